Background: an optimization exercise with open tools, aiming at small area. Do not read the settings as production practice. Only simulation tests tie the RTL to the original design; equivalence was not proved. Runs are listed by start time; runs that overlapped did not see each other's results, and the first one shown may already differ from the original design. Not every run is shown, and edits may drop behaviour that the tests do not exercise. Power and IR drop assume default switching activity.

==> design.v <==
module font_fixed (
   input  wire [6:0] ch,
   input  wire [3:0] row,
   input  wire [2:0] col,
   output wire       dot
);
   reg [7:0] b;
   always @* begin
      case ({ch, row})
         11'h3a4: b = 8'h18;
         11'h3a5: b = 8'h18;
         11'h3a9: b = 8'h18;
         11'h3aa: b = 8'h18;
         11'h422: b = 8'hfc;
         11'h423: b = 8'h66;
         11'h424: b = 8'h66;
         11'h425: b = 8'h66;
         11'h426: b = 8'h7c;
         11'h427: b = 8'h66;
         11'h428: b = 8'h66;
         11'h429: b = 8'h66;
         11'h42a: b = 8'h66;
         11'h42b: b = 8'hfc;
         11'h472: b = 8'h3c;
         11'h473: b = 8'h66;
         11'h474: b = 8'hc2;
         11'h475: b = 8'hc0;
         11'h476: b = 8'hc0;
         11'h477: b = 8'hde;
         11'h478: b = 8'hc6;
         11'h479: b = 8'hc6;
         11'h47a: b = 8'h66;
         11'h47b: b = 8'h3a;
         11'h4e2: b = 8'hc6;
         11'h4e3: b = 8'he6;
         11'h4e4: b = 8'hf6;
         11'h4e5: b = 8'hfe;
         11'h4e6: b = 8'hde;
         11'h4e7: b = 8'hce;
         11'h4e8: b = 8'hc6;
         11'h4e9: b = 8'hc6;
         11'h4ea: b = 8'hc6;
         11'h4eb: b = 8'hc6;
         11'h4f2: b = 8'h7c;
         11'h4f3: b = 8'hc6;
         11'h4f4: b = 8'hc6;
         11'h4f5: b = 8'hc6;
         11'h4f6: b = 8'hc6;
         11'h4f7: b = 8'hc6;
         11'h4f8: b = 8'hc6;
         11'h4f9: b = 8'hc6;
         11'h4fa: b = 8'hc6;
         11'h4fb: b = 8'h7c;
         11'h502: b = 8'hfc;
         11'h503: b = 8'h66;
         11'h504: b = 8'h66;
         11'h505: b = 8'h66;
         11'h506: b = 8'h7c;
         11'h507: b = 8'h60;
         11'h508: b = 8'h60;
         11'h509: b = 8'h60;
         11'h50a: b = 8'h60;
         11'h50b: b = 8'hf0;
         11'h532: b = 8'h7c;
         11'h533: b = 8'hc6;
         11'h534: b = 8'hc6;
         11'h535: b = 8'h60;
         11'h536: b = 8'h38;
         11'h537: b = 8'h0c;
         11'h538: b = 8'h06;
         11'h539: b = 8'hc6;
         11'h53a: b = 8'hc6;
         11'h53b: b = 8'h7c;
         11'h615: b = 8'h78;
         11'h616: b = 8'h0c;
         11'h617: b = 8'h7c;
         11'h618: b = 8'hcc;
         11'h619: b = 8'hcc;
         11'h61a: b = 8'hcc;
         11'h61b: b = 8'h76;
         11'h635: b = 8'h7c;
         11'h636: b = 8'hc6;
         11'h637: b = 8'hc0;
         11'h638: b = 8'hc0;
         11'h639: b = 8'hc0;
         11'h63a: b = 8'hc6;
         11'h63b: b = 8'h7c;
         11'h655: b = 8'h7c;
         11'h656: b = 8'hc6;
         11'h657: b = 8'hfe;
         11'h658: b = 8'hc0;
         11'h659: b = 8'hc0;
         11'h65a: b = 8'hc6;
         11'h65b: b = 8'h7c;
         11'h6c2: b = 8'h38;
         11'h6c3: b = 8'h18;
         11'h6c4: b = 8'h18;
         11'h6c5: b = 8'h18;
         11'h6c6: b = 8'h18;
         11'h6c7: b = 8'h18;
         11'h6c8: b = 8'h18;
         11'h6c9: b = 8'h18;
         11'h6ca: b = 8'h18;
         11'h6cb: b = 8'h3c;
         11'h6d5: b = 8'hec;
         11'h6d6: b = 8'hfe;
         11'h6d7: b = 8'hd6;
         11'h6d8: b = 8'hd6;
         11'h6d9: b = 8'hd6;
         11'h6da: b = 8'hd6;
         11'h6db: b = 8'hc6;
         11'h6f5: b = 8'h7c;
         11'h6f6: b = 8'hc6;
         11'h6f7: b = 8'hc6;
         11'h6f8: b = 8'hc6;
         11'h6f9: b = 8'hc6;
         11'h6fa: b = 8'hc6;
         11'h6fb: b = 8'h7c;
         11'h725: b = 8'hdc;
         11'h726: b = 8'h76;
         11'h727: b = 8'h66;
         11'h728: b = 8'h60;
         11'h729: b = 8'h60;
         11'h72a: b = 8'h60;
         11'h72b: b = 8'hf0;
         11'h765: b = 8'h66;
         11'h766: b = 8'h66;
         11'h767: b = 8'h66;
         11'h768: b = 8'h66;
         11'h769: b = 8'h66;
         11'h76a: b = 8'h3c;
         11'h76b: b = 8'h18;
         default: b = 8'h00;
      endcase
   end
   assign dot = b[~col];
endmodule
module font_digit (
   input  wire [3:0] d,
   input  wire [3:0] row,
   input  wire [2:0] col,
   output wire       dot
);
   reg [7:0] b;
   always @* begin
      case ({d, row})
         8'h02: b = 8'h38;
         8'h03: b = 8'h6c;
         8'h04: b = 8'hc6;
         8'h05: b = 8'hc6;
         8'h06: b = 8'hd6;
         8'h07: b = 8'hd6;
         8'h08: b = 8'hc6;
         8'h09: b = 8'hc6;
         8'h0a: b = 8'h6c;
         8'h0b: b = 8'h38;
         8'h12: b = 8'h18;
         8'h13: b = 8'h38;
         8'h14: b = 8'h78;
         8'h15: b = 8'h18;
         8'h16: b = 8'h18;
         8'h17: b = 8'h18;
         8'h18: b = 8'h18;
         8'h19: b = 8'h18;
         8'h1a: b = 8'h18;
         8'h1b: b = 8'h7e;
         8'h22: b = 8'h7c;
         8'h23: b = 8'hc6;
         8'h24: b = 8'h06;
         8'h25: b = 8'h0c;
         8'h26: b = 8'h18;
         8'h27: b = 8'h30;
         8'h28: b = 8'h60;
         8'h29: b = 8'hc0;
         8'h2a: b = 8'hc6;
         8'h2b: b = 8'hfe;
         8'h32: b = 8'h7c;
         8'h33: b = 8'hc6;
         8'h34: b = 8'h06;
         8'h35: b = 8'h06;
         8'h36: b = 8'h3c;
         8'h37: b = 8'h06;
         8'h38: b = 8'h06;
         8'h39: b = 8'h06;
         8'h3a: b = 8'hc6;
         8'h3b: b = 8'h7c;
         8'h42: b = 8'h0c;
         8'h43: b = 8'h1c;
         8'h44: b = 8'h3c;
         8'h45: b = 8'h6c;
         8'h46: b = 8'hcc;
         8'h47: b = 8'hfe;
         8'h48: b = 8'h0c;
         8'h49: b = 8'h0c;
         8'h4a: b = 8'h0c;
         8'h4b: b = 8'h1e;
         8'h52: b = 8'hfe;
         8'h53: b = 8'hc0;
         8'h54: b = 8'hc0;
         8'h55: b = 8'hc0;
         8'h56: b = 8'hfc;
         8'h57: b = 8'h06;
         8'h58: b = 8'h06;
         8'h59: b = 8'h06;
         8'h5a: b = 8'hc6;
         8'h5b: b = 8'h7c;
         8'h62: b = 8'h38;
         8'h63: b = 8'h60;
         8'h64: b = 8'hc0;
         8'h65: b = 8'hc0;
         8'h66: b = 8'hfc;
         8'h67: b = 8'hc6;
         8'h68: b = 8'hc6;
         8'h69: b = 8'hc6;
         8'h6a: b = 8'hc6;
         8'h6b: b = 8'h7c;
         8'h72: b = 8'hfe;
         8'h73: b = 8'hc6;
         8'h74: b = 8'h06;
         8'h75: b = 8'h06;
         8'h76: b = 8'h0c;
         8'h77: b = 8'h18;
         8'h78: b = 8'h30;
         8'h79: b = 8'h30;
         8'h7a: b = 8'h30;
         8'h7b: b = 8'h30;
         8'h82: b = 8'h7c;
         8'h83: b = 8'hc6;
         8'h84: b = 8'hc6;
         8'h85: b = 8'hc6;
         8'h86: b = 8'h7c;
         8'h87: b = 8'hc6;
         8'h88: b = 8'hc6;
         8'h89: b = 8'hc6;
         8'h8a: b = 8'hc6;
         8'h8b: b = 8'h7c;
         8'h92: b = 8'h7c;
         8'h93: b = 8'hc6;
         8'h94: b = 8'hc6;
         8'h95: b = 8'hc6;
         8'h96: b = 8'h7e;
         8'h97: b = 8'h06;
         8'h98: b = 8'h06;
         8'h99: b = 8'h06;
         8'h9a: b = 8'h0c;
         8'h9b: b = 8'h78;
         8'ha4: b = 8'h18;
         8'ha5: b = 8'h18;
         8'ha9: b = 8'h18;
         8'haa: b = 8'h18;
         8'hb4: b = 8'h18;
         8'hb5: b = 8'h18;
         8'hb9: b = 8'h18;
         8'hba: b = 8'h18;
         8'hbb: b = 8'h30;
         8'hc3: b = 8'h06;
         8'hc4: b = 8'h0c;
         8'hc5: b = 8'h18;
         8'hc6: b = 8'h30;
         8'hc7: b = 8'h60;
         8'hc8: b = 8'h30;
         8'hc9: b = 8'h18;
         8'hca: b = 8'h0c;
         8'hcb: b = 8'h06;
         8'hd5: b = 8'h7e;
         8'hd8: b = 8'h7e;
         8'he3: b = 8'h60;
         8'he4: b = 8'h30;
         8'he5: b = 8'h18;
         8'he6: b = 8'h0c;
         8'he7: b = 8'h06;
         8'he8: b = 8'h0c;
         8'he9: b = 8'h18;
         8'hea: b = 8'h30;
         8'heb: b = 8'h60;
         8'hf2: b = 8'h7c;
         8'hf3: b = 8'hc6;
         8'hf4: b = 8'hc6;
         8'hf5: b = 8'h0c;
         8'hf6: b = 8'h18;
         8'hf7: b = 8'h18;
         8'hf8: b = 8'h18;
         8'hfa: b = 8'h18;
         8'hfb: b = 8'h18;
         default: b = 8'h00;
      endcase
   end
   assign dot = b[~col];
endmodule
module text (
   input  wire        clk,
   input  wire        rst,
   input  wire [9:0]  pixel_x,
   input  wire [9:0]  pixel_y,
   input  wire [3:0]  dig0,
   input  wire [3:0]  dig1,
   input  wire [1:0]  ball_num,
   output wire [2:0]  text_strings_on,
   output reg         text_bit_on,
   output wire [2:0]  text_color
);
   localparam [1:0] A_NONE = 2'd0, A_LOGO = 2'd1, A_SCORE = 2'd2, A_OVER = 2'd3;
   wire score_on = (pixel_y[9:5] == 5'd0) && (pixel_x[9:8] == 2'd0);
   wire logo_on  = (pixel_y[9:7] == 3'd2) && (pixel_x[9:6] >= 4'd3) && (pixel_x[9:6] <= 4'd6);
   wire over_on  = (pixel_y[9:6] == 4'd3) && (pixel_x[9:5] >= 5'd5) && (pixel_x[9:5] <= 5'd13);
   reg  [6:0] ch;
   reg  [3:0] row;
   reg  [2:0] col;
   reg  [1:0] area;
   reg  [1:0] sel;       
   always @* begin
      ch   = 7'h20;
      row  = 4'd0;
      col  = 3'd0;
      area = A_NONE;
      sel  = 2'd0;
      if (score_on) begin
         area = A_SCORE;
         row  = pixel_y[4:1];
         col  = pixel_x[3:1];
         case (pixel_x[7:4])
           4'h0 : ch = 7'h53;  
           4'h1 : ch = 7'h63;  
           4'h2 : ch = 7'h6f;  
           4'h3 : ch = 7'h72;  
           4'h4 : ch = 7'h65;  
           4'h5 : ch = 7'h3a;  
           4'h6 : sel = 2'd1;
           4'h7 : sel = 2'd2;
           4'h8 : ch = 7'h20;
           4'h9 : ch = 7'h20;
           4'ha : ch = 7'h42;  
           4'hb : ch = 7'h61;  
           4'hc : ch = 7'h6c;  
           4'hd : ch = 7'h6c;  
           4'he : ch = 7'h3a;  
           default : sel = 2'd3;
         endcase
      end else if (logo_on) begin
         area = A_LOGO;
         row  = pixel_y[6:3];
         col  = pixel_x[5:3];
         case (pixel_x[8:6])
           3'o3 : ch = 7'h50;  
           3'o4 : ch = 7'h4f;  
           3'o5 : ch = 7'h4e;  
           default : ch = 7'h47;  
         endcase
      end else if (over_on) begin
         area = A_OVER;
         row  = pixel_y[5:2];
         col  = pixel_x[4:2];
         case (pixel_x[8:5])
           4'h5 : ch = 7'h47;  
           4'h6 : ch = 7'h61;  
           4'h7 : ch = 7'h6d;  
           4'h8 : ch = 7'h65;  
           4'h9 : ch = 7'h20; 
           4'ha : ch = 7'h4f;  
           4'hb : ch = 7'h76;  
           4'hc : ch = 7'h65;  
           default : ch = 7'h72;  
         endcase
      end
   end
   wire fixed_dot;
   font_fixed u_fixed (.ch(ch), .row(row), .col(col), .dot(fixed_dot));
   reg [1:0] a_sel;
   reg [6:0] a_info;
   always @(posedge clk) begin
      a_sel  <= sel;
      a_info <= (sel != 2'd0) ? {row, col} : {area, fixed_dot, 4'b0000};
   end
   reg [3:0] digit;
   always @* begin
      case (a_sel)
        2'd1 :   digit = dig1;
        2'd2 :   digit = dig0;
        default: digit = {2'b00, ball_num};
      endcase
   end
   wire digit_dot;
   font_digit u_digit (.d(digit), .row(a_info[6:3]), .col(a_info[2:0]), .dot(digit_dot));
   reg [1:0] b_area, c_area, d_area, e_area;
   reg       b_dot, c_dot, d_dot;
   always @(posedge clk) begin
      if (a_sel != 2'd0) begin
         b_area <= A_SCORE;
         b_dot  <= digit_dot;
      end else begin
         b_area <= a_info[6:5];
         b_dot  <= a_info[4];
      end
      c_area <= b_area;
      c_dot  <= b_dot;
      d_area <= c_area;
      d_dot  <= c_dot;
      e_area <= d_area;
   end
   always @(posedge clk) begin
      if (rst)
         text_bit_on <= 1'b0;
      else
         text_bit_on <= d_dot;
   end
   assign text_strings_on = {e_area == A_OVER, e_area == A_SCORE, e_area == A_LOGO};
   assign text_color      = 3'b011;
endmodule
==> run.sh <==
#!/bin/bash
# synth_recipe.tcl (not shown) runs the flow's synth.tcl, then flattens the netlist and writes it again
# the make line also repeats each setting of config.mk as NAME=value (left out here)
make -C /OpenROAD-flow-scripts/flow DESIGN_CONFIG=/design/flow/config.mk WORK_HOME=/design/flow/orfs CLKGATE_MAP_FILE= SYNTH_SCRIPT=/design/flow/synth_recipe.tcl finish
==> config.mk <==
export PLATFORM = sky130hd
export DESIGN_NAME = text
export DESIGN_NICKNAME = text
export VERILOG_FILES = /design/flow/design.v
export SDC_FILE = /design/flow/constraint.sdc
export NUM_CORES = 4
export LEC_CHECK = 0
export CAP_MARGIN = 20
export CORE_MARGIN = 2
export CORE_UTILIZATION = 25
export SLEW_MARGIN = 20
export SYNTH_MEMORY_MAX_BITS = 16384
==> constraint.sdc <==
create_clock -name core_clock -period 10.0 [get_ports {clk}]
set_input_delay 2.0000 -clock core_clock [delete_from_list [all_inputs] [get_ports {clk}]]
set_output_delay 2.0000 -clock core_clock [all_outputs]
set_load 0.01 [all_outputs]
==> out/qor.csv, run 1 <==
stage;metric;value;unit
status;status;complete, no violations;
power_and_ir_drop;p_leak;1.706;nW
sta;setup-violations-final;0;
routing;wl;15490;um
cells_and_area;areaGrowthSynthToFinish;11.53;%
flow_run;maxCapViolCount;0;
global_route;grt_util_all_layers;0.1528;
global_route;grt_pass1_vias;4755;
synthesis;yosysWarnings;3;
synthesis;synthTopCellsByArea;dfxtp_1 9.2%, ha_1 7.2%, a21oi_1 5.9%, nand2_1 5.9%, nor2_1 5.9%;
synthesis;synth_top_area_frac;0.09243;
sta;hold_ws;0.3242;ns
routing;drt_first_pass_iters;6;
cts;clock_latency;0.25;ns
sta;fin_tns_setup;0;ns
setup_path;critPathMaxFanout;20;
floorplan;die_y;138.9;um
cells_and_area;final_nets;721;
setup_path;r2r-end;b_dot;
setup_path;reg2reg_depth;13;
placement;hpwl;11600;um
synthesis;synth_area_per_cell;6.881;sq um
routing;wl_per_cell;17.38;um
setup_path;path_cells;clkdlybuf4s50_1, inv_1, ha_1, o2111a_1, and2_4, a221oi_4, nand4b_2, o32ai_1, a2111oi_2, nand3_1, nor4_1, a31oi_1, a22oi_1, mux2i_1;
cts;cts_root_buffer;clkbuf_16;
sta;fmax;148.5;MHz
sta;slew_viol_final;0;
placement;portBuffers;33;
routing;drt_iter0_markers;722;
cts;cts_setup_buffers;0;
global_route;overflow;0;
global_route;grt_pass1_wl;24960;um
cts;clockBufferDepth;2;
cts;cts_resized;0;
synthesis;synth_largest_area_cell;dfxtp_1;
global_route;antenna_found_initial;0;
power_and_ir_drop;ir_worst_vdd;0.04494;mV
synthesis;async_flop_share;0;
synthesis;synth.cell_area;4548;sq um
cts;cts_tree;built;
setup_path;r2r-start;a_sel[0];
sta;min_period;6.734;ns
floorplan;dieArea;19290;sq um
placement;dp_slack;3.104;ns
floorplan;dieWidth;138.9;um
setup_path;reg2reg_slack;6.26;ns
sta;slew_headroom;0.3654;
setup_path;critPathSlowestCell;clkdlybuf4s50_1;
sta;skew;0.001673;ns
floorplan;coreArea;17900;sq um
placement;gp_congestion;0.9931;
setup_path;endpoint_kind;register;
routing;drc;0;
min_path;hold_class;reg -> reg;
cells_and_area;num_antenna_cells;0;
cells_and_area;drive_gt1_frac;0.09366;
cts;clk_pin_slew_worst_paths;0.06;ns
synthesis;synthTopCellsByCount;72 x nand2_1, 71 x nor2_1, 54 x a21oi_1;
synthesis;synth_seq_cells;21;
floorplan;core.rowCount;49;
setup_path;critPathMaxStageDelay;0.86;ns
power_and_ir_drop;power_density;54.09;nW/um^2
setup_path;crit_path_end;a_info[4];
setup_path;path_class;in -> reg;
sta;hold_violations;0;
setup_path;cp-startpoint;pixel_x[6];
global_route;grt_start_max_net_pins;44;
synthesis;syn_inst;661;
cts;clkSinkCount;21;
synthesis;synth_most_common_cell;nand2_1;
sta;tightest_slew;0.9518;ns
min_path;hp-start;d_area[1];
synthesis;synth_edf_count;0;
synthesis;yosysSeqAreaShare;0.09243;
routing;postRouteAntennaNets;0;
sta;fin_ws;3.266;ns
synthesis;synthFlopType;dfxtp_1;
sta;rsz0062_at_grt;no;
cts;htree_levels;1;
cts;hold_buffers;0;
routing;dr_total_vias;5305;
setup_path;worst_setup_path_start_kind;input pin;
synthesis;synth.distinct_cells;103;
setup_path;cp.required;10.10;ns
routing;viasPerCell;5.954;
cts;cts_buffers;3;
sta;period_share;0.6734;
floorplan;initial_utilization;0.2541;
setup_path;arrival;6.84;ns
floorplan;ios;39;
[sequential cells by signal, summed over array words and instances, names as in the netlist]
register	flops
text_bit_on	1
a_info	7
e_area	2
d_area	2
c_dot	1
c_area	2
b_area	2
b_dot	1
a_sel	2
d_dot	1
[power by group]
part,leakage [nW],internal [W],switching [W],total [W]
sequential,0.170,0.0000856,0.00000107,0.0000867
clock,0.0409,0.0000537,0.0000300,0.0000837
combinational,1.49,0.0000395,0.0000645,0.000104
[worst max-delay path: cells and delay by family]
family                   cells  cell delay [ns]
AND/OR/NAND/NOR              4             1.33
multiplexers                 1             0.10
buffers and inverters        2             1.20
AO/OA/AOI/OAI                6             1.84
adder cells (fa/ha/maj)      1             0.33
[placed cells by master (no fill, tap or decap), types with 4 or more instances in the layout]
master           synthesis  layout
nand2b_1                13      13
a211oi_1                20      20
nor2b_1                 10      10
nor4_1                   9       9
nand3b_1                 4       4
nor2_1                  71      71
nor3_1                  29      29
nand4_1                  7       7
buf_4                    7       8
and3_1                   7       7
dfxtp_1                 21      21
a21oi_1                 54      53
a22o_1                   7       7
o2111ai_1                5       5
o21ai_0                 45      45
a22oi_1                 12      12
inv_1                   15      15
ha_1                    26      26
o32ai_1                  4       4
o21a_1                   6       6
nand2_1                 72      72
nand3_1                 23      23
mux2i_1                  5       5
o211ai_1                13      13
o22ai_1                  6       6
o31ai_1                  4       4
a21o_1                   4       4
a311oi_1                 5       5
nand2_2                  4       4
or3_1                    5       5
a31oi_1                 11      11
clkdlybuf4s50_1          0      33
[routing by layer]
metal / part of all wire / routed length [um] / up-vias / global-route usage
met5: 0 / 0 / - / 0
met4: 0.032 / 492 / 0 / 0.05369
met3: 0.065 / 1004 / 42 / 0.01312
met2: 0.47 / 7238 / 268 / 0.2520
met1: 0.44 / 6754 / 2469 / 0.2093
li1: - / - / 2526 / -
[cell families (layout without fill, tap and decap cells)]
group           after synthesis  count (layout)  share of synthesized area
buf+inv                      62              62                    0.06685
other cells                   2               3                   0.001651
flops                        21              21                    0.09243
compound gates              250             250                     0.4091
xor+xnor                      3               3                   0.005778
simple gates                290             290                     0.3343
mux                           7               7                    0.01843
fa+ha+maj                    26              26                    0.07153
[final cells by class]
| class | instances | area, sq um |
|---|---|---|
| fillers | 1939 | 12830 |
| multi-input cells | 579 | 3831 |
| flip-flops and latches | 21 | 420.4 |
| repair buffers | 41 | 390.4 |
| well taps | 229 | 286.5 |
| clock buffers | 3 | 75.07 |
| inverters | 17 | 63.81 |
| clock inverters | 1 | 5.005 |
[through the flow]
stage          utilization   power, W  cell area [sq um]  instances
2_1_floorplan            -  0.0001569               4552        662
3_3_place_gp        0.2789  0.0001903               4992        887
3_5_place_dp        0.2789  0.0001898               4992        887
4_1_cts             0.2833  0.0002738               5072        891
5_1_grt             0.2833  0.0002884               5072        891
6_report            0.2833  0.0002744               5072        891
[worst min-delay path by stage]
| stage | endpoint | depth (start not counted) |
|---|---|---|
| 6_report | e_area[1] | 0 |
| 4_1_cts | c_area[0] | 0 |
| 2_1_floorplan | c_area[0] | 0 |
| 3_5_place_dp | e_area[0] | 0 |
| 3_3_place_gp | d_dot | 0 |
| 5_1_grt | e_area[0] | 0 |
==> inputs of run 2 (changes only) <==
--- a/config.mk
+++ b/config.mk
@@ -5,8 +5,9 @@
 export SDC_FILE = /design/flow/constraint.sdc
 export NUM_CORES = 4
 export LEC_CHECK = 0
+export ABC_AREA = 1
 export CAP_MARGIN = 20
 export CORE_MARGIN = 2
-export CORE_UTILIZATION = 25
+export CORE_UTILIZATION = 70
 export SLEW_MARGIN = 20
 export SYNTH_MEMORY_MAX_BITS = 16384
==> run 2 against run 1 <==
Against the previous run:
- still clean
- synthesized cell count rose by 16%
- critical path depth rose by 9
- clock power fell by 33%
- area after synthesis fell by 5.3%
- combinational power fell by 25%
- global-route usage rose by 27 points
- cell area fell by 8.2%
- via count rose by 5.5%
- routed wire length fell by 9.1%
- final cell count fell by 3.3%
- critical path type unchanged
- critical endpoint unchanged
- largest cell class unchanged
- highest routed layer unchanged
==> out/qor.csv, run 2 <==
stage;metric;value;unit;change
status;status;complete, no violations;;
power_and_ir_drop;ir_worst_vdd;0.05014;mV;+12%
synthesis;yosysWarnings;3;;unchanged
synthesis;synth_area_per_cell;5.596;sq um;-19%
sta;fmax;184.2;MHz;+24%
global_route;grt_pass1_vias;5000;;+5.2%
sta;slew_viol_final;0;;unchanged
cts;hold_buffers;0;;unchanged
routing;drc;0;;unchanged
min_path;hp-start;b_area[1];;
placement;portBuffers;33;;unchanged
synthesis;synth.cell_area;4309;sq um;-5.3%
cts;cts_resized;0;;unchanged
routing;wl_per_cell;16.33;um;-6.1%
routing;postRouteAntennaNets;0;;unchanged
cells_and_area;final_cell_mix;208 x nand2_1, 100 x nor2_1, 90 x nand3_1, 82 x inv_1, 45 x o21ai_0;;
synthesis;yosysSeqAreaShare;0.09756;;+0.005126
synthesis;async_flop_share;0;;unchanged
min_path;worstHoldEndpoint;c_area[1];;
synthesis;synth_largest_area_cell;nand2_1;;
sta;fin_tns_setup;0;ns;unchanged
cells_and_area;fin_cells;862;;-3.3%
flow_run;maxCapViolCount;0;;unchanged
setup_path;arrival;5.59;ns;-1.25 ns
setup_path;r2r-start;a_sel[1];;
global_route;grt_pass1_wl;22540;um;-9.7%
placement;dp_cells;858;;-3.3%
setup_path;reg2reg_slack;5.98;ns;-0.28 ns
cells_and_area;final_nets;846;;+17%
sta;min_period;5.429;ns;-1.305 ns
cells_and_area;n_fill_cell;495;;-74%
sta;tightest_slew;1.115;ns;+0.1634 ns
cells_and_area;drive_gt1_frac;0.1004;;+0.006726
global_route;overflow;0;;unchanged
min_path;hold_path_depth;0;;unchanged
synthesis;synth_edf_count;0;;unchanged
setup_path;endpoint_kind;register;;
power_and_ir_drop;p_int;0.0001407;W;-21%
floorplan;initial_utilization;0.7278;;+0.4738
synthesis;synth.distinct_cells;48;;-53%
cts;htree_levels;1;;unchanged
synthesis;synthFlopType;dfxtp_1;;
cells_and_area;regMostFlops;a_info;;
setup_path;r2r-end;b_dot;;
cts;cts_tree;built;;
cts;cts_buffers;3;;unchanged
floorplan;dieWidth;82.46;um;-41%
cells_and_area;fin_util;0.7861;;+0.5028
setup_path;cp.required;10.16;ns;+0.06 ns
cts;clock_latency;0.26;ns;about the same
placement;hpwl;10680;um;-7.9%
routing;wl;14080;um;-9.1%
synthesis;synthTopCellsByCount;208 x nand2_1, 100 x nor2_1, 90 x nand3_1;;
setup_path;path_class;in -> reg;;
cells_and_area;largest_reg_flops;7;;unchanged
placement;gp_congestion;1.085;;+9.2%
cts;clockBufferDepth;2;;unchanged
sta;period_share;0.5429;;-0.1305
synthesis;synth_top_area_frac;0.1812;;+0.08875
power_and_ir_drop;power_density;47.25;nW/um^2;-13%
routing;drt_first_pass_iters;8;;+2
global_route;antenna_found_initial;0;;unchanged
floorplan;core.rowCount;28;;-43%
synthesis;synthTopCellsByArea;nand2_1 18%, nand3_1 10%, dfxtp_1 9.8%, nor2_1 8.7%, ha_1 7.5%;;
power_and_ir_drop;sw_frac_of_total;0.3601;;+0.01190
synthesis;synth_seq_cells;21;;unchanged
routing;viasPerCell;6.493;;+9.1%
cells_and_area;num_antenna_cells;0;;unchanged
floorplan;dieArea;6800;sq um;-65%
setup_path;worst_setup_path_start_kind;input pin;;
power_and_ir_drop;p_clk_frac;0.254;;-0.051
sta;hold_ws;0.3309;ns;+0.006700 ns
floorplan;ios;39;;unchanged
power_and_ir_drop;p_leak;2.333;nW;+37%
power_and_ir_drop;p_sw;0.00007919;W;-17%
sta;slew_headroom;0.2538;;-0.1117
sta;hold_violations;0;;unchanged
cts;cts_root_buffer;clkbuf_8;;
setup_path;critPathMaxFanout;11;;-45%
cells_and_area;areaGrowthSynthToFinish;8.014;%;
power_and_ir_drop;pwr-share-seq;0.389;;+0.073
floorplan;coreArea;5921;sq um;-67%
synthesis;synth_most_common_cell;nand2_1;;
cts;clkSinkCount;21;;unchanged
cts;clk_pin_slew_worst_paths;0.08;ns;+0.02 ns
sta;rsz0062_at_grt;no;;
cells_and_area;final_common_cell;nand2_1;;
routing;drt_iter0_markers;759;;+5.1%
setup_path;reg2reg_depth;16;;+3
min_path;hold_class;reg -> reg;;
floorplan;die_y;82.46;um;-41%
global_route;grt_start_max_net_pins;29;;-34%
sta;skew;0.001438;ns;-0.0002353 ns
sta;setup-violations-final;0;;unchanged
synthesis;syn_inst;770;;+16%
routing;dr_total_vias;5597;;+5.5%
power_and_ir_drop;pwr-share-comb;0.357;;-0.022
cts;cts_setup_buffers;0;;unchanged
global_route;grt_util_all_layers;0.4226;;+0.2698
==> run 2: critical path: stages <==
cell	delay, ns
clkdlybuf4s50_1	0.65
inv_1	0.23
ha_1	0.27
nand2_2	0.09
nand3_2	0.31
nand2_2	0.22
nand2_2	0.09
nand2_1	0.12
nand2_1	0.14
nand2_2	0.15
inv_2	0.07
nand2_2	0.08
nand2_1	0.10
nand2_1	0.07
a21oi_1	0.04
o21ai_0	0.23
nand3_1	0.21
nor3_2	0.21
nand2_1	0.07
nand2_1	0.08
nand2_1	0.05
nand2_1	0.07
nand2_1	0.04
==> run 2: final cells by class <==
cell class	instances	area (sq um)	share of cell area
clock inverter	1	5.005	0.001075
timing repair buffer	35	345.3	0.07419
clock buffer	3	41.29	0.008871
inverter	95	359.1	0.07715
tap	75	93.84	0.02016
multi-input combinational	632	3390	0.7282
sequential	21	420.4	0.09032
==> run 2: metrics by stage <==
step / setup slack [ns] / power [W] / cell area [sq um]
2_1_floorplan: 5.925 / 0.0001384 / 4313
3_3_place_gp: 4.548 / 0.0001596 / 4608
3_5_place_dp: 4.433 / 0.0001623 / 4608
4_1_cts: 4.696 / 0.0002163 / 4654
5_1_grt: 4.293 / 0.0002301 / 4654
6_report: 4.571 / 0.0002199 / 4654
==> run 2: per-layer routing <==
metal	up-vias	wire length, um	global-route usage	part of all wire
met2	454	6505	0.7097	0.46
met3	127	1689	0.1022	0.12
met5	-	0	0	0
met4	0	916	0.2567	0.065
li1	2575	-	-	-
met1	2441	4967	0.4812	0.35
==> run 2: how the worst max path moves through the flow <==
stage               depth (start not counted)  slack [ns]         to       start
floorplan                                  21        5.93  a_info[4]  pixel_x[6]
global placement                           23        4.55  a_info[4]  pixel_x[6]
detailed placement                         21        4.43  a_info[4]  pixel_y[8]
CTS                                        21        4.70  a_info[4]  pixel_y[8]
global route                               21        4.29  a_info[4]  pixel_y[8]
finish                                     23        4.57  a_info[4]  pixel_x[6]
==> run 2: kinds of logic (layout without fill, tap and decap cells) <==
logic type,Yosys count,in the layout,share of synthesized area
and+or+nand+nor,478,478,0.5299
AOI/OAI and AO/OA,125,125,0.1786
buffers and inverters,118,134,0.1167
adders and majority gates,26,26,0.07549
DFF,21,21,0.09756
other,2,3,0.001743
==> run 2: power by group through the flow <==
| stage | Clock (W) | Combinational (W) | Sequential [W] |
|---|---|---|---|
| finish | 0.0000558 | 0.0000785 | 0.0000856 |
| global placement | 0 | 0.0000721 | 0.0000875 |
| detailed placement | 0 | 0.0000747 | 0.0000876 |
| floorplan | 0 | 0.0000514 | 0.0000870 |
| CTS | 0.0000556 | 0.0000751 | 0.0000856 |
| global route | 0.0000592 | 0.0000850 | 0.0000858 |
==> inputs of run 3 (changes only) <==
==> design.v (replaced) <==
module combA (
   input  wire [9:0] pixel_x,
   input  wire [9:0] pixel_y,
   output wire [1:0] sel_o,
   output wire [6:0] info_o
);
  wire new_n30, new_n31, new_n32, new_n33, new_n34, new_n35, new_n36,
    new_n37, new_n38, new_n39, new_n40, new_n41, new_n42, new_n43, new_n48,
    new_n49, new_n50, new_n51, new_n52, new_n53, new_n54, new_n55, new_n56,
    new_n57, new_n58, new_n59, new_n60, new_n61, new_n62, new_n63, new_n64,
    new_n65, new_n66, new_n67, new_n68, new_n70, new_n71, new_n72, new_n73,
    new_n74, new_n75, new_n77, new_n78, new_n79, new_n80, new_n81, new_n82,
    new_n83, new_n84, new_n85, new_n86, new_n87, new_n88, new_n89, new_n90,
    new_n91, new_n92, new_n93, new_n94, new_n95, new_n96, new_n97, new_n98,
    new_n99, new_n100, new_n101, new_n102, new_n103, new_n104, new_n105,
    new_n106, new_n107, new_n108, new_n109, new_n110, new_n111, new_n112,
    new_n113, new_n114, new_n115, new_n116, new_n117, new_n118, new_n119,
    new_n120, new_n121, new_n122, new_n123, new_n124, new_n125, new_n126,
    new_n127, new_n128, new_n129, new_n130, new_n131, new_n132, new_n133,
    new_n134, new_n135, new_n136, new_n137, new_n138, new_n139, new_n140,
    new_n141, new_n142, new_n143, new_n144, new_n145, new_n146, new_n147,
    new_n148, new_n149, new_n150, new_n151, new_n152, new_n153, new_n154,
    new_n155, new_n156, new_n157, new_n158, new_n159, new_n160, new_n161,
    new_n162, new_n163, new_n164, new_n165, new_n166, new_n167, new_n168,
    new_n169, new_n170, new_n171, new_n172, new_n173, new_n174, new_n175,
    new_n176, new_n177, new_n178, new_n179, new_n180, new_n181, new_n182,
    new_n183, new_n184, new_n185, new_n186, new_n187, new_n188, new_n189,
    new_n190, new_n191, new_n192, new_n193, new_n194, new_n195, new_n196,
    new_n197, new_n198, new_n199, new_n200, new_n201, new_n202, new_n203,
    new_n204, new_n205, new_n206, new_n207, new_n208, new_n209, new_n210,
    new_n211, new_n212, new_n213, new_n214, new_n215, new_n216, new_n217,
    new_n218, new_n219, new_n220, new_n221, new_n222, new_n223, new_n224,
    new_n225, new_n226, new_n227, new_n228, new_n229, new_n230, new_n231,
    new_n232, new_n233, new_n234, new_n235, new_n236, new_n237, new_n238,
    new_n239, new_n240, new_n241, new_n242, new_n243, new_n244, new_n245,
    new_n246, new_n247, new_n248, new_n249, new_n250, new_n251, new_n252,
    new_n253, new_n254, new_n255, new_n256, new_n257, new_n258, new_n259,
    new_n260, new_n261, new_n262, new_n263, new_n264, new_n265, new_n266,
    new_n267, new_n268, new_n269, new_n270, new_n271, new_n272, new_n273,
    new_n274, new_n275, new_n276, new_n277, new_n278, new_n279, new_n280,
    new_n281, new_n282, new_n283, new_n284, new_n285, new_n286, new_n287,
    new_n288, new_n289, new_n290, new_n291, new_n292, new_n293, new_n294,
    new_n295, new_n296, new_n297, new_n298, new_n299, new_n300, new_n301,
    new_n302, new_n303, new_n304, new_n305, new_n306, new_n307, new_n308,
    new_n309, new_n310, new_n311, new_n312, new_n313, new_n314, new_n315,
    new_n316, new_n317, new_n318, new_n319, new_n320, new_n321, new_n322,
    new_n323, new_n324, new_n325, new_n326, new_n327, new_n328, new_n329,
    new_n331, new_n333;
  assign new_n30 = pixel_x[4]  & ~pixel_x[7] ;
  assign new_n31 = pixel_x[4]  & pixel_x[5] ;
  assign new_n32 = pixel_x[5]  & pixel_x[7] ;
  assign new_n33 = ~new_n30 & ~new_n32;
  assign new_n34 = ~new_n31 & ~new_n33;
  assign new_n35 = ~pixel_x[9]  & ~pixel_y[9] ;
  assign new_n36 = ~pixel_y[8]  & new_n35;
  assign new_n37 = ~pixel_x[8]  & ~pixel_y[5] ;
  assign new_n38 = ~pixel_y[6]  & ~pixel_y[7] ;
  assign new_n39 = new_n37 & new_n38;
  assign new_n40 = new_n36 & new_n39;
  assign new_n41 = pixel_x[6]  & new_n40;
  assign new_n42 = pixel_x[5]  & new_n41;
  assign new_n43 = ~new_n34 & new_n42;
  assign sel_o[0]  = ~new_n30 & new_n43;
  assign sel_o[1]  = pixel_x[4]  & new_n42;
  assign info_o[0]  = pixel_x[1]  & new_n43;
  assign info_o[1]  = pixel_x[2]  & new_n43;
  assign new_n48 = pixel_y[6]  & pixel_y[7] ;
  assign new_n49 = new_n36 & new_n48;
  assign new_n50 = pixel_x[6]  & pixel_x[7] ;
  assign new_n51 = pixel_x[8]  & ~new_n50;
  assign new_n52 = ~pixel_x[8]  & new_n50;
  assign new_n53 = ~new_n51 & ~new_n52;
  assign new_n54 = ~pixel_y[7]  & pixel_y[8] ;
  assign new_n55 = new_n35 & new_n54;
  assign new_n56 = pixel_x[8]  & new_n55;
  assign new_n57 = ~pixel_x[6]  & new_n32;
  assign new_n58 = new_n49 & new_n57;
  assign new_n59 = ~new_n56 & ~new_n58;
  assign new_n60 = new_n53 & new_n59;
  assign new_n61 = new_n49 & ~new_n60;
  assign new_n62 = ~new_n53 & new_n55;
  assign new_n63 = ~new_n61 & ~new_n62;
  assign new_n64 = pixel_x[3]  & new_n63;
  assign new_n65 = pixel_x[4]  & new_n61;
  assign new_n66 = pixel_x[5]  & new_n62;
  assign new_n67 = ~new_n65 & ~new_n66;
  assign new_n68 = ~new_n64 & new_n67;
  assign info_o[2]  = new_n43 & ~new_n68;
  assign new_n70 = ~new_n40 & ~new_n61;
  assign new_n71 = pixel_y[3]  & new_n70;
  assign new_n72 = pixel_y[2]  & new_n61;
  assign new_n73 = pixel_y[1]  & new_n40;
  assign new_n74 = ~new_n72 & ~new_n73;
  assign new_n75 = ~new_n71 & new_n74;
  assign info_o[3]  = new_n43 & ~new_n75;
  assign new_n77 = pixel_y[4]  & new_n70;
  assign new_n78 = pixel_y[3]  & new_n61;
  assign new_n79 = pixel_y[2]  & new_n40;
  assign new_n80 = ~new_n78 & ~new_n79;
  assign new_n81 = ~new_n77 & new_n80;
  assign new_n82 = new_n43 & ~new_n81;
  assign new_n83 = pixel_x[3]  & new_n70;
  assign new_n84 = pixel_x[2]  & new_n61;
  assign new_n85 = pixel_x[1]  & new_n40;
  assign new_n86 = ~new_n84 & ~new_n85;
  assign new_n87 = ~new_n83 & new_n86;
  assign new_n88 = pixel_x[6]  & new_n49;
  assign new_n89 = ~pixel_x[5]  & new_n88;
  assign new_n90 = ~pixel_x[7]  & new_n55;
  assign new_n91 = new_n50 & ~new_n55;
  assign new_n92 = ~new_n90 & ~new_n91;
  assign new_n93 = ~new_n89 & new_n92;
  assign new_n94 = ~pixel_x[6]  & new_n40;
  assign new_n95 = ~pixel_x[4]  & new_n94;
  assign new_n96 = ~pixel_x[7]  & new_n95;
  assign new_n97 = pixel_x[5]  & pixel_x[8] ;
  assign new_n98 = new_n61 & ~new_n97;
  assign new_n99 = pixel_x[7]  & new_n94;
  assign new_n100 = new_n31 & new_n99;
  assign new_n101 = ~pixel_x[6]  & new_n56;
  assign new_n102 = ~pixel_x[5]  & ~pixel_x[7] ;
  assign new_n103 = new_n40 & new_n102;
  assign new_n104 = ~new_n101 & ~new_n103;
  assign new_n105 = ~new_n100 & new_n104;
  assign new_n106 = ~new_n98 & new_n105;
  assign new_n107 = ~new_n96 & new_n106;
  assign new_n108 = pixel_x[6]  & ~new_n40;
  assign new_n109 = ~new_n94 & ~new_n108;
  assign new_n110 = ~pixel_x[7]  & ~new_n109;
  assign new_n111 = new_n34 & new_n40;
  assign new_n112 = new_n59 & ~new_n111;
  assign new_n113 = ~new_n110 & new_n112;
  assign new_n114 = new_n107 & ~new_n113;
  assign new_n115 = new_n93 & new_n114;
  assign new_n116 = pixel_y[5]  & ~new_n61;
  assign new_n117 = pixel_y[4]  & new_n61;
  assign new_n118 = pixel_y[3]  & new_n40;
  assign new_n119 = ~new_n117 & ~new_n118;
  assign new_n120 = ~new_n116 & new_n119;
  assign new_n121 = pixel_y[4]  & ~pixel_y[6] ;
  assign new_n122 = ~pixel_y[5]  & ~new_n121;
  assign new_n123 = ~new_n62 & new_n122;
  assign new_n124 = ~pixel_y[6]  & new_n62;
  assign new_n125 = ~new_n123 & ~new_n124;
  assign new_n126 = ~new_n120 & ~new_n125;
  assign new_n127 = ~new_n81 & new_n126;
  assign new_n128 = ~new_n75 & ~new_n81;
  assign new_n129 = new_n120 & new_n125;
  assign new_n130 = ~new_n128 & new_n129;
  assign new_n131 = ~new_n127 & ~new_n130;
  assign new_n132 = ~new_n107 & new_n113;
  assign new_n133 = ~pixel_x[5]  & pixel_y[7] ;
  assign new_n134 = pixel_x[6]  & ~new_n133;
  assign new_n135 = ~pixel_x[6]  & new_n133;
  assign new_n136 = ~new_n134 & ~new_n135;
  assign new_n137 = new_n132 & new_n136;
  assign new_n138 = ~new_n128 & ~new_n137;
  assign new_n139 = ~new_n131 & ~new_n138;
  assign new_n140 = new_n81 & new_n129;
  assign new_n141 = new_n75 & new_n81;
  assign new_n142 = ~new_n120 & ~new_n141;
  assign new_n143 = ~new_n125 & new_n142;
  assign new_n144 = ~new_n140 & ~new_n143;
  assign new_n145 = pixel_x[6]  & ~new_n144;
  assign new_n146 = ~new_n139 & ~new_n145;
  assign new_n147 = new_n115 & ~new_n146;
  assign new_n148 = new_n120 & ~new_n128;
  assign new_n149 = ~new_n125 & ~new_n127;
  assign new_n150 = ~new_n148 & new_n149;
  assign new_n151 = ~pixel_x[6]  & new_n130;
  assign new_n152 = ~new_n150 & ~new_n151;
  assign new_n153 = pixel_x[7]  & ~new_n59;
  assign new_n154 = ~new_n106 & new_n153;
  assign new_n155 = ~new_n81 & new_n154;
  assign new_n156 = new_n32 & new_n95;
  assign new_n157 = new_n52 & new_n55;
  assign new_n158 = ~new_n156 & ~new_n157;
  assign new_n159 = ~new_n155 & new_n158;
  assign new_n160 = ~new_n152 & ~new_n159;
  assign new_n161 = new_n75 & new_n127;
  assign new_n162 = ~new_n99 & ~new_n108;
  assign new_n163 = new_n115 & new_n162;
  assign new_n164 = new_n161 & new_n163;
  assign new_n165 = new_n128 & new_n129;
  assign new_n166 = new_n137 & new_n165;
  assign new_n167 = ~new_n164 & ~new_n166;
  assign new_n168 = ~new_n160 & new_n167;
  assign new_n169 = ~new_n147 & new_n168;
  assign new_n170 = ~new_n81 & new_n120;
  assign new_n171 = ~new_n126 & ~new_n129;
  assign new_n172 = ~new_n170 & new_n171;
  assign new_n173 = new_n120 & new_n141;
  assign new_n174 = ~pixel_x[5]  & new_n96;
  assign new_n175 = ~new_n142 & new_n174;
  assign new_n176 = ~new_n173 & new_n175;
  assign new_n177 = ~new_n93 & ~new_n113;
  assign new_n178 = ~new_n107 & new_n177;
  assign new_n179 = ~new_n176 & ~new_n178;
  assign new_n180 = new_n75 & new_n125;
  assign new_n181 = new_n170 & ~new_n180;
  assign new_n182 = ~new_n150 & new_n181;
  assign new_n183 = ~new_n179 & ~new_n182;
  assign new_n184 = pixel_x[5]  & ~pixel_x[8] ;
  assign new_n185 = new_n88 & new_n184;
  assign new_n186 = ~new_n149 & new_n185;
  assign new_n187 = pixel_x[8]  & ~new_n93;
  assign new_n188 = new_n114 & new_n187;
  assign new_n189 = new_n140 & new_n154;
  assign new_n190 = ~new_n188 & ~new_n189;
  assign new_n191 = ~new_n186 & new_n190;
  assign new_n192 = ~new_n183 & new_n191;
  assign new_n193 = ~new_n172 & ~new_n192;
  assign new_n194 = ~pixel_x[4]  & ~pixel_x[5] ;
  assign new_n195 = ~new_n31 & ~new_n194;
  assign new_n196 = new_n94 & ~new_n195;
  assign new_n197 = new_n40 & new_n194;
  assign new_n198 = pixel_x[6]  & ~new_n197;
  assign new_n199 = new_n59 & ~new_n198;
  assign new_n200 = ~new_n196 & new_n199;
  assign new_n201 = ~new_n107 & new_n200;
  assign new_n202 = ~new_n131 & new_n201;
  assign new_n203 = new_n75 & ~new_n81;
  assign new_n204 = ~pixel_x[5]  & ~new_n203;
  assign new_n205 = new_n202 & ~new_n204;
  assign new_n206 = new_n140 & new_n174;
  assign new_n207 = ~new_n205 & ~new_n206;
  assign new_n208 = ~new_n193 & new_n207;
  assign new_n209 = new_n169 & new_n208;
  assign new_n210 = new_n150 & new_n188;
  assign new_n211 = new_n129 & new_n155;
  assign new_n212 = ~new_n210 & ~new_n211;
  assign new_n213 = new_n126 & new_n154;
  assign new_n214 = new_n141 & new_n213;
  assign new_n215 = new_n93 & ~new_n128;
  assign new_n216 = new_n132 & ~new_n136;
  assign new_n217 = ~new_n215 & new_n216;
  assign new_n218 = new_n127 & new_n217;
  assign new_n219 = ~new_n128 & ~new_n188;
  assign new_n220 = new_n128 & ~new_n154;
  assign new_n221 = new_n126 & ~new_n220;
  assign new_n222 = ~new_n219 & new_n221;
  assign new_n223 = ~new_n218 & ~new_n222;
  assign new_n224 = ~new_n214 & new_n223;
  assign new_n225 = new_n212 & new_n224;
  assign new_n226 = new_n209 & new_n225;
  assign new_n227 = new_n87 & ~new_n226;
  assign new_n228 = pixel_x[3]  & ~new_n62;
  assign new_n229 = pixel_x[4]  & new_n62;
  assign new_n230 = ~new_n228 & ~new_n229;
  assign new_n231 = ~new_n40 & ~new_n230;
  assign new_n232 = pixel_x[2]  & new_n40;
  assign new_n233 = ~new_n231 & ~new_n232;
  assign new_n234 = ~new_n227 & ~new_n233;
  assign new_n235 = ~pixel_x[5]  & new_n107;
  assign new_n236 = new_n81 & new_n180;
  assign new_n237 = ~new_n81 & ~new_n180;
  assign new_n238 = ~new_n113 & ~new_n237;
  assign new_n239 = ~new_n236 & new_n238;
  assign new_n240 = ~new_n235 & ~new_n239;
  assign new_n241 = new_n41 & ~new_n240;
  assign new_n242 = new_n165 & ~new_n241;
  assign new_n243 = new_n154 & new_n182;
  assign new_n244 = pixel_x[6]  & ~new_n81;
  assign new_n245 = new_n129 & new_n244;
  assign new_n246 = new_n115 & new_n245;
  assign new_n247 = ~new_n243 & ~new_n246;
  assign new_n248 = ~new_n165 & new_n247;
  assign new_n249 = ~new_n242 & ~new_n248;
  assign new_n250 = ~new_n93 & new_n128;
  assign new_n251 = new_n143 & ~new_n250;
  assign new_n252 = new_n217 & new_n251;
  assign new_n253 = ~new_n87 & ~new_n252;
  assign new_n254 = ~new_n249 & new_n253;
  assign new_n255 = new_n209 & new_n254;
  assign new_n256 = ~new_n172 & new_n241;
  assign new_n257 = ~new_n75 & new_n126;
  assign new_n258 = new_n137 & new_n257;
  assign new_n259 = new_n247 & ~new_n258;
  assign new_n260 = ~new_n256 & new_n259;
  assign new_n261 = new_n182 & new_n241;
  assign new_n262 = new_n161 & new_n174;
  assign new_n263 = new_n87 & ~new_n262;
  assign new_n264 = ~new_n252 & new_n263;
  assign new_n265 = ~new_n261 & new_n264;
  assign new_n266 = new_n188 & new_n257;
  assign new_n267 = new_n233 & ~new_n266;
  assign new_n268 = new_n265 & new_n267;
  assign new_n269 = new_n260 & new_n268;
  assign new_n270 = ~new_n255 & ~new_n269;
  assign new_n271 = ~new_n158 & new_n182;
  assign new_n272 = ~pixel_y[3]  & new_n271;
  assign new_n273 = new_n81 & new_n257;
  assign new_n274 = new_n163 & new_n273;
  assign new_n275 = new_n127 & new_n188;
  assign new_n276 = ~new_n274 & ~new_n275;
  assign new_n277 = ~new_n272 & new_n276;
  assign new_n278 = ~new_n81 & new_n258;
  assign new_n279 = ~new_n179 & new_n182;
  assign new_n280 = ~new_n158 & new_n161;
  assign new_n281 = ~new_n165 & ~new_n273;
  assign new_n282 = new_n201 & ~new_n281;
  assign new_n283 = ~new_n280 & ~new_n282;
  assign new_n284 = ~new_n279 & new_n283;
  assign new_n285 = ~new_n278 & new_n284;
  assign new_n286 = ~new_n174 & new_n220;
  assign new_n287 = new_n139 & ~new_n286;
  assign new_n288 = new_n285 & ~new_n287;
  assign new_n289 = new_n277 & new_n288;
  assign new_n290 = ~new_n270 & new_n289;
  assign new_n291 = ~new_n234 & ~new_n290;
  assign new_n292 = ~new_n68 & ~new_n291;
  assign new_n293 = ~new_n157 & ~new_n163;
  assign new_n294 = new_n129 & ~new_n293;
  assign new_n295 = new_n126 & new_n157;
  assign new_n296 = ~new_n137 & ~new_n174;
  assign new_n297 = new_n273 & ~new_n296;
  assign new_n298 = ~new_n295 & ~new_n297;
  assign new_n299 = ~new_n294 & new_n298;
  assign new_n300 = new_n169 & new_n299;
  assign new_n301 = new_n285 & new_n300;
  assign new_n302 = ~new_n87 & ~new_n301;
  assign new_n303 = ~new_n126 & new_n139;
  assign new_n304 = ~new_n213 & new_n233;
  assign new_n305 = ~new_n202 & new_n304;
  assign new_n306 = ~new_n252 & new_n305;
  assign new_n307 = ~new_n303 & new_n306;
  assign new_n308 = ~new_n193 & new_n307;
  assign new_n309 = new_n277 & new_n308;
  assign new_n310 = ~new_n302 & new_n309;
  assign new_n311 = new_n212 & new_n265;
  assign new_n312 = ~new_n249 & new_n311;
  assign new_n313 = new_n301 & new_n312;
  assign new_n314 = new_n130 & new_n185;
  assign new_n315 = ~new_n87 & ~new_n314;
  assign new_n316 = ~new_n262 & new_n315;
  assign new_n317 = ~new_n274 & new_n316;
  assign new_n318 = new_n167 & new_n223;
  assign new_n319 = new_n317 & new_n318;
  assign new_n320 = new_n284 & new_n319;
  assign new_n321 = new_n260 & new_n320;
  assign new_n322 = ~new_n313 & ~new_n321;
  assign new_n323 = ~new_n233 & ~new_n271;
  assign new_n324 = ~new_n322 & new_n323;
  assign new_n325 = ~new_n310 & ~new_n324;
  assign new_n326 = new_n165 & ~new_n293;
  assign new_n327 = new_n68 & ~new_n326;
  assign new_n328 = ~new_n325 & new_n327;
  assign new_n329 = ~new_n292 & ~new_n328;
  assign info_o[4]  = new_n82 | new_n329;
  assign new_n331 = new_n43 & ~new_n120;
  assign info_o[5]  = ~new_n63 | new_n331;
  assign new_n333 = new_n43 & ~new_n125;
  assign info_o[6]  = ~new_n70 & ~new_n333;
endmodule
module combB (
   input  wire [1:0] a_sel,
   input  wire [6:0] a_info,
   input  wire [3:0] dig0,
   input  wire [3:0] dig1,
   input  wire [1:0] ball_num,
   output wire [1:0] b_area,
   output wire b_dot
);
  wire new_n23, new_n26, new_n27, new_n28, new_n29, new_n30, new_n31,
    new_n32, new_n33, new_n34, new_n35, new_n36, new_n37, new_n38, new_n39,
    new_n40, new_n41, new_n42, new_n43, new_n44, new_n45, new_n46, new_n47,
    new_n48, new_n49, new_n50, new_n51, new_n52, new_n53, new_n54, new_n55,
    new_n56, new_n57, new_n58, new_n59, new_n60, new_n61, new_n62, new_n63,
    new_n64, new_n65, new_n66, new_n67, new_n68, new_n69, new_n70, new_n71,
    new_n72, new_n73, new_n74, new_n75, new_n76, new_n77, new_n78, new_n79,
    new_n80, new_n81, new_n82, new_n83, new_n84, new_n85, new_n86, new_n87,
    new_n88, new_n89, new_n90, new_n91, new_n92, new_n93, new_n94, new_n95,
    new_n96, new_n97, new_n98, new_n99, new_n100, new_n101, new_n102,
    new_n103, new_n104, new_n105, new_n106, new_n107, new_n108, new_n109,
    new_n110, new_n111, new_n112, new_n113, new_n114, new_n115, new_n116,
    new_n117, new_n118, new_n119, new_n120, new_n121, new_n122, new_n123,
    new_n124, new_n125, new_n126, new_n127, new_n128, new_n129, new_n130,
    new_n131, new_n132, new_n133, new_n134, new_n135, new_n136, new_n137,
    new_n138, new_n139, new_n140, new_n141, new_n142, new_n143, new_n144,
    new_n145, new_n146, new_n147, new_n148, new_n149, new_n150, new_n151,
    new_n152, new_n153, new_n154, new_n155, new_n156, new_n157, new_n158,
    new_n159, new_n160, new_n161, new_n162, new_n163, new_n164, new_n165,
    new_n166, new_n167, new_n168, new_n169, new_n170, new_n171, new_n172,
    new_n173, new_n174, new_n175, new_n176, new_n177, new_n178, new_n179,
    new_n180, new_n181, new_n182, new_n183, new_n184, new_n185, new_n186,
    new_n187, new_n188, new_n189, new_n190, new_n191, new_n192, new_n193,
    new_n194, new_n195, new_n196, new_n197, new_n198, new_n199, new_n200,
    new_n201, new_n202, new_n203, new_n204, new_n205, new_n206, new_n207,
    new_n208, new_n209, new_n210, new_n211, new_n212, new_n213, new_n214,
    new_n215, new_n216, new_n217, new_n218, new_n219, new_n220, new_n221,
    new_n222, new_n223, new_n224, new_n225, new_n226, new_n227, new_n228,
    new_n229, new_n230, new_n231, new_n232, new_n233, new_n234, new_n235,
    new_n236, new_n237, new_n238, new_n239, new_n240, new_n241, new_n242,
    new_n243, new_n244, new_n245, new_n246, new_n247, new_n248, new_n249,
    new_n250, new_n251, new_n252, new_n253, new_n254, new_n255, new_n256,
    new_n257, new_n258, new_n259, new_n260, new_n261, new_n262, new_n263,
    new_n264, new_n265, new_n266, new_n267, new_n268, new_n269, new_n270,
    new_n271, new_n272, new_n273, new_n274, new_n275, new_n276, new_n277,
    new_n278, new_n279, new_n280, new_n281, new_n282, new_n283, new_n284,
    new_n285, new_n286, new_n287, new_n288, new_n289, new_n290, new_n291,
    new_n292, new_n293, new_n294, new_n295, new_n296, new_n297;
  assign new_n23 = ~a_sel[0]  & ~a_sel[1] ;
  assign b_area[0]  = a_info[5]  & new_n23;
  assign b_area[1]  = a_info[6]  | ~new_n23;
  assign new_n26 = ~a_sel[0]  & dig0[2] ;
  assign new_n27 = ~a_sel[1]  & dig1[2] ;
  assign new_n28 = ~new_n26 & ~new_n27;
  assign new_n29 = a_sel[0]  & a_sel[1] ;
  assign new_n30 = ~new_n23 & ~new_n29;
  assign new_n31 = ~ball_num[1]  & ~new_n30;
  assign new_n32 = ~a_sel[1]  & ~dig1[1] ;
  assign new_n33 = ~a_sel[0]  & ~dig0[1] ;
  assign new_n34 = ~new_n32 & ~new_n33;
  assign new_n35 = ~new_n31 & new_n34;
  assign new_n36 = ~new_n28 & ~new_n35;
  assign new_n37 = ~ball_num[0]  & ~new_n30;
  assign new_n38 = ~a_sel[0]  & ~dig0[0] ;
  assign new_n39 = ~a_sel[1]  & ~dig1[0] ;
  assign new_n40 = ~new_n38 & ~new_n39;
  assign new_n41 = ~new_n37 & new_n40;
  assign new_n42 = a_info[5]  & ~a_info[6] ;
  assign new_n43 = ~a_info[4]  & new_n42;
  assign new_n44 = a_info[3]  & new_n43;
  assign new_n45 = ~a_info[5]  & a_info[6] ;
  assign new_n46 = ~a_info[3]  & ~a_info[4] ;
  assign new_n47 = new_n45 & new_n46;
  assign new_n48 = ~new_n44 & ~new_n47;
  assign new_n49 = new_n41 & ~new_n48;
  assign new_n50 = a_info[3]  & a_info[4] ;
  assign new_n51 = new_n42 & new_n50;
  assign new_n52 = ~new_n41 & new_n51;
  assign new_n53 = ~new_n49 & ~new_n52;
  assign new_n54 = new_n36 & ~new_n53;
  assign new_n55 = new_n28 & ~new_n35;
  assign new_n56 = a_info[4]  & ~a_info[6] ;
  assign new_n57 = ~a_info[5]  & new_n41;
  assign new_n58 = new_n56 & new_n57;
  assign new_n59 = new_n41 & new_n43;
  assign new_n60 = ~new_n58 & ~new_n59;
  assign new_n61 = ~a_info[3]  & new_n56;
  assign new_n62 = new_n45 & new_n50;
  assign new_n63 = ~new_n61 & ~new_n62;
  assign new_n64 = a_info[4]  & ~a_info[5] ;
  assign new_n65 = ~new_n42 & ~new_n45;
  assign new_n66 = ~new_n64 & new_n65;
  assign new_n67 = ~new_n41 & ~new_n66;
  assign new_n68 = new_n63 & ~new_n67;
  assign new_n69 = new_n60 & new_n68;
  assign new_n70 = new_n55 & ~new_n69;
  assign new_n71 = ~new_n46 & ~new_n50;
  assign new_n72 = ~new_n60 & ~new_n71;
  assign new_n73 = ~new_n28 & new_n35;
  assign new_n74 = ~new_n52 & new_n73;
  assign new_n75 = new_n72 & new_n74;
  assign new_n76 = ~a_sel[0]  & dig0[3] ;
  assign new_n77 = ~a_sel[1]  & dig1[3] ;
  assign new_n78 = ~new_n76 & ~new_n77;
  assign new_n79 = ~new_n75 & ~new_n78;
  assign new_n80 = ~new_n70 & new_n79;
  assign new_n81 = ~new_n54 & new_n80;
  assign new_n82 = a_info[6]  & new_n41;
  assign new_n83 = ~a_info[5]  & new_n82;
  assign new_n84 = new_n50 & new_n83;
  assign new_n85 = ~new_n41 & new_n45;
  assign new_n86 = ~new_n50 & new_n85;
  assign new_n87 = new_n35 & ~new_n64;
  assign new_n88 = a_info[5]  & new_n72;
  assign new_n89 = a_info[3]  & ~new_n41;
  assign new_n90 = new_n56 & new_n89;
  assign new_n91 = ~new_n41 & new_n42;
  assign new_n92 = ~new_n35 & ~new_n91;
  assign new_n93 = ~new_n90 & new_n92;
  assign new_n94 = ~new_n88 & new_n93;
  assign new_n95 = ~new_n87 & ~new_n94;
  assign new_n96 = ~new_n86 & ~new_n95;
  assign new_n97 = ~new_n84 & new_n96;
  assign new_n98 = new_n28 & ~new_n97;
  assign new_n99 = ~a_info[3]  & a_info[4] ;
  assign new_n100 = new_n57 & new_n99;
  assign new_n101 = a_info[4]  & new_n91;
  assign new_n102 = new_n60 & ~new_n101;
  assign new_n103 = new_n41 & new_n61;
  assign new_n104 = new_n102 & ~new_n103;
  assign new_n105 = ~new_n100 & new_n104;
  assign new_n106 = ~new_n44 & ~new_n84;
  assign new_n107 = new_n105 & new_n106;
  assign new_n108 = new_n36 & ~new_n107;
  assign new_n109 = ~new_n58 & ~new_n91;
  assign new_n110 = ~new_n86 & new_n109;
  assign new_n111 = new_n73 & ~new_n110;
  assign new_n112 = new_n78 & ~new_n111;
  assign new_n113 = ~new_n108 & new_n112;
  assign new_n114 = ~new_n98 & new_n113;
  assign new_n115 = ~new_n81 & ~new_n114;
  assign new_n116 = new_n64 & new_n89;
  assign new_n117 = ~new_n58 & ~new_n116;
  assign new_n118 = new_n73 & ~new_n117;
  assign new_n119 = ~new_n115 & ~new_n118;
  assign new_n120 = ~a_info[1]  & ~a_info[2] ;
  assign new_n121 = ~new_n119 & new_n120;
  assign new_n122 = new_n36 & ~new_n68;
  assign new_n123 = new_n78 & ~new_n122;
  assign new_n124 = ~new_n41 & ~new_n96;
  assign new_n125 = new_n50 & new_n82;
  assign new_n126 = new_n55 & ~new_n125;
  assign new_n127 = ~new_n124 & new_n126;
  assign new_n128 = new_n41 & ~new_n65;
  assign new_n129 = a_info[4]  & new_n128;
  assign new_n130 = ~new_n103 & ~new_n129;
  assign new_n131 = ~new_n64 & ~new_n128;
  assign new_n132 = ~new_n65 & new_n131;
  assign new_n133 = new_n91 & ~new_n99;
  assign new_n134 = new_n132 & ~new_n133;
  assign new_n135 = new_n130 & ~new_n134;
  assign new_n136 = new_n45 & ~new_n99;
  assign new_n137 = new_n135 & new_n136;
  assign new_n138 = new_n36 & ~new_n51;
  assign new_n139 = ~new_n100 & new_n138;
  assign new_n140 = ~new_n137 & new_n139;
  assign new_n141 = new_n55 & new_n132;
  assign new_n142 = new_n28 & ~new_n141;
  assign new_n143 = ~new_n43 & new_n131;
  assign new_n144 = new_n142 & new_n143;
  assign new_n145 = new_n73 & ~new_n85;
  assign new_n146 = new_n104 & new_n145;
  assign new_n147 = ~new_n144 & ~new_n146;
  assign new_n148 = ~new_n140 & new_n147;
  assign new_n149 = ~new_n127 & new_n148;
  assign new_n150 = new_n123 & ~new_n149;
  assign new_n151 = new_n46 & new_n85;
  assign new_n152 = new_n35 & ~new_n151;
  assign new_n153 = new_n102 & new_n152;
  assign new_n154 = ~new_n35 & ~new_n49;
  assign new_n155 = new_n45 & new_n71;
  assign new_n156 = ~new_n43 & ~new_n155;
  assign new_n157 = ~new_n41 & ~new_n156;
  assign new_n158 = ~a_info[3]  & new_n157;
  assign new_n159 = ~new_n116 & ~new_n158;
  assign new_n160 = new_n154 & new_n159;
  assign new_n161 = ~new_n28 & ~new_n160;
  assign new_n162 = ~new_n153 & new_n161;
  assign new_n163 = new_n55 & ~new_n66;
  assign new_n164 = ~new_n125 & new_n163;
  assign new_n165 = ~new_n78 & ~new_n164;
  assign new_n166 = ~new_n162 & new_n165;
  assign new_n167 = ~a_info[1]  & a_info[2] ;
  assign new_n168 = ~new_n166 & new_n167;
  assign new_n169 = ~new_n150 & new_n168;
  assign new_n170 = a_info[1]  & ~a_info[2] ;
  assign new_n171 = new_n51 & new_n73;
  assign new_n172 = ~new_n163 & ~new_n171;
  assign new_n173 = new_n41 & ~new_n172;
  assign new_n174 = new_n28 & new_n63;
  assign new_n175 = ~new_n101 & new_n174;
  assign new_n176 = new_n73 & ~new_n83;
  assign new_n177 = ~new_n41 & new_n61;
  assign new_n178 = ~new_n100 & ~new_n177;
  assign new_n179 = new_n176 & new_n178;
  assign new_n180 = new_n46 & new_n91;
  assign new_n181 = new_n36 & ~new_n103;
  assign new_n182 = ~new_n90 & new_n181;
  assign new_n183 = ~new_n180 & new_n182;
  assign new_n184 = ~new_n179 & ~new_n183;
  assign new_n185 = ~new_n62 & ~new_n184;
  assign new_n186 = ~new_n175 & ~new_n185;
  assign new_n187 = ~new_n173 & ~new_n186;
  assign new_n188 = new_n78 & ~new_n187;
  assign new_n189 = new_n35 & ~new_n82;
  assign new_n190 = ~new_n63 & ~new_n189;
  assign new_n191 = new_n28 & ~new_n190;
  assign new_n192 = new_n28 & new_n35;
  assign new_n193 = ~new_n156 & new_n192;
  assign new_n194 = new_n191 & ~new_n193;
  assign new_n195 = ~new_n78 & ~new_n194;
  assign new_n196 = ~a_info[3]  & new_n83;
  assign new_n197 = new_n73 & ~new_n157;
  assign new_n198 = ~new_n196 & new_n197;
  assign new_n199 = new_n130 & new_n198;
  assign new_n200 = new_n36 & new_n48;
  assign new_n201 = ~new_n134 & new_n200;
  assign new_n202 = ~new_n199 & ~new_n201;
  assign new_n203 = new_n195 & new_n202;
  assign new_n204 = ~new_n188 & ~new_n203;
  assign new_n205 = new_n170 & ~new_n204;
  assign new_n206 = a_info[0]  & ~new_n205;
  assign new_n207 = ~new_n169 & new_n206;
  assign new_n208 = ~new_n121 & new_n207;
  assign new_n209 = ~new_n100 & new_n174;
  assign new_n210 = new_n73 & ~new_n135;
  assign new_n211 = ~new_n35 & new_n157;
  assign new_n212 = ~new_n44 & ~new_n49;
  assign new_n213 = ~new_n55 & new_n212;
  assign new_n214 = ~new_n211 & new_n213;
  assign new_n215 = ~new_n210 & new_n214;
  assign new_n216 = ~new_n209 & ~new_n215;
  assign new_n217 = ~new_n78 & ~new_n193;
  assign new_n218 = ~new_n216 & new_n217;
  assign new_n219 = new_n63 & ~new_n129;
  assign new_n220 = new_n176 & ~new_n219;
  assign new_n221 = ~new_n41 & new_n44;
  assign new_n222 = new_n63 & ~new_n221;
  assign new_n223 = new_n192 & ~new_n222;
  assign new_n224 = new_n55 & ~new_n131;
  assign new_n225 = ~new_n223 & ~new_n224;
  assign new_n226 = new_n123 & new_n225;
  assign new_n227 = ~new_n220 & new_n226;
  assign new_n228 = ~a_info[1]  & ~new_n227;
  assign new_n229 = ~new_n218 & new_n228;
  assign new_n230 = new_n74 & ~new_n86;
  assign new_n231 = new_n60 & new_n230;
  assign new_n232 = ~new_n61 & new_n189;
  assign new_n233 = ~new_n131 & new_n232;
  assign new_n234 = ~new_n35 & ~new_n50;
  assign new_n235 = new_n35 & new_n50;
  assign new_n236 = ~new_n234 & ~new_n235;
  assign new_n237 = new_n83 & new_n236;
  assign new_n238 = ~new_n180 & ~new_n237;
  assign new_n239 = ~new_n233 & new_n238;
  assign new_n240 = new_n142 & new_n239;
  assign new_n241 = ~new_n231 & ~new_n240;
  assign new_n242 = ~new_n140 & new_n241;
  assign new_n243 = new_n78 & ~new_n242;
  assign new_n244 = ~new_n72 & new_n74;
  assign new_n245 = ~new_n116 & new_n154;
  assign new_n246 = ~new_n28 & ~new_n245;
  assign new_n247 = ~new_n244 & new_n246;
  assign new_n248 = ~new_n62 & new_n163;
  assign new_n249 = new_n178 & new_n248;
  assign new_n250 = ~new_n78 & ~new_n249;
  assign new_n251 = ~new_n247 & new_n250;
  assign new_n252 = a_info[1]  & ~new_n251;
  assign new_n253 = ~new_n243 & new_n252;
  assign new_n254 = ~new_n229 & ~new_n253;
  assign new_n255 = a_info[2]  & ~new_n254;
  assign new_n256 = new_n36 & ~new_n105;
  assign new_n257 = new_n63 & new_n64;
  assign new_n258 = a_info[3]  & new_n85;
  assign new_n259 = ~new_n257 & ~new_n258;
  assign new_n260 = new_n192 & ~new_n259;
  assign new_n261 = ~new_n141 & ~new_n260;
  assign new_n262 = new_n112 & new_n261;
  assign new_n263 = ~new_n256 & new_n262;
  assign new_n264 = ~new_n179 & ~new_n231;
  assign new_n265 = new_n159 & ~new_n264;
  assign new_n266 = ~new_n28 & ~new_n47;
  assign new_n267 = ~new_n101 & new_n266;
  assign new_n268 = new_n154 & new_n267;
  assign new_n269 = ~new_n78 & ~new_n191;
  assign new_n270 = ~new_n268 & new_n269;
  assign new_n271 = ~new_n265 & new_n270;
  assign new_n272 = ~new_n80 & new_n120;
  assign new_n273 = ~new_n271 & new_n272;
  assign new_n274 = ~new_n263 & new_n273;
  assign new_n275 = new_n64 & ~new_n100;
  assign new_n276 = new_n55 & ~new_n275;
  assign new_n277 = ~new_n88 & new_n276;
  assign new_n278 = new_n41 & ~new_n63;
  assign new_n279 = new_n36 & ~new_n133;
  assign new_n280 = ~new_n63 & new_n64;
  assign new_n281 = ~new_n52 & ~new_n280;
  assign new_n282 = ~new_n73 & new_n281;
  assign new_n283 = new_n152 & new_n282;
  assign new_n284 = ~new_n279 & ~new_n283;
  assign new_n285 = ~new_n278 & ~new_n284;
  assign new_n286 = ~new_n116 & new_n179;
  assign new_n287 = new_n78 & ~new_n286;
  assign new_n288 = ~new_n285 & new_n287;
  assign new_n289 = ~new_n277 & new_n288;
  assign new_n290 = ~new_n271 & ~new_n289;
  assign new_n291 = new_n170 & ~new_n290;
  assign new_n292 = ~a_info[0]  & ~new_n291;
  assign new_n293 = ~new_n274 & new_n292;
  assign new_n294 = ~new_n255 & new_n293;
  assign new_n295 = ~new_n208 & ~new_n294;
  assign new_n296 = ~new_n23 & ~new_n295;
  assign new_n297 = ~a_info[4]  & new_n23;
  assign b_dot = ~new_n296 & ~new_n297;
endmodule
module text (
   input  wire        clk,
   input  wire        rst,
   input  wire [9:0]  pixel_x,
   input  wire [9:0]  pixel_y,
   input  wire [3:0]  dig0,
   input  wire [3:0]  dig1,
   input  wire [1:0]  ball_num,
   output wire [2:0]  text_strings_on,
   output reg         text_bit_on,
   output wire [2:0]  text_color
);
   wire [1:0] sel;
   wire [6:0] info;
   combA u_a (.pixel_x(pixel_x), .pixel_y(pixel_y), .sel_o(sel), .info_o(info));
   reg [1:0] a_sel;
   reg [6:0] a_info;
   always @(posedge clk) begin
      a_sel  <= sel;
      a_info <= info;
   end
   wire [1:0] area_b;
   wire       dot_b;
   combB u_b (.a_sel(a_sel), .a_info(a_info), .dig0(dig0), .dig1(dig1), .ball_num(ball_num),
              .b_area(area_b), .b_dot(dot_b));
   reg [1:0] b_area, c_area, d_area, e_area;
   reg       b_dot, c_dot, d_dot;
   always @(posedge clk) begin
      b_area <= area_b;
      b_dot  <= dot_b;
      c_area <= b_area;
      c_dot  <= b_dot;
      d_area <= c_area;
      d_dot  <= c_dot;
      e_area <= d_area;
   end
   always @(posedge clk) begin
      if (rst)
         text_bit_on <= 1'b0;
      else
         text_bit_on <= d_dot;
   end
   assign text_strings_on = {e_area == 2'd3, e_area == 2'd2, e_area == 2'd1};
   assign text_color      = 3'b011;
endmodule
--- a/config.mk
+++ b/config.mk
@@ -8,6 +8,7 @@
 export ABC_AREA = 1
 export CAP_MARGIN = 20
 export CORE_MARGIN = 2
-export CORE_UTILIZATION = 70
+export CORE_UTILIZATION = 25
+export CTS_BUF_LIST = sky130_fd_sc_hd__clkbuf_2 sky130_fd_sc_hd__clkbuf_4
 export SLEW_MARGIN = 20
 export SYNTH_MEMORY_MAX_BITS = 16384
==> run 3 against run 2 <==
Against the previous run:
- critical path type unchanged
- routed wire length decreased by 30%
- highest routed layer unchanged
- still clean on timing, DRC and antenna
- largest cell class unchanged
- fmax increased by 5.7%
- power is 11% higher
==> out/qor.csv, run 3 <==
stage;metric;value;unit;change
status;status;complete, no violations;;
sta;min_period;5.137;ns;-0.2923 ns
sta;slew_headroom;0.5769;;+0.3231
synthesis;yosysWarnings;1;;-2
global_route;grt_pass1_wl;16200;um;-28%
synthesis;synth.mux.area_fraction;0;;unchanged
sta;rsz0062_at_grt;no;;
placement;dp_slack;4.582;ns;+0.1490 ns
power_and_ir_drop;p_leak;1.828;nW;-22%
routing;drc;0;;unchanged
synthesis;synthTopCellsByArea;nand2_1 16%, dfxtp_1 13%, inv_1 10%, nand3_1 8.3%, nor2_1 7.4%;;
synthesis;synth_fa_ha_area_frac;0.05488;;-0.02061
global_route;antenna_found_initial;0;;unchanged
global_route;overflow;0;;unchanged
routing;postRouteAntennaNets;0;;unchanged
synthesis;yosysSeqAreaShare;0.1317;;+0.03415
cells_and_area;final_cell_area;3735;sq um;-20%
sta;hold_ws;0.3369;ns;+0.005982 ns
placement;gp_congestion;1.013;;-6.7%
floorplan;initial_utilization;0.2550;;-0.4728
sta;fmax;194.7;MHz;+5.7%
placement;hpwl;8130;um;-24%
cells_and_area;drive_gt1_frac;0.1227;;+0.02228
setup_path;arrival;5.34;ns;-0.25 ns
cells_and_area;largest_reg_flops;7;;unchanged
cells_and_area;final_common_cell;nand2_1;;
sta;fin_tns_setup;0;ns;unchanged
sta;hold_violations;0;;unchanged
floorplan;coreArea;12520;sq um;+110%
setup_path;path_buf_inv;5;;+2
sta;period_share;0.5137;;-0.02923
cells_and_area;regMostFlops;a_info;;
synthesis;synth_area_per_cell;5.751;sq um;+2.8%
setup_path;critPathMaxStageDelay;0.70;ns;+0.05 ns
routing;drt_first_pass_iters;7;;-1
synthesis;synthFlopType;dfxtp_1;;
synthesis;synthTopCellsByCount;134 x nand2_1, 87 x inv_1, 63 x nor2_1;;
placement;portBuffers;33;;unchanged
synthesis;synth_largest_area_cell;nand2_1;;
cts;cts_resized;0;;unchanged
floorplan;dieWidth;117.0;um;+42%
cts;cts_buffers;3;;unchanged
cells_and_area;final_nets;634;;-25%
synthesis;synth.distinct_cells;50;;+4.2%
floorplan;ios;39;;unchanged
global_route;grt_util_all_layers;0.1446;;-0.2780
cts;clockBufferDepth;2;;unchanged
cts;clock_latency;0.29;ns;+0.03 ns
cts;clk_pin_slew_worst_paths;0.11;ns;+0.03 ns
routing;dr_total_vias;3661;;-35%
setup_path;critPathMaxFanout;10;;-1
cts;clkSinkCount;21;;unchanged
routing;wl;9815;um;-30%
floorplan;dieArea;13690;sq um;+100%
sta;skew;0.005268;ns;+0.003831 ns
cells_and_area;n_fill_cell;1445;;+190%
floorplan;core.rowCount;41;;+46%
routing;wl_per_cell;12.93;um;-21%
synthesis;synthXorXnorAreaFrac;0.002744;;+0.002744
setup_path;path_cells;clkdlybuf4s50_1, nand2_1, inv_1, ha_1, nor2_2, inv_2, o21ai_4, inv_1, ha_1, nand2_2, nor2_2, nand2_1, nand2_1, inv_1, nand2_1, a21oi_2, nand4_1, nand2_1, nand2_1, nand2_1, nand2_1, nand2_1, nand2_1;;
setup_path;critPathSlowestCell;clkdlybuf4s50_1;;
cts;cts_tree;built;;
synthesis;synth_top_family_by_area;simple AND/OR/NAND/NOR gates;;
synthesis;synth_edf_count;0;;unchanged
synthesis;synth_most_common_cell;nand2_1;;
cells_and_area;areaGrowthSynthToFinish;17.01;%;
sta;slew_viol_final;0;;unchanged
cells_and_area;fin_cells;759;;-12%
sta;setup-violations-final;0;;unchanged
flow_run;maxCapViolCount;0;;unchanged
cts;cts_root_buffer;clkbuf_4;;
power_and_ir_drop;power_density;65.27;nW/um^2;+38%
cells_and_area;final_cell_mix;134 x nand2_1, 87 x inv_1, 63 x nor2_1, 53 x nand3_1, 33 x clkdlybuf4s50_1;;
cells_and_area;num_antenna_cells;0;;unchanged
setup_path;critPathTopFamily;simple AND/OR/NAND/NOR gates;;
setup_path;cp.required;10.20;ns;+0.04 ns
placement;dpl_cell_area;3705;sq um;-20%
synthesis;synth-simple-area-share;0.5104;;-0.01952
setup_path;cpMostUsedCell;nand2_1;;
min_path;hold_class;reg -> reg;;
synthesis;syn_inst;555;;-28%
synthesis;async_flop_share;0;;unchanged
cts;cts_setup_buffers;0;;unchanged
routing;viasPerCell;4.823;;-26%
synthesis;synth.cell_area;3192;sq um;-26%
sta;fin_ws;4.863;ns;+0.2923 ns
global_route;grt_start_max_net_pins;16;;-45%
setup_path;path_class;in -> reg;;
placement;dp_cells;755;;-12%
synthesis;synth_top_area_frac;0.1576;;-0.02360
routing;drt_iter0_markers;346;;-54%
cts;hold_buffers;0;;unchanged
synthesis;synth_seq_cells;21;;unchanged
sta;tightest_slew;0.6280;ns;-0.4872 ns
synthesis;synth_compound_area_frac;0.1682;;-0.01040
global_route;grt_pass1_vias;3396;;-32%
cts;htree_levels;1;;unchanged
power_and_ir_drop;ir_worst_vdd;0.04214;mV;-16%
setup_path;worst_setup_path_start_kind;input pin;;
setup_path;endpoint_kind;register;;
floorplan;die_y;117.0;um;+42%
-- run 3: kinds of logic (layout without fill, tap and decap cells) --
family | after synthesis | after routing
other cells | 2 | 3
simple gates | 325 | 325
compound gates | 86 | 86
fa+ha+maj | 14 | 14
buf+inv | 106 | 137
xor+xnor | 1 | 1
flops | 21 | 21
-- run 3: where the power goes --
part | internal [W] | switching, W
Clock | 0.0000182 | 0.0000227
Sequential | 0.0000875 | 0.00000258
Combinational | 0.0000406 | 0.0000722
Total | 0.000146 | 0.0000975
-- run 3: worst paths after layout --
| check | startpoint | end | slack [ns] | cells after the start |
|---|---|---|---|---|
| setup / recovery | pixel_x[6] | a_info[4] | 4.86 | 23 |
| hold / removal | b_dot | c_dot | 0.34 | 0 |
| setup reg to reg | a_sel[1] | b_dot | 6.76 | 19 |
| hold reg to reg | b_dot | c_dot | 0.34 | 0 |
-- run 3: layer usage --
| layer | wire length (um) | part of all wire | vias up | global-route usage |
|---|---|---|---|---|
| met5 | 0 | 0 | - | 0 |
| met4 | 314 | 0.032 | 0 | 0.04941 |
| met3 | 739 | 0.075 | 35 | 0.01905 |
| met2 | 4173 | 0.43 | 184 | 0.2304 |
| met1 | 4588 | 0.47 | 1578 | 0.2012 |
| li1 | - | - | 1864 | - |
-- run 3: final cells by class --
type / count / area [sq um] / share of cell area
inverters: 100 / 377.9 / 0.1012
clock buffers: 4 / 30.03 / 0.008040
multi-input cells: 429 / 2361 / 0.6322
repair buffers: 33 / 330.3 / 0.08844
well taps: 172 / 215.2 / 0.05762
flip-flops and latches: 21 / 420.4 / 0.1126
-- run 3: stage by stage --
stage           power, W    util
2_1_floorplan  0.0001671       -
3_3_place_gp   0.0002039  0.2960
3_5_place_dp   0.0002021  0.2960
4_1_cts        0.0002433  0.2984
5_1_grt        0.0002621  0.2984
6_report       0.0002438  0.2984
-- run 3: worst register-to-register path, stage by stage, from the launching register on --
cell and delay (ns):
dfxtp_1 0.45, inv_1 0.07, ha_1 0.30, or2_2 0.30, nand2_1 0.41, nor2_1 0.12, nand3_1 0.15, o21ai_0 0.15
nand2_1 0.19, nor2_1 0.06, o31ai_1 0.19, nand3_1 0.15, o21ai_0 0.18, nand2_1 0.07, nand2_1 0.06, nand2_1 0.05
nand2_1 0.05, nand3_1 0.07, nand2_1 0.06, nand2_1 0.05
==> inputs of run 4 (changes only) <==
==> flow/run.sh (new file) <==
#!/bin/bash
# Own layout flow: the standard synthesis, then the combinational logic is
# re-mapped for area (flip-flops untouched, same names and cells), then the standard flow's
# standard layout (floorplan .. finish) with small port buffers.
set -euo pipefail
W=$PWD
F=$W/flow
R=$W/orfs/results/$FLOW_PLATFORM/text/base
YOSYS=${YOSYS_EXE:-$FLOW_HOME/../tools/install/yosys/bin/yosys}
[ -x "$YOSYS" ] || YOSYS=yosys
LIB=$FLOW_HOME/platforms/$FLOW_PLATFORM/lib/sky130_fd_sc_hd__tt_025C_1v80.lib

# 1. standard synthesis
bash standard.sh synth > $W/1_synth.log 2>&1

# 2. area re-mapping of the combinational logic
cp $R/1_2_yosys.v $W/1_2_yosys.std.v
if REMAP_LIB=$LIB REMAP_RESULTS=$R REMAP_ABC=$F/remap.script FLOW_TOP=$FLOW_TOP \
     $YOSYS -c $F/remap.tcl > $W/2_remap.log 2>&1 &&
   bash $F/eqcheck.sh $YOSYS $LIB $W/1_2_yosys.std.v $R/1_2_yosys.remap.v $FLOW_TOP > $W/3_eqcheck.log 2>&1; then
  cp $R/1_2_yosys.remap.v $R/1_2_yosys.v
  rm -f $R/1_synth.odb $R/1_synth.sdc
  echo "remapped netlist in use" >> $W/3_eqcheck.log
else
  echo "remap failed or not equivalent: standard netlist kept" >> $W/3_eqcheck.log
fi

# 3. standard layout
bash standard.sh "BUFFER_PORTS_ARGS=-buffer_cell sky130_fd_sc_hd__buf_1" finish > $W/4_layout.log 2>&1
==> flow/eqcheck.sh (new file) <==
#!/bin/bash
# eqcheck.sh YOSYS LIB gold.v gate.v TOP : equivalence of two netlists, registers matched by name
Y=$1; LIB=$2; T=$5
D=$(mktemp -d)
sed "s/^module $T(/module gold(/; s/^module $T (/module gold (/" $3 > $D/gold.v
sed "s/^module $T(/module gate(/; s/^module $T (/module gate (/" $4 > $D/gate.v
$Y -p "read_liberty -ignore_miss_func $LIB; read_verilog $D/gold.v; read_verilog $D/gate.v; setattr -mod -set keep 1 gold gate; flatten gold gate; proc; opt_clean; async2sync; equiv_make gold gate equiv; hierarchy -top equiv; equiv_simple -seq 2; equiv_induct; equiv_status -assert"
r=$?; rm -rf $D; exit $r
==> flow/remap.script (new file) <==
strash
dch -f
amap
==> flow/remap.tcl (new file) <==
# Re-map the combinational logic of the standard synthesis netlist for area.
# The flip-flops are kept as they are (same instances, names and cells).
yosys -import
set lib $::env(REMAP_LIB)
set res $::env(REMAP_RESULTS)
read_liberty -ignore_miss_func $lib
read_verilog -defer $res/1_2_yosys.v
hierarchy -top $::env(FLOW_TOP)
# keep sequential cells as instances
foreach m [split [exec sh -c {grep -o 'sky130_fd_sc_hd__df[a-z0-9_]*' "$0" | sort -u} $res/1_2_yosys.v] "\n"] {
  if {$m ne ""} { setattr -mod -set keep_hierarchy 1 $m }
}
flatten
opt_clean -purge
stat
abc -script $::env(REMAP_ABC) -liberty $lib -dont_use sky130_fd_sc_hd__probe_p_8 -dont_use sky130_fd_sc_hd__probec_p_8 -dont_use *lpflow*
opt_clean -purge
hilomap -singleton -hicell sky130_fd_sc_hd__conb_1 HI -locell sky130_fd_sc_hd__conb_1 LO
insbuf -buf sky130_fd_sc_hd__buf_1 A X
splitnets
opt_clean -purge
hierarchy -top $::env(FLOW_TOP)
tee -o $res/remap_stat.txt stat -liberty $lib
select -module $::env(FLOW_TOP)
write_verilog -noattr -nohex -nodec -selected $res/1_2_yosys.remap.v
==> standard.sh (new file) <==
#!/bin/bash
# synth_recipe.tcl (not shown) runs the flow's synth.tcl, then flattens the netlist and writes it again
# the make line also repeats each setting of config.mk as NAME=value (left out here)
make -C /OpenROAD-flow-scripts/flow DESIGN_CONFIG=/design/flow/config.mk WORK_HOME=/design/flow/orfs CLKGATE_MAP_FILE= SYNTH_SCRIPT=/design/flow/synth_recipe.tcl "${@:-finish}"
removed: run.sh
==> run 4 against run 3 <==
Against the previous run:
- setup slack got worse by 2.1 ns
- utilization fell by 0.22 points
- largest power group is now sequential cells
- hold slack barely moved
- critical path type unchanged
- sequential power fell by 1%
- largest cell class unchanged
- non-clock buffer count rose by 4
- still clean on timing, DRC and antenna
==> out/qor.csv, run 4 <==
stage;metric;value;unit;change
setup_path;arrival;7.43;ns;+2.09 ns
global_route;grt_util_all_layers;0.1708;;+0.02624
power_and_ir_drop;power_density;76.78;nW/um^2;+18%
setup_path;endpoint_kind;register;;
status;status;complete, no violations;;
setup_path;critPathMaxFanout;8;;-2
placement;gp_congestion;0.9875;;-2.5%
cts;cts_buffers;3;;unchanged
cells_and_area;largest_reg_flops;7;;unchanged
flow_run;maxCapViolCount;0;;unchanged
cts;hold_buffers;0;;unchanged
cts;clockBufferDepth;2;;unchanged
global_route;grt_start_max_net_pins;17;;+1
global_route;antenna_found_initial;0;;unchanged
placement;dp_cells;587;;-22%
sta;fmax;138.0;MHz;-29%
cts;cts_tree;built;;
routing;drt_iter0_markers;366;;+5.8%
floorplan;core.rowCount;35;;-15%
setup_path;critPathTopFamily;compound AO/OA/AOI/OAI gates;;
placement;portBuffers;33;;unchanged
global_route;overflow;0;;unchanged
sta;rsz0062_at_grt;no;;
cells_and_area;final_cell_mix;115 x nor2_1, 67 x clkinv_1, 38 x o21ai_0, 33 x buf_1, 31 x nand2_1;;
sta;period_share;0.7245;;+0.2109
floorplan;coreArea;9284;sq um;-26%
routing;drt_first_pass_iters;5;;-2
synthesis;synth_area_per_cell;5.697;sq um;-0.94%
cells_and_area;num_antenna_cells;0;;unchanged
routing;postRouteAntennaNets;0;;unchanged
floorplan;initial_utilization;0.2596;;+0.004571
cts;clk_pin_slew_worst_paths;0.11;ns;about the same
power_and_ir_drop;p_int;0.0001287;W;-12%
power_and_ir_drop;p_clk_frac;0.187;;+0.019
cells_and_area;fin_util;0.2962;;-0.002155
sta;tightest_slew;0.8552;ns;+0.2272 ns
sta;hold_violations;0;;unchanged
power_and_ir_drop;pwr-share-seq;0.421;;+0.051
setup_path;cpMostUsedCell;o21ai_0;;
cts;clkSinkCount;21;;unchanged
floorplan;die_y;102.2;um;-13%
cells_and_area;fin_cells;591;;-22%
setup_path;cp.required;10.19;ns;about the same
cts;cts_setup_buffers;0;;unchanged
routing;wl;8675;um;-12%
global_route;grt_pass1_vias;3177;;-6.4%
cts;cts_root_buffer;clkbuf_4;;
sta;setup-violations-final;0;;unchanged
global_route;grt_pass1_wl;14560;um;-10%
setup_path;path_cells;buf_1, or2_0, or2_0, or3_1, o41a_1, a21oi_1, clkinv_1, a222oi_1, clkinv_1, a21oi_1, o21ai_0, o211ai_1, o21ai_0, a21o_1, a2111oi_0, nor2_1, nor4_1, a31oi_1, nor2_1, nand2b_1, o21ai_0;;
min_path;hold_class;reg -> reg;;
sta;skew;0.001224;ns;-0.004044 ns
setup_path;critPathMaxStageDelay;0.71;ns;about the same
placement;dpl_cell_area;2718;sq um;-27%
cts;htree_levels;1;;unchanged
placement;dp_slack;2.715;ns;-1.868 ns
power_and_ir_drop;p_leak;0.8819;nW;-52%
cells_and_area;drive_gt1_frac;0.01948;;-0.1032
power_and_ir_drop;p_sw;0.00008243;W;-15%
sta;fin_ws;2.755;ns;-2.109 ns
synthesis;yosysWarnings;1;;unchanged
sta;slew_headroom;0.4246;;-0.1523
routing;dr_total_vias;3390;;-7.4%
floorplan;dieArea;10440;sq um;-24%
cells_and_area;final_cell_area;2750;sq um;-26%
setup_path;worst_setup_path_start_kind;input pin;;
routing;wl_per_cell;14.68;um;+14%
routing;drc;0;;unchanged
sta;min_period;7.245;ns;+2.109 ns
power_and_ir_drop;ir_worst_vdd;0.03552;mV;-16%
cells_and_area;regMostFlops;a_info;;
floorplan;dieWidth;102.2;um;-13%
power_and_ir_drop;sw_frac_of_total;0.3904;;-0.009554
setup_path;path_buf_inv;3;;-2
floorplan;ios;39;;unchanged
cells_and_area;areaGrowthSynthToFinish;14.12;%;
cts;clock_latency;0.30;ns;about the same
cells_and_area;final_common_cell;nor2_1;;
sta;fin_tns_setup;0;ns;unchanged
sta;slew_viol_final;0;;unchanged
placement;hpwl;6913;um;-15%
power_and_ir_drop;pwr-share-comb;0.392;;-0.071
cts;cts_resized;0;;unchanged
routing;viasPerCell;5.736;;+19%
synthesis;synth.cell_area;2410;sq um;-25%
synthesis;syn_inst;423;;-24%
cells_and_area;final_nets;495;;-22%
setup_path;path_class;in -> reg;;
setup_path;critPathSlowestCell;a222oi_1;;
[run 4: per-layer routing]
metal | up-vias | share of wire | track usage
met5 | - | 0 | 0
met4 | 0 | 0.067 | 0.1036
met3 | 70 | 0.12 | 0.03899
met2 | 300 | 0.41 | 0.2682
met1 | 1439 | 0.40 | 0.2127
li1 | 1581 | - | -
[run 4: cell type report]
cell class                      instances  area (sq um)
Sequential cell                        21         420.4
Clock buffer                            3         22.52
Tap cell                              129         161.4
Timing Repair Buffer                   37         153.9
Clock inverter                          1         5.005
Multi-Input combinational cell        333          1735
Inverter                               67         251.5
Fill cell                            1052          6534
[run 4: per-stage QoR]
step                      hold slack [ns]  power (W)
after floorplan                    0.3096  0.0001455
after global placement             0.3122  0.0001720
after detailed placement           0.3121  0.0001696
after CTS                          0.3388  0.0002085
after global routing               0.3450  0.0002243
final                              0.3373  0.0002112
[run 4: path summary, 6_finish.rpt]
kind	startpoint	end	slack, ns	cells after the start
max	pixel_x[9]	a_info[4]	2.75	21
min	b_area[0]	c_area[0]	0.34	0
max reg2reg	a_sel[1]	b_dot	6.14	20
min reg2reg	b_area[0]	c_area[0]	0.34	0
[run 4: power groups by stage]
stage,Sequential (W),Clock [W],Combinational (W)
floorplan,0.0000907,0,0.0000548
global placement,0.0000907,0,0.0000813
detailed placement,0.0000908,0,0.0000788
CTS,0.0000889,0.0000404,0.0000792
global route,0.0000895,0.0000440,0.0000909
finish,0.0000889,0.0000396,0.0000827
==> inputs of run 5 (changes only) <==
==> design.v (replaced) <==
module combA (
   input  wire [9:0] pixel_x,
   input  wire [9:0] pixel_y,
   output wire [1:0] sel_o,
   output wire [6:0] info_o
);
  wire new_n30, new_n31, new_n32, new_n33, new_n34, new_n35, new_n36,
    new_n37, new_n38, new_n39, new_n40, new_n41, new_n42, new_n43, new_n44,
    new_n45, new_n46, new_n47, new_n48, new_n49, new_n50, new_n51, new_n52,
    new_n53, new_n54, new_n55, new_n56, new_n57, new_n58, new_n59, new_n60,
    new_n61, new_n62, new_n63, new_n64, new_n66, new_n68, new_n69, new_n70,
    new_n71, new_n72, new_n73, new_n74, new_n75, new_n76, new_n77, new_n79,
    new_n80, new_n81, new_n82, new_n83, new_n85, new_n86, new_n87, new_n88,
    new_n89, new_n90, new_n92, new_n93, new_n94, new_n95, new_n96, new_n98,
    new_n99, new_n100, new_n101, new_n102, new_n103, new_n104, new_n105,
    new_n106, new_n107, new_n108, new_n109, new_n110, new_n111, new_n112,
    new_n113, new_n114, new_n115, new_n116, new_n117, new_n118, new_n119,
    new_n120, new_n121, new_n122, new_n123, new_n124, new_n125, new_n126,
    new_n127, new_n128, new_n129, new_n130, new_n131, new_n132, new_n133,
    new_n134, new_n135, new_n136, new_n137, new_n138, new_n139, new_n140,
    new_n141, new_n142, new_n143, new_n144, new_n145, new_n146, new_n147,
    new_n148, new_n149, new_n150, new_n151, new_n152, new_n153, new_n154,
    new_n155, new_n156, new_n157, new_n158, new_n159, new_n160, new_n161,
    new_n162, new_n163, new_n164, new_n165, new_n166, new_n167, new_n168,
    new_n169, new_n170, new_n171, new_n172, new_n173, new_n174, new_n175,
    new_n176, new_n177, new_n178, new_n179, new_n180, new_n181, new_n182,
    new_n183, new_n184, new_n185, new_n186, new_n187, new_n188, new_n189,
    new_n190, new_n191, new_n192, new_n193, new_n194, new_n195, new_n196,
    new_n197, new_n198, new_n199, new_n200, new_n201, new_n202, new_n203,
    new_n204, new_n205, new_n206, new_n207, new_n208, new_n209, new_n210,
    new_n211, new_n212, new_n213, new_n214, new_n215, new_n216, new_n217,
    new_n218, new_n219, new_n220, new_n221, new_n222, new_n223, new_n224,
    new_n225, new_n226, new_n227, new_n228, new_n229, new_n230, new_n231,
    new_n232, new_n233, new_n234, new_n235, new_n236, new_n237, new_n238,
    new_n239, new_n240, new_n241, new_n242, new_n243, new_n244, new_n245,
    new_n246, new_n247, new_n248, new_n249, new_n250, new_n251, new_n252,
    new_n253, new_n254, new_n255, new_n256, new_n257, new_n258, new_n259,
    new_n260, new_n261, new_n262, new_n263, new_n264, new_n265, new_n266,
    new_n267, new_n268, new_n269, new_n270, new_n271, new_n272, new_n273,
    new_n274, new_n275, new_n276, new_n277, new_n278, new_n279, new_n280,
    new_n281, new_n282, new_n283, new_n284, new_n285, new_n286, new_n287,
    new_n288, new_n289, new_n290, new_n291, new_n292, new_n293, new_n294,
    new_n295, new_n296, new_n297, new_n298, new_n299, new_n300, new_n301,
    new_n302, new_n303, new_n304, new_n305, new_n306, new_n307, new_n308,
    new_n309, new_n310, new_n311, new_n312, new_n313, new_n314, new_n315,
    new_n316, new_n317, new_n318, new_n319, new_n320, new_n322, new_n324,
    new_n325;
  assign new_n30 = pixel_x[6]  & pixel_x[7] ;
  assign new_n31 = pixel_x[8]  & new_n30;
  assign new_n32 = ~pixel_x[8]  & ~new_n30;
  assign new_n33 = ~new_n31 & ~new_n32;
  assign new_n34 = pixel_x[7]  & ~pixel_x[8] ;
  assign new_n35 = pixel_x[5]  & new_n34;
  assign new_n36 = ~new_n33 & ~new_n35;
  assign new_n37 = ~pixel_x[9]  & ~pixel_y[9] ;
  assign new_n38 = pixel_y[6]  & pixel_y[7] ;
  assign new_n39 = ~pixel_y[8]  & new_n38;
  assign new_n40 = new_n37 & new_n39;
  assign new_n41 = ~new_n36 & new_n40;
  assign new_n42 = pixel_x[5]  & pixel_x[8] ;
  assign new_n43 = new_n41 & ~new_n42;
  assign new_n44 = ~pixel_y[7]  & new_n37;
  assign new_n45 = ~pixel_x[8]  & ~pixel_y[5] ;
  assign new_n46 = ~pixel_y[6]  & ~pixel_y[8] ;
  assign new_n47 = new_n45 & new_n46;
  assign new_n48 = new_n44 & new_n47;
  assign new_n49 = pixel_x[1]  & pixel_x[2] ;
  assign new_n50 = pixel_x[3]  & new_n49;
  assign new_n51 = pixel_y[3]  & pixel_y[4] ;
  assign new_n52 = ~pixel_y[2]  & ~pixel_y[3] ;
  assign new_n53 = ~pixel_y[4]  & new_n52;
  assign new_n54 = ~new_n51 & ~new_n53;
  assign new_n55 = ~new_n50 & new_n54;
  assign new_n56 = new_n48 & new_n55;
  assign new_n57 = pixel_x[4]  & pixel_x[5] ;
  assign new_n58 = pixel_x[7]  & ~new_n57;
  assign new_n59 = ~pixel_x[7]  & new_n57;
  assign new_n60 = ~new_n58 & ~new_n59;
  assign new_n61 = new_n56 & new_n60;
  assign new_n62 = ~new_n43 & ~new_n61;
  assign new_n63 = pixel_x[5]  & pixel_x[6] ;
  assign new_n64 = new_n56 & new_n63;
  assign sel_o[0]  = ~new_n62 & new_n64;
  assign new_n66 = pixel_x[6]  & new_n56;
  assign sel_o[1]  = new_n57 & new_n66;
  assign new_n68 = ~pixel_x[4]  & ~pixel_x[7] ;
  assign new_n69 = ~new_n57 & ~new_n68;
  assign new_n70 = new_n64 & ~new_n69;
  assign new_n71 = pixel_x[2]  & new_n41;
  assign new_n72 = pixel_y[8]  & new_n44;
  assign new_n73 = new_n33 & new_n72;
  assign new_n74 = pixel_x[3]  & new_n73;
  assign new_n75 = pixel_x[1]  & new_n48;
  assign new_n76 = ~new_n74 & ~new_n75;
  assign new_n77 = ~new_n71 & new_n76;
  assign info_o[0]  = new_n70 & ~new_n77;
  assign new_n79 = pixel_x[3]  & new_n41;
  assign new_n80 = pixel_x[4]  & new_n73;
  assign new_n81 = pixel_x[2]  & new_n48;
  assign new_n82 = ~new_n80 & ~new_n81;
  assign new_n83 = ~new_n79 & new_n82;
  assign info_o[1]  = new_n70 & ~new_n83;
  assign new_n85 = ~new_n41 & ~new_n73;
  assign new_n86 = pixel_x[3]  & new_n85;
  assign new_n87 = pixel_x[4]  & new_n41;
  assign new_n88 = pixel_x[5]  & new_n73;
  assign new_n89 = ~new_n87 & ~new_n88;
  assign new_n90 = ~new_n86 & new_n89;
  assign info_o[2]  = new_n70 & ~new_n90;
  assign new_n92 = pixel_y[1]  & new_n85;
  assign new_n93 = pixel_y[2]  & new_n41;
  assign new_n94 = pixel_y[3]  & new_n73;
  assign new_n95 = ~new_n93 & ~new_n94;
  assign new_n96 = ~new_n92 & new_n95;
  assign info_o[3]  = new_n70 & ~new_n96;
  assign new_n98 = ~pixel_x[4]  & ~pixel_x[5] ;
  assign new_n99 = ~new_n57 & ~new_n98;
  assign new_n100 = new_n48 & ~new_n99;
  assign new_n101 = ~pixel_x[6]  & new_n72;
  assign new_n102 = new_n62 & ~new_n101;
  assign new_n103 = ~pixel_x[6]  & ~pixel_x[7] ;
  assign new_n104 = new_n100 & ~new_n103;
  assign new_n105 = pixel_x[6]  & ~pixel_x[7] ;
  assign new_n106 = ~pixel_x[7]  & new_n48;
  assign new_n107 = ~pixel_x[5]  & ~new_n72;
  assign new_n108 = ~new_n106 & new_n107;
  assign new_n109 = ~new_n63 & ~new_n108;
  assign new_n110 = ~new_n105 & ~new_n109;
  assign new_n111 = ~new_n104 & ~new_n110;
  assign new_n112 = ~new_n102 & new_n111;
  assign new_n113 = new_n100 & new_n112;
  assign new_n114 = pixel_y[3]  & new_n41;
  assign new_n115 = pixel_y[4]  & new_n73;
  assign new_n116 = pixel_y[2]  & new_n48;
  assign new_n117 = ~new_n115 & ~new_n116;
  assign new_n118 = ~new_n114 & new_n117;
  assign new_n119 = ~new_n96 & ~new_n118;
  assign new_n120 = pixel_x[7]  & ~new_n63;
  assign new_n121 = new_n66 & new_n120;
  assign new_n122 = new_n119 & ~new_n121;
  assign new_n123 = ~pixel_x[6]  & ~new_n100;
  assign new_n124 = ~new_n104 & ~new_n123;
  assign new_n125 = ~new_n34 & ~new_n124;
  assign new_n126 = ~new_n62 & new_n125;
  assign new_n127 = ~pixel_y[6]  & new_n73;
  assign new_n128 = ~pixel_y[4]  & pixel_y[5] ;
  assign new_n129 = pixel_y[4]  & ~pixel_y[5] ;
  assign new_n130 = ~new_n128 & ~new_n129;
  assign new_n131 = ~pixel_y[6]  & ~new_n130;
  assign new_n132 = ~pixel_y[5]  & ~new_n131;
  assign new_n133 = ~new_n73 & new_n132;
  assign new_n134 = ~new_n127 & ~new_n133;
  assign new_n135 = pixel_y[3]  & ~new_n73;
  assign new_n136 = ~pixel_y[5]  & ~new_n41;
  assign new_n137 = ~new_n135 & new_n136;
  assign new_n138 = ~pixel_y[4]  & new_n41;
  assign new_n139 = ~new_n137 & ~new_n138;
  assign new_n140 = ~new_n134 & new_n139;
  assign new_n141 = ~new_n118 & new_n140;
  assign new_n142 = new_n134 & ~new_n139;
  assign new_n143 = ~new_n119 & new_n142;
  assign new_n144 = ~new_n141 & ~new_n143;
  assign new_n145 = new_n126 & ~new_n144;
  assign new_n146 = new_n96 & ~new_n118;
  assign new_n147 = ~pixel_x[5]  & ~new_n146;
  assign new_n148 = new_n145 & ~new_n147;
  assign new_n149 = new_n96 & new_n134;
  assign new_n150 = ~new_n96 & ~new_n134;
  assign new_n151 = ~new_n149 & ~new_n150;
  assign new_n152 = new_n100 & new_n151;
  assign new_n153 = pixel_x[8]  & pixel_y[5] ;
  assign new_n154 = ~new_n45 & ~new_n153;
  assign new_n155 = ~new_n152 & ~new_n154;
  assign new_n156 = new_n118 & ~new_n155;
  assign new_n157 = ~pixel_x[7]  & pixel_x[8] ;
  assign new_n158 = new_n105 & new_n128;
  assign new_n159 = ~pixel_x[8]  & pixel_y[8] ;
  assign new_n160 = pixel_x[7]  & ~new_n159;
  assign new_n161 = new_n112 & new_n160;
  assign new_n162 = new_n140 & new_n161;
  assign new_n163 = ~new_n158 & ~new_n162;
  assign new_n164 = new_n119 & ~new_n163;
  assign new_n165 = ~new_n157 & ~new_n164;
  assign new_n166 = ~new_n156 & new_n165;
  assign new_n167 = new_n112 & ~new_n166;
  assign new_n168 = ~new_n148 & ~new_n167;
  assign new_n169 = ~new_n140 & ~new_n143;
  assign new_n170 = ~new_n168 & ~new_n169;
  assign new_n171 = ~new_n100 & ~new_n157;
  assign new_n172 = new_n112 & ~new_n171;
  assign new_n173 = ~new_n118 & ~new_n139;
  assign new_n174 = ~new_n151 & new_n173;
  assign new_n175 = new_n172 & new_n174;
  assign new_n176 = new_n43 & new_n63;
  assign new_n177 = new_n102 & new_n111;
  assign new_n178 = new_n72 & new_n157;
  assign new_n179 = new_n177 & new_n178;
  assign new_n180 = ~new_n176 & ~new_n179;
  assign new_n181 = ~new_n131 & ~new_n142;
  assign new_n182 = ~new_n141 & new_n181;
  assign new_n183 = ~new_n180 & ~new_n182;
  assign new_n184 = ~new_n175 & ~new_n183;
  assign new_n185 = ~new_n170 & new_n184;
  assign new_n186 = pixel_x[7]  & new_n177;
  assign new_n187 = ~pixel_y[8]  & ~new_n186;
  assign new_n188 = ~pixel_x[8]  & ~new_n187;
  assign new_n189 = ~new_n96 & new_n140;
  assign new_n190 = ~new_n143 & ~new_n189;
  assign new_n191 = new_n177 & ~new_n190;
  assign new_n192 = ~new_n140 & ~new_n174;
  assign new_n193 = new_n144 & ~new_n192;
  assign new_n194 = ~new_n191 & ~new_n193;
  assign new_n195 = new_n188 & ~new_n194;
  assign new_n196 = new_n118 & new_n189;
  assign new_n197 = new_n144 & ~new_n196;
  assign new_n198 = pixel_x[6]  & new_n42;
  assign new_n199 = ~new_n173 & new_n198;
  assign new_n200 = ~new_n197 & new_n199;
  assign new_n201 = new_n161 & new_n174;
  assign new_n202 = new_n119 & new_n142;
  assign new_n203 = new_n120 & ~new_n123;
  assign new_n204 = ~new_n102 & new_n203;
  assign new_n205 = new_n202 & new_n204;
  assign new_n206 = pixel_x[7]  & new_n40;
  assign new_n207 = ~new_n106 & ~new_n206;
  assign new_n208 = new_n177 & ~new_n207;
  assign new_n209 = new_n141 & new_n208;
  assign new_n210 = ~new_n205 & ~new_n209;
  assign new_n211 = ~new_n201 & new_n210;
  assign new_n212 = ~new_n200 & new_n211;
  assign new_n213 = ~new_n195 & new_n212;
  assign new_n214 = ~new_n111 & new_n141;
  assign new_n215 = ~new_n34 & ~new_n96;
  assign new_n216 = new_n214 & new_n215;
  assign new_n217 = ~new_n113 & ~new_n162;
  assign new_n218 = new_n96 & new_n118;
  assign new_n219 = ~new_n217 & new_n218;
  assign new_n220 = ~new_n216 & ~new_n219;
  assign new_n221 = new_n213 & new_n220;
  assign new_n222 = new_n185 & new_n221;
  assign new_n223 = new_n41 & new_n158;
  assign new_n224 = ~new_n113 & ~new_n223;
  assign new_n225 = new_n96 & ~new_n224;
  assign new_n226 = new_n222 & new_n225;
  assign new_n227 = new_n151 & new_n173;
  assign new_n228 = ~pixel_y[6]  & new_n227;
  assign new_n229 = new_n188 & new_n228;
  assign new_n230 = new_n189 & new_n204;
  assign new_n231 = ~new_n121 & ~new_n161;
  assign new_n232 = new_n227 & ~new_n231;
  assign new_n233 = ~new_n230 & ~new_n232;
  assign new_n234 = ~new_n229 & new_n233;
  assign new_n235 = ~new_n226 & new_n234;
  assign new_n236 = ~new_n122 & ~new_n235;
  assign new_n237 = ~new_n113 & ~new_n236;
  assign new_n238 = ~new_n121 & ~new_n139;
  assign new_n239 = ~new_n119 & ~new_n238;
  assign new_n240 = ~new_n237 & ~new_n239;
  assign new_n241 = new_n185 & ~new_n229;
  assign new_n242 = ~new_n77 & new_n213;
  assign new_n243 = new_n241 & new_n242;
  assign new_n244 = ~new_n240 & new_n243;
  assign new_n245 = ~new_n118 & ~new_n149;
  assign new_n246 = new_n118 & new_n149;
  assign new_n247 = new_n66 & new_n69;
  assign new_n248 = ~new_n246 & new_n247;
  assign new_n249 = ~new_n245 & new_n248;
  assign new_n250 = ~new_n121 & ~new_n249;
  assign new_n251 = ~new_n164 & new_n250;
  assign new_n252 = ~new_n113 & ~new_n179;
  assign new_n253 = new_n141 & ~new_n252;
  assign new_n254 = new_n77 & ~new_n253;
  assign new_n255 = new_n251 & new_n254;
  assign new_n256 = new_n235 & new_n255;
  assign new_n257 = ~new_n244 & ~new_n256;
  assign new_n258 = new_n180 & ~new_n216;
  assign new_n259 = ~pixel_x[8]  & new_n140;
  assign new_n260 = new_n146 & new_n259;
  assign new_n261 = ~new_n196 & ~new_n260;
  assign new_n262 = ~new_n180 & new_n261;
  assign new_n263 = ~new_n258 & ~new_n262;
  assign new_n264 = new_n83 & ~new_n263;
  assign new_n265 = new_n196 & new_n208;
  assign new_n266 = ~new_n196 & ~new_n202;
  assign new_n267 = new_n126 & ~new_n266;
  assign new_n268 = ~new_n187 & new_n260;
  assign new_n269 = new_n172 & new_n227;
  assign new_n270 = ~new_n268 & ~new_n269;
  assign new_n271 = ~new_n267 & new_n270;
  assign new_n272 = ~new_n265 & new_n271;
  assign new_n273 = ~new_n144 & new_n204;
  assign new_n274 = new_n272 & ~new_n273;
  assign new_n275 = new_n264 & new_n274;
  assign new_n276 = ~new_n257 & new_n275;
  assign new_n277 = new_n142 & new_n161;
  assign new_n278 = new_n222 & ~new_n277;
  assign new_n279 = new_n77 & ~new_n278;
  assign new_n280 = ~new_n83 & ~new_n279;
  assign new_n281 = ~new_n90 & ~new_n280;
  assign new_n282 = ~new_n276 & new_n281;
  assign new_n283 = new_n70 & ~new_n118;
  assign new_n284 = pixel_y[5]  & new_n183;
  assign new_n285 = ~new_n209 & ~new_n284;
  assign new_n286 = ~new_n119 & ~new_n285;
  assign new_n287 = ~new_n77 & ~new_n205;
  assign new_n288 = new_n251 & new_n287;
  assign new_n289 = new_n214 & ~new_n258;
  assign new_n290 = ~new_n159 & ~new_n208;
  assign new_n291 = new_n142 & ~new_n290;
  assign new_n292 = new_n119 & new_n291;
  assign new_n293 = ~new_n265 & ~new_n292;
  assign new_n294 = ~new_n289 & new_n293;
  assign new_n295 = new_n288 & new_n294;
  assign new_n296 = ~new_n286 & new_n295;
  assign new_n297 = new_n113 & new_n196;
  assign new_n298 = ~new_n291 & ~new_n297;
  assign new_n299 = new_n213 & new_n298;
  assign new_n300 = new_n179 & new_n193;
  assign new_n301 = new_n77 & ~new_n263;
  assign new_n302 = ~new_n300 & new_n301;
  assign new_n303 = new_n299 & new_n302;
  assign new_n304 = ~new_n296 & ~new_n303;
  assign new_n305 = ~new_n83 & new_n271;
  assign new_n306 = ~new_n304 & new_n305;
  assign new_n307 = new_n235 & new_n306;
  assign new_n308 = ~new_n230 & new_n272;
  assign new_n309 = new_n299 & new_n308;
  assign new_n310 = ~new_n77 & ~new_n309;
  assign new_n311 = new_n143 & new_n204;
  assign new_n312 = ~new_n162 & ~new_n311;
  assign new_n313 = ~new_n145 & new_n312;
  assign new_n314 = new_n293 & new_n313;
  assign new_n315 = new_n264 & new_n314;
  assign new_n316 = ~new_n310 & new_n315;
  assign new_n317 = new_n241 & new_n316;
  assign new_n318 = new_n90 & ~new_n317;
  assign new_n319 = ~new_n307 & new_n318;
  assign new_n320 = ~new_n283 & ~new_n319;
  assign info_o[4]  = new_n282 | ~new_n320;
  assign new_n322 = pixel_y[3]  & new_n70;
  assign info_o[5]  = ~new_n85 | new_n322;
  assign new_n324 = new_n70 & ~new_n134;
  assign new_n325 = ~new_n41 & ~new_n48;
  assign info_o[6]  = ~new_n324 & ~new_n325;
endmodule
module combB (
   input  wire [1:0] a_sel,
   input  wire [6:0] a_info,
   input  wire [3:0] dig0,
   input  wire [3:0] dig1,
   input  wire [1:0] ball_num,
   output wire [1:0] b_area,
   output wire b_dot
);
  wire new_n23, new_n26, new_n27, new_n28, new_n29, new_n30, new_n31,
    new_n32, new_n33, new_n34, new_n35, new_n36, new_n37, new_n38, new_n39,
    new_n40, new_n41, new_n42, new_n43, new_n44, new_n45, new_n46, new_n47,
    new_n48, new_n49, new_n50, new_n51, new_n52, new_n53, new_n54, new_n55,
    new_n56, new_n57, new_n58, new_n59, new_n60, new_n61, new_n62, new_n63,
    new_n64, new_n65, new_n66, new_n67, new_n68, new_n69, new_n70, new_n71,
    new_n72, new_n73, new_n74, new_n75, new_n76, new_n77, new_n78, new_n79,
    new_n80, new_n81, new_n82, new_n83, new_n84, new_n85, new_n86, new_n87,
    new_n88, new_n89, new_n90, new_n91, new_n92, new_n93, new_n94, new_n95,
    new_n96, new_n97, new_n98, new_n99, new_n100, new_n101, new_n102,
    new_n103, new_n104, new_n105, new_n106, new_n107, new_n108, new_n109,
    new_n110, new_n111, new_n112, new_n113, new_n114, new_n115, new_n116,
    new_n117, new_n118, new_n119, new_n120, new_n121, new_n122, new_n123,
    new_n124, new_n125, new_n126, new_n127, new_n128, new_n129, new_n130,
    new_n131, new_n132, new_n133, new_n134, new_n135, new_n136, new_n137,
    new_n138, new_n139, new_n140, new_n141, new_n142, new_n143, new_n144,
    new_n145, new_n146, new_n147, new_n148, new_n149, new_n150, new_n151,
    new_n152, new_n153, new_n154, new_n155, new_n156, new_n157, new_n158,
    new_n159, new_n160, new_n161, new_n162, new_n163, new_n164, new_n165,
    new_n166, new_n167, new_n168, new_n169, new_n170, new_n171, new_n172,
    new_n173, new_n174, new_n175, new_n176, new_n177, new_n178, new_n179,
    new_n180, new_n181, new_n182, new_n183, new_n184, new_n185, new_n186,
    new_n187, new_n188, new_n189, new_n190, new_n191, new_n192, new_n193,
    new_n194, new_n195, new_n196, new_n197, new_n198, new_n199, new_n200,
    new_n201, new_n202, new_n203, new_n204, new_n205, new_n206, new_n207,
    new_n208, new_n209, new_n210, new_n211, new_n212, new_n213, new_n214,
    new_n215, new_n216, new_n217, new_n218, new_n219, new_n220, new_n221,
    new_n222, new_n223, new_n224, new_n225, new_n226, new_n227, new_n228,
    new_n229, new_n230, new_n231, new_n232, new_n233, new_n234, new_n235,
    new_n236, new_n237, new_n238, new_n239, new_n240, new_n241, new_n242,
    new_n243, new_n244, new_n245, new_n246;
  assign new_n23 = ~a_sel[0]  & ~a_sel[1] ;
  assign b_area[0]  = a_info[5]  & new_n23;
  assign b_area[1]  = a_info[6]  | ~new_n23;
  assign new_n26 = a_sel[0]  & a_sel[1] ;
  assign new_n27 = ~ball_num[1]  & new_n26;
  assign new_n28 = ~a_sel[0]  & ~dig0[1] ;
  assign new_n29 = ~a_sel[1]  & ~dig1[1] ;
  assign new_n30 = ~new_n28 & ~new_n29;
  assign new_n31 = ~new_n27 & new_n30;
  assign new_n32 = a_info[3]  & a_info[4] ;
  assign new_n33 = a_info[6]  & new_n32;
  assign new_n34 = ~a_info[3]  & ~a_info[6] ;
  assign new_n35 = ~a_info[4]  & ~a_info[6] ;
  assign new_n36 = a_info[5]  & new_n35;
  assign new_n37 = new_n34 & ~new_n36;
  assign new_n38 = ~new_n33 & ~new_n37;
  assign new_n39 = ~new_n31 & ~new_n38;
  assign new_n40 = ~a_sel[1]  & dig1[2] ;
  assign new_n41 = ~a_sel[0]  & dig0[2] ;
  assign new_n42 = ~new_n40 & ~new_n41;
  assign new_n43 = ~a_sel[1]  & dig1[0] ;
  assign new_n44 = a_sel[0]  & ~ball_num[0] ;
  assign new_n45 = ~a_sel[0]  & ~dig0[0] ;
  assign new_n46 = a_sel[1]  & ~new_n45;
  assign new_n47 = ~new_n44 & new_n46;
  assign new_n48 = ~new_n43 & ~new_n47;
  assign new_n49 = new_n42 & new_n48;
  assign new_n50 = new_n33 & ~new_n49;
  assign new_n51 = new_n42 & ~new_n50;
  assign new_n52 = new_n31 & ~new_n42;
  assign new_n53 = ~a_info[5]  & ~a_info[6] ;
  assign new_n54 = ~new_n35 & ~new_n53;
  assign new_n55 = ~new_n48 & ~new_n54;
  assign new_n56 = a_info[4]  & a_info[6] ;
  assign new_n57 = ~new_n53 & ~new_n56;
  assign new_n58 = new_n48 & new_n57;
  assign new_n59 = ~a_info[3]  & a_info[6] ;
  assign new_n60 = ~a_info[4]  & ~new_n59;
  assign new_n61 = new_n58 & ~new_n60;
  assign new_n62 = ~new_n55 & ~new_n61;
  assign new_n63 = new_n52 & ~new_n62;
  assign new_n64 = ~new_n51 & ~new_n63;
  assign new_n65 = ~new_n39 & ~new_n64;
  assign new_n66 = ~a_info[3]  & new_n48;
  assign new_n67 = ~new_n36 & ~new_n56;
  assign new_n68 = ~new_n31 & ~new_n67;
  assign new_n69 = new_n66 & new_n68;
  assign new_n70 = ~new_n31 & ~new_n48;
  assign new_n71 = a_info[5]  & ~a_info[6] ;
  assign new_n72 = a_info[3]  & new_n71;
  assign new_n73 = ~new_n59 & ~new_n72;
  assign new_n74 = ~a_info[4]  & ~new_n73;
  assign new_n75 = new_n70 & new_n74;
  assign new_n76 = ~new_n69 & ~new_n75;
  assign new_n77 = ~new_n63 & new_n76;
  assign new_n78 = ~new_n42 & new_n48;
  assign new_n79 = ~new_n31 & new_n78;
  assign new_n80 = ~new_n71 & new_n79;
  assign new_n81 = a_info[3]  & new_n80;
  assign new_n82 = new_n77 & ~new_n81;
  assign new_n83 = ~new_n52 & ~new_n67;
  assign new_n84 = ~a_info[3]  & ~new_n83;
  assign new_n85 = ~new_n32 & ~new_n53;
  assign new_n86 = ~new_n70 & new_n85;
  assign new_n87 = ~new_n84 & new_n86;
  assign new_n88 = ~new_n34 & new_n57;
  assign new_n89 = new_n49 & new_n88;
  assign new_n90 = ~new_n37 & ~new_n89;
  assign new_n91 = ~a_info[6]  & new_n90;
  assign new_n92 = new_n63 & ~new_n91;
  assign new_n93 = ~new_n87 & ~new_n92;
  assign new_n94 = ~new_n82 & new_n93;
  assign new_n95 = ~new_n31 & new_n48;
  assign new_n96 = ~new_n31 & ~new_n56;
  assign new_n97 = ~new_n95 & ~new_n96;
  assign new_n98 = new_n65 & ~new_n97;
  assign new_n99 = new_n42 & new_n71;
  assign new_n100 = new_n70 & new_n99;
  assign new_n101 = ~new_n98 & ~new_n100;
  assign new_n102 = ~new_n94 & new_n101;
  assign new_n103 = new_n65 & ~new_n102;
  assign new_n104 = ~a_sel[1]  & dig1[3] ;
  assign new_n105 = ~a_sel[0]  & dig0[3] ;
  assign new_n106 = ~new_n104 & ~new_n105;
  assign new_n107 = ~new_n48 & ~new_n77;
  assign new_n108 = a_info[3]  & new_n78;
  assign new_n109 = new_n82 & new_n108;
  assign new_n110 = ~new_n107 & ~new_n109;
  assign new_n111 = ~new_n87 & ~new_n110;
  assign new_n112 = ~new_n53 & ~new_n68;
  assign new_n113 = new_n66 & new_n112;
  assign new_n114 = ~new_n42 & ~new_n113;
  assign new_n115 = ~new_n65 & ~new_n114;
  assign new_n116 = ~new_n111 & ~new_n115;
  assign new_n117 = ~new_n106 & ~new_n116;
  assign new_n118 = ~new_n103 & new_n117;
  assign new_n119 = ~new_n31 & new_n42;
  assign new_n120 = new_n58 & new_n119;
  assign new_n121 = new_n106 & ~new_n120;
  assign new_n122 = new_n78 & ~new_n112;
  assign new_n123 = ~a_info[3]  & ~new_n56;
  assign new_n124 = new_n31 & ~new_n123;
  assign new_n125 = new_n42 & ~new_n124;
  assign new_n126 = ~new_n50 & ~new_n125;
  assign new_n127 = ~new_n122 & new_n126;
  assign new_n128 = new_n121 & ~new_n127;
  assign new_n129 = ~new_n118 & ~new_n128;
  assign new_n130 = ~a_info[0]  & ~new_n129;
  assign new_n131 = ~new_n108 & new_n118;
  assign new_n132 = ~new_n48 & new_n52;
  assign new_n133 = new_n54 & new_n132;
  assign new_n134 = ~new_n119 & ~new_n133;
  assign new_n135 = new_n93 & ~new_n134;
  assign new_n136 = ~new_n93 & ~new_n133;
  assign new_n137 = new_n76 & ~new_n136;
  assign new_n138 = ~new_n135 & new_n137;
  assign new_n139 = ~new_n106 & ~new_n138;
  assign new_n140 = ~new_n31 & new_n51;
  assign new_n141 = new_n77 & ~new_n140;
  assign new_n142 = ~new_n94 & new_n141;
  assign new_n143 = new_n139 & new_n142;
  assign new_n144 = ~new_n79 & ~new_n133;
  assign new_n145 = new_n91 & new_n144;
  assign new_n146 = ~new_n90 & ~new_n144;
  assign new_n147 = ~new_n34 & new_n85;
  assign new_n148 = ~new_n146 & ~new_n147;
  assign new_n149 = ~new_n145 & new_n148;
  assign new_n150 = new_n42 & new_n70;
  assign new_n151 = a_info[6]  & new_n132;
  assign new_n152 = ~new_n150 & ~new_n151;
  assign new_n153 = ~new_n149 & new_n152;
  assign new_n154 = new_n106 & ~new_n153;
  assign new_n155 = ~new_n143 & ~new_n154;
  assign new_n156 = ~new_n131 & new_n155;
  assign new_n157 = ~new_n130 & new_n156;
  assign new_n158 = a_info[6]  & new_n48;
  assign new_n159 = ~new_n71 & ~new_n158;
  assign new_n160 = new_n32 & ~new_n159;
  assign new_n161 = a_info[3]  & ~new_n85;
  assign new_n162 = ~new_n71 & ~new_n161;
  assign new_n163 = ~new_n48 & new_n162;
  assign new_n164 = ~new_n42 & ~new_n163;
  assign new_n165 = ~new_n160 & new_n164;
  assign new_n166 = new_n31 & new_n165;
  assign new_n167 = ~new_n51 & ~new_n166;
  assign new_n168 = new_n90 & ~new_n167;
  assign new_n169 = new_n31 & ~new_n92;
  assign new_n170 = ~new_n165 & ~new_n169;
  assign new_n171 = ~new_n168 & ~new_n170;
  assign new_n172 = ~new_n66 & new_n171;
  assign new_n173 = new_n38 & ~new_n88;
  assign new_n174 = new_n96 & new_n173;
  assign new_n175 = new_n48 & ~new_n71;
  assign new_n176 = ~new_n174 & ~new_n175;
  assign new_n177 = new_n51 & new_n176;
  assign new_n178 = ~new_n172 & new_n177;
  assign new_n179 = ~new_n80 & new_n106;
  assign new_n180 = ~new_n48 & new_n72;
  assign new_n181 = new_n179 & ~new_n180;
  assign new_n182 = ~new_n178 & new_n181;
  assign new_n183 = ~a_info[0]  & ~new_n182;
  assign new_n184 = ~new_n118 & new_n183;
  assign new_n185 = a_info[1]  & ~new_n184;
  assign new_n186 = ~new_n157 & new_n185;
  assign new_n187 = ~new_n58 & new_n140;
  assign new_n188 = ~new_n153 & new_n187;
  assign new_n189 = ~a_info[3]  & new_n98;
  assign new_n190 = new_n106 & ~new_n189;
  assign new_n191 = ~new_n59 & ~new_n190;
  assign new_n192 = new_n188 & ~new_n191;
  assign new_n193 = ~new_n99 & new_n179;
  assign new_n194 = ~new_n119 & ~new_n193;
  assign new_n195 = ~new_n111 & new_n194;
  assign new_n196 = ~a_info[3]  & new_n122;
  assign new_n197 = ~a_info[6]  & ~new_n32;
  assign new_n198 = ~new_n56 & ~new_n197;
  assign new_n199 = ~new_n52 & ~new_n198;
  assign new_n200 = ~new_n48 & ~new_n53;
  assign new_n201 = ~new_n199 & new_n200;
  assign new_n202 = ~new_n196 & ~new_n201;
  assign new_n203 = ~new_n194 & ~new_n202;
  assign new_n204 = ~a_info[1]  & ~new_n203;
  assign new_n205 = ~new_n195 & new_n204;
  assign new_n206 = ~new_n192 & new_n205;
  assign new_n207 = ~new_n130 & new_n206;
  assign new_n208 = ~a_info[2]  & ~new_n207;
  assign new_n209 = ~new_n186 & new_n208;
  assign new_n210 = ~new_n98 & new_n139;
  assign new_n211 = ~new_n90 & new_n197;
  assign new_n212 = ~new_n95 & new_n153;
  assign new_n213 = ~a_info[6]  & new_n42;
  assign new_n214 = new_n31 & new_n213;
  assign new_n215 = ~new_n151 & ~new_n214;
  assign new_n216 = ~new_n212 & new_n215;
  assign new_n217 = ~new_n211 & ~new_n216;
  assign new_n218 = new_n121 & ~new_n217;
  assign new_n219 = ~new_n210 & ~new_n218;
  assign new_n220 = ~a_info[0]  & ~new_n219;
  assign new_n221 = ~new_n48 & new_n197;
  assign new_n222 = new_n52 & ~new_n158;
  assign new_n223 = ~new_n221 & new_n222;
  assign new_n224 = new_n106 & ~new_n223;
  assign new_n225 = new_n42 & ~new_n54;
  assign new_n226 = ~new_n49 & ~new_n55;
  assign new_n227 = ~new_n225 & ~new_n226;
  assign new_n228 = new_n171 & new_n227;
  assign new_n229 = ~new_n188 & ~new_n228;
  assign new_n230 = new_n224 & ~new_n229;
  assign new_n231 = new_n142 & ~new_n224;
  assign new_n232 = a_info[0]  & ~new_n231;
  assign new_n233 = ~new_n230 & new_n232;
  assign new_n234 = ~new_n220 & ~new_n233;
  assign new_n235 = ~a_info[1]  & ~new_n234;
  assign new_n236 = ~new_n171 & ~new_n187;
  assign new_n237 = new_n224 & ~new_n236;
  assign new_n238 = new_n102 & ~new_n224;
  assign new_n239 = ~a_info[0]  & a_info[1] ;
  assign new_n240 = ~new_n238 & new_n239;
  assign new_n241 = ~new_n237 & new_n240;
  assign new_n242 = a_info[2]  & ~new_n241;
  assign new_n243 = ~new_n235 & new_n242;
  assign new_n244 = ~new_n209 & ~new_n243;
  assign new_n245 = ~new_n23 & ~new_n244;
  assign new_n246 = ~a_info[4]  & new_n23;
  assign b_dot = ~new_n245 & ~new_n246;
endmodule
module text (
   input  wire        clk,
   input  wire        rst,
   input  wire [9:0]  pixel_x,
   input  wire [9:0]  pixel_y,
   input  wire [3:0]  dig0,
   input  wire [3:0]  dig1,
   input  wire [1:0]  ball_num,
   output wire [2:0]  text_strings_on,
   output reg         text_bit_on,
   output wire [2:0]  text_color
);
   wire [1:0] sel;
   wire [6:0] info;
   combA u_a (.pixel_x(pixel_x), .pixel_y(pixel_y), .sel_o(sel), .info_o(info));
   reg [1:0] a_sel;
   reg [6:0] a_info;
   always @(posedge clk) begin
      a_sel  <= sel;
      a_info <= info;
   end
   wire [1:0] area_b;
   wire       dot_b;
   combB u_b (.a_sel(a_sel), .a_info(a_info), .dig0(dig0), .dig1(dig1), .ball_num(ball_num),
              .b_area(area_b), .b_dot(dot_b));
   reg [1:0] b_area, c_area, d_area, e_area;
   reg       b_dot, c_dot, d_dot;
   always @(posedge clk) begin
      b_area <= area_b;
      b_dot  <= dot_b;
      c_area <= b_area;
      c_dot  <= b_dot;
      d_area <= c_area;
      d_dot  <= c_dot;
      e_area <= d_area;
   end
   always @(posedge clk) begin
      if (rst)
         text_bit_on <= 1'b0;
      else
         text_bit_on <= d_dot;
   end
   assign text_strings_on = {e_area == 2'd3, e_area == 2'd2, e_area == 2'd1};
   assign text_color      = 3'b011;
endmodule
==> flow/run.sh (replaced) <==
#!/bin/bash
# Own layout flow:
# 2. an area synthesis of the same RTL (Yosys generic synthesis without fsm/share,
#    flattened; ABC area mapping with a few scripts), its flip-flops renamed to the
#    standard netlist's names; the smallest result that Yosys proves equivalent to
#    the standard netlist (flip-flops paired by name) replaces it;
# 3. the standard layout (floorplan .. finish), with buf_1 port buffers.
set -euo pipefail
W=$PWD
F=$W/flow
R=$W/orfs/results/$FLOW_PLATFORM/text/base
YOSYS=${YOSYS_EXE:-$FLOW_HOME/../tools/install/yosys/bin/yosys}
[ -x "$YOSYS" ] || YOSYS=yosys
LIB=$FLOW_HOME/platforms/$FLOW_PLATFORM/lib/sky130_fd_sc_hd__tt_025C_1v80.lib

# 1. standard synthesis
bash standard.sh synth > $W/1_synth.log 2>&1
cp $R/1_2_yosys.v $W/1_2_yosys.std.v

# 2. area synthesis
best=""; best_area=""
for s in $F/remap*.script; do
  n=$(basename $s .script)
  mkdir -p $W/$n
  if REMAP_LIB=$LIB REMAP_OUT=$W/$n REMAP_DESIGN=$FLOW_DESIGN REMAP_ABC=$s FLOW_TOP=$FLOW_TOP \
       $YOSYS -c $F/resynth.tcl > $W/2_$n.log 2>&1 &&
     python3 $F/rename_ffs.py $W/1_2_yosys.std.v $W/$n/1_2_yosys.raw.v $W/$n/1_2_yosys.remap.v >> $W/2_$n.log 2>&1 &&
     bash $F/eqcheck.sh $YOSYS $LIB $W/1_2_yosys.std.v $W/$n/1_2_yosys.remap.v $FLOW_TOP > $W/3_eqcheck_$n.log 2>&1; then
    a=$(awk '/Chip area for (top )?module/ {print $NF}' $W/$n/remap_stat.txt | tail -1)
    echo "$n $a" >> $W/3_remap_areas.log
    if [ -z "$best" ] || awk -v a="$a" -v b="$best_area" 'BEGIN {exit !(a < b)}'; then
      best=$n; best_area=$a
    fi
  else
    echo "$n failed" >> $W/3_remap_areas.log
  fi
done
if [ -n "$best" ]; then
  cp $W/$best/1_2_yosys.remap.v $R/1_2_yosys.v
  rm -f $R/1_synth.odb $R/1_synth.sdc
  echo "using $best ($best_area)" >> $W/3_remap_areas.log
else
  echo "standard netlist kept" >> $W/3_remap_areas.log
fi

# 3. standard layout
bash standard.sh "BUFFER_PORTS_ARGS=-buffer_cell sky130_fd_sc_hd__buf_1" finish > $W/4_layout.log 2>&1
==> flow/remap1.script (new file) <==
strash
dch
amap
==> flow/remap2.script (new file) <==
strash
dch -f
amap
==> flow/remap3.script (new file) <==
strash
&get -n
&dch -f
&nf -R 1000 -p
&put
==> flow/remap4.script (new file) <==
strash
dch -f
amap
strash
dch -f
amap
==> flow/rename_ffs.py (new file) <==
#!/usr/bin/env python3
"""rename_ffs.py STD.v RAW.v OUT.v: give each flip-flop instance of RAW.v the
instance name of the standard netlist's flip-flop that drives the same Q net,
and rename RAW.v's other auto-named (_N_) instances and nets apart from the
standard netlist's. Fails unless both have the same flip-flops (count, Q nets
and cell types)."""
import re, sys
std, raw, out = sys.argv[1:4]
pat = re.compile(r'^\s*(sky130_fd_sc_hd__df\w+)\s+(\S+)\s*\((.*?)\);', re.S | re.M)
def ffs(txt):
    d = {}
    for m in pat.finditer(txt):
        q = re.search(r'\.Q\(\s*(.*?)\s*\)', m.group(3), re.S).group(1).strip()
        d[q] = (m.group(1), m.group(2))
    return d
s_txt, r_txt = open(std).read(), open(raw).read()
s_ff, r_ff = ffs(s_txt), ffs(r_txt)
if set(s_ff) != set(r_ff):
    sys.exit('flip-flop Q nets differ: %s' % sorted(set(s_ff) ^ set(r_ff)))
for q in s_ff:
    if s_ff[q][0] != r_ff[q][0]:
        sys.exit('cell type differs for %s: %s vs %s' % (q, s_ff[q][0], r_ff[q][0]))
# auto-named objects _N_ -> _rN_ so no internal name is shared with STD.v
r_txt = re.sub(r'(?<![\w$\\])_(\d+)_(?![\w$])', r'_r\1_', r_txt)
def ren(m):
    q = re.search(r'\.Q\(\s*(.*?)\s*\)', m.group(3), re.S).group(1).strip()
    q = re.sub(r'(?<![\w$\\])_(\d+)_(?![\w$])', r'_r\1_', q)
    return m.group(0)
# rename the flip-flop instances
def ren2(m):
    body = m.group(3)
    q = re.search(r'\.Q\(\s*(.*?)\s*\)', body, re.S).group(1).strip()
    key = re.sub(r'_r(\d+)_', r'_\1_', q)
    name = s_ff[key][1]
    return '%s %s (%s);' % (m.group(1), name + (' ' if name.startswith('\\') else ''), body)
r_txt = pat.sub(lambda m: '  ' + ren2(m), r_txt)
open(out, 'w').write(r_txt)
==> flow/resynth.tcl (new file) <==
# Area synthesis of the design's RTL (design.v): Yosys's generic synthesis
# without its fsm and share passes, flattened, flip-flops mapped with
# dfflibmap, combinational logic mapped by ABC with an area script.
# rename_ffs.py then gives each flip-flop the name of the standard
# synthesis's flip-flop on the same net.
yosys -import
set lib $::env(REMAP_LIB)
set out $::env(REMAP_OUT)
set dont_use {-dont_use sky130_fd_sc_hd__probe_p_8 -dont_use sky130_fd_sc_hd__probec_p_8 -dont_use *lpflow*}
read_verilog -sv $::env(REMAP_DESIGN)
hierarchy -check -top $::env(FLOW_TOP)
synth -top $::env(FLOW_TOP) -flatten -nofsm -noshare -noabc
opt -purge
dfflibmap -liberty $lib {*}$dont_use
opt
setundef -zero
abc -script $::env(REMAP_ABC) -liberty $lib {*}$dont_use
opt_clean -purge
hilomap -singleton -hicell sky130_fd_sc_hd__conb_1 HI -locell sky130_fd_sc_hd__conb_1 LO
insbuf -buf sky130_fd_sc_hd__buf_1 A X
splitnets
opt_clean -purge
tee -o $out/remap_stat.txt stat -liberty $lib
write_verilog -noattr -nohex -nodec $out/1_2_yosys.raw.v
==> config.mk (replaced) <==
export PLATFORM = sky130hd
export DESIGN_NAME = text
export DESIGN_NICKNAME = text
export VERILOG_FILES = /design/flow/design.v
export SDC_FILE = /design/flow/constraint.sdc
export NUM_CORES = 4
export LEC_CHECK = 0
export CAP_MARGIN = 20
export CORE_MARGIN = 2
export CORE_UTILIZATION = 30
export CTS_BUF_LIST = sky130_fd_sc_hd__clkbuf_4
export GPL_TIMING_DRIVEN = 0
export SLEW_MARGIN = 20
export SYNTH_MEMORY_MAX_BITS = 16384
removed: flow/remap.script
removed: flow/remap.tcl
==> run 5 against run 4 <==
Against the previous run:
- count of clock-buffer cells in the layout unchanged
- combinational power fell by 26%
- final cell count is 13% lower
- sequential power down 2%
- flip-flop and latch count did not move
- critical path type unchanged
- first-iteration DRC count down 31%
- still clean
- largest power group unchanged
- largest cell class unchanged
- synthesized cell count shrank 11%
- clock power decreased by 3%
==> out/qor.csv, run 5 <==
stage;metric;value;unit;change
floorplan;coreArea;7176;sq um;-23%
sta;skew;0.002626;ns;+0.001402 ns
sta;tightest_slew;1.086;ns;+0.2309 ns
sta;slew_viol_final;0;;unchanged
routing;wl;7339;um;-15%
sta;min_period;8.003;ns;+0.7582 ns
cts;cts_setup_buffers;0;;unchanged
floorplan;die_y;89.46;um;-12%
synthesis;yosysWarnings;1;;unchanged
cells_and_area;final_cell_mix;110 x nor2_1, 50 x clkinv_1, 36 x buf_1, 33 x o21ai_0, 24 x nand2_1;;
routing;drt_iter0_markers;254;;-31%
global_route;overflow;0;;unchanged
placement;gp_congestion;0.9843;;-0.32%
power_and_ir_drop;sw_frac_of_total;0.3540;;-0.03640
cts;cts_tree;built;;
sta;fin_tns_setup;0;ns;unchanged
min_path;hold_class;reg -> reg;;
setup_path;critPathMaxStageDelay;0.91;ns;+0.20 ns
cells_and_area;fin_cells;512;;-13%
cells_and_area;final_nets;446;;-9.9%
cts;clockBufferDepth;2;;unchanged
cts;clkSinkCount;21;;unchanged
sta;hold_ws;0.3365;ns;-0.0008190 ns
synthesis;synth.cell_area;2191;sq um;-9.1%
setup_path;reg2reg_slack;5.27;ns;-0.87 ns
power_and_ir_drop;ir_worst_vdd;0.03515;mV;-1.1%
routing;viasPerCell;5.695;;-0.71%
placement;hpwl;5914;um;-14%
routing;dr_total_vias;2916;;-14%
cells_and_area;drive_gt1_frac;0.009685;;-0.009795
cts;clk_pin_slew_worst_paths;0.11;ns;about the same
sta;hold_violations;0;;unchanged
floorplan;core.rowCount;31;;-11%
sta;fmax;124.9;MHz;-9.5%
power_and_ir_drop;pwr-share-comb;0.328;;-0.064
sta;rsz0062_at_grt;no;;
global_route;grt_pass1_vias;2745;;-14%
global_route;grt_pass1_wl;12450;um;-14%
status;status;complete, no violations;;
global_route;antenna_found_initial;0;;unchanged
routing;drc;0;;unchanged
power_and_ir_drop;p_leak;0.7977;nW;-9.5%
flow_run;maxCapViolCount;0;;unchanged
placement;portBuffers;33;;unchanged
setup_path;critPathSlowestCell;a222oi_1;;
cells_and_area;largest_reg_flops;7;;unchanged
cts;cts_resized;0;;unchanged
cts;cts_buffers;3;;unchanged
setup_path;worst_setup_path_start_kind;input pin;;
setup_path;arrival;8.20;ns;+0.77 ns
power_and_ir_drop;p_int;0.0001208;W;-6.2%
setup_path;endpoint_kind;register;;
setup_path;cp.required;10.20;ns;about the same
placement;dp_cells;508;;-13%
setup_path;path_class;in -> reg;;
global_route;grt_util_all_layers;0.1940;;+0.02321
setup_path;critPathMaxFanout;11;;+3
routing;drt_first_pass_iters;5;;unchanged
floorplan;initial_utilization;0.3053;;+0.04575
synthesis;syn_inst;375;;-11%
cts;hold_buffers;0;;unchanged
synthesis;synth_area_per_cell;5.842;sq um;+2.6%
routing;wl_per_cell;14.33;um;-2.3%
floorplan;dieArea;8002;sq um;-23%
sta;period_share;0.8003;;+0.07582
power_and_ir_drop;power_density;75.71;nW/um^2;-1.4%
cells_and_area;num_antenna_cells;0;;unchanged
global_route;grt_start_max_net_pins;14;;-3
cells_and_area;final_common_cell;nor2_1;;
sta;slew_headroom;0.2760;;-0.1487
sta;fin_ws;1.997;ns;-0.7582 ns
cells_and_area;regMostFlops;a_info;;
power_and_ir_drop;pwr-share-seq;0.466;;+0.045
cells_and_area;areaGrowthSynthToFinish;12.74;%;
power_and_ir_drop;p_sw;0.00006619;W;-20%
cts;cts_root_buffer;clkbuf_4;;
floorplan;dieWidth;89.46;um;-12%
routing;postRouteAntennaNets;0;;unchanged
cts;htree_levels;1;;unchanged
power_and_ir_drop;p_clk_frac;0.206;;+0.019
placement;dpl_cell_area;2442;sq um;-10%
setup_path;path_cells;buf_1, clkinv_1, nor2_1, nand2_1, a21oi_1, nor2_1, a222oi_1, nand2_1, o21ai_0, nand3_1, a211oi_1, a21oi_1, o21ai_0, nor4_1, a2111oi_0, nor2_1, o22a_1, nor4b_1, a41oi_1, nor3_1, nor2_1, or2_0;;
cells_and_area;final_cell_area;2470;sq um;-10%
sta;setup-violations-final;0;;unchanged
cts;clock_latency;0.30;ns;about the same
setup_path;cpMostUsedCell;nor2_1;;
placement;dp_slack;1.908;ns;-0.8066 ns
floorplan;ios;39;;unchanged
-- run 5: cell count changes in the layout (fill, tap and decap cells not counted), moves of 4 or more --
cell,change
nand2_1,-7
o21ai_0,-5
buf_4,-4
nor2_1,-5
clkinv_1,-17
nor3_1,-9
-- run 5: final cells by class --
type                            instances  area, sq um
Clock inverter                          1        5.005
Sequential cell                        21        420.4
Buffer                                  3        11.26
Clock buffer                            3        22.52
Multi-Input combinational cell        302         1575
Tap cell                               99        123.9
Timing Repair Buffer                   33        123.9
Inverter                               50        187.7
Fill cell                             781         4706
-- run 5: final timing paths --
check / start / to / cells past startpoint
min reg2reg: d_area[0] / e_area[0] / 0
max reg2reg: a_sel[0] / b_dot / 20
min: d_area[0] / e_area[0] / 0
max: pixel_x[7] / a_info[4] / 22
-- run 5: per-stage QoR --
step	util	power [W]
after floorplan	-	0.0001294
after global placement	0.3404	0.0001496
after detailed placement	0.3404	0.0001483
after CTS	0.3442	0.0001874
after global routing	0.3442	0.0002011
final	0.3442	0.0001870
-- run 5: layer usage --
| layer | track usage | up-vias | wire length (um) |
|---|---|---|---|
| met5 | 0 | - | 0 |
| met4 | 0.09769 | 0 | 384 |
| met3 | 0.02678 | 46 | 576 |
| met2 | 0.3448 | 188 | 3491 |
| met1 | 0.2261 | 1253 | 2886 |
| li1 | - | 1429 | - |
-- run 5: worst max-delay path: cells and delay by family --
kind	cells	cell delay (ns)
compound gates	9	3.63
simple gates	11	1.94
buf+inv	2	0.61
-- run 5: power by group through the flow --
stage	sequential [W]	clock, W	combinational, W
final	0.0000871	0.0000385	0.0000614
after global routing	0.0000873	0.0000447	0.0000690
after detailed placement	0.0000890	0	0.0000593
after floorplan	0.0000887	0	0.0000406
after CTS	0.0000871	0.0000408	0.0000596
after global placement	0.0000890	0	0.0000606
==> inputs of run 6 (changes only) <==
--- a/flow/run.sh
+++ b/flow/run.sh
@@ -44,4 +44,4 @@
 fi
 
 # 3. standard layout
-bash standard.sh "BUFFER_PORTS_ARGS=-buffer_cell sky130_fd_sc_hd__buf_1" finish > $W/4_layout.log 2>&1
+bash standard.sh "BUFFER_PORTS_ARGS=-buffer_cell sky130_fd_sc_hd__buf_1" "CTS_ARGS=-sink_clustering_enable -sink_clustering_size 30 -sink_clustering_max_diameter 1000 -buf_list sky130_fd_sc_hd__clkbuf_4 -root_buf sky130_fd_sc_hd__clkbuf_4 -dont_use_dummy_load -repair_clock_nets" finish > $W/4_layout.log 2>&1
--- a/flow/resynth.tcl
+++ b/flow/resynth.tcl
@@ -16,8 +16,8 @@
 setundef -zero
 abc -script $::env(REMAP_ABC) -liberty $lib {*}$dont_use
 opt_clean -purge
-hilomap -singleton -hicell sky130_fd_sc_hd__conb_1 HI -locell sky130_fd_sc_hd__conb_1 LO
-insbuf -buf sky130_fd_sc_hd__buf_1 A X
+hilomap -hicell sky130_fd_sc_hd__conb_1 HI -locell sky130_fd_sc_hd__conb_1 LO
+
 splitnets
 opt_clean -purge
 tee -o $out/remap_stat.txt stat -liberty $lib
==> run 6 against run 5 <==
Against the previous run:
- cell area shrank 0.46%
- clock skew grew 0.0084 ns
- setup slack gained 0.12 ns
==> out/qor.csv, run 6 <==
stage;metric;value;unit;change
status;status;complete, no violations;;
placement;hpwl;6000;um;+1.5%
cts;htree_levels;1;;unchanged
power_and_ir_drop;pwr-share-comb;0.335;;+0.007
cts;cts_root_buffer;clkbuf_4;;
floorplan;dieWidth;89.31;um;-0.16%
setup_path;path_buf_inv;5;;+3
cts;clock_latency;0.29;ns;about the same
sta;min_period;7.880;ns;-0.1237 ns
sta;setup-violations-final;0;;unchanged
global_route;antenna_found_initial;0;;unchanged
cts;clockBufferDepth;2;;unchanged
cells_and_area;drive_gt1_frac;0.009756;;+0.00007087
cells_and_area;regMostFlops;a_info;;
cts;clk_pin_slew_worst_paths;0.10;ns;about the same
global_route;grt_pass1_wl;11960;um;-3.9%
cells_and_area;fin_cells;509;;-0.59%
setup_path;arrival;8.07;ns;-0.13 ns
cells_and_area;largest_reg_flops;7;;unchanged
cells_and_area;final_nets;444;;-0.45%
sta;rsz0062_at_grt;no;;
placement;gp_congestion;0.9601;;-2.5%
setup_path;path_cells;buf_1, clkinv_1, nor2_1, nand2_1, a21oi_1, nor2_1, a221oi_1, clkinv_1, nor2_1, clkinv_1, nor2_1, clkinv_1, nand2_1, a21oi_1, o21ai_0, nor4_1, a2111oi_0, nor2_1, o22a_1, nor4b_1, a41oi_1, nor3_1, nor2_1, or2_0;;
global_route;grt_pass1_vias;2610;;-4.9%
setup_path;reg2reg_slack;5.19;ns;-0.08 ns
flow_run;maxCapViolCount;0;;unchanged
setup_path;critPathMaxFanout;11;;unchanged
floorplan;initial_utilization;0.3059;;+0.0006075
sta;slew_viol_final;0;;unchanged
global_route;grt_start_max_net_pins;14;;unchanged
floorplan;ios;39;;unchanged
floorplan;coreArea;7137;sq um;-0.54%
routing;drt_iter0_markers;365;;+44%
cts;hold_buffers;0;;unchanged
routing;dr_total_vias;2955;;+1.3%
cells_and_area;final_common_cell;nor2_1;;
power_and_ir_drop;p_sw;0.00006462;W;-2.4%
power_and_ir_drop;ir_worst_vdd;0.03488;mV;-0.75%
global_route;grt_util_all_layers;0.1876;;-0.006437
setup_path;critPathSlowestCell;a2111oi_0;;
synthesis;syn_inst;373;;-0.53%
synthesis;yosysWarnings;1;;unchanged
setup_path;cp.required;10.19;ns;about the same
routing;viasPerCell;5.806;;+1.9%
routing;postRouteAntennaNets;0;;unchanged
sta;fin_tns_setup;0;ns;unchanged
floorplan;core.rowCount;31;;unchanged
placement;dp_cells;505;;-0.59%
min_path;hold_class;reg -> reg;;
cells_and_area;num_antenna_cells;0;;unchanged
power_and_ir_drop;p_leak;0.7944;nW;-0.42%
setup_path;critPathMaxStageDelay;0.80;ns;-0.11 ns
cts;clkSinkCount;21;;unchanged
floorplan;die_y;89.31;um;-0.16%
sta;tightest_slew;0.8869;ns;-0.1992 ns
floorplan;dieArea;7976;sq um;-0.32%
sta;skew;0.01107;ns;+0.008449 ns
power_and_ir_drop;pwr-share-seq;0.473;;+0.007
power_and_ir_drop;p_clk_frac;0.192;;-0.014
sta;hold_violations;0;;unchanged
routing;drc;0;;unchanged
sta;fmax;126.9;MHz;+1.6%
power_and_ir_drop;power_density;75.01;nW/um^2;-0.93%
power_and_ir_drop;sw_frac_of_total;0.3504;;-0.003576
cts;cts_resized;0;;unchanged
setup_path;worst_setup_path_start_kind;input pin;;
cells_and_area;areaGrowthSynthToFinish;12.61;%;
routing;drt_first_pass_iters;6;;+1
cts;cts_buffers;3;;unchanged
sta;slew_headroom;0.3934;;+0.1175
power_and_ir_drop;p_int;0.0001198;W;-0.83%
setup_path;cpMostUsedCell;nor2_1;;
cells_and_area;final_cell_mix;110 x nor2_1, 50 x clkinv_1, 33 x o21ai_0, 33 x buf_1, 24 x nand2_1;;
global_route;overflow;0;;unchanged
placement;portBuffers;33;;unchanged
cts;cts_setup_buffers;0;;unchanged
cts;cts_tree;built;;
setup_path;path_class;in -> reg;;
routing;wl_per_cell;14.67;um;+2.4%
synthesis;synth_area_per_cell;5.853;sq um;+0.19%
routing;wl;7468;um;+1.8%
sta;period_share;0.7880;;-0.01237
synthesis;synth.cell_area;2183;sq um;-0.34%
setup_path;endpoint_kind;register;;
setup_path;critPathTopFamily;compound AO/OA/AOI/OAI gates;;
-- run 6: worst paths after layout --
kind,start,end,cells past startpoint
max,pixel_x[7],a_info[4],24
min reg2reg,b_area[0],c_area[0],0
max reg2reg,a_sel[0],b_dot,19
min,b_area[0],c_area[0],0
-- run 6: stage by stage --
step                utilization  total power (W)  instance area [sq um]  hold slack (ns)  setup WS, ns
floorplan                     -        0.0001290                   2183           0.3096         3.358
global placement         0.3406        0.0001493                   2431           0.3118         1.660
detailed placement       0.3406        0.0001484                   2431           0.3121         1.852
CTS                      0.3438        0.0001835                   2454           0.3284         2.172
global route             0.3445        0.0001965                   2459           0.3285         1.628
finish                   0.3445        0.0001844                   2459           0.3277         2.120
-- run 6: power by group through the flow --
stage	Combinational, W	Clock [W]	Sequential, W
finish	0.0000618	0.0000354	0.0000871
global placement	0.0000603	0	0.0000891
CTS	0.0000596	0.0000368	0.0000871
floorplan	0.0000403	0	0.0000887
detailed placement	0.0000593	0	0.0000891
global route	0.0000680	0.0000411	0.0000874
-- run 6: area by class of cell --
| class | instances | area, sq um |
|---|---|---|
| clock buffers | 3 | 22.52 |
| inverters | 50 | 187.7 |
| multi-input cells | 302 | 1575 |
| fillers | 820 | 4678 |
| well taps | 99 | 123.9 |
| flip-flops and latches | 21 | 420.4 |
| repair buffers | 34 | 128.9 |
-- run 6: per-layer routing --
metal,part of all wire,wire length [um],vias up,global-route usage
li1,-,-,1418,-
met1,0.42,3137,1277,0.2547
met2,0.44,3291,234,0.3051
met3,0.11,814,26,0.02493
met4,0.030,224,0,0.06513
met5,0,0,-,0
==> inputs of run 7 (changes only) <==
==> design.v (replaced) <==
module combA (
   input  wire [9:0] pixel_x,
   input  wire [9:0] pixel_y,
   output wire [1:0] sel_o,
   output wire [6:0] info_o
);
  wire new_n30, new_n31, new_n32, new_n33, new_n34, new_n35, new_n36,
    new_n37, new_n38, new_n39, new_n40, new_n41, new_n42, new_n43, new_n44,
    new_n45, new_n46, new_n47, new_n48, new_n49, new_n50, new_n53, new_n54,
    new_n55, new_n56, new_n57, new_n58, new_n59, new_n60, new_n61, new_n62,
    new_n63, new_n64, new_n65, new_n66, new_n67, new_n68, new_n69, new_n70,
    new_n72, new_n73, new_n74, new_n75, new_n76, new_n79, new_n80, new_n81,
    new_n82, new_n83, new_n84, new_n86, new_n87, new_n88, new_n89, new_n90,
    new_n91, new_n92, new_n93, new_n94, new_n95, new_n96, new_n97, new_n98,
    new_n99, new_n100, new_n101, new_n102, new_n103, new_n104, new_n105,
    new_n106, new_n107, new_n108, new_n109, new_n110, new_n111, new_n112,
    new_n113, new_n114, new_n115, new_n116, new_n117, new_n118, new_n119,
    new_n120, new_n121, new_n122, new_n123, new_n124, new_n125, new_n126,
    new_n127, new_n128, new_n129, new_n130, new_n131, new_n132, new_n133,
    new_n134, new_n135, new_n136, new_n137, new_n138, new_n139, new_n140,
    new_n141, new_n142, new_n143, new_n144, new_n145, new_n146, new_n147,
    new_n148, new_n149, new_n150, new_n151, new_n152, new_n153, new_n154,
    new_n155, new_n156, new_n157, new_n158, new_n159, new_n160, new_n161,
    new_n162, new_n163, new_n164, new_n165, new_n166, new_n167, new_n168,
    new_n169, new_n170, new_n171, new_n172, new_n173, new_n174, new_n175,
    new_n176, new_n177, new_n178, new_n179, new_n180, new_n181, new_n182,
    new_n183, new_n184, new_n185, new_n186, new_n187, new_n188, new_n189,
    new_n190, new_n191, new_n192, new_n193, new_n194, new_n195, new_n196,
    new_n197, new_n198, new_n199, new_n200, new_n201, new_n202, new_n203,
    new_n204, new_n205, new_n206, new_n207, new_n208, new_n209, new_n210,
    new_n211, new_n212, new_n213, new_n214, new_n215, new_n216, new_n217,
    new_n218, new_n219, new_n220, new_n221, new_n222, new_n223, new_n224,
    new_n225, new_n226, new_n227, new_n228, new_n229, new_n230, new_n231,
    new_n232, new_n233, new_n234, new_n235, new_n236, new_n237, new_n238,
    new_n239, new_n240, new_n241, new_n242, new_n243, new_n244, new_n245,
    new_n246, new_n247, new_n248, new_n249, new_n250, new_n251, new_n252,
    new_n253, new_n254, new_n255, new_n256, new_n257, new_n258, new_n259,
    new_n260, new_n261, new_n262, new_n263, new_n264, new_n265, new_n266,
    new_n267, new_n268, new_n269, new_n270, new_n271, new_n272, new_n273,
    new_n274, new_n275, new_n276, new_n277, new_n278, new_n279, new_n280,
    new_n281, new_n282, new_n283, new_n284, new_n285, new_n286, new_n287,
    new_n288, new_n289, new_n290, new_n291, new_n292, new_n293, new_n294,
    new_n295, new_n296, new_n297, new_n298, new_n299, new_n300, new_n301,
    new_n302, new_n303, new_n304, new_n305, new_n306, new_n307, new_n308,
    new_n310, new_n312, new_n313;
  assign new_n30 = pixel_x[5]  & pixel_x[6] ;
  assign new_n31 = ~pixel_x[9]  & ~pixel_y[9] ;
  assign new_n32 = ~pixel_y[8]  & new_n31;
  assign new_n33 = ~pixel_x[8]  & ~pixel_y[5] ;
  assign new_n34 = ~pixel_y[6]  & ~pixel_y[7] ;
  assign new_n35 = new_n33 & new_n34;
  assign new_n36 = new_n32 & new_n35;
  assign new_n37 = pixel_x[1]  & pixel_x[2] ;
  assign new_n38 = pixel_x[3]  & new_n37;
  assign new_n39 = pixel_y[3]  & pixel_y[4] ;
  assign new_n40 = ~pixel_y[2]  & ~pixel_y[3] ;
  assign new_n41 = ~pixel_y[4]  & new_n40;
  assign new_n42 = ~new_n39 & ~new_n41;
  assign new_n43 = ~new_n38 & new_n42;
  assign new_n44 = new_n36 & new_n43;
  assign new_n45 = pixel_x[4]  & new_n44;
  assign new_n46 = ~pixel_x[4]  & ~pixel_x[7] ;
  assign new_n47 = new_n44 & new_n46;
  assign new_n48 = ~new_n45 & ~new_n47;
  assign new_n49 = new_n30 & ~new_n48;
  assign new_n50 = ~pixel_x[7]  & new_n45;
  assign sel_o[0]  = new_n49 & ~new_n50;
  assign sel_o[1]  = new_n30 & new_n45;
  assign new_n53 = pixel_x[6]  & pixel_x[7] ;
  assign new_n54 = pixel_x[8]  & ~new_n53;
  assign new_n55 = ~pixel_x[8]  & new_n53;
  assign new_n56 = ~new_n54 & ~new_n55;
  assign new_n57 = ~pixel_x[6]  & pixel_x[7] ;
  assign new_n58 = pixel_x[5]  & new_n57;
  assign new_n59 = new_n56 & ~new_n58;
  assign new_n60 = pixel_y[6]  & pixel_y[7] ;
  assign new_n61 = new_n32 & new_n60;
  assign new_n62 = ~new_n59 & new_n61;
  assign new_n63 = pixel_x[2]  & new_n62;
  assign new_n64 = ~pixel_y[7]  & pixel_y[8] ;
  assign new_n65 = new_n31 & new_n64;
  assign new_n66 = ~new_n56 & new_n65;
  assign new_n67 = pixel_x[3]  & new_n66;
  assign new_n68 = pixel_x[1]  & new_n36;
  assign new_n69 = ~new_n67 & ~new_n68;
  assign new_n70 = ~new_n63 & new_n69;
  assign info_o[0]  = new_n49 & ~new_n70;
  assign new_n72 = pixel_x[3]  & new_n62;
  assign new_n73 = pixel_x[4]  & new_n66;
  assign new_n74 = pixel_x[2]  & new_n36;
  assign new_n75 = ~new_n73 & ~new_n74;
  assign new_n76 = ~new_n72 & new_n75;
  assign info_o[1]  = new_n49 & ~new_n76;
  assign info_o[2]  = pixel_x[3]  & new_n49;
  assign new_n79 = ~new_n62 & ~new_n66;
  assign new_n80 = pixel_y[1]  & new_n79;
  assign new_n81 = pixel_y[2]  & new_n62;
  assign new_n82 = pixel_y[3]  & new_n66;
  assign new_n83 = ~new_n81 & ~new_n82;
  assign new_n84 = ~new_n80 & new_n83;
  assign info_o[3]  = new_n49 & ~new_n84;
  assign new_n86 = pixel_y[3]  & new_n62;
  assign new_n87 = pixel_y[4]  & new_n66;
  assign new_n88 = pixel_y[2]  & new_n36;
  assign new_n89 = ~new_n87 & ~new_n88;
  assign new_n90 = ~new_n86 & new_n89;
  assign new_n91 = new_n49 & ~new_n90;
  assign new_n92 = ~pixel_x[4]  & new_n58;
  assign new_n93 = ~new_n61 & new_n92;
  assign new_n94 = ~pixel_y[8]  & ~new_n93;
  assign new_n95 = ~pixel_x[8]  & ~new_n94;
  assign new_n96 = pixel_y[4]  & ~pixel_y[6] ;
  assign new_n97 = ~pixel_y[5]  & ~new_n96;
  assign new_n98 = ~new_n66 & ~new_n97;
  assign new_n99 = pixel_y[6]  & new_n66;
  assign new_n100 = ~new_n98 & ~new_n99;
  assign new_n101 = pixel_y[5]  & ~new_n62;
  assign new_n102 = pixel_y[4]  & new_n62;
  assign new_n103 = pixel_y[3]  & new_n36;
  assign new_n104 = ~new_n102 & ~new_n103;
  assign new_n105 = ~new_n101 & new_n104;
  assign new_n106 = new_n100 & new_n105;
  assign new_n107 = new_n84 & new_n106;
  assign new_n108 = new_n90 & ~new_n105;
  assign new_n109 = ~new_n84 & new_n106;
  assign new_n110 = ~new_n108 & ~new_n109;
  assign new_n111 = new_n95 & ~new_n110;
  assign new_n112 = new_n84 & new_n108;
  assign new_n113 = pixel_x[8]  & new_n30;
  assign new_n114 = ~new_n90 & new_n105;
  assign new_n115 = new_n113 & ~new_n114;
  assign new_n116 = ~new_n112 & new_n115;
  assign new_n117 = ~new_n111 & ~new_n116;
  assign new_n118 = ~pixel_x[8]  & new_n61;
  assign new_n119 = ~new_n66 & ~new_n118;
  assign new_n120 = new_n57 & ~new_n119;
  assign new_n121 = ~new_n90 & ~new_n100;
  assign new_n122 = new_n84 & new_n121;
  assign new_n123 = ~new_n109 & ~new_n122;
  assign new_n124 = new_n120 & ~new_n123;
  assign new_n125 = ~new_n84 & ~new_n90;
  assign new_n126 = ~new_n100 & new_n125;
  assign new_n127 = new_n100 & ~new_n125;
  assign new_n128 = pixel_x[8]  & new_n58;
  assign new_n129 = new_n61 & new_n128;
  assign new_n130 = pixel_x[4]  & pixel_x[5] ;
  assign new_n131 = ~pixel_x[6]  & new_n130;
  assign new_n132 = new_n59 & new_n131;
  assign new_n133 = ~new_n129 & ~new_n132;
  assign new_n134 = ~new_n105 & ~new_n133;
  assign new_n135 = ~new_n93 & ~new_n134;
  assign new_n136 = ~new_n127 & ~new_n135;
  assign new_n137 = ~new_n126 & new_n136;
  assign new_n138 = ~new_n124 & ~new_n137;
  assign new_n139 = new_n117 & new_n138;
  assign new_n140 = pixel_x[6]  & new_n66;
  assign new_n141 = ~new_n110 & new_n140;
  assign new_n142 = ~pixel_x[5]  & ~pixel_x[6] ;
  assign new_n143 = new_n47 & new_n142;
  assign new_n144 = new_n30 & new_n118;
  assign new_n145 = ~new_n143 & ~new_n144;
  assign new_n146 = ~new_n105 & ~new_n145;
  assign new_n147 = ~new_n84 & new_n90;
  assign new_n148 = new_n146 & new_n147;
  assign new_n149 = ~new_n100 & ~new_n133;
  assign new_n150 = ~pixel_x[8]  & pixel_y[8] ;
  assign new_n151 = ~new_n149 & ~new_n150;
  assign new_n152 = ~new_n148 & new_n151;
  assign new_n153 = ~new_n141 & new_n152;
  assign new_n154 = new_n139 & new_n153;
  assign new_n155 = ~new_n84 & new_n154;
  assign new_n156 = ~new_n107 & ~new_n155;
  assign new_n157 = new_n95 & ~new_n156;
  assign new_n158 = ~pixel_x[5]  & pixel_x[6] ;
  assign new_n159 = new_n61 & new_n158;
  assign new_n160 = ~pixel_x[6]  & new_n66;
  assign new_n161 = ~new_n159 & ~new_n160;
  assign new_n162 = ~pixel_x[7]  & ~new_n161;
  assign new_n163 = ~new_n143 & ~new_n162;
  assign new_n164 = new_n105 & ~new_n163;
  assign new_n165 = ~new_n84 & new_n164;
  assign new_n166 = new_n84 & ~new_n90;
  assign new_n167 = ~new_n50 & ~new_n61;
  assign new_n168 = new_n142 & ~new_n167;
  assign new_n169 = ~new_n30 & ~new_n142;
  assign new_n170 = new_n47 & new_n169;
  assign new_n171 = ~new_n168 & ~new_n170;
  assign new_n172 = ~pixel_x[5]  & ~new_n171;
  assign new_n173 = ~new_n166 & new_n172;
  assign new_n174 = ~new_n108 & ~new_n171;
  assign new_n175 = ~new_n162 & ~new_n174;
  assign new_n176 = ~new_n106 & ~new_n175;
  assign new_n177 = ~new_n173 & new_n176;
  assign new_n178 = ~new_n165 & ~new_n177;
  assign new_n179 = ~new_n126 & ~new_n178;
  assign new_n180 = ~new_n90 & ~new_n105;
  assign new_n181 = ~new_n45 & new_n180;
  assign new_n182 = new_n172 & new_n181;
  assign new_n183 = ~pixel_y[5]  & ~new_n180;
  assign new_n184 = new_n144 & ~new_n183;
  assign new_n185 = pixel_x[8]  & new_n140;
  assign new_n186 = new_n90 & new_n100;
  assign new_n187 = ~new_n121 & ~new_n186;
  assign new_n188 = new_n84 & new_n143;
  assign new_n189 = ~new_n187 & new_n188;
  assign new_n190 = ~new_n185 & ~new_n189;
  assign new_n191 = ~new_n184 & new_n190;
  assign new_n192 = ~new_n182 & new_n191;
  assign new_n193 = ~new_n179 & new_n192;
  assign new_n194 = ~new_n164 & new_n171;
  assign new_n195 = ~new_n187 & ~new_n194;
  assign new_n196 = new_n45 & new_n58;
  assign new_n197 = pixel_x[7]  & new_n158;
  assign new_n198 = new_n61 & new_n197;
  assign new_n199 = ~new_n196 & ~new_n198;
  assign new_n200 = new_n180 & ~new_n199;
  assign new_n201 = ~new_n195 & ~new_n200;
  assign new_n202 = ~new_n84 & ~new_n201;
  assign new_n203 = ~new_n90 & new_n95;
  assign new_n204 = ~new_n164 & ~new_n203;
  assign new_n205 = new_n127 & ~new_n204;
  assign new_n206 = ~new_n202 & ~new_n205;
  assign new_n207 = new_n126 & ~new_n199;
  assign new_n208 = new_n134 & new_n166;
  assign new_n209 = ~new_n207 & ~new_n208;
  assign new_n210 = ~new_n185 & new_n199;
  assign new_n211 = new_n108 & ~new_n210;
  assign new_n212 = ~new_n182 & ~new_n211;
  assign new_n213 = ~new_n84 & ~new_n212;
  assign new_n214 = new_n209 & ~new_n213;
  assign new_n215 = new_n206 & new_n214;
  assign new_n216 = ~new_n70 & ~new_n215;
  assign new_n217 = new_n70 & ~new_n126;
  assign new_n218 = ~new_n154 & ~new_n217;
  assign new_n219 = ~new_n120 & ~new_n174;
  assign new_n220 = ~new_n114 & ~new_n219;
  assign new_n221 = pixel_x[3]  & new_n79;
  assign new_n222 = pixel_x[4]  & new_n62;
  assign new_n223 = pixel_x[5]  & new_n66;
  assign new_n224 = ~new_n222 & ~new_n223;
  assign new_n225 = ~new_n221 & new_n224;
  assign new_n226 = ~new_n84 & new_n100;
  assign new_n227 = new_n199 & ~new_n226;
  assign new_n228 = new_n100 & ~new_n144;
  assign new_n229 = new_n133 & new_n228;
  assign new_n230 = ~new_n125 & ~new_n229;
  assign new_n231 = ~new_n227 & new_n230;
  assign new_n232 = new_n76 & ~new_n231;
  assign new_n233 = new_n225 & new_n232;
  assign new_n234 = ~new_n220 & new_n233;
  assign new_n235 = ~new_n218 & new_n234;
  assign new_n236 = ~new_n216 & new_n235;
  assign new_n237 = new_n193 & new_n236;
  assign new_n238 = ~new_n120 & ~new_n143;
  assign new_n239 = new_n90 & ~new_n100;
  assign new_n240 = ~new_n238 & new_n239;
  assign new_n241 = new_n209 & ~new_n240;
  assign new_n242 = new_n139 & new_n241;
  assign new_n243 = new_n193 & new_n242;
  assign new_n244 = new_n146 & new_n166;
  assign new_n245 = new_n120 & new_n126;
  assign new_n246 = ~new_n244 & ~new_n245;
  assign new_n247 = ~new_n213 & new_n246;
  assign new_n248 = ~new_n147 & new_n187;
  assign new_n249 = pixel_x[6]  & ~new_n46;
  assign new_n250 = ~new_n130 & new_n249;
  assign new_n251 = new_n44 & new_n250;
  assign new_n252 = ~new_n248 & new_n251;
  assign new_n253 = ~new_n184 & ~new_n252;
  assign new_n254 = ~new_n126 & ~new_n253;
  assign new_n255 = ~new_n84 & ~new_n133;
  assign new_n256 = ~new_n125 & ~new_n185;
  assign new_n257 = ~new_n255 & new_n256;
  assign new_n258 = ~new_n120 & new_n125;
  assign new_n259 = ~new_n105 & ~new_n258;
  assign new_n260 = ~new_n257 & new_n259;
  assign new_n261 = new_n44 & new_n197;
  assign new_n262 = new_n113 & new_n121;
  assign new_n263 = ~new_n261 & ~new_n262;
  assign new_n264 = ~new_n260 & new_n263;
  assign new_n265 = ~new_n254 & new_n264;
  assign new_n266 = new_n247 & new_n265;
  assign new_n267 = new_n70 & ~new_n266;
  assign new_n268 = new_n243 & new_n267;
  assign new_n269 = new_n70 & new_n247;
  assign new_n270 = ~new_n243 & ~new_n269;
  assign new_n271 = ~new_n84 & ~new_n238;
  assign new_n272 = new_n210 & ~new_n271;
  assign new_n273 = new_n180 & ~new_n272;
  assign new_n274 = ~new_n225 & ~new_n273;
  assign new_n275 = new_n232 & new_n274;
  assign new_n276 = ~new_n270 & new_n275;
  assign new_n277 = ~new_n268 & new_n276;
  assign new_n278 = ~new_n126 & ~new_n269;
  assign new_n279 = ~new_n154 & ~new_n278;
  assign new_n280 = ~new_n266 & ~new_n269;
  assign new_n281 = new_n107 & new_n261;
  assign new_n282 = ~new_n76 & new_n225;
  assign new_n283 = ~new_n281 & new_n282;
  assign new_n284 = new_n209 & new_n283;
  assign new_n285 = ~new_n280 & new_n284;
  assign new_n286 = ~new_n279 & new_n285;
  assign new_n287 = ~new_n277 & ~new_n286;
  assign new_n288 = new_n107 & new_n120;
  assign new_n289 = new_n126 & new_n261;
  assign new_n290 = new_n61 & new_n84;
  assign new_n291 = new_n262 & new_n290;
  assign new_n292 = ~new_n289 & ~new_n291;
  assign new_n293 = ~new_n288 & new_n292;
  assign new_n294 = new_n206 & new_n293;
  assign new_n295 = ~new_n287 & new_n294;
  assign new_n296 = ~new_n237 & ~new_n295;
  assign new_n297 = ~new_n157 & ~new_n296;
  assign new_n298 = new_n120 & ~new_n147;
  assign new_n299 = ~new_n166 & new_n298;
  assign new_n300 = new_n243 & ~new_n299;
  assign new_n301 = new_n70 & ~new_n300;
  assign new_n302 = ~new_n76 & ~new_n225;
  assign new_n303 = ~new_n301 & new_n302;
  assign new_n304 = new_n105 & new_n186;
  assign new_n305 = ~new_n100 & ~new_n105;
  assign new_n306 = ~new_n304 & ~new_n305;
  assign new_n307 = ~new_n303 & new_n306;
  assign new_n308 = ~new_n297 & new_n307;
  assign info_o[4]  = new_n91 | new_n308;
  assign new_n310 = pixel_y[3]  & new_n49;
  assign info_o[5]  = ~new_n79 | new_n310;
  assign new_n312 = new_n49 & new_n100;
  assign new_n313 = ~new_n36 & ~new_n62;
  assign info_o[6]  = ~new_n312 & ~new_n313;
endmodule
module combB (
   input  wire [1:0] a_sel,
   input  wire [6:0] a_info,
   input  wire [3:0] dig0,
   input  wire [3:0] dig1,
   input  wire [1:0] ball_num,
   output wire [1:0] b_area,
   output wire b_dot
);
  wire new_n23, new_n26, new_n27, new_n28, new_n29, new_n30, new_n31,
    new_n32, new_n33, new_n34, new_n35, new_n36, new_n37, new_n38, new_n39,
    new_n40, new_n41, new_n42, new_n43, new_n44, new_n45, new_n46, new_n47,
    new_n48, new_n49, new_n50, new_n51, new_n52, new_n53, new_n54, new_n55,
    new_n56, new_n57, new_n58, new_n59, new_n60, new_n61, new_n62, new_n63,
    new_n64, new_n65, new_n66, new_n67, new_n68, new_n69, new_n70, new_n71,
    new_n72, new_n73, new_n74, new_n75, new_n76, new_n77, new_n78, new_n79,
    new_n80, new_n81, new_n82, new_n83, new_n84, new_n85, new_n86, new_n87,
    new_n88, new_n89, new_n90, new_n91, new_n92, new_n93, new_n94, new_n95,
    new_n96, new_n97, new_n98, new_n99, new_n100, new_n101, new_n102,
    new_n103, new_n104, new_n105, new_n106, new_n107, new_n108, new_n109,
    new_n110, new_n111, new_n112, new_n113, new_n114, new_n115, new_n116,
    new_n117, new_n118, new_n119, new_n120, new_n121, new_n122, new_n123,
    new_n124, new_n125, new_n126, new_n127, new_n128, new_n129, new_n130,
    new_n131, new_n132, new_n133, new_n134, new_n135, new_n136, new_n137,
    new_n138, new_n139, new_n140, new_n141, new_n142, new_n143, new_n144,
    new_n145, new_n146, new_n147, new_n148, new_n149, new_n150, new_n151,
    new_n152, new_n153, new_n154, new_n155, new_n156, new_n157, new_n158,
    new_n159, new_n160, new_n161, new_n162, new_n163, new_n164, new_n165,
    new_n166, new_n167, new_n168, new_n169, new_n170, new_n171, new_n172,
    new_n173, new_n174, new_n175, new_n176, new_n177, new_n178, new_n179,
    new_n180, new_n181, new_n182, new_n183, new_n184, new_n185, new_n186,
    new_n187, new_n188, new_n189, new_n190, new_n191, new_n192, new_n193,
    new_n194, new_n195, new_n196, new_n197, new_n198, new_n199, new_n200,
    new_n201, new_n202, new_n203, new_n204, new_n205, new_n206, new_n207,
    new_n208, new_n209, new_n210, new_n211, new_n212, new_n213, new_n214,
    new_n215, new_n216, new_n217, new_n218, new_n219, new_n220, new_n221,
    new_n222, new_n223, new_n224, new_n225, new_n226, new_n227, new_n228,
    new_n229, new_n230, new_n231, new_n232, new_n233, new_n234, new_n235,
    new_n236, new_n237, new_n238, new_n239, new_n240;
  assign new_n23 = ~a_sel[0]  & ~a_sel[1] ;
  assign b_area[0]  = a_info[5]  & new_n23;
  assign b_area[1]  = a_info[6]  | ~new_n23;
  assign new_n26 = ~a_sel[1]  & dig1[0] ;
  assign new_n27 = a_sel[0]  & ~ball_num[0] ;
  assign new_n28 = ~a_sel[0]  & ~dig0[0] ;
  assign new_n29 = a_sel[1]  & ~new_n28;
  assign new_n30 = ~new_n27 & new_n29;
  assign new_n31 = ~new_n26 & ~new_n30;
  assign new_n32 = ~a_sel[1]  & dig1[2] ;
  assign new_n33 = ~a_sel[0]  & dig0[2] ;
  assign new_n34 = ~new_n32 & ~new_n33;
  assign new_n35 = ~a_sel[1]  & dig1[1] ;
  assign new_n36 = a_sel[0]  & ~ball_num[1] ;
  assign new_n37 = ~a_sel[0]  & ~dig0[1] ;
  assign new_n38 = a_sel[1]  & ~new_n37;
  assign new_n39 = ~new_n36 & new_n38;
  assign new_n40 = ~new_n35 & ~new_n39;
  assign new_n41 = ~new_n31 & ~new_n40;
  assign new_n42 = a_info[3]  & a_info[4] ;
  assign new_n43 = a_info[5]  & new_n42;
  assign new_n44 = ~a_info[6]  & ~new_n43;
  assign new_n45 = new_n41 & ~new_n44;
  assign new_n46 = ~new_n34 & ~new_n45;
  assign new_n47 = new_n31 & new_n40;
  assign new_n48 = a_info[5]  & ~a_info[6] ;
  assign new_n49 = a_info[4]  & new_n48;
  assign new_n50 = new_n41 & new_n49;
  assign new_n51 = ~new_n47 & ~new_n50;
  assign new_n52 = ~new_n34 & ~new_n51;
  assign new_n53 = a_info[6]  & new_n42;
  assign new_n54 = new_n41 & new_n53;
  assign new_n55 = ~a_info[4]  & new_n48;
  assign new_n56 = ~a_info[3]  & ~new_n55;
  assign new_n57 = ~a_info[6]  & new_n56;
  assign new_n58 = ~new_n53 & ~new_n57;
  assign new_n59 = ~new_n47 & ~new_n58;
  assign new_n60 = ~new_n54 & new_n59;
  assign new_n61 = ~new_n52 & ~new_n60;
  assign new_n62 = new_n46 & new_n61;
  assign new_n63 = a_info[0]  & a_info[3] ;
  assign new_n64 = ~new_n55 & ~new_n63;
  assign new_n65 = ~a_info[5]  & ~a_info[6] ;
  assign new_n66 = a_info[3]  & ~new_n65;
  assign new_n67 = ~a_info[4]  & new_n66;
  assign new_n68 = a_info[0]  & new_n67;
  assign new_n69 = ~new_n64 & ~new_n68;
  assign new_n70 = new_n52 & ~new_n69;
  assign new_n71 = ~new_n62 & ~new_n70;
  assign new_n72 = new_n31 & ~new_n40;
  assign new_n73 = ~new_n56 & ~new_n66;
  assign new_n74 = a_info[4]  & a_info[6] ;
  assign new_n75 = ~new_n73 & ~new_n74;
  assign new_n76 = new_n72 & ~new_n75;
  assign new_n77 = new_n47 & new_n49;
  assign new_n78 = ~new_n76 & ~new_n77;
  assign new_n79 = ~new_n63 & ~new_n78;
  assign new_n80 = a_info[3]  & new_n79;
  assign new_n81 = ~new_n71 & ~new_n80;
  assign new_n82 = ~new_n65 & ~new_n74;
  assign new_n83 = new_n47 & ~new_n82;
  assign new_n84 = ~new_n31 & new_n40;
  assign new_n85 = ~new_n53 & new_n84;
  assign new_n86 = ~new_n83 & ~new_n85;
  assign new_n87 = a_info[3]  & new_n55;
  assign new_n88 = new_n72 & new_n87;
  assign new_n89 = new_n31 & new_n49;
  assign new_n90 = new_n57 & ~new_n89;
  assign new_n91 = ~new_n54 & ~new_n90;
  assign new_n92 = ~new_n88 & new_n91;
  assign new_n93 = new_n86 & new_n92;
  assign new_n94 = new_n81 & new_n93;
  assign new_n95 = new_n31 & ~new_n94;
  assign new_n96 = a_info[5]  & ~new_n40;
  assign new_n97 = ~new_n44 & ~new_n74;
  assign new_n98 = ~new_n96 & ~new_n97;
  assign new_n99 = ~new_n72 & ~new_n98;
  assign new_n100 = ~new_n95 & new_n99;
  assign new_n101 = new_n95 & new_n98;
  assign new_n102 = new_n46 & ~new_n101;
  assign new_n103 = ~new_n100 & new_n102;
  assign new_n104 = ~new_n40 & new_n82;
  assign new_n105 = new_n58 & ~new_n84;
  assign new_n106 = ~new_n86 & ~new_n105;
  assign new_n107 = new_n34 & ~new_n106;
  assign new_n108 = ~new_n104 & new_n107;
  assign new_n109 = new_n73 & new_n84;
  assign new_n110 = a_info[5]  & new_n109;
  assign new_n111 = a_info[6]  & new_n72;
  assign new_n112 = ~new_n110 & ~new_n111;
  assign new_n113 = ~new_n108 & new_n112;
  assign new_n114 = ~new_n103 & new_n113;
  assign new_n115 = new_n41 & ~new_n67;
  assign new_n116 = new_n31 & new_n67;
  assign new_n117 = ~new_n115 & ~new_n116;
  assign new_n118 = ~a_info[0]  & ~new_n65;
  assign new_n119 = ~new_n73 & ~new_n118;
  assign new_n120 = ~new_n117 & new_n119;
  assign new_n121 = ~a_info[3]  & ~a_info[4] ;
  assign new_n122 = a_info[6]  & new_n121;
  assign new_n123 = ~new_n87 & ~new_n122;
  assign new_n124 = new_n84 & ~new_n123;
  assign new_n125 = ~new_n34 & ~new_n124;
  assign new_n126 = new_n40 & new_n122;
  assign new_n127 = new_n125 & ~new_n126;
  assign new_n128 = ~new_n120 & new_n127;
  assign new_n129 = ~new_n79 & new_n128;
  assign new_n130 = new_n40 & ~new_n58;
  assign new_n131 = new_n34 & ~new_n54;
  assign new_n132 = ~new_n130 & new_n131;
  assign new_n133 = ~new_n129 & ~new_n132;
  assign new_n134 = new_n34 & ~new_n40;
  assign new_n135 = ~new_n49 & ~new_n122;
  assign new_n136 = ~new_n42 & ~new_n65;
  assign new_n137 = new_n135 & new_n136;
  assign new_n138 = a_info[0]  & new_n137;
  assign new_n139 = new_n134 & new_n138;
  assign new_n140 = ~new_n133 & ~new_n139;
  assign new_n141 = ~new_n49 & ~new_n76;
  assign new_n142 = new_n140 & ~new_n141;
  assign new_n143 = ~new_n43 & ~new_n122;
  assign new_n144 = new_n31 & ~new_n143;
  assign new_n145 = ~new_n90 & ~new_n144;
  assign new_n146 = ~new_n40 & ~new_n145;
  assign new_n147 = ~new_n53 & ~new_n83;
  assign new_n148 = ~new_n109 & new_n147;
  assign new_n149 = ~new_n146 & new_n148;
  assign new_n150 = ~a_info[0]  & ~new_n149;
  assign new_n151 = new_n42 & ~new_n65;
  assign new_n152 = new_n47 & ~new_n151;
  assign new_n153 = ~new_n58 & ~new_n65;
  assign new_n154 = ~new_n83 & new_n153;
  assign new_n155 = ~new_n152 & ~new_n154;
  assign new_n156 = ~a_info[0]  & ~new_n155;
  assign new_n157 = ~a_info[6]  & ~new_n49;
  assign new_n158 = new_n72 & new_n157;
  assign new_n159 = new_n46 & ~new_n158;
  assign new_n160 = ~new_n156 & new_n159;
  assign new_n161 = new_n150 & ~new_n160;
  assign new_n162 = ~new_n142 & new_n161;
  assign new_n163 = ~a_info[1]  & ~new_n162;
  assign new_n164 = ~new_n114 & new_n163;
  assign new_n165 = ~a_sel[1]  & dig1[3] ;
  assign new_n166 = ~a_sel[0]  & dig0[3] ;
  assign new_n167 = ~new_n165 & ~new_n166;
  assign new_n168 = ~new_n89 & new_n105;
  assign new_n169 = a_info[0]  & ~new_n168;
  assign new_n170 = new_n34 & ~new_n169;
  assign new_n171 = ~new_n150 & new_n170;
  assign new_n172 = a_info[1]  & ~new_n171;
  assign new_n173 = ~new_n81 & new_n172;
  assign new_n174 = new_n167 & ~new_n173;
  assign new_n175 = ~new_n164 & new_n174;
  assign new_n176 = new_n41 & new_n157;
  assign new_n177 = new_n125 & ~new_n176;
  assign new_n178 = ~new_n142 & new_n177;
  assign new_n179 = ~new_n34 & ~new_n75;
  assign new_n180 = new_n34 & new_n44;
  assign new_n181 = ~new_n47 & ~new_n180;
  assign new_n182 = ~new_n179 & new_n181;
  assign new_n183 = ~new_n133 & new_n182;
  assign new_n184 = ~a_info[0]  & new_n133;
  assign new_n185 = ~a_info[1]  & ~new_n134;
  assign new_n186 = ~new_n184 & new_n185;
  assign new_n187 = ~new_n183 & new_n186;
  assign new_n188 = ~new_n178 & new_n187;
  assign new_n189 = a_info[1]  & ~new_n140;
  assign new_n190 = ~new_n167 & ~new_n189;
  assign new_n191 = ~new_n188 & new_n190;
  assign new_n192 = ~a_info[2]  & ~new_n191;
  assign new_n193 = ~new_n175 & new_n192;
  assign new_n194 = new_n82 & new_n84;
  assign new_n195 = new_n72 & ~new_n135;
  assign new_n196 = new_n177 & ~new_n195;
  assign new_n197 = ~new_n53 & ~new_n134;
  assign new_n198 = ~new_n196 & new_n197;
  assign new_n199 = ~new_n31 & new_n74;
  assign new_n200 = ~new_n34 & ~new_n123;
  assign new_n201 = ~new_n57 & ~new_n200;
  assign new_n202 = ~new_n199 & new_n201;
  assign new_n203 = new_n198 & new_n202;
  assign new_n204 = new_n47 & new_n137;
  assign new_n205 = new_n117 & ~new_n204;
  assign new_n206 = new_n196 & new_n205;
  assign new_n207 = ~new_n167 & ~new_n206;
  assign new_n208 = ~new_n203 & new_n207;
  assign new_n209 = ~new_n194 & new_n208;
  assign new_n210 = new_n34 & new_n167;
  assign new_n211 = ~new_n93 & new_n210;
  assign new_n212 = ~a_info[0]  & ~new_n211;
  assign new_n213 = ~new_n209 & new_n212;
  assign new_n214 = a_info[1]  & ~new_n213;
  assign new_n215 = new_n134 & ~new_n137;
  assign new_n216 = new_n208 & ~new_n215;
  assign new_n217 = ~new_n61 & new_n167;
  assign new_n218 = ~a_info[1]  & ~new_n217;
  assign new_n219 = new_n212 & new_n218;
  assign new_n220 = ~new_n216 & new_n219;
  assign new_n221 = ~a_info[0]  & ~a_info[1] ;
  assign new_n222 = ~new_n55 & ~new_n73;
  assign new_n223 = new_n84 & ~new_n222;
  assign new_n224 = new_n160 & ~new_n223;
  assign new_n225 = ~new_n74 & ~new_n157;
  assign new_n226 = new_n72 & new_n225;
  assign new_n227 = new_n107 & ~new_n226;
  assign new_n228 = new_n167 & ~new_n227;
  assign new_n229 = ~new_n224 & new_n228;
  assign new_n230 = new_n47 & ~new_n75;
  assign new_n231 = ~new_n167 & ~new_n230;
  assign new_n232 = ~new_n198 & new_n231;
  assign new_n233 = ~new_n229 & ~new_n232;
  assign new_n234 = ~new_n221 & ~new_n233;
  assign new_n235 = a_info[2]  & ~new_n234;
  assign new_n236 = ~new_n220 & new_n235;
  assign new_n237 = ~new_n214 & new_n236;
  assign new_n238 = ~new_n23 & ~new_n237;
  assign new_n239 = ~new_n193 & new_n238;
  assign new_n240 = ~a_info[4]  & new_n23;
  assign b_dot = ~new_n239 & ~new_n240;
endmodule
module text (
   input  wire        clk,
   input  wire        rst,
   input  wire [9:0]  pixel_x,
   input  wire [9:0]  pixel_y,
   input  wire [3:0]  dig0,
   input  wire [3:0]  dig1,
   input  wire [1:0]  ball_num,
   output wire [2:0]  text_strings_on,
   output reg         text_bit_on,
   output wire [2:0]  text_color
);
   wire [1:0] sel;
   wire [6:0] info;
   combA u_a (.pixel_x(pixel_x), .pixel_y(pixel_y), .sel_o(sel), .info_o(info));
   reg [1:0] a_sel;
   reg [6:0] a_info;
   always @(posedge clk) begin
      a_sel  <= sel;
      a_info <= info;
   end
   wire [1:0] area_b;
   wire       dot_b;
   combB u_b (.a_sel(a_sel), .a_info(a_info), .dig0(dig0), .dig1(dig1), .ball_num(ball_num),
              .b_area(area_b), .b_dot(dot_b));
   reg [1:0] b_area, c_area, d_area, e_area;
   reg       b_dot, c_dot, d_dot;
   always @(posedge clk) begin
      b_area <= area_b;
      b_dot  <= dot_b;
      c_area <= b_area;
      c_dot  <= b_dot;
      d_area <= c_area;
      d_dot  <= c_dot;
      e_area <= d_area;
   end
   always @(posedge clk) begin
      if (rst)
         text_bit_on <= 1'b0;
      else
         text_bit_on <= d_dot;
   end
   assign text_strings_on = {e_area == 2'd3, e_area == 2'd2, e_area == 2'd1};
   assign text_color      = 3'b011;
endmodule
==> run 7 against run 6 <==
Against the previous run:
- area after synthesis down 4.8%
- combinational power fell by 1%
- via count decreased by 4.3%
- setup slack better by 0.83 ns
- first-iteration DRC count down 35%
- cell area shrank 4.8%
- die area fell by 4.6%
- non-clock buffer count rose by 1
- largest cell class unchanged
- highest routed layer unchanged
==> out/qor.csv, run 7 <==
stage;metric;value;unit;change
placement;hpwl;5509;um;-8.2%
power_and_ir_drop;p_clk_frac;0.187;;-0.005
cells_and_area;drive_gt1_frac;0.01546;;+0.005708
power_and_ir_drop;ir_worst_vdd;0.04968;mV;+42%
routing;drc;0;;unchanged
setup_path;reg2reg_depth;21;;+2
setup_path;arrival;7.18;ns;-0.89 ns
setup_path;path_class;in -> reg;;
routing;drt_first_pass_iters;5;;-1
sta;hold_ws;0.3207;ns;-0.006986 ns
cells_and_area;final_cell_mix;87 x nor2_1, 57 x clkinv_1, 33 x buf_1, 28 x o21ai_0, 23 x a21oi_1;;
floorplan;core.rowCount;30;;-3.2%
power_and_ir_drop;pwr-share-seq;0.482;;+0.009
setup_path;crit_path_end;a_info[4];;
floorplan;dieWidth;87.23;um;-2.3%
flow_run;maxCapViolCount;0;;unchanged
cts;cts_tree;built;;
sta;min_period;7.054;ns;-0.8252 ns
setup_path;cp-startpoint;pixel_x[6];;
setup_path;endpoint_kind;register;;
sta;setup-violations-final;0;;unchanged
cells_and_area;final_common_cell;nor2_1;;
power_and_ir_drop;p_leak;0.7443;nW;-6.3%
setup_path;r2r-end;b_dot;;
cts;clkSinkCount;21;;unchanged
cts;cts_buffers;3;;unchanged
global_route;grt_pass1_vias;2513;;-3.7%
power_and_ir_drop;sw_frac_of_total;0.3379;;-0.01253
synthesis;synth.cell_area;2078;sq um;-4.8%
cells_and_area;final_nets;422;;-5.0%
global_route;antenna_found_initial;0;;unchanged
power_and_ir_drop;p_sw;0.00006226;W;-3.6%
sta;slew_headroom;0.3028;;-0.09066
cts;cts_root_buffer;clkbuf_4;;
routing;highest_layer;met4;;
sta;fmax;141.8;MHz;+12%
global_route;grt_start_max_net_pins;12;;-2
floorplan;dieArea;7609;sq um;-4.6%
cts;cts_resized;0;;unchanged
sta;slew_viol_final;0;;unchanged
cts;clock_latency;0.29;ns;about the same
floorplan;initial_utilization;0.3076;;+0.001667
global_route;grt_util_all_layers;0.1803;;-0.007302
synthesis;syn_inst;350;;-6.2%
routing;wl_per_cell;14.83;um;+1.1%
cts;hold_buffers;0;;unchanged
cells_and_area;largest_reg_flops;7;;unchanged
sta;skew;0.01019;ns;-0.0008881 ns
routing;viasPerCell;6.045;;+4.1%
power_and_ir_drop;power_density;78.72;nW/um^2;+5.0%
routing;postRouteAntennaNets;0;;unchanged
sta;hold_violations;0;;unchanged
cts;clockBufferDepth;2;;unchanged
placement;gp_congestion;0.9453;;-1.5%
routing;dr_total_vias;2829;;-4.3%
cells_and_area;num_antenna_cells;0;;unchanged
power_and_ir_drop;p_int;0.0001220;W;+1.9%
synthesis;yosysWarnings;1;;unchanged
setup_path;r2r-start;a_sel[0];;
routing;wl;6942;um;-7.0%
placement;portBuffers;33;;unchanged
global_route;grt_pass1_wl;11350;um;-5.1%
cells_and_area;areaGrowthSynthToFinish;12.64;%;about the same
setup_path;worst_setup_path_start_kind;input pin;;
cells_and_area;regMostFlops;a_info;;
floorplan;die_y;87.23;um;-2.3%
global_route;overflow;0;;unchanged
cts;clk_pin_slew_worst_paths;0.10;ns;about the same
setup_path;critPathMaxFanout;8;;-3
routing;met1_length;2793;um;-11%
sta;tightest_slew;1.046;ns;+0.1589 ns
status;status;complete, no violations;;
routing;drt_iter0_markers;236;;-35%
floorplan;ios;39;;unchanged
floorplan;coreArea;6756;sq um;-5.3%
sta;period_share;0.7054;;-0.08252
cts;cts_setup_buffers;0;;unchanged
power_and_ir_drop;pwr-share-comb;0.331;;-0.004
setup_path;reg2reg_slack;5.87;ns;+0.68 ns
min_path;hold_class;reg -> reg;;
synthesis;synth_area_per_cell;5.938;sq um;+1.4%
sta;rsz0062_at_grt;no;;
routing;wl_met2;3290;um;about the same
routing;wl_met3;626;um;-23%
cts;htree_levels;1;;unchanged
sta;fin_tns_setup;0;ns;unchanged
setup_path;cp.required;10.13;ns;-0.06 ns
==> run 7: how the worst min path moves through the flow <==
| stage | from | to | slack (ns) | cells past startpoint |
|---|---|---|---|---|
| after floorplan | b_area[0] | c_area[0] | 0.31 | 0 |
| after global placement | c_area[0] | d_area[0] | 0.31 | 0 |
| after detailed placement | c_area[0] | d_area[0] | 0.31 | 0 |
| after CTS | b_area[0] | c_area[0] | 0.32 | 0 |
| after global routing | b_area[0] | c_area[0] | 0.34 | 0 |
| final | b_area[0] | c_area[0] | 0.32 | 0 |
==> run 7: final cells by class <==
type | instances | area (sq um)
flip-flops and latches | 21 | 420.4
multi-input cells | 272 | 1450
clock buffers | 3 | 22.52
repair buffers | 35 | 133.9
inverters | 57 | 214.0
well taps | 80 | 100.1
fillers | 757 | 4415
==> run 7: power by group through the flow <==
stage	Combinational, W	Sequential [W]	Clock, W
finish	0.0000610	0.0000888	0.0000345
global route	0.0000672	0.0000892	0.0000409
CTS	0.0000589	0.0000887	0.0000362
detailed placement	0.0000586	0.0000907	0
global placement	0.0000588	0.0000907	0
floorplan	0.0000401	0.0000905	0
==> run 7: through the flow <==
stage	area, sq um	power [W]	instances	util	setup slack (ns)
after CTS	2341	0.0001838	468	0.3465	3.151
after global routing	2341	0.0001972	468	0.3465	2.422
after floorplan	2078	0.0001306	350	-	3.521
final	2341	0.0001843	468	0.3465	2.946
after detailed placement	2318	0.0001493	465	0.3431	2.863
after global placement	2302	0.0001494	463	0.3407	1.775
==> run 7: layer usage <==
metal  GRT usage  vias up
met3     0.02275       27
met2      0.3144      192
met4     0.06154        0
met1      0.2281     1262
met5           0        -
li1            -     1348
==> run 7: critical path, stage by stage <==
cell and delay, ns:
buf_1 0.21, clkinv_1 0.25, nor2_1 0.18, nor2_1 0.05, a21oi_1 0.19, and2_0 0.19
nor2_1 0.14, a222oi_1 0.95, clkinv_1 0.48, nand2_1 0.26, o21ai_0 0.18, nand3_1 0.15
nor4b_1 0.29, o21ai_0 0.23, nor4bb_1 0.47, o221ai_1 0.20, o32a_1 0.20, nor4_1 0.18
nor2_1 0.09, o21bai_1 0.16, nand2_1 0.06, o21ai_0 0.07
==> inputs of run 8 (changes only) <==
==> design.v (replaced) <==
module combA (
   input  wire [9:0] pixel_x,
   input  wire [9:0] pixel_y,
   output wire [1:0] sel_o,
   output wire [6:0] info_o
);
  wire new_n30, new_n31, new_n32, new_n33, new_n34, new_n35, new_n36,
    new_n37, new_n38, new_n39, new_n40, new_n41, new_n42, new_n43, new_n44,
    new_n45, new_n46, new_n47, new_n48, new_n49, new_n50, new_n53, new_n54,
    new_n55, new_n56, new_n57, new_n58, new_n59, new_n60, new_n61, new_n62,
    new_n63, new_n64, new_n65, new_n66, new_n67, new_n68, new_n69, new_n70,
    new_n72, new_n73, new_n74, new_n75, new_n76, new_n79, new_n80, new_n81,
    new_n82, new_n83, new_n84, new_n86, new_n87, new_n88, new_n89, new_n90,
    new_n91, new_n92, new_n93, new_n94, new_n95, new_n96, new_n97, new_n98,
    new_n99, new_n100, new_n101, new_n102, new_n103, new_n104, new_n105,
    new_n106, new_n107, new_n108, new_n109, new_n110, new_n111, new_n112,
    new_n113, new_n114, new_n115, new_n116, new_n117, new_n118, new_n119,
    new_n120, new_n121, new_n122, new_n123, new_n124, new_n125, new_n126,
    new_n127, new_n128, new_n129, new_n130, new_n131, new_n132, new_n133,
    new_n134, new_n135, new_n136, new_n137, new_n138, new_n139, new_n140,
    new_n141, new_n142, new_n143, new_n144, new_n145, new_n146, new_n147,
    new_n148, new_n149, new_n150, new_n151, new_n152, new_n153, new_n154,
    new_n155, new_n156, new_n157, new_n158, new_n159, new_n160, new_n161,
    new_n162, new_n163, new_n164, new_n165, new_n166, new_n167, new_n168,
    new_n169, new_n170, new_n171, new_n172, new_n173, new_n174, new_n175,
    new_n176, new_n177, new_n178, new_n179, new_n180, new_n181, new_n182,
    new_n183, new_n184, new_n185, new_n186, new_n187, new_n188, new_n189,
    new_n190, new_n191, new_n192, new_n193, new_n194, new_n195, new_n196,
    new_n197, new_n198, new_n199, new_n200, new_n201, new_n202, new_n203,
    new_n204, new_n205, new_n206, new_n207, new_n208, new_n209, new_n210,
    new_n211, new_n212, new_n213, new_n214, new_n215, new_n216, new_n217,
    new_n218, new_n219, new_n220, new_n221, new_n222, new_n223, new_n224,
    new_n225, new_n226, new_n227, new_n228, new_n229, new_n230, new_n231,
    new_n232, new_n233, new_n234, new_n235, new_n236, new_n237, new_n238,
    new_n239, new_n240, new_n241, new_n242, new_n243, new_n244, new_n245,
    new_n246, new_n247, new_n248, new_n249, new_n250, new_n251, new_n252,
    new_n253, new_n254, new_n255, new_n256, new_n257, new_n258, new_n259,
    new_n260, new_n261, new_n262, new_n263, new_n264, new_n265, new_n266,
    new_n267, new_n268, new_n269, new_n270, new_n271, new_n272, new_n273,
    new_n274, new_n275, new_n276, new_n277, new_n278, new_n279, new_n280,
    new_n281, new_n282, new_n283, new_n284, new_n285, new_n286, new_n287,
    new_n288, new_n289, new_n290, new_n291, new_n292, new_n293, new_n294,
    new_n295, new_n296, new_n297, new_n298, new_n300, new_n302, new_n303;
  assign new_n30 = pixel_x[4]  & ~pixel_x[7] ;
  assign new_n31 = pixel_x[4]  & pixel_x[5] ;
  assign new_n32 = ~pixel_x[4]  & ~pixel_x[7] ;
  assign new_n33 = ~new_n31 & ~new_n32;
  assign new_n34 = pixel_x[5]  & pixel_x[6] ;
  assign new_n35 = ~pixel_x[9]  & ~pixel_y[9] ;
  assign new_n36 = ~pixel_y[8]  & new_n35;
  assign new_n37 = ~pixel_x[8]  & ~pixel_y[5] ;
  assign new_n38 = ~pixel_y[6]  & ~pixel_y[7] ;
  assign new_n39 = new_n37 & new_n38;
  assign new_n40 = new_n36 & new_n39;
  assign new_n41 = pixel_x[1]  & pixel_x[2] ;
  assign new_n42 = pixel_x[3]  & new_n41;
  assign new_n43 = pixel_y[3]  & pixel_y[4] ;
  assign new_n44 = ~pixel_y[2]  & ~pixel_y[3] ;
  assign new_n45 = ~pixel_y[4]  & new_n44;
  assign new_n46 = ~new_n43 & ~new_n45;
  assign new_n47 = ~new_n42 & new_n46;
  assign new_n48 = new_n40 & new_n47;
  assign new_n49 = new_n34 & new_n48;
  assign new_n50 = ~new_n33 & new_n49;
  assign sel_o[0]  = ~new_n30 & new_n50;
  assign sel_o[1]  = pixel_x[4]  & new_n49;
  assign new_n53 = pixel_x[6]  & pixel_x[7] ;
  assign new_n54 = ~pixel_x[8]  & ~new_n53;
  assign new_n55 = pixel_x[8]  & new_n53;
  assign new_n56 = ~new_n54 & ~new_n55;
  assign new_n57 = ~pixel_x[6]  & pixel_x[7] ;
  assign new_n58 = pixel_x[5]  & new_n57;
  assign new_n59 = ~new_n56 & ~new_n58;
  assign new_n60 = pixel_y[6]  & pixel_y[7] ;
  assign new_n61 = new_n36 & new_n60;
  assign new_n62 = ~new_n59 & new_n61;
  assign new_n63 = pixel_x[2]  & new_n62;
  assign new_n64 = ~pixel_y[7]  & pixel_y[8] ;
  assign new_n65 = new_n35 & new_n64;
  assign new_n66 = new_n56 & new_n65;
  assign new_n67 = pixel_x[3]  & new_n66;
  assign new_n68 = pixel_x[1]  & new_n40;
  assign new_n69 = ~new_n67 & ~new_n68;
  assign new_n70 = ~new_n63 & new_n69;
  assign info_o[0]  = new_n50 & ~new_n70;
  assign new_n72 = pixel_x[3]  & new_n62;
  assign new_n73 = pixel_x[4]  & new_n66;
  assign new_n74 = pixel_x[2]  & new_n40;
  assign new_n75 = ~new_n73 & ~new_n74;
  assign new_n76 = ~new_n72 & new_n75;
  assign info_o[1]  = new_n50 & ~new_n76;
  assign info_o[2]  = pixel_x[3]  & new_n50;
  assign new_n79 = ~new_n62 & ~new_n66;
  assign new_n80 = pixel_y[1]  & new_n79;
  assign new_n81 = pixel_y[2]  & new_n62;
  assign new_n82 = pixel_y[3]  & new_n66;
  assign new_n83 = ~new_n81 & ~new_n82;
  assign new_n84 = ~new_n80 & new_n83;
  assign info_o[3]  = new_n50 & ~new_n84;
  assign new_n86 = pixel_y[3]  & new_n62;
  assign new_n87 = pixel_y[4]  & new_n66;
  assign new_n88 = pixel_y[2]  & new_n40;
  assign new_n89 = ~new_n87 & ~new_n88;
  assign new_n90 = ~new_n86 & new_n89;
  assign new_n91 = new_n50 & ~new_n90;
  assign new_n92 = ~pixel_x[5]  & ~pixel_x[6] ;
  assign new_n93 = new_n32 & new_n92;
  assign new_n94 = new_n48 & new_n93;
  assign new_n95 = ~pixel_x[6]  & new_n66;
  assign new_n96 = ~pixel_x[5]  & pixel_x[6] ;
  assign new_n97 = new_n61 & new_n96;
  assign new_n98 = ~new_n95 & ~new_n97;
  assign new_n99 = ~pixel_x[7]  & ~new_n98;
  assign new_n100 = ~new_n94 & ~new_n99;
  assign new_n101 = ~pixel_y[6]  & new_n66;
  assign new_n102 = pixel_y[4]  & ~pixel_y[6] ;
  assign new_n103 = ~pixel_y[5]  & ~new_n102;
  assign new_n104 = ~new_n66 & new_n103;
  assign new_n105 = ~new_n101 & ~new_n104;
  assign new_n106 = ~new_n84 & ~new_n105;
  assign new_n107 = ~new_n84 & new_n90;
  assign new_n108 = new_n90 & new_n105;
  assign new_n109 = ~new_n90 & ~new_n105;
  assign new_n110 = ~new_n108 & ~new_n109;
  assign new_n111 = new_n84 & new_n110;
  assign new_n112 = ~new_n107 & ~new_n111;
  assign new_n113 = ~new_n106 & new_n112;
  assign new_n114 = pixel_y[5]  & ~new_n62;
  assign new_n115 = pixel_y[4]  & new_n62;
  assign new_n116 = pixel_y[3]  & new_n40;
  assign new_n117 = ~new_n115 & ~new_n116;
  assign new_n118 = ~new_n114 & new_n117;
  assign new_n119 = ~new_n90 & new_n118;
  assign new_n120 = new_n113 & new_n119;
  assign new_n121 = ~new_n100 & new_n120;
  assign new_n122 = ~pixel_x[8]  & pixel_y[8] ;
  assign new_n123 = ~pixel_x[4]  & ~new_n61;
  assign new_n124 = ~pixel_x[8]  & new_n58;
  assign new_n125 = new_n123 & new_n124;
  assign new_n126 = ~new_n122 & ~new_n125;
  assign new_n127 = new_n84 & new_n126;
  assign new_n128 = ~new_n90 & ~new_n118;
  assign new_n129 = ~new_n34 & new_n48;
  assign new_n130 = new_n31 & new_n129;
  assign new_n131 = ~new_n97 & ~new_n130;
  assign new_n132 = pixel_x[7]  & ~new_n131;
  assign new_n133 = ~new_n84 & ~new_n132;
  assign new_n134 = new_n128 & ~new_n133;
  assign new_n135 = new_n61 & new_n92;
  assign new_n136 = ~new_n32 & ~new_n92;
  assign new_n137 = ~new_n30 & new_n92;
  assign new_n138 = ~new_n136 & ~new_n137;
  assign new_n139 = new_n129 & new_n138;
  assign new_n140 = ~new_n135 & ~new_n139;
  assign new_n141 = new_n110 & ~new_n140;
  assign new_n142 = ~new_n134 & ~new_n141;
  assign new_n143 = ~new_n127 & ~new_n142;
  assign new_n144 = ~new_n121 & ~new_n143;
  assign new_n145 = ~new_n105 & ~new_n128;
  assign new_n146 = ~new_n140 & ~new_n145;
  assign new_n147 = new_n84 & ~new_n90;
  assign new_n148 = ~pixel_x[5]  & ~new_n147;
  assign new_n149 = new_n146 & ~new_n148;
  assign new_n150 = ~new_n99 & ~new_n149;
  assign new_n151 = new_n144 & ~new_n150;
  assign new_n152 = ~new_n84 & ~new_n118;
  assign new_n153 = new_n94 & ~new_n152;
  assign new_n154 = ~new_n113 & new_n153;
  assign new_n155 = ~pixel_x[8]  & new_n61;
  assign new_n156 = new_n34 & new_n155;
  assign new_n157 = ~pixel_y[5]  & ~new_n128;
  assign new_n158 = new_n156 & ~new_n157;
  assign new_n159 = pixel_x[6]  & ~pixel_x[7] ;
  assign new_n160 = new_n123 & new_n159;
  assign new_n161 = ~new_n135 & ~new_n160;
  assign new_n162 = new_n128 & ~new_n161;
  assign new_n163 = new_n66 & new_n159;
  assign new_n164 = ~new_n162 & ~new_n163;
  assign new_n165 = ~new_n158 & new_n164;
  assign new_n166 = ~new_n154 & new_n165;
  assign new_n167 = ~new_n151 & new_n166;
  assign new_n168 = ~new_n66 & ~new_n155;
  assign new_n169 = new_n57 & ~new_n168;
  assign new_n170 = ~new_n94 & ~new_n169;
  assign new_n171 = new_n108 & ~new_n170;
  assign new_n172 = ~new_n90 & new_n113;
  assign new_n173 = ~pixel_x[6]  & ~pixel_x[8] ;
  assign new_n174 = new_n30 & new_n173;
  assign new_n175 = pixel_x[7]  & pixel_x[8] ;
  assign new_n176 = new_n61 & new_n175;
  assign new_n177 = ~new_n174 & ~new_n176;
  assign new_n178 = pixel_x[5]  & ~new_n177;
  assign new_n179 = new_n128 & new_n178;
  assign new_n180 = ~new_n90 & new_n169;
  assign new_n181 = pixel_x[6]  & new_n101;
  assign new_n182 = ~new_n180 & ~new_n181;
  assign new_n183 = ~new_n128 & ~new_n182;
  assign new_n184 = ~new_n125 & ~new_n183;
  assign new_n185 = ~new_n179 & new_n184;
  assign new_n186 = ~new_n172 & ~new_n185;
  assign new_n187 = pixel_x[8]  & new_n34;
  assign new_n188 = new_n90 & new_n118;
  assign new_n189 = ~new_n107 & ~new_n128;
  assign new_n190 = ~new_n188 & new_n189;
  assign new_n191 = new_n187 & ~new_n190;
  assign new_n192 = ~new_n84 & ~new_n90;
  assign new_n193 = new_n105 & new_n192;
  assign new_n194 = ~new_n179 & ~new_n193;
  assign new_n195 = ~new_n133 & ~new_n194;
  assign new_n196 = ~new_n191 & ~new_n195;
  assign new_n197 = ~new_n186 & new_n196;
  assign new_n198 = ~new_n171 & new_n197;
  assign new_n199 = new_n167 & new_n198;
  assign new_n200 = ~new_n107 & new_n169;
  assign new_n201 = ~new_n147 & new_n200;
  assign new_n202 = new_n199 & ~new_n201;
  assign new_n203 = new_n70 & ~new_n202;
  assign new_n204 = ~new_n76 & ~new_n203;
  assign new_n205 = ~new_n94 & ~new_n156;
  assign new_n206 = ~new_n118 & ~new_n205;
  assign new_n207 = new_n147 & new_n206;
  assign new_n208 = new_n169 & new_n193;
  assign new_n209 = ~new_n207 & ~new_n208;
  assign new_n210 = ~new_n132 & ~new_n163;
  assign new_n211 = new_n90 & ~new_n118;
  assign new_n212 = ~new_n210 & new_n211;
  assign new_n213 = ~new_n162 & ~new_n212;
  assign new_n214 = ~new_n84 & ~new_n213;
  assign new_n215 = new_n209 & ~new_n214;
  assign new_n216 = ~pixel_y[3]  & pixel_y[5] ;
  assign new_n217 = new_n163 & new_n216;
  assign new_n218 = ~new_n158 & ~new_n217;
  assign new_n219 = ~new_n193 & ~new_n218;
  assign new_n220 = pixel_x[6]  & new_n33;
  assign new_n221 = new_n48 & new_n220;
  assign new_n222 = ~new_n112 & new_n221;
  assign new_n223 = new_n90 & new_n178;
  assign new_n224 = ~new_n180 & ~new_n223;
  assign new_n225 = new_n152 & ~new_n224;
  assign new_n226 = new_n53 & new_n129;
  assign new_n227 = pixel_y[3]  & new_n187;
  assign new_n228 = new_n105 & new_n227;
  assign new_n229 = ~new_n226 & ~new_n228;
  assign new_n230 = ~new_n225 & new_n229;
  assign new_n231 = ~new_n222 & new_n230;
  assign new_n232 = ~new_n219 & new_n231;
  assign new_n233 = new_n215 & new_n232;
  assign new_n234 = ~new_n70 & ~new_n233;
  assign new_n235 = new_n185 & new_n233;
  assign new_n236 = ~new_n234 & ~new_n235;
  assign new_n237 = new_n199 & new_n236;
  assign new_n238 = new_n70 & new_n215;
  assign new_n239 = ~new_n199 & ~new_n238;
  assign new_n240 = ~new_n105 & new_n169;
  assign new_n241 = new_n62 & new_n228;
  assign new_n242 = ~new_n240 & ~new_n241;
  assign new_n243 = new_n84 & new_n118;
  assign new_n244 = ~new_n242 & new_n243;
  assign new_n245 = new_n144 & ~new_n244;
  assign new_n246 = ~new_n106 & ~new_n132;
  assign new_n247 = ~new_n105 & ~new_n156;
  assign new_n248 = ~new_n178 & new_n247;
  assign new_n249 = ~new_n192 & ~new_n248;
  assign new_n250 = ~new_n246 & new_n249;
  assign new_n251 = new_n76 & ~new_n250;
  assign new_n252 = ~new_n84 & ~new_n170;
  assign new_n253 = new_n210 & ~new_n252;
  assign new_n254 = new_n128 & ~new_n253;
  assign new_n255 = new_n193 & new_n226;
  assign new_n256 = ~new_n254 & ~new_n255;
  assign new_n257 = new_n251 & new_n256;
  assign new_n258 = new_n245 & new_n257;
  assign new_n259 = ~new_n239 & new_n258;
  assign new_n260 = ~new_n237 & new_n259;
  assign new_n261 = ~new_n204 & ~new_n260;
  assign new_n262 = pixel_x[3]  & new_n79;
  assign new_n263 = pixel_x[4]  & new_n62;
  assign new_n264 = pixel_x[5]  & new_n66;
  assign new_n265 = ~new_n263 & ~new_n264;
  assign new_n266 = ~new_n262 & new_n265;
  assign new_n267 = ~new_n261 & ~new_n266;
  assign new_n268 = new_n105 & new_n178;
  assign new_n269 = new_n126 & ~new_n268;
  assign new_n270 = ~new_n146 & ~new_n169;
  assign new_n271 = ~new_n119 & ~new_n270;
  assign new_n272 = new_n251 & ~new_n271;
  assign new_n273 = new_n167 & new_n272;
  assign new_n274 = new_n226 & ~new_n273;
  assign new_n275 = new_n269 & ~new_n274;
  assign new_n276 = new_n120 & ~new_n275;
  assign new_n277 = ~new_n76 & ~new_n195;
  assign new_n278 = new_n245 & new_n277;
  assign new_n279 = ~new_n234 & new_n278;
  assign new_n280 = new_n107 & new_n206;
  assign new_n281 = new_n269 & ~new_n280;
  assign new_n282 = ~new_n214 & new_n281;
  assign new_n283 = new_n144 & new_n282;
  assign new_n284 = new_n197 & new_n283;
  assign new_n285 = ~new_n70 & ~new_n284;
  assign new_n286 = new_n273 & ~new_n285;
  assign new_n287 = ~new_n279 & ~new_n286;
  assign new_n288 = new_n209 & new_n284;
  assign new_n289 = new_n70 & new_n278;
  assign new_n290 = ~new_n288 & new_n289;
  assign new_n291 = new_n266 & ~new_n290;
  assign new_n292 = ~new_n287 & new_n291;
  assign new_n293 = new_n105 & ~new_n118;
  assign new_n294 = ~new_n105 & new_n188;
  assign new_n295 = ~new_n293 & ~new_n294;
  assign new_n296 = ~new_n292 & new_n295;
  assign new_n297 = ~new_n276 & ~new_n296;
  assign new_n298 = ~new_n267 & ~new_n297;
  assign info_o[4]  = new_n91 | new_n298;
  assign new_n300 = pixel_y[3]  & new_n50;
  assign info_o[5]  = ~new_n79 | new_n300;
  assign new_n302 = new_n50 & ~new_n105;
  assign new_n303 = ~new_n40 & ~new_n62;
  assign info_o[6]  = ~new_n302 & ~new_n303;
endmodule
module combB (
   input  wire [1:0] a_sel,
   input  wire [6:0] a_info,
   input  wire [3:0] dig0,
   input  wire [3:0] dig1,
   input  wire [1:0] ball_num,
   output wire [1:0] b_area,
   output wire b_dot
);
  wire new_n23, new_n26, new_n27, new_n28, new_n29, new_n30, new_n31,
    new_n32, new_n33, new_n34, new_n35, new_n36, new_n37, new_n38, new_n39,
    new_n40, new_n41, new_n42, new_n43, new_n44, new_n45, new_n46, new_n47,
    new_n48, new_n49, new_n50, new_n51, new_n52, new_n53, new_n54, new_n55,
    new_n56, new_n57, new_n58, new_n59, new_n60, new_n61, new_n62, new_n63,
    new_n64, new_n65, new_n66, new_n67, new_n68, new_n69, new_n70, new_n71,
    new_n72, new_n73, new_n74, new_n75, new_n76, new_n77, new_n78, new_n79,
    new_n80, new_n81, new_n82, new_n83, new_n84, new_n85, new_n86, new_n87,
    new_n88, new_n89, new_n90, new_n91, new_n92, new_n93, new_n94, new_n95,
    new_n96, new_n97, new_n98, new_n99, new_n100, new_n101, new_n102,
    new_n103, new_n104, new_n105, new_n106, new_n107, new_n108, new_n109,
    new_n110, new_n111, new_n112, new_n113, new_n114, new_n115, new_n116,
    new_n117, new_n118, new_n119, new_n120, new_n121, new_n122, new_n123,
    new_n124, new_n125, new_n126, new_n127, new_n128, new_n129, new_n130,
    new_n131, new_n132, new_n133, new_n134, new_n135, new_n136, new_n137,
    new_n138, new_n139, new_n140, new_n141, new_n142, new_n143, new_n144,
    new_n145, new_n146, new_n147, new_n148, new_n149, new_n150, new_n151,
    new_n152, new_n153, new_n154, new_n155, new_n156, new_n157, new_n158,
    new_n159, new_n160, new_n161, new_n162, new_n163, new_n164, new_n165,
    new_n166, new_n167, new_n168, new_n169, new_n170, new_n171, new_n172,
    new_n173, new_n174, new_n175, new_n176, new_n177, new_n178, new_n179,
    new_n180, new_n181, new_n182, new_n183, new_n184, new_n185, new_n186,
    new_n187, new_n188, new_n189, new_n190, new_n191, new_n192, new_n193,
    new_n194, new_n195, new_n196, new_n197, new_n198, new_n199, new_n200,
    new_n201, new_n202, new_n203, new_n204, new_n205, new_n206, new_n207,
    new_n208, new_n209, new_n210, new_n211, new_n212, new_n213, new_n214,
    new_n215, new_n216, new_n217, new_n218, new_n219, new_n220, new_n221,
    new_n222, new_n223;
  assign new_n23 = ~a_sel[0]  & ~a_sel[1] ;
  assign b_area[0]  = a_info[5]  & new_n23;
  assign b_area[1]  = a_info[6]  | ~new_n23;
  assign new_n26 = a_info[5]  & ~a_info[6] ;
  assign new_n27 = a_info[4]  & new_n26;
  assign new_n28 = ~a_info[6]  & ~new_n27;
  assign new_n29 = ~a_sel[1]  & dig1[0] ;
  assign new_n30 = a_sel[0]  & ~ball_num[0] ;
  assign new_n31 = ~a_sel[0]  & ~dig0[0] ;
  assign new_n32 = a_sel[1]  & ~new_n31;
  assign new_n33 = ~new_n30 & new_n32;
  assign new_n34 = ~new_n29 & ~new_n33;
  assign new_n35 = ~new_n28 & ~new_n34;
  assign new_n36 = ~a_sel[1]  & dig1[1] ;
  assign new_n37 = a_sel[0]  & ~ball_num[1] ;
  assign new_n38 = ~a_sel[0]  & ~dig0[1] ;
  assign new_n39 = a_sel[1]  & ~new_n38;
  assign new_n40 = ~new_n37 & new_n39;
  assign new_n41 = ~new_n36 & ~new_n40;
  assign new_n42 = ~a_sel[1]  & dig1[2] ;
  assign new_n43 = ~a_sel[0]  & dig0[2] ;
  assign new_n44 = ~new_n42 & ~new_n43;
  assign new_n45 = a_info[4]  & a_info[6] ;
  assign new_n46 = a_info[3]  & new_n45;
  assign new_n47 = ~a_info[5]  & ~a_info[6] ;
  assign new_n48 = ~a_info[4]  & ~new_n47;
  assign new_n49 = ~a_info[3]  & ~a_info[6] ;
  assign new_n50 = ~new_n48 & new_n49;
  assign new_n51 = ~new_n46 & ~new_n50;
  assign new_n52 = new_n44 & new_n51;
  assign new_n53 = new_n41 & new_n52;
  assign new_n54 = ~new_n34 & ~new_n41;
  assign new_n55 = new_n28 & new_n54;
  assign new_n56 = new_n26 & ~new_n41;
  assign new_n57 = a_info[4]  & new_n56;
  assign new_n58 = ~new_n45 & ~new_n47;
  assign new_n59 = new_n41 & ~new_n58;
  assign new_n60 = new_n34 & ~new_n59;
  assign new_n61 = ~new_n57 & new_n60;
  assign new_n62 = a_info[3]  & new_n61;
  assign new_n63 = ~new_n55 & ~new_n62;
  assign new_n64 = a_info[3]  & new_n48;
  assign new_n65 = ~a_info[4]  & ~new_n64;
  assign new_n66 = new_n35 & new_n65;
  assign new_n67 = ~new_n35 & new_n64;
  assign new_n68 = ~new_n44 & ~new_n67;
  assign new_n69 = ~new_n66 & new_n68;
  assign new_n70 = ~new_n63 & new_n69;
  assign new_n71 = new_n41 & ~new_n62;
  assign new_n72 = ~new_n69 & new_n71;
  assign new_n73 = ~new_n70 & ~new_n72;
  assign new_n74 = new_n34 & new_n41;
  assign new_n75 = new_n26 & new_n65;
  assign new_n76 = a_info[3]  & new_n47;
  assign new_n77 = ~new_n75 & ~new_n76;
  assign new_n78 = ~new_n45 & new_n77;
  assign new_n79 = new_n74 & ~new_n78;
  assign new_n80 = ~new_n41 & ~new_n45;
  assign new_n81 = new_n34 & new_n80;
  assign new_n82 = ~new_n64 & ~new_n75;
  assign new_n83 = ~new_n47 & new_n82;
  assign new_n84 = new_n81 & new_n83;
  assign new_n85 = ~new_n55 & ~new_n84;
  assign new_n86 = ~new_n79 & new_n85;
  assign new_n87 = ~new_n44 & ~new_n86;
  assign new_n88 = a_info[0]  & ~new_n87;
  assign new_n89 = new_n73 & ~new_n88;
  assign new_n90 = ~new_n47 & new_n54;
  assign new_n91 = ~a_info[3]  & ~new_n90;
  assign new_n92 = ~new_n86 & new_n91;
  assign new_n93 = a_info[4]  & new_n90;
  assign new_n94 = new_n69 & ~new_n93;
  assign new_n95 = ~new_n92 & new_n94;
  assign new_n96 = ~new_n41 & new_n44;
  assign new_n97 = ~a_info[3]  & new_n45;
  assign new_n98 = new_n96 & ~new_n97;
  assign new_n99 = new_n82 & new_n98;
  assign new_n100 = ~new_n95 & ~new_n99;
  assign new_n101 = ~new_n89 & new_n100;
  assign new_n102 = ~new_n34 & new_n46;
  assign new_n103 = new_n44 & new_n102;
  assign new_n104 = ~new_n101 & ~new_n103;
  assign new_n105 = ~new_n53 & ~new_n104;
  assign new_n106 = ~new_n51 & ~new_n74;
  assign new_n107 = ~new_n34 & new_n41;
  assign new_n108 = ~new_n59 & ~new_n107;
  assign new_n109 = ~new_n106 & new_n108;
  assign new_n110 = new_n44 & ~new_n109;
  assign new_n111 = new_n77 & new_n107;
  assign new_n112 = new_n110 & ~new_n111;
  assign new_n113 = new_n44 & ~new_n46;
  assign new_n114 = ~new_n26 & new_n74;
  assign new_n115 = ~new_n113 & ~new_n114;
  assign new_n116 = ~new_n84 & ~new_n115;
  assign new_n117 = ~new_n112 & new_n116;
  assign new_n118 = new_n84 & new_n112;
  assign new_n119 = ~a_info[0]  & ~new_n118;
  assign new_n120 = ~new_n117 & new_n119;
  assign new_n121 = a_info[3]  & ~new_n120;
  assign new_n122 = new_n61 & ~new_n121;
  assign new_n123 = ~new_n90 & new_n106;
  assign new_n124 = ~a_info[6]  & new_n123;
  assign new_n125 = new_n95 & ~new_n124;
  assign new_n126 = new_n122 & new_n125;
  assign new_n127 = ~new_n105 & ~new_n126;
  assign new_n128 = new_n35 & new_n127;
  assign new_n129 = ~a_sel[1]  & dig1[3] ;
  assign new_n130 = ~a_sel[0]  & dig0[3] ;
  assign new_n131 = ~new_n129 & ~new_n130;
  assign new_n132 = ~new_n53 & new_n73;
  assign new_n133 = ~new_n131 & ~new_n132;
  assign new_n134 = ~a_info[0]  & ~new_n127;
  assign new_n135 = new_n133 & ~new_n134;
  assign new_n136 = ~new_n128 & new_n135;
  assign new_n137 = new_n44 & ~new_n56;
  assign new_n138 = ~new_n120 & new_n137;
  assign new_n139 = new_n28 & ~new_n56;
  assign new_n140 = new_n122 & new_n139;
  assign new_n141 = ~a_info[0]  & new_n46;
  assign new_n142 = ~new_n96 & new_n141;
  assign new_n143 = ~new_n90 & ~new_n142;
  assign new_n144 = new_n115 & new_n143;
  assign new_n145 = ~new_n140 & new_n144;
  assign new_n146 = ~new_n138 & ~new_n145;
  assign new_n147 = ~new_n45 & ~new_n50;
  assign new_n148 = new_n35 & new_n147;
  assign new_n149 = new_n100 & ~new_n102;
  assign new_n150 = new_n27 & new_n34;
  assign new_n151 = new_n52 & ~new_n107;
  assign new_n152 = ~new_n150 & new_n151;
  assign new_n153 = ~new_n75 & ~new_n152;
  assign new_n154 = new_n110 & new_n153;
  assign new_n155 = new_n149 & new_n154;
  assign new_n156 = new_n131 & ~new_n155;
  assign new_n157 = ~new_n148 & new_n156;
  assign new_n158 = ~new_n146 & new_n157;
  assign new_n159 = ~a_info[1]  & ~new_n158;
  assign new_n160 = ~new_n136 & new_n159;
  assign new_n161 = ~new_n74 & ~new_n101;
  assign new_n162 = a_info[3]  & ~new_n48;
  assign new_n163 = ~new_n161 & new_n162;
  assign new_n164 = ~new_n44 & ~new_n123;
  assign new_n165 = a_info[6]  & new_n54;
  assign new_n166 = new_n164 & ~new_n165;
  assign new_n167 = ~new_n140 & new_n166;
  assign new_n168 = ~new_n163 & new_n167;
  assign new_n169 = a_info[0]  & ~new_n152;
  assign new_n170 = ~new_n120 & ~new_n169;
  assign new_n171 = new_n131 & ~new_n170;
  assign new_n172 = ~new_n168 & new_n171;
  assign new_n173 = ~new_n127 & ~new_n131;
  assign new_n174 = a_info[1]  & ~new_n173;
  assign new_n175 = ~new_n172 & new_n174;
  assign new_n176 = ~a_info[2]  & ~new_n175;
  assign new_n177 = ~new_n160 & new_n176;
  assign new_n178 = new_n44 & ~new_n123;
  assign new_n179 = ~new_n28 & ~new_n44;
  assign new_n180 = new_n28 & new_n44;
  assign new_n181 = ~new_n179 & ~new_n180;
  assign new_n182 = new_n81 & new_n181;
  assign new_n183 = ~new_n28 & new_n41;
  assign new_n184 = ~new_n34 & ~new_n50;
  assign new_n185 = ~new_n96 & new_n184;
  assign new_n186 = ~new_n183 & new_n185;
  assign new_n187 = ~new_n182 & ~new_n186;
  assign new_n188 = new_n156 & new_n187;
  assign new_n189 = ~new_n87 & ~new_n188;
  assign new_n190 = ~new_n178 & new_n189;
  assign new_n191 = ~new_n34 & new_n45;
  assign new_n192 = new_n53 & ~new_n191;
  assign new_n193 = ~new_n131 & ~new_n192;
  assign new_n194 = new_n100 & new_n193;
  assign new_n195 = ~new_n190 & new_n194;
  assign new_n196 = new_n56 & new_n62;
  assign new_n197 = new_n44 & new_n109;
  assign new_n198 = ~new_n196 & new_n197;
  assign new_n199 = ~new_n34 & new_n57;
  assign new_n200 = ~new_n74 & ~new_n199;
  assign new_n201 = new_n164 & new_n200;
  assign new_n202 = new_n131 & ~new_n201;
  assign new_n203 = ~new_n198 & new_n202;
  assign new_n204 = new_n162 & new_n179;
  assign new_n205 = ~new_n123 & ~new_n204;
  assign new_n206 = new_n203 & new_n205;
  assign new_n207 = new_n123 & ~new_n181;
  assign new_n208 = ~a_info[0]  & ~new_n207;
  assign new_n209 = ~new_n206 & new_n208;
  assign new_n210 = ~new_n195 & new_n209;
  assign new_n211 = a_info[1]  & ~new_n210;
  assign new_n212 = new_n133 & new_n149;
  assign new_n213 = ~a_info[0]  & ~a_info[1] ;
  assign new_n214 = ~new_n212 & ~new_n213;
  assign new_n215 = new_n189 & new_n214;
  assign new_n216 = ~new_n203 & new_n213;
  assign new_n217 = ~new_n194 & new_n216;
  assign new_n218 = a_info[2]  & ~new_n217;
  assign new_n219 = ~new_n215 & new_n218;
  assign new_n220 = ~new_n211 & new_n219;
  assign new_n221 = ~new_n177 & ~new_n220;
  assign new_n222 = ~new_n23 & ~new_n221;
  assign new_n223 = a_info[4]  & new_n23;
  assign b_dot = new_n222 | new_n223;
endmodule
module text (
   input  wire        clk,
   input  wire        rst,
   input  wire [9:0]  pixel_x,
   input  wire [9:0]  pixel_y,
   input  wire [3:0]  dig0,
   input  wire [3:0]  dig1,
   input  wire [1:0]  ball_num,
   output wire [2:0]  text_strings_on,
   output reg         text_bit_on,
   output wire [2:0]  text_color
);
   wire [1:0] sel;
   wire [6:0] info;
   combA u_a (.pixel_x(pixel_x), .pixel_y(pixel_y), .sel_o(sel), .info_o(info));
   reg [1:0] a_sel;
   reg [6:0] a_info;
   always @(posedge clk) begin
      a_sel  <= sel;
      a_info <= info;
   end
   wire [1:0] area_b;
   wire       dot_b;
   combB u_b (.a_sel(a_sel), .a_info(a_info), .dig0(dig0), .dig1(dig1), .ball_num(ball_num),
              .b_area(area_b), .b_dot(dot_b));
   reg [1:0] b_area, c_area, d_area, e_area;
   reg       b_dot, c_dot, d_dot;
   always @(posedge clk) begin
      b_area <= area_b;
      b_dot  <= dot_b;
      c_area <= b_area;
      c_dot  <= b_dot;
      d_area <= c_area;
      d_dot  <= c_dot;
      e_area <= d_area;
   end
   always @(posedge clk) begin
      if (rst)
         text_bit_on <= 1'b0;
      else
         text_bit_on <= d_dot;
   end
   assign text_strings_on = {e_area == 2'd3, e_area == 2'd2, e_area == 2'd1};
   assign text_color      = 3'b011;
endmodule
--- a/flow/run.sh
+++ b/flow/run.sh
@@ -12,6 +12,7 @@
 YOSYS=${YOSYS_EXE:-$FLOW_HOME/../tools/install/yosys/bin/yosys}
 [ -x "$YOSYS" ] || YOSYS=yosys
 LIB=$FLOW_HOME/platforms/$FLOW_PLATFORM/lib/sky130_fd_sc_hd__tt_025C_1v80.lib
+TO=""; command -v timeout > /dev/null && TO="timeout 900"
 
 # 1. standard synthesis
 bash standard.sh synth > $W/1_synth.log 2>&1
@@ -23,9 +24,9 @@
   n=$(basename $s .script)
   mkdir -p $W/$n
   if REMAP_LIB=$LIB REMAP_OUT=$W/$n REMAP_DESIGN=$FLOW_DESIGN REMAP_ABC=$s FLOW_TOP=$FLOW_TOP \
-       $YOSYS -c $F/resynth.tcl > $W/2_$n.log 2>&1 &&
+       $TO $YOSYS -c $F/resynth.tcl > $W/2_$n.log 2>&1 &&
      python3 $F/rename_ffs.py $W/1_2_yosys.std.v $W/$n/1_2_yosys.raw.v $W/$n/1_2_yosys.remap.v >> $W/2_$n.log 2>&1 &&
-     bash $F/eqcheck.sh $YOSYS $LIB $W/1_2_yosys.std.v $W/$n/1_2_yosys.remap.v $FLOW_TOP > $W/3_eqcheck_$n.log 2>&1; then
+     $TO bash $F/eqcheck.sh $YOSYS $LIB $W/1_2_yosys.std.v $W/$n/1_2_yosys.remap.v $FLOW_TOP > $W/3_eqcheck_$n.log 2>&1; then
     a=$(awk '/Chip area for (top )?module/ {print $NF}' $W/$n/remap_stat.txt | tail -1)
     echo "$n $a" >> $W/3_remap_areas.log
     if [ -z "$best" ] || awk -v a="$a" -v b="$best_area" 'BEGIN {exit !(a < b)}'; then
==> flow/remap5.script (new file) <==
strash
dch
amap
strash
dch
amap
==> flow/remap6.script (new file) <==
strash
dch -f
amap
strash
dch -f
amap
strash
dch -f
amap
==> flow/remap7.script (new file) <==
strash
dch
amap
strash
dch
amap
strash
dch
amap
==> flow/remap8.script (new file) <==
strash
dch -f
amap
strash
dch
amap
==> run 8 against run 7 <==
Against the previous run:
- count of clock-buffer cells in the layout did not move
- global-route usage barely moved
- utilization rose by 0.75 points
- final cell count fell by 3.8%
- critical path depth rose by 3
- critical path type unchanged
- critical endpoint unchanged
==> out/qor.csv, run 8 <==
stage;metric;value;unit;change
status;status;complete, no violations;;
floorplan;initial_utilization;0.3131;;+0.005480
power_and_ir_drop;power_density;79.70;nW/um^2;+1.2%
synthesis;yosysWarnings;1;;unchanged
setup_path;path_class;in -> reg;;
setup_path;cp.required;10.14;ns;about the same
cells_and_area;drive_gt1_frac;0.01609;;+0.0006219
routing;wl_met3;658;um;+5.1%
flow_run;maxCapViolCount;0;;unchanged
cts;cts_resized;0;;unchanged
routing;highest_layer;met4;;
global_route;grt_util_all_layers;0.1798;;-0.0004651
synthesis;synth.cell_area;2011;sq um;-3.3%
cells_and_area;fin_util;0.3540;;+0.007503
cts;cts_buffers;3;;unchanged
cells_and_area;regMostFlops;a_info;;
setup_path;r2r-end;b_dot;;
power_and_ir_drop;p_leak;0.7279;nW;-2.2%
global_route;overflow;0;;unchanged
routing;drt_first_pass_iters;23;;+18
power_and_ir_drop;ir_worst_vdd;0.04867;mV;-2.0%
min_path;hold_class;reg -> reg;;
sta;slew_headroom;0.4382;;+0.1354
min_path;worstHoldEndpoint;e_area[1];;
sta;hold_violations;0;;unchanged
cells_and_area;final_nets;407;;-3.6%
cts;clk_pin_slew_worst_paths;0.11;ns;about the same
setup_path;worst_setup_path_start_kind;input pin;;
power_and_ir_drop;power.total;0.0001812;W;-1.7%
routing;met1_length;2579;um;-7.7%
cts;hold_buffers;0;;unchanged
setup_path;critPathMaxStageDelay;0.64;ns;-0.31 ns
sta;fmax;149.0;MHz;+5.1%
placement;hpwl;5363;um;-2.6%
setup_path;critPathSlowestCell;a222oi_1;;
floorplan;coreArea;6422;sq um;-4.9%
min_path;hp-start;d_area[1];;
sta;min_period;6.712;ns;-0.3428 ns
setup_path;critPathTopFamily;compound AO/OA/AOI/OAI gates;;
routing;drc;0;;unchanged
placement;gp_congestion;0.9821;;+3.9%
sta;period_share;0.6712;;-0.03428
routing;drt_iter0_markers;286;;+21%
floorplan;dieWidth;85.87;um;-1.6%
sta;rsz0062_at_grt;no;;
sta;fin_tns_setup;0;ns;unchanged
setup_path;arrival;6.85;ns;-0.33 ns
routing;wl_met2;3124;um;-5.0%
cts;cts_tree;built;;
sta;setup-violations-final;0;;unchanged
routing;viasPerCell;6.060;;+0.25%
synthesis;synth_area_per_cell;6.020;sq um;+1.4%
cts;cts_setup_buffers;0;;unchanged
global_route;grt_start_max_net_pins;13;;+1
setup_path;cpMostUsedCell;o21ai_0;;
floorplan;dieArea;7373;sq um;-3.1%
cts;clockBufferDepth;2;;unchanged
setup_path;r2r-start;a_sel[0];;
setup_path;reg2reg_depth;20;;-4.8%
cells_and_area;largest_reg_flops;7;;unchanged
global_route;antenna_found_initial;0;;unchanged
cts;clkSinkCount;21;;unchanged
cells_and_area;final_cell_mix;79 x nor2_1, 43 x clkinv_1, 33 x buf_1, 31 x nand2_1, 26 x o21ai_0;;
sta;slew_viol_final;0;;unchanged
sta;hold_ws;0.3367;ns;+0.01595 ns
cells_and_area;num_antenna_cells;0;;unchanged
routing;postRouteAntennaNets;0;;unchanged
floorplan;die_y;85.87;um;-1.6%
floorplan;ios;39;;unchanged
cts;cts_root_buffer;clkbuf_4;;
cts;clock_latency;0.29;ns;about the same
cells_and_area;areaGrowthSynthToFinish;13.07;%;
setup_path;critPathMaxFanout;9;;+1
placement;portBuffers;33;;unchanged
cells_and_area;final_common_cell;nor2_1;;
global_route;grt_pass1_vias;2473;;-1.6%
floorplan;core.rowCount;29;;-3.3%
sta;skew;0.01913;ns;+0.008949 ns
routing;wl;6562;um;-5.5%
cts;htree_levels;1;;unchanged
global_route;grt_pass1_wl;11190;um;-1.4%
setup_path;reg2reg_slack;5.44;ns;-0.43 ns
synthesis;syn_inst;334;;-4.6%
routing;wl_per_cell;14.58;um;-1.7%
routing;dr_total_vias;2727;;-3.6%
setup_path;endpoint_kind;register;;
sta;tightest_slew;0.8427;ns;-0.2031 ns
setup_path;path_buf_inv;5;;+2
min_path;hold_path_depth;0;;unchanged
## run 8: per-layer routing
metal / GRT usage / vias up
met5: 0 / -
met3: 0.01925 / 30
li1: - / 1299
met1: 0.2226 / 1181
met2: 0.3242 / 217
met4: 0.05628 / 0
## run 8: worst max-delay path by stage
| stage | startpoint | end | slack (ns) | cells past startpoint |
|---|---|---|---|---|
| 3_3_place_gp | pixel_x[6] | a_info[4] | 2.30 | 24 |
| 2_1_floorplan | pixel_x[9] | a_info[4] | 3.84 | 21 |
| 6_report | pixel_x[6] | a_info[4] | 3.29 | 25 |
| 4_1_cts | pixel_x[6] | a_info[4] | 3.45 | 25 |
| 3_5_place_dp | pixel_x[6] | a_info[4] | 3.19 | 25 |
| 5_1_grt | pixel_x[6] | a_info[4] | 2.83 | 26 |
## run 8: layout make-up
type / count / area, sq um
inverter: 43 / 161.4
multi-input combinational: 270 / 1429
fill: 716 / 4149
timing repair buffer: 36 / 143.9
sequential: 21 / 420.4
clock buffer: 3 / 22.52
tap: 77 / 96.34
## run 8: power breakdown
| part | internal (W) | total, W | switching, W |
|---|---|---|---|
| sequential | 0.0000869 | 0.0000883 | 0.00000138 |
| combinational | 0.0000198 | 0.0000585 | 0.0000388 |
| clock | 0.0000140 | 0.0000343 | 0.0000204 |
## run 8: through the flow
stage	std cells	area (sq um)	setup slack, ns
after floorplan	334	2011	3.842
after global placement	444	2231	2.302
after detailed placement	447	2251	3.185
after CTS	450	2273	3.454
after global routing	450	2273	2.829
final	450	2273	3.288
==> inputs of run 9 (changes only) <==
==> flow/remap10.script (new file) <==
strash
dch -f
amap -m
strash
dch -f
amap -m
strash
dch -f
amap -m
==> flow/remap9.script (new file) <==
strash
dch -f
amap -m
--- a/config.mk
+++ b/config.mk
@@ -7,7 +7,7 @@
 export LEC_CHECK = 0
 export CAP_MARGIN = 20
 export CORE_MARGIN = 2
-export CORE_UTILIZATION = 30
+export CORE_UTILIZATION = 22
 export CTS_BUF_LIST = sky130_fd_sc_hd__clkbuf_4
 export GPL_TIMING_DRIVEN = 0
 export SLEW_MARGIN = 20
==> run 9 against run 8 <==
Against the previous run:
- utilization is 9.2 points lower
- sequential share of layout area is 0.27 points lower
- power is 1.2% higher
- fmax is 4.9% lower
- register-to-register slack worse by 0.17 ns
- clock skew is 0.00094 ns higher
- clock power is 7.0% higher
- routed wire length is 0.88% higher
- non-clock buffer count is 1 lower
- combinational power hardly changed
- critical path type unchanged
- highest routed layer unchanged
==> out/qor.csv, run 9 <==
stage;metric;value;unit;change
sta;min_period;7.057;ns;+0.3449 ns
power_and_ir_drop;power.total;0.0001833;W;+1.2%
placement;hpwl;5337;um;-0.49%
routing;drc;0;;unchanged
cts;htree_levels;1;;unchanged
placement;portBuffers;33;;unchanged
setup_path;endpoint_kind;register;;
floorplan;die_y;99.60;um;+16%
setup_path;arrival;7.23;ns;+0.38 ns
sta;slew_viol_final;0;;unchanged
synthesis;syn_inst;334;;unchanged
setup_path;reg2reg_depth;20;;unchanged
sta;tightest_slew;1.020;ns;+0.1769 ns
sta;skew;0.02007;ns;+0.0009371 ns
cts;cts_tree;built;;
cts;clkSinkCount;21;;unchanged
min_path;hp-start;b_dot;;
status;status;complete, no violations;;
global_route;grt_util_all_layers;0.1277;;-0.05212
global_route;grt_pass1_vias;2461;;-0.49%
cts;cts_buffers;3;;unchanged
cts;cts_resized;0;;unchanged
cts;clockBufferDepth;2;;unchanged
floorplan;ios;39;;unchanged
floorplan;coreArea;8806;sq um;+37%
sta;fin_tns_setup;0;ns;unchanged
setup_path;critPathMaxFanout;9;;unchanged
sta;fmax;141.7;MHz;-4.9%
global_route;overflow;0;;unchanged
routing;drt_first_pass_iters;5;;-78%
cells_and_area;num_antenna_cells;0;;unchanged
synthesis;synth_area_per_cell;6.020;sq um;unchanged
synthesis;synth.cell_area;2011;sq um;unchanged
cells_and_area;final_nets;406;;-0.25%
cells_and_area;areaGrowthSynthToFinish;14.75;%;
routing;postRouteAntennaNets;0;;unchanged
sta;period_share;0.7057;;+0.03449
global_route;grt_pass1_wl;10830;um;-3.2%
min_path;hold_class;reg -> reg;;
setup_path;r2r-start;a_sel[0];;
routing;viasPerCell;5.565;;-8.2%
power_and_ir_drop;p_leak;0.7262;nW;-0.24%
sta;slew_headroom;0.3203;;-0.1179
cts;hold_buffers;0;;unchanged
cells_and_area;largest_reg_flops;7;;unchanged
setup_path;reg2reg_slack;5.27;ns;-0.17 ns
power_and_ir_drop;ir_worst_vdd;0.04014;mV;-18%
floorplan;core.rowCount;34;;+17%
power_and_ir_drop;power_density;79.46;nW/um^2;-0.30%
cts;clock_latency;0.30;ns;about the same
setup_path;r2r-end;b_dot;;
setup_path;worst_setup_path_start_kind;input pin;;
cells_and_area;final_cell_mix;79 x nor2_1, 43 x clkinv_1, 33 x buf_1, 31 x nand2_1, 26 x o21ai_0;;
routing;wl;6620;um;+0.88%
cts;clk_pin_slew_worst_paths;0.11;ns;about the same
cts;cts_setup_buffers;0;;unchanged
cells_and_area;fin_cells;480;;+6.7%
routing;drt_iter0_markers;247;;-14%
min_path;worstHoldEndpoint;c_dot;;
global_route;antenna_found_initial;0;;unchanged
synthesis;yosysWarnings;1;;unchanged
cells_and_area;drive_gt1_frac;0.01344;;-0.002645
flow_run;maxCapViolCount;0;;unchanged
routing;wl_per_cell;13.79;um;-5.4%
cells_and_area;regMostFlops;a_info;;
placement;gp_congestion;1.014;;+3.2%
floorplan;initial_utilization;0.2283;;-0.08474
cells_and_area;final_common_cell;nor2_1;;
sta;setup-violations-final;0;;unchanged
cts;cts_root_buffer;clkbuf_4;;
min_path;hold_path_depth;0;;unchanged
placement;dp_cells;477;;+6.7%
routing;dr_total_vias;2671;;-2.1%
sta;rsz0062_at_grt;no;;
floorplan;dieArea;9920;sq um;+35%
setup_path;cp.required;10.17;ns;+0.03 ns
floorplan;dieWidth;99.60;um;+16%
sta;hold_violations;0;;unchanged
global_route;grt_start_max_net_pins;13;;unchanged
setup_path;path_class;in -> reg;;
-- run 9: worst max-delay path by stage --
stage                     startpoint   endpoint  slack, ns  depth (start not counted)
after floorplan           pixel_x[9]  a_info[4]       3.84                         21
after global placement    pixel_x[6]  a_info[4]       2.03                         24
after detailed placement  pixel_x[6]  a_info[4]       2.89                         26
after CTS                 pixel_x[6]  a_info[4]       3.17                         25
after global routing      pixel_x[6]  a_info[4]       2.65                         25
final                     pixel_x[6]  a_info[4]       2.94                         25
-- run 9: layer usage --
metal / track usage / up-vias / wire length [um]
met3: 0.01897 / 27 / 565
met1: 0.1513 / 1180 / 2679
li1: - / 1290 / -
met4: 0.05058 / 0 / 191
met2: 0.2302 / 174 / 3185
met5: 0 / - / 0
-- run 9: layout make-up --
| cell class | instances | area (sq um) |
|---|---|---|
| tap | 108 | 135.1 |
| sequential | 21 | 420.4 |
| multi-input combinational | 270 | 1429 |
| timing repair buffer | 35 | 138.9 |
| fill | 987 | 6499 |
| inverter | 43 | 161.4 |
| clock buffer | 3 | 22.52 |
-- run 9: metrics by stage --
| step | area (sq um) | hold slack, ns | setup WS (ns) | utilization |
|---|---|---|---|---|
| floorplan | 2011 | 0.3096 | 3.842 | - |
| detailed placement | 2285 | 0.3121 | 2.887 | 0.2594 |
| finish | 2307 | 0.3104 | 2.943 | 0.2620 |
| global route | 2307 | 0.2974 | 2.646 | 0.2620 |
| CTS | 2307 | 0.3090 | 3.166 | 0.2620 |
| global placement | 2270 | 0.3102 | 2.029 | 0.2577 |
-- run 9: critical path: stages --
cell             delay [ns]
buf_1                  0.18
clkinv_1               0.26
o22ai_1                0.24
nor3_1                 0.08
nand2_1                0.13
clkinv_1               0.24
a222oi_1               0.70
clkdlybuf4s18_2        0.38
clkinv_1               0.20
o22ai_1                0.31
nand2_1                0.09
nand2_1                0.12
o21ai_0                0.17
or3_1                  0.43
nor2_1                 0.12
a21oi_1                0.08
o21a_1                 0.13
nor4_1                 0.34
nor3b_1                0.36
o21ai_0                0.13
o21ai_0                0.11
a31oi_1                0.10
o21bai_1               0.18
nand2b_1               0.07
o21ai_0                0.07
-- run 9: where the power goes --
part	internal (W)	switching, W
logic	0.0000194	0.0000390
registers	0.0000869	0.00000136
clock network	0.0000140	0.0000226
==> inputs of run 10 (changes only) <==
--- a/design.v
+++ b/design.v
@@ -352,210 +352,207 @@
     new_n194, new_n195, new_n196, new_n197, new_n198, new_n199, new_n200,
     new_n201, new_n202, new_n203, new_n204, new_n205, new_n206, new_n207,
     new_n208, new_n209, new_n210, new_n211, new_n212, new_n213, new_n214,
-    new_n215, new_n216, new_n217, new_n218, new_n219, new_n220, new_n221,
-    new_n222, new_n223;
+    new_n215, new_n216, new_n217, new_n218, new_n219, new_n220, new_n221;
   assign new_n23 = ~a_sel[0]  & ~a_sel[1] ;
   assign b_area[0]  = a_info[5]  & new_n23;
   assign b_area[1]  = a_info[6]  | ~new_n23;
-  assign new_n26 = a_info[5]  & ~a_info[6] ;
-  assign new_n27 = a_info[4]  & new_n26;
-  assign new_n28 = ~a_info[6]  & ~new_n27;
-  assign new_n29 = ~a_sel[1]  & dig1[0] ;
-  assign new_n30 = a_sel[0]  & ~ball_num[0] ;
-  assign new_n31 = ~a_sel[0]  & ~dig0[0] ;
-  assign new_n32 = a_sel[1]  & ~new_n31;
-  assign new_n33 = ~new_n30 & new_n32;
-  assign new_n34 = ~new_n29 & ~new_n33;
-  assign new_n35 = ~new_n28 & ~new_n34;
-  assign new_n36 = ~a_sel[1]  & dig1[1] ;
+  assign new_n26 = ~a_sel[0]  & ~dig0[0] ;
+  assign new_n27 = a_sel[0]  & ~ball_num[0] ;
+  assign new_n28 = ~new_n26 & ~new_n27;
+  assign new_n29 = a_sel[1]  & ~new_n28;
+  assign new_n30 = ~a_sel[1]  & ~dig1[0] ;
+  assign new_n31 = ~new_n29 & ~new_n30;
+  assign new_n32 = a_info[5]  & ~a_info[6] ;
+  assign new_n33 = a_info[4]  & new_n32;
+  assign new_n34 = ~a_info[6]  & ~new_n33;
+  assign new_n35 = new_n31 & ~new_n34;
+  assign new_n36 = ~a_sel[0]  & ~dig0[1] ;
   assign new_n37 = a_sel[0]  & ~ball_num[1] ;
-  assign new_n38 = ~a_sel[0]  & ~dig0[1] ;
+  assign new_n38 = ~new_n36 & ~new_n37;
   assign new_n39 = a_sel[1]  & ~new_n38;
-  assign new_n40 = ~new_n37 & new_n39;
-  assign new_n41 = ~new_n36 & ~new_n40;
+  assign new_n40 = ~a_sel[1]  & ~dig1[1] ;
+  assign new_n41 = ~new_n39 & ~new_n40;
   assign new_n42 = ~a_sel[1]  & dig1[2] ;
   assign new_n43 = ~a_sel[0]  & dig0[2] ;
   assign new_n44 = ~new_n42 & ~new_n43;
   assign new_n45 = a_info[4]  & a_info[6] ;
   assign new_n46 = a_info[3]  & new_n45;
-  assign new_n47 = ~a_info[5]  & ~a_info[6] ;
-  assign new_n48 = ~a_info[4]  & ~new_n47;
-  assign new_n49 = ~a_info[3]  & ~a_info[6] ;
-  assign new_n50 = ~new_n48 & new_n49;
-  assign new_n51 = ~new_n46 & ~new_n50;
-  assign new_n52 = new_n44 & new_n51;
-  assign new_n53 = new_n41 & new_n52;
-  assign new_n54 = ~new_n34 & ~new_n41;
-  assign new_n55 = new_n28 & new_n54;
-  assign new_n56 = new_n26 & ~new_n41;
-  assign new_n57 = a_info[4]  & new_n56;
-  assign new_n58 = ~new_n45 & ~new_n47;
-  assign new_n59 = new_n41 & ~new_n58;
-  assign new_n60 = new_n34 & ~new_n59;
-  assign new_n61 = ~new_n57 & new_n60;
-  assign new_n62 = a_info[3]  & new_n61;
-  assign new_n63 = ~new_n55 & ~new_n62;
-  assign new_n64 = a_info[3]  & new_n48;
-  assign new_n65 = ~a_info[4]  & ~new_n64;
-  assign new_n66 = new_n35 & new_n65;
-  assign new_n67 = ~new_n35 & new_n64;
-  assign new_n68 = ~new_n44 & ~new_n67;
-  assign new_n69 = ~new_n66 & new_n68;
-  assign new_n70 = ~new_n63 & new_n69;
-  assign new_n71 = new_n41 & ~new_n62;
-  assign new_n72 = ~new_n69 & new_n71;
-  assign new_n73 = ~new_n70 & ~new_n72;
-  assign new_n74 = new_n34 & new_n41;
-  assign new_n75 = new_n26 & new_n65;
-  assign new_n76 = a_info[3]  & new_n47;
-  assign new_n77 = ~new_n75 & ~new_n76;
-  assign new_n78 = ~new_n45 & new_n77;
-  assign new_n79 = new_n74 & ~new_n78;
-  assign new_n80 = ~new_n41 & ~new_n45;
-  assign new_n81 = new_n34 & new_n80;
-  assign new_n82 = ~new_n64 & ~new_n75;
-  assign new_n83 = ~new_n47 & new_n82;
-  assign new_n84 = new_n81 & new_n83;
-  assign new_n85 = ~new_n55 & ~new_n84;
-  assign new_n86 = ~new_n79 & new_n85;
-  assign new_n87 = ~new_n44 & ~new_n86;
-  assign new_n88 = a_info[0]  & ~new_n87;
-  assign new_n89 = new_n73 & ~new_n88;
-  assign new_n90 = ~new_n47 & new_n54;
-  assign new_n91 = ~a_info[3]  & ~new_n90;
-  assign new_n92 = ~new_n86 & new_n91;
-  assign new_n93 = a_info[4]  & new_n90;
-  assign new_n94 = new_n69 & ~new_n93;
-  assign new_n95 = ~new_n92 & new_n94;
-  assign new_n96 = ~new_n41 & new_n44;
-  assign new_n97 = ~a_info[3]  & new_n45;
-  assign new_n98 = new_n96 & ~new_n97;
-  assign new_n99 = new_n82 & new_n98;
-  assign new_n100 = ~new_n95 & ~new_n99;
-  assign new_n101 = ~new_n89 & new_n100;
-  assign new_n102 = ~new_n34 & new_n46;
-  assign new_n103 = new_n44 & new_n102;
-  assign new_n104 = ~new_n101 & ~new_n103;
-  assign new_n105 = ~new_n53 & ~new_n104;
-  assign new_n106 = ~new_n51 & ~new_n74;
-  assign new_n107 = ~new_n34 & new_n41;
-  assign new_n108 = ~new_n59 & ~new_n107;
-  assign new_n109 = ~new_n106 & new_n108;
-  assign new_n110 = new_n44 & ~new_n109;
-  assign new_n111 = new_n77 & new_n107;
-  assign new_n112 = new_n110 & ~new_n111;
-  assign new_n113 = new_n44 & ~new_n46;
-  assign new_n114 = ~new_n26 & new_n74;
-  assign new_n115 = ~new_n113 & ~new_n114;
-  assign new_n116 = ~new_n84 & ~new_n115;
-  assign new_n117 = ~new_n112 & new_n116;
-  assign new_n118 = new_n84 & new_n112;
-  assign new_n119 = ~a_info[0]  & ~new_n118;
-  assign new_n120 = ~new_n117 & new_n119;
-  assign new_n121 = a_info[3]  & ~new_n120;
-  assign new_n122 = new_n61 & ~new_n121;
-  assign new_n123 = ~new_n90 & new_n106;
-  assign new_n124 = ~a_info[6]  & new_n123;
-  assign new_n125 = new_n95 & ~new_n124;
-  assign new_n126 = new_n122 & new_n125;
-  assign new_n127 = ~new_n105 & ~new_n126;
-  assign new_n128 = new_n35 & new_n127;
-  assign new_n129 = ~a_sel[1]  & dig1[3] ;
-  assign new_n130 = ~a_sel[0]  & dig0[3] ;
-  assign new_n131 = ~new_n129 & ~new_n130;
-  assign new_n132 = ~new_n53 & new_n73;
-  assign new_n133 = ~new_n131 & ~new_n132;
-  assign new_n134 = ~a_info[0]  & ~new_n127;
-  assign new_n135 = new_n133 & ~new_n134;
-  assign new_n136 = ~new_n128 & new_n135;
-  assign new_n137 = new_n44 & ~new_n56;
-  assign new_n138 = ~new_n120 & new_n137;
-  assign new_n139 = new_n28 & ~new_n56;
-  assign new_n140 = new_n122 & new_n139;
-  assign new_n141 = ~a_info[0]  & new_n46;
-  assign new_n142 = ~new_n96 & new_n141;
-  assign new_n143 = ~new_n90 & ~new_n142;
-  assign new_n144 = new_n115 & new_n143;
-  assign new_n145 = ~new_n140 & new_n144;
-  assign new_n146 = ~new_n138 & ~new_n145;
-  assign new_n147 = ~new_n45 & ~new_n50;
-  assign new_n148 = new_n35 & new_n147;
-  assign new_n149 = new_n100 & ~new_n102;
-  assign new_n150 = new_n27 & new_n34;
-  assign new_n151 = new_n52 & ~new_n107;
-  assign new_n152 = ~new_n150 & new_n151;
-  assign new_n153 = ~new_n75 & ~new_n152;
-  assign new_n154 = new_n110 & new_n153;
-  assign new_n155 = new_n149 & new_n154;
-  assign new_n156 = new_n131 & ~new_n155;
-  assign new_n157 = ~new_n148 & new_n156;
-  assign new_n158 = ~new_n146 & new_n157;
-  assign new_n159 = ~a_info[1]  & ~new_n158;
-  assign new_n160 = ~new_n136 & new_n159;
-  assign new_n161 = ~new_n74 & ~new_n101;
-  assign new_n162 = a_info[3]  & ~new_n48;
-  assign new_n163 = ~new_n161 & new_n162;
-  assign new_n164 = ~new_n44 & ~new_n123;
-  assign new_n165 = a_info[6]  & new_n54;
-  assign new_n166 = new_n164 & ~new_n165;
-  assign new_n167 = ~new_n140 & new_n166;
-  assign new_n168 = ~new_n163 & new_n167;
-  assign new_n169 = a_info[0]  & ~new_n152;
-  assign new_n170 = ~new_n120 & ~new_n169;
-  assign new_n171 = new_n131 & ~new_n170;
-  assign new_n172 = ~new_n168 & new_n171;
-  assign new_n173 = ~new_n127 & ~new_n131;
-  assign new_n174 = a_info[1]  & ~new_n173;
-  assign new_n175 = ~new_n172 & new_n174;
-  assign new_n176 = ~a_info[2]  & ~new_n175;
-  assign new_n177 = ~new_n160 & new_n176;
-  assign new_n178 = new_n44 & ~new_n123;
-  assign new_n179 = ~new_n28 & ~new_n44;
-  assign new_n180 = new_n28 & new_n44;
-  assign new_n181 = ~new_n179 & ~new_n180;
-  assign new_n182 = new_n81 & new_n181;
-  assign new_n183 = ~new_n28 & new_n41;
-  assign new_n184 = ~new_n34 & ~new_n50;
-  assign new_n185 = ~new_n96 & new_n184;
-  assign new_n186 = ~new_n183 & new_n185;
-  assign new_n187 = ~new_n182 & ~new_n186;
-  assign new_n188 = new_n156 & new_n187;
-  assign new_n189 = ~new_n87 & ~new_n188;
-  assign new_n190 = ~new_n178 & new_n189;
-  assign new_n191 = ~new_n34 & new_n45;
-  assign new_n192 = new_n53 & ~new_n191;
-  assign new_n193 = ~new_n131 & ~new_n192;
-  assign new_n194 = new_n100 & new_n193;
-  assign new_n195 = ~new_n190 & new_n194;
-  assign new_n196 = new_n56 & new_n62;
-  assign new_n197 = new_n44 & new_n109;
-  assign new_n198 = ~new_n196 & new_n197;
-  assign new_n199 = ~new_n34 & new_n57;
-  assign new_n200 = ~new_n74 & ~new_n199;
-  assign new_n201 = new_n164 & new_n200;
-  assign new_n202 = new_n131 & ~new_n201;
-  assign new_n203 = ~new_n198 & new_n202;
-  assign new_n204 = new_n162 & new_n179;
-  assign new_n205 = ~new_n123 & ~new_n204;
-  assign new_n206 = new_n203 & new_n205;
-  assign new_n207 = new_n123 & ~new_n181;
-  assign new_n208 = ~a_info[0]  & ~new_n207;
-  assign new_n209 = ~new_n206 & new_n208;
-  assign new_n210 = ~new_n195 & new_n209;
-  assign new_n211 = a_info[1]  & ~new_n210;
-  assign new_n212 = new_n133 & new_n149;
-  assign new_n213 = ~a_info[0]  & ~a_info[1] ;
-  assign new_n214 = ~new_n212 & ~new_n213;
-  assign new_n215 = new_n189 & new_n214;
-  assign new_n216 = ~new_n203 & new_n213;
-  assign new_n217 = ~new_n194 & new_n216;
-  assign new_n218 = a_info[2]  & ~new_n217;
-  assign new_n219 = ~new_n215 & new_n218;
-  assign new_n220 = ~new_n211 & new_n219;
-  assign new_n221 = ~new_n177 & ~new_n220;
-  assign new_n222 = ~new_n23 & ~new_n221;
-  assign new_n223 = a_info[4]  & new_n23;
-  assign b_dot = new_n222 | new_n223;
+  assign new_n47 = new_n44 & ~new_n46;
+  assign new_n48 = ~a_info[3]  & ~a_info[6] ;
+  assign new_n49 = ~a_info[3]  & ~a_info[4] ;
+  assign new_n50 = a_info[5]  & new_n49;
+  assign new_n51 = new_n48 & ~new_n50;
+  assign new_n52 = new_n47 & ~new_n51;
+  assign new_n53 = ~new_n41 & new_n52;
+  assign new_n54 = ~new_n31 & ~new_n41;
+  assign new_n55 = ~a_info[5]  & ~a_info[6] ;
+  assign new_n56 = a_info[3]  & ~new_n55;
+  assign new_n57 = ~a_info[4]  & new_n56;
+  assign new_n58 = new_n34 & ~new_n51;
+  assign new_n59 = ~new_n57 & new_n58;
+  assign new_n60 = ~new_n45 & ~new_n59;
+  assign new_n61 = new_n54 & ~new_n60;
+  assign new_n62 = ~new_n31 & new_n41;
+  assign new_n63 = a_info[6]  & ~new_n49;
+  assign new_n64 = ~new_n34 & ~new_n63;
+  assign new_n65 = new_n62 & new_n64;
+  assign new_n66 = new_n31 & new_n41;
+  assign new_n67 = new_n34 & new_n66;
+  assign new_n68 = ~new_n65 & ~new_n67;
+  assign new_n69 = ~new_n61 & new_n68;
+  assign new_n70 = ~new_n44 & ~new_n69;
+  assign new_n71 = ~new_n55 & new_n66;
+  assign new_n72 = ~a_info[3]  & ~new_n71;
+  assign new_n73 = new_n70 & new_n72;
+  assign new_n74 = a_info[4]  & new_n71;
+  assign new_n75 = ~new_n35 & new_n57;
+  assign new_n76 = new_n35 & new_n49;
+  assign new_n77 = ~new_n44 & ~new_n76;
+  assign new_n78 = ~new_n75 & new_n77;
+  assign new_n79 = ~new_n74 & new_n78;
+  assign new_n80 = ~new_n73 & new_n79;
+  assign new_n81 = new_n41 & new_n44;
+  assign new_n82 = ~new_n46 & ~new_n55;
+  assign new_n83 = ~new_n64 & new_n82;
+  assign new_n84 = new_n81 & ~new_n83;
+  assign new_n85 = ~new_n80 & ~new_n84;
+  assign new_n86 = a_info[0]  & ~new_n70;
+  assign new_n87 = ~new_n33 & new_n62;
+  assign new_n88 = ~new_n45 & ~new_n55;
+  assign new_n89 = new_n54 & new_n88;
+  assign new_n90 = ~new_n87 & ~new_n89;
+  assign new_n91 = a_info[3]  & ~new_n90;
+  assign new_n92 = ~new_n41 & ~new_n91;
+  assign new_n93 = ~new_n78 & ~new_n92;
+  assign new_n94 = ~new_n67 & new_n78;
+  assign new_n95 = ~new_n91 & new_n94;
+  assign new_n96 = ~new_n93 & ~new_n95;
+  assign new_n97 = ~new_n86 & ~new_n96;
+  assign new_n98 = new_n85 & ~new_n97;
+  assign new_n99 = new_n31 & new_n45;
+  assign new_n100 = a_info[3]  & new_n99;
+  assign new_n101 = new_n44 & new_n100;
+  assign new_n102 = ~new_n98 & ~new_n101;
+  assign new_n103 = ~new_n53 & ~new_n102;
+  assign new_n104 = new_n41 & ~new_n51;
+  assign new_n105 = ~new_n89 & ~new_n104;
+  assign new_n106 = new_n44 & new_n105;
+  assign new_n107 = new_n31 & ~new_n41;
+  assign new_n108 = ~new_n59 & new_n107;
+  assign new_n109 = new_n106 & ~new_n108;
+  assign new_n110 = ~new_n32 & new_n54;
+  assign new_n111 = ~new_n47 & ~new_n110;
+  assign new_n112 = ~new_n65 & ~new_n111;
+  assign new_n113 = ~new_n109 & new_n112;
+  assign new_n114 = new_n65 & new_n109;
+  assign new_n115 = ~a_info[0]  & ~new_n114;
+  assign new_n116 = ~new_n113 & new_n115;
+  assign new_n117 = a_info[3]  & ~new_n116;
+  assign new_n118 = ~new_n90 & ~new_n117;
+  assign new_n119 = new_n80 & ~new_n105;
+  assign new_n120 = new_n118 & new_n119;
+  assign new_n121 = ~new_n103 & ~new_n120;
+  assign new_n122 = new_n35 & new_n121;
+  assign new_n123 = ~a_info[0]  & ~new_n121;
+  assign new_n124 = ~a_sel[1]  & dig1[3] ;
+  assign new_n125 = ~a_sel[0]  & dig0[3] ;
+  assign new_n126 = ~new_n124 & ~new_n125;
+  assign new_n127 = ~new_n53 & ~new_n96;
+  assign new_n128 = ~new_n126 & ~new_n127;
+  assign new_n129 = ~new_n123 & new_n128;
+  assign new_n130 = ~new_n122 & new_n129;
+  assign new_n131 = new_n32 & new_n41;
+  assign new_n132 = new_n34 & ~new_n131;
+  assign new_n133 = new_n118 & new_n132;
+  assign new_n134 = ~a_info[0]  & new_n46;
+  assign new_n135 = ~new_n81 & new_n134;
+  assign new_n136 = ~new_n71 & ~new_n135;
+  assign new_n137 = new_n111 & new_n136;
+  assign new_n138 = ~new_n133 & new_n137;
+  assign new_n139 = new_n44 & ~new_n131;
+  assign new_n140 = ~new_n116 & new_n139;
+  assign new_n141 = ~new_n138 & ~new_n140;
+  assign new_n142 = new_n85 & ~new_n100;
+  assign new_n143 = ~new_n31 & ~new_n33;
+  assign new_n144 = ~new_n66 & ~new_n143;
+  assign new_n145 = new_n52 & ~new_n144;
+  assign new_n146 = ~new_n50 & ~new_n145;
+  assign new_n147 = new_n106 & new_n146;
+  assign new_n148 = new_n142 & new_n147;
+  assign new_n149 = new_n126 & ~new_n148;
+  assign new_n150 = ~new_n45 & ~new_n48;
+  assign new_n151 = new_n35 & new_n150;
+  assign new_n152 = new_n149 & ~new_n151;
+  assign new_n153 = ~new_n141 & new_n152;
+  assign new_n154 = ~a_info[1]  & ~new_n153;
+  assign new_n155 = ~new_n130 & new_n154;
+  assign new_n156 = a_info[3]  & new_n98;
+  assign new_n157 = ~a_info[6]  & ~new_n156;
+  assign new_n158 = new_n66 & ~new_n157;
+  assign new_n159 = ~new_n46 & ~new_n51;
+  assign new_n160 = ~new_n54 & ~new_n159;
+  assign new_n161 = ~new_n71 & new_n160;
+  assign new_n162 = ~new_n44 & ~new_n161;
+  assign new_n163 = a_info[3]  & new_n54;
+  assign new_n164 = ~new_n98 & new_n163;
+  assign new_n165 = new_n162 & ~new_n164;
+  assign new_n166 = ~new_n133 & new_n165;
+  assign new_n167 = ~new_n158 & new_n166;
+  assign new_n168 = a_info[0]  & ~new_n145;
+  assign new_n169 = ~new_n116 & ~new_n168;
+  assign new_n170 = new_n126 & ~new_n169;
+  assign new_n171 = ~new_n167 & new_n170;
+  assign new_n172 = ~new_n121 & ~new_n126;
+  assign new_n173 = a_info[1]  & ~new_n172;
+  assign new_n174 = ~new_n171 & new_n173;
+  assign new_n175 = ~a_info[2]  & ~new_n174;
+  assign new_n176 = ~new_n155 & new_n175;
+  assign new_n177 = ~new_n34 & ~new_n44;
+  assign new_n178 = new_n34 & new_n44;
+  assign new_n179 = ~new_n177 & ~new_n178;
+  assign new_n180 = ~new_n45 & new_n179;
+  assign new_n181 = ~new_n66 & ~new_n180;
+  assign new_n182 = new_n91 & new_n131;
+  assign new_n183 = new_n47 & ~new_n105;
+  assign new_n184 = ~new_n182 & new_n183;
+  assign new_n185 = new_n33 & new_n66;
+  assign new_n186 = ~new_n54 & ~new_n185;
+  assign new_n187 = new_n162 & new_n186;
+  assign new_n188 = new_n126 & ~new_n187;
+  assign new_n189 = ~new_n184 & new_n188;
+  assign new_n190 = a_info[4]  & new_n56;
+  assign new_n191 = new_n189 & ~new_n190;
+  assign new_n192 = ~new_n44 & ~new_n191;
+  assign new_n193 = ~new_n62 & ~new_n192;
+  assign new_n194 = ~new_n181 & ~new_n193;
+  assign new_n195 = new_n31 & new_n53;
+  assign new_n196 = new_n149 & ~new_n195;
+  assign new_n197 = ~new_n194 & new_n196;
+  assign new_n198 = new_n128 & new_n142;
+  assign new_n199 = ~a_info[0]  & ~a_info[1] ;
+  assign new_n200 = ~new_n70 & ~new_n199;
+  assign new_n201 = ~new_n198 & new_n200;
+  assign new_n202 = ~new_n197 & new_n201;
+  assign new_n203 = new_n53 & ~new_n99;
+  assign new_n204 = ~new_n126 & ~new_n203;
+  assign new_n205 = new_n85 & new_n204;
+  assign new_n206 = ~new_n189 & ~new_n205;
+  assign new_n207 = ~new_n161 & ~new_n192;
+  assign new_n208 = ~new_n206 & new_n207;
+  assign new_n209 = new_n70 & new_n205;
+  assign new_n210 = new_n161 & ~new_n179;
+  assign new_n211 = ~a_info[0]  & ~new_n210;
+  assign new_n212 = ~new_n209 & new_n211;
+  assign new_n213 = ~new_n208 & new_n212;
+  assign new_n214 = a_info[1]  & ~new_n213;
+  assign new_n215 = new_n199 & new_n206;
+  assign new_n216 = a_info[2]  & ~new_n215;
+  assign new_n217 = ~new_n214 & new_n216;
+  assign new_n218 = ~new_n202 & new_n217;
+  assign new_n219 = ~new_n23 & ~new_n218;
+  assign new_n220 = ~new_n176 & new_n219;
+  assign new_n221 = ~a_info[4]  & new_n23;
+  assign b_dot = ~new_n220 & ~new_n221;
 endmodule
 module text (
    input  wire        clk,
--- a/config.mk
+++ b/config.mk
@@ -7,7 +7,7 @@
 export LEC_CHECK = 0
 export CAP_MARGIN = 20
 export CORE_MARGIN = 2
-export CORE_UTILIZATION = 22
+export CORE_UTILIZATION = 25
 export CTS_BUF_LIST = sky130_fd_sc_hd__clkbuf_4
 export GPL_TIMING_DRIVEN = 0
 export SLEW_MARGIN = 20
==> run 10 against run 9 <==
Against the previous run:
- clock power shrank 3%
- power is 1.0% lower
- routed wire length is 2.4% higher
- cell area is 0.22% lower
- sequential share of layout area about the same
- area after synthesis up 0.12%
- clock skew up 0.0069 ns
- synthesized cell count rose by 1.5%
- utilization rose by 3.4 points
==> out/qor.csv, run 10 <==
stage;metric;value;unit;change
routing;wl;6782;um;+2.4%
floorplan;initial_utilization;0.2592;;+0.03085
cts;clk_pin_slew_worst_paths;0.12;ns;about the same
cts;cts_resized;0;;unchanged
sta;tightest_slew;1.182;ns;+0.1621 ns
cells_and_area;multiInputGateArea;1398;sq um;-2.2%
routing;wl_per_cell;14.13;um;+2.4%
sta;skew;0.02696;ns;+0.006884 ns
global_route;met3_usage;0.02408;;+0.005103
floorplan;coreArea;7767;sq um;-12%
global_route;grt.busiest_layer;met2;;
status;status;complete, no violations;;
min_path;hold_class;reg -> reg;;
sta;setup-violations-final;0;;unchanged
cells_and_area;final_cell_mix;83 x nor2_1, 52 x clkinv_1, 33 x buf_1, 25 x nand2_1, 25 x o21ai_0;;
routing;viasPerCell;5.652;;+1.6%
sta;hold_violations;0;;unchanged
setup_path;worst_setup_path_start_kind;input pin;;
cells_and_area;final_common_cell;nor2_1;;
sta;rsz0062_at_grt;no;;
sta;fin_tns_setup;0;ns;unchanged
routing;drt_iter0_markers;278;;+13%
setup_path;path_cells;buf_1, or2_0, or2_0, nand3b_1, a21oi_1, clkinv_1, a222oi_1, clkinv_1, or3_1, nor2_1, a21oi_1, o21ai_0, nor4b_1, o311ai_0, a31oi_1, nor2_1, nor2_1, a31oi_1, nor2_1, o22ai_1;;
setup_path;endpoint_kind;register;;
cells_and_area;num_antenna_cells;0;;unchanged
floorplan;die_y;93.74;um;-5.9%
cells_and_area;final_nets;412;;+1.5%
synthesis;yosysWarnings;1;;unchanged
routing;postRouteAntennaNets;0;;unchanged
setup_path;path_class;in -> reg;;
power_and_ir_drop;ir_worst_vdd;0.03778;mV;-5.9%
cells_and_area;regMostFlops;a_info;;
sta;slew_viol_final;0;;unchanged
setup_path;critPathMaxStageDelay;1.07;ns;+0.37 ns
global_route;grt_start_max_net_pins;14;;+1
global_route;grt_util_all_layers;0.1514;;+0.02370
floorplan;dieWidth;93.74;um;-5.9%
cts;cts_buffers;3;;unchanged
cells_and_area;areaGrowthSynthToFinish;14.36;%;
routing;drc;0;;unchanged
sta;slew_headroom;0.2122;;-0.1081
cts;htree_levels;1;;unchanged
floorplan;core.rowCount;32;;-5.9%
routing;dr_total_vias;2713;;+1.6%
global_route;grt_use_met2;0.2655;;+0.03523
cells_and_area;seqCellArea;420.4;sq um;unchanged
placement;gp_congestion;1.026;;+1.2%
cells_and_area;drive_gt1_frac;0.01587;;+0.002432
global_route;grt.met1_usage;0.1812;;+0.02997
setup_path;critPathSlowestCell;a222oi_1;;
placement;hpwl;5536;um;+3.7%
floorplan;dieArea;8786;sq um;-11%
sta;min_period;7.048;ns;-0.008890 ns
global_route;grt_pass1_wl;11050;um;+2.0%
power_and_ir_drop;p_leak;0.7071;nW;-2.6%
cells_and_area;n_fill_cell;865;;-12%
global_route;antenna_found_initial;0;;unchanged
flow_run;maxCapViolCount;0;;unchanged
cts;clkSinkCount;21;;unchanged
sta;period_share;0.7048;;-0.0008890
cts;cts_root_buffer;clkbuf_4;;
synthesis;synth.cell_area;2013;sq um;+0.12%
sta;fmax;141.9;MHz;+0.13%
cells_and_area;largest_reg_flops;7;;unchanged
routing;drt_first_pass_iters;6;;+1
setup_path;cpMostUsedCell;nor2_1;;
global_route;overflow;0;;unchanged
setup_path;critPathMaxFanout;8;;-1
cts;clockBufferDepth;2;;unchanged
power_and_ir_drop;power_density;78.82;nW/um^2;-0.80%
cts;cts_tree;built;;
setup_path;cp.required;10.13;ns;-0.04 ns
setup_path;arrival;7.18;ns;-0.05 ns
floorplan;ios;39;;unchanged
cts;hold_buffers;0;;unchanged
placement;portBuffers;33;;unchanged
cells_and_area;fin_util;0.2964;;+0.03439
synthesis;syn_inst;339;;+1.5%
global_route;grt_pass1_vias;2509;;+2.0%
synthesis;synth_area_per_cell;5.939;sq um;-1.4%
cts;clock_latency;0.30;ns;about the same
cts;cts_setup_buffers;0;;unchanged
[run 10: final timing paths]
path                    from         to  slack [ns]  depth (start not counted)
setup / recovery  pixel_x[9]  a_info[4]        2.95                         20
hold / removal     c_area[0]  d_area[0]        0.34                          0
setup reg to reg    a_sel[0]      b_dot        5.08                         19
hold reg to reg    c_area[0]  d_area[0]        0.34                          0
[run 10: critical path: cells and delay by family]
kind | cells | cell delay, ns
AO/OA/AOI/OAI | 8 | 2.53
AND/OR/NAND/NOR | 9 | 1.91
buffers and inverters | 3 | 0.70
[run 10: layout make-up]
class                      instances  area share
timing repair buffer              36     0.06033
sequential                        21      0.1826
multi-input combinational        266      0.6071
tap                              102     0.05543
inverter                          52     0.08478
clock buffer                       3    0.009783
[run 10: stage by stage]
| step | cells | setup slack [ns] | hold slack, ns | instance area (sq um) | power [W] |
|---|---|---|---|---|---|
| 2_1_floorplan | 339 | 3.772 | 0.3096 | 2013 | 0.0001270 |
| 3_3_place_gp | 474 | 2.109 | 0.3106 | 2265 | 0.0001466 |
| 3_5_place_dp | 477 | 2.945 | 0.3143 | 2280 | 0.0001459 |
| 4_1_cts | 480 | 3.211 | 0.3437 | 2302 | 0.0001819 |
| 5_1_grt | 480 | 2.736 | 0.3505 | 2302 | 0.0001942 |
| 6_report | 480 | 2.952 | 0.3415 | 2302 | 0.0001815 |
[run 10: power breakdown]
| group | internal (W) | switching (W) | leakage [nW] |
|---|---|---|---|
| combinational | 0.0000187 | 0.0000382 | 0.523 |
| sequential | 0.0000869 | 0.00000212 | 0.171 |
| clock | 0.0000140 | 0.0000215 | 0.0138 |
| total | 0.000120 | 0.0000618 | 0.707 |
[run 10: per-layer routing]
| metal | share of wire | up-vias |
|---|---|---|
| met2 | 0.47 | 186 |
| met4 | 0.040 | 0 |
| li1 | - | 1306 |
| met5 | 0 | - |
| met1 | 0.39 | 1187 |
| met3 | 0.092 | 34 |
==> inputs of run 11 (changes only) <==
--- a/flow/run.sh
+++ b/flow/run.sh
@@ -1,7 +1,8 @@
 #!/bin/bash
 # Own layout flow:
-# 2. an area synthesis of the same RTL (Yosys generic synthesis without fsm/share,
-#    flattened; ABC area mapping with a few scripts), its flip-flops renamed to the
+# 2. area syntheses of the same RTL (resynth*.tcl: Yosys generic synthesis without
+#    fsm/share, flattened before or after mapping, or proc/flatten/techmap only;
+#    ABC area mapping with a few scripts), its flip-flops renamed to the
 #    standard netlist's names; the smallest result that Yosys proves equivalent to
 #    the standard netlist (flip-flops paired by name) replaces it;
 # 3. the standard layout (floorplan .. finish), with buf_1 port buffers.
@@ -20,11 +21,12 @@
 
 # 2. area synthesis
 best=""; best_area=""
+for rs in $F/resynth*.tcl; do
 for s in $F/remap*.script; do
-  n=$(basename $s .script)
+  n=$(basename $rs .tcl)_$(basename $s .script)
   mkdir -p $W/$n
   if REMAP_LIB=$LIB REMAP_OUT=$W/$n REMAP_DESIGN=$FLOW_DESIGN REMAP_ABC=$s FLOW_TOP=$FLOW_TOP \
-       $TO $YOSYS -c $F/resynth.tcl > $W/2_$n.log 2>&1 &&
+       $TO $YOSYS -c $rs > $W/2_$n.log 2>&1 &&
      python3 $F/rename_ffs.py $W/1_2_yosys.std.v $W/$n/1_2_yosys.raw.v $W/$n/1_2_yosys.remap.v >> $W/2_$n.log 2>&1 &&
      $TO bash $F/eqcheck.sh $YOSYS $LIB $W/1_2_yosys.std.v $W/$n/1_2_yosys.remap.v $FLOW_TOP > $W/3_eqcheck_$n.log 2>&1; then
     a=$(awk '/Chip area for (top )?module/ {print $NF}' $W/$n/remap_stat.txt | tail -1)
@@ -36,6 +38,7 @@
     echo "$n failed" >> $W/3_remap_areas.log
   fi
 done
+done
 if [ -n "$best" ]; then
   cp $W/$best/1_2_yosys.remap.v $R/1_2_yosys.v
   rm -f $R/1_synth.odb $R/1_synth.sdc
==> flow/resynth_h.tcl (new file) <==
# Area synthesis of the design's RTL (design.v): Yosys's generic synthesis
# without its fsm and share passes, flattened, flip-flops mapped with
# dfflibmap, combinational logic mapped by ABC with an area script.
# rename_ffs.py then gives each flip-flop the name of the standard
# synthesis's flip-flop on the same net.
yosys -import
set lib $::env(REMAP_LIB)
set out $::env(REMAP_OUT)
set dont_use {-dont_use sky130_fd_sc_hd__probe_p_8 -dont_use sky130_fd_sc_hd__probec_p_8 -dont_use *lpflow*}
read_verilog -sv $::env(REMAP_DESIGN)
hierarchy -check -top $::env(FLOW_TOP)
synth -top $::env(FLOW_TOP) -nofsm -noshare -noabc
opt -purge
dfflibmap -liberty $lib {*}$dont_use
opt
setundef -zero
abc -script $::env(REMAP_ABC) -liberty $lib {*}$dont_use
flatten
opt_clean -purge
hilomap -hicell sky130_fd_sc_hd__conb_1 HI -locell sky130_fd_sc_hd__conb_1 LO

splitnets
opt_clean -purge
tee -o $out/remap_stat.txt stat -liberty $lib
write_verilog -noattr -nohex -nodec $out/1_2_yosys.raw.v
==> flow/resynth_r.tcl (new file) <==
# Area synthesis of the design's RTL (design.v), kept close to the RTL's own
# gate structure: proc, flatten and techmap only (no fsm or share passes), flip-flops mapped with
# dfflibmap, combinational logic mapped by ABC with an area script.
# rename_ffs.py then gives each flip-flop the name of the standard
# synthesis's flip-flop on the same net.
yosys -import
set lib $::env(REMAP_LIB)
set out $::env(REMAP_OUT)
set dont_use {-dont_use sky130_fd_sc_hd__probe_p_8 -dont_use sky130_fd_sc_hd__probec_p_8 -dont_use *lpflow*}
read_verilog -sv $::env(REMAP_DESIGN)
hierarchy -check -top $::env(FLOW_TOP)
yosys proc
flatten
opt_clean
techmap
opt_clean
dfflibmap -liberty $lib {*}$dont_use
opt_clean
abc -script $::env(REMAP_ABC) -liberty $lib {*}$dont_use
opt_clean -purge
hilomap -hicell sky130_fd_sc_hd__conb_1 HI -locell sky130_fd_sc_hd__conb_1 LO

splitnets
opt_clean -purge
tee -o $out/remap_stat.txt stat -liberty $lib
write_verilog -noattr -nohex -nodec $out/1_2_yosys.raw.v
==> run 11 against run 10 <==
Against the previous run:
- still clean on timing, DRC and antenna
- power rose by 1.3%
- area after synthesis shrank 0.31%
- synthesized cell count fell by 1.8%
- routed wire length about the same
- setup slack worse by 0.20 ns
- clock power increased by 5.9%
- largest power group unchanged
==> out/qor.csv, run 11 <==
stage;metric;value;unit;change
status;status;complete, no violations;;
routing;drt_first_pass_iters;6;;unchanged
power_and_ir_drop;p_leak;0.7372;nW;+4.3%
global_route;grt_pass1_wl;11290;um;+2.2%
sta;slew_viol_final;0;;unchanged
routing;drt_iter0_markers;249;;-10%
sta;period_share;0.7245;;+0.01972
min_path;hp-start;c_area[0];;
placement;hpwl;5372;um;-3.0%
cells_and_area;drive_gt1_frac;0.02413;;+0.008256
cts;cts_setup_buffers;0;;unchanged
cts;hold_buffers;0;;unchanged
floorplan;coreArea;7767;sq um;unchanged
power_and_ir_drop;ir_worst_vdd;0.03340;mV;-12%
floorplan;dieWidth;93.60;um;-0.15%
routing;wl;6776;um;about the same
routing;viasPerCell;5.762;;+1.9%
cells_and_area;final_nets;407;;-1.2%
global_route;grt_pass1_vias;2480;;-1.2%
setup_path;cp-startpoint;pixel_x[6];;
sta;slew_headroom;0.4063;;+0.1941
global_route;antenna_found_initial;0;;unchanged
sta;rsz0062_at_grt;no;;
cells_and_area;seqCellArea;420.4;sq um;unchanged
cts;cts_root_buffer;clkbuf_4;;
floorplan;core.rowCount;32;;unchanged
cells_and_area;largest_reg_flops;7;;unchanged
flow_run;maxCapViolCount;0;;unchanged
sta;min_period;7.245;ns;+0.1972 ns
routing;drc;0;;unchanged
setup_path;endpoint_kind;register;;
cts;htree_levels;1;;unchanged
sta;tightest_slew;0.8905;ns;-0.2912 ns
setup_path;critPathMaxFanout;10;;+2
cells_and_area;n_fill_cell;864;;-0.12%
floorplan;initial_utilization;0.2584;;-0.0008054
routing;postRouteAntennaNets;0;;unchanged
floorplan;die_y;93.60;um;-0.15%
cts;clkSinkCount;21;;unchanged
min_path;hold_class;reg -> reg;;
synthesis;yosysWarnings;1;;unchanged
sta;skew;0.01845;ns;-0.008506 ns
cts;clock_latency;0.31;ns;about the same
floorplan;ios;39;;unchanged
global_route;grt_start_max_net_pins;13;;-1
cts;cts_resized;0;;unchanged
cells_and_area;areaGrowthSynthToFinish;15.52;%;
setup_path;r2r-start;a_sel[0];;
placement;gp_congestion;1.017;;-0.94%
cts;clk_pin_slew_worst_paths;0.11;ns;about the same
cells_and_area;num_antenna_cells;0;;unchanged
floorplan;dieArea;8760;sq um;-0.30%
setup_path;arrival;7.42;ns;+0.24 ns
cts;cts_buffers;3;;unchanged
cells_and_area;multiInputGateArea;1438;sq um;+2.9%
cells_and_area;final_cell_area;2318;sq um;+0.71%
cells_and_area;fin_util;0.2985;;+0.002094
cells_and_area;regMostFlops;a_info;;
cts;clockBufferDepth;2;;unchanged
synthesis;synth.cell_area;2007;sq um;-0.31%
setup_path;path_class;in -> reg;;
power_and_ir_drop;power_density;79.29;nW/um^2;+0.59%
routing;dr_total_vias;2737;;+0.88%
sta;setup-violations-final;0;;unchanged
placement;dpl_cell_area;2296;sq um;+0.71%
cells_and_area;final_cell_mix;82 x nor2_1, 43 x clkinv_1, 33 x buf_1, 32 x nand2_1, 25 x o21ai_0;;
power_and_ir_drop;power.total;0.0001838;W;+1.3%
global_route;grt_util_all_layers;0.1553;;+0.003905
synthesis;synth_area_per_cell;6.027;sq um;+1.5%
routing;wl_per_cell;14.27;um;+0.96%
placement;portBuffers;33;;unchanged
cts;cts_tree;built;;
cells_and_area;final_common_cell;nor2_1;;
sta;fin_tns_setup;0;ns;unchanged
sta;hold_violations;0;;unchanged
global_route;overflow;0;;unchanged
sta;fmax;138.0;MHz;-2.7%
synthesis;syn_inst;333;;-1.8%
setup_path;cp.required;10.18;ns;+0.05 ns
setup_path;worst_setup_path_start_kind;input pin;;
run 11: cell count changes in the layout (fill, tap and decap cells not counted), sizes merged, moves of 4 or more:
cell    change
nor3        -9
a21oi       -6
nand2       +7
clkinv      -9
o311ai      +4
run 11: worst paths after layout:
path | endpoint | slack [ns] | depth (start not counted)
setup / recovery | a_info[4] | 2.76 | 23
hold / removal | d_area[0] | 0.34 | 0
setup reg to reg | b_dot | 5.66 | 19
hold reg to reg | d_area[0] | 0.34 | 0
run 11: cell type report:
class / count / share of cell area
Tap cell: 102 / 0.05505
Multi-Input combinational cell: 269 / 0.6201
Inverter: 43 / 0.06962
Clock buffer: 3 / 0.009714
Sequential cell: 21 / 0.1813
Timing Repair Buffer: 37 / 0.06422
run 11: per-layer routing:
metal / wire, um / global-route usage / share of wire
met1: 2713 / 0.1914 / 0.40
met2: 2997 / 0.2692 / 0.44
met3: 733 / 0.01934 / 0.11
met4: 332 / 0.07005 / 0.049
met5: 0 / 0 / 0
run 11: worst max-delay path: stages:
cell      delay, ns
buf_1          0.23
clkinv_1       0.27
nor2_1         0.14
o22ai_1        0.12
nor4b_2        0.79
clkinv_1       0.31
a32oi_1        0.64
clkinv_1       0.43
o22ai_1        0.30
o21ai_0        0.16
nor2_1         0.21
nand3_1        0.17
nor2_1         0.16
a21oi_1        0.10
o21ai_0        0.11
o311ai_0       0.23
nor3_1         0.32
o21ai_0        0.15
a21oi_1        0.18
a31oi_1        0.06
nor2_1         0.13
nor2_1         0.05
o21bai_1       0.15
run 11: report_power, final:
part           total (W)  switching, W  internal, W  leakage (nW)
sequential     0.0000888    0.00000181    0.0000870         0.171
clock          0.0000376     0.0000235    0.0000141        0.0138
combinational  0.0000575     0.0000385    0.0000190         0.553
total           0.000184     0.0000638     0.000120         0.737
run 11: stage by stage:
step | hold WS (ns) | setup slack, ns | instances
floorplan | 0.3096 | 3.513 | 333
global placement | 0.3106 | 1.542 | 468
detailed placement | 0.3121 | 2.649 | 472
CTS | 0.3414 | 2.961 | 475
global route | 0.3438 | 2.277 | 475
finish | 0.3385 | 2.755 | 475

## static timing again, ports no longer ideal
No port has a modelled driver above. Below, the same layouts with a new extraction and two added sets of constraints. Step 1, drivers: a clkbuf_16 drives clk and a buf_2 each remaining input, both assumed. Step 2 also shifts input and output timing later by t, the mid clock arrival at the registers, as if the neighbouring blocks saw the same clock. a / b / c = ideal / step 1 / step 2; a / b = the first two.
| run | t, ns | setup slack, ns | hold slack, ns | worst data-port slew with drivers (ns) |
|---|---|---|---|---|
| run 1 | 0.288 | 3.266 / 3.279 / 2.991 | 0.324 / 0.324 / 0.324 | 0.05 |
| run 2 | 0.286 | 4.571 / 4.574 / 4.288 | 0.331 / 0.331 / 0.331 | 0.04 |
| run 3 | 0.310 | 4.863 / 4.863 / 4.553 | 0.337 / 0.337 / 0.337 | 0.04 |
| run 4 | 0.323 | 2.755 / 2.761 / 2.438 | 0.337 / 0.337 / 0.337 | 0.04 |
| run 5 | 0.320 | 1.997 / 1.994 / 1.674 | 0.336 / 0.336 / 0.336 | 0.04 |
| run 6 | 0.310 | 2.120 / 2.119 / 1.809 | 0.328 / 0.328 / 0.328 | 0.04 |
| run 7 | 0.301 | 2.946 / 2.936 / 2.635 | 0.321 / 0.321 / 0.321 | 0.03 |
| run 8 | 0.299 | 3.288 / 3.281 / 2.982 | 0.337 / 0.337 / 0.337 | 0.04 |
| run 9 | 0.316 | 2.943 / 2.942 / 2.626 | 0.310 / 0.310 / 0.310 | 0.03 |
| run 10 | 0.306 | 2.952 / 2.953 / 2.646 | 0.341 / 0.341 / 0.341 | 0.03 |
| run 11 | 0.323 | 2.755 / 2.758 / 2.435 | 0.338 / 0.338 / 0.338 | 0.03 |
After both steps every run listed still meets setup and hold. For run 5, which loses most, drivers alone change the setup slack by -0.003 ns; drivers and shift together by -0.323 ns.
